This is an optimization exercise on Yosys and OpenROAD, whose aim is small area, not a production implementation. Only simulation tests tie the RTL to the original design; equivalence was not proved. Order is by start time. A run may have started before the one above it ended, and the first run may already hold edits. Not every run is shown, and edits may drop behaviour that the tests do not exercise.

**flow/run.sh**
```bash
#!/bin/bash
# synth_recipe.tcl (not shown) runs the flow's synth.tcl, then flattens the netlist and writes it again
# the make line also repeats each setting of config.mk as NAME=value (left out here)
make -C /OpenROAD-flow-scripts/flow DESIGN_CONFIG=/design/flow/config.mk WORK_HOME=/design/flow/orfs CLKGATE_MAP_FILE= SYNTH_SCRIPT=/design/flow/synth_recipe.tcl finish
```
**flow/config.mk**
```make
export PLATFORM = sky130hd
export DESIGN_NAME = sort16_top
export DESIGN_NICKNAME = sort16_top
export VERILOG_FILES = /design/flow/design.v
export SDC_FILE = /design/flow/constraint.sdc
export NUM_CORES = 4
export LEC_CHECK = 0
export ABC_AREA = 1
export CAP_MARGIN = 20
export CORE_MARGIN = 2
export CORE_UTILIZATION = 50
export PLACE_DENSITY = 0.65
export SLEW_MARGIN = 20
```
**flow/constraint.sdc**
```tcl
create_clock -name core_clock -period 7.0 [get_ports {clk}]
set_input_delay 1.4000 -clock core_clock [delete_from_list [all_inputs] [get_ports {clk}]]
set_output_delay 1.4000 -clock core_clock [all_outputs]
set_load 0.01 [all_outputs]
```
**flow/design.v**
```verilog
module sort16_top (
    input  logic         clk,
    input  logic         rst_n,
    input  logic         in_valid,
    input  logic [255:0] in_data,    
    output logic         out_valid,
    output logic [255:0] out_data    
);
    logic [1:0] valid;
    always_ff @(posedge clk) begin
        if (!rst_n) valid <= '0;
        else valid <= {valid[0:0], in_valid};
    end
    assign out_valid = valid[1];
    logic [15:0] v0_0, v0_1, v0_2, v0_3, v0_4, v0_5, v0_6, v0_7, v0_8, v0_9, v0_10, v0_11, v0_12, v0_13, v0_14, v0_15;
    assign v0_0 = in_data[15:0];
    assign v0_1 = in_data[31:16];
    assign v0_2 = in_data[47:32];
    assign v0_3 = in_data[63:48];
    assign v0_4 = in_data[79:64];
    assign v0_5 = in_data[95:80];
    assign v0_6 = in_data[111:96];
    assign v0_7 = in_data[127:112];
    assign v0_8 = in_data[143:128];
    assign v0_9 = in_data[159:144];
    assign v0_10 = in_data[175:160];
    assign v0_11 = in_data[191:176];
    assign v0_12 = in_data[207:192];
    assign v0_13 = in_data[223:208];
    assign v0_14 = in_data[239:224];
    assign v0_15 = in_data[255:240];
    logic s1_0_13;
    gt16 u_s1_0_13 (.a(v0_0), .b(v0_13), .gt(s1_0_13));
    logic s1_1_12;
    gt16 u_s1_1_12 (.a(v0_1), .b(v0_12), .gt(s1_1_12));
    logic s1_2_15;
    gt16 u_s1_2_15 (.a(v0_2), .b(v0_15), .gt(s1_2_15));
    logic s1_3_14;
    gt16 u_s1_3_14 (.a(v0_3), .b(v0_14), .gt(s1_3_14));
    logic s1_4_8;
    gt16 u_s1_4_8 (.a(v0_4), .b(v0_8), .gt(s1_4_8));
    logic s1_5_6;
    gt16 u_s1_5_6 (.a(v0_5), .b(v0_6), .gt(s1_5_6));
    logic s1_7_11;
    gt16 u_s1_7_11 (.a(v0_7), .b(v0_11), .gt(s1_7_11));
    logic s1_9_10;
    gt16 u_s1_9_10 (.a(v0_9), .b(v0_10), .gt(s1_9_10));
    logic [15:0] v1_0, v1_13;
    assign v1_0 = s1_0_13 ? v0_13 : v0_0;
    assign v1_13 = s1_0_13 ? v0_0 : v0_13;
    logic [15:0] v1_1, v1_12;
    assign v1_1 = s1_1_12 ? v0_12 : v0_1;
    assign v1_12 = s1_1_12 ? v0_1 : v0_12;
    logic [15:0] v1_2, v1_15;
    assign v1_2 = s1_2_15 ? v0_15 : v0_2;
    assign v1_15 = s1_2_15 ? v0_2 : v0_15;
    logic [15:0] v1_3, v1_14;
    assign v1_3 = s1_3_14 ? v0_14 : v0_3;
    assign v1_14 = s1_3_14 ? v0_3 : v0_14;
    logic [15:0] v1_4, v1_8;
    assign v1_4 = s1_4_8 ? v0_8 : v0_4;
    assign v1_8 = s1_4_8 ? v0_4 : v0_8;
    logic [15:0] v1_5, v1_6;
    assign v1_5 = s1_5_6 ? v0_6 : v0_5;
    assign v1_6 = s1_5_6 ? v0_5 : v0_6;
    logic [15:0] v1_7, v1_11;
    assign v1_7 = s1_7_11 ? v0_11 : v0_7;
    assign v1_11 = s1_7_11 ? v0_7 : v0_11;
    logic [15:0] v1_9, v1_10;
    assign v1_9 = s1_9_10 ? v0_10 : v0_9;
    assign v1_10 = s1_9_10 ? v0_9 : v0_10;
    logic s2_0_5;
    gt16 u_s2_0_5 (.a(v1_0), .b(v1_5), .gt(s2_0_5));
    logic s2_1_7;
    gt16 u_s2_1_7 (.a(v1_1), .b(v1_7), .gt(s2_1_7));
    logic s2_2_9;
    gt16 u_s2_2_9 (.a(v1_2), .b(v1_9), .gt(s2_2_9));
    logic s2_3_4;
    gt16 u_s2_3_4 (.a(v1_3), .b(v1_4), .gt(s2_3_4));
    logic s2_6_13;
    gt16 u_s2_6_13 (.a(v1_6), .b(v1_13), .gt(s2_6_13));
    logic s2_8_14;
    gt16 u_s2_8_14 (.a(v1_8), .b(v1_14), .gt(s2_8_14));
    logic s2_10_15;
    gt16 u_s2_10_15 (.a(v1_10), .b(v1_15), .gt(s2_10_15));
    logic s2_11_12;
    gt16 u_s2_11_12 (.a(v1_11), .b(v1_12), .gt(s2_11_12));
    logic [15:0] v2_0, v2_5;
    assign v2_0 = s2_0_5 ? v1_5 : v1_0;
    assign v2_5 = s2_0_5 ? v1_0 : v1_5;
    logic [15:0] v2_1, v2_7;
    assign v2_1 = s2_1_7 ? v1_7 : v1_1;
    assign v2_7 = s2_1_7 ? v1_1 : v1_7;
    logic [15:0] v2_2, v2_9;
    assign v2_2 = s2_2_9 ? v1_9 : v1_2;
    assign v2_9 = s2_2_9 ? v1_2 : v1_9;
    logic [15:0] v2_3, v2_4;
    assign v2_3 = s2_3_4 ? v1_4 : v1_3;
    assign v2_4 = s2_3_4 ? v1_3 : v1_4;
    logic [15:0] v2_6, v2_13;
    assign v2_6 = s2_6_13 ? v1_13 : v1_6;
    assign v2_13 = s2_6_13 ? v1_6 : v1_13;
    logic [15:0] v2_8, v2_14;
    assign v2_8 = s2_8_14 ? v1_14 : v1_8;
    assign v2_14 = s2_8_14 ? v1_8 : v1_14;
    logic [15:0] v2_10, v2_15;
    assign v2_10 = s2_10_15 ? v1_15 : v1_10;
    assign v2_15 = s2_10_15 ? v1_10 : v1_15;
    logic [15:0] v2_11, v2_12;
    assign v2_11 = s2_11_12 ? v1_12 : v1_11;
    assign v2_12 = s2_11_12 ? v1_11 : v1_12;
    logic s3_0_1;
    gt16 u_s3_0_1 (.a(v2_0), .b(v2_1), .gt(s3_0_1));
    logic s3_2_3;
    gt16 u_s3_2_3 (.a(v2_2), .b(v2_3), .gt(s3_2_3));
    logic s3_4_5;
    gt16 u_s3_4_5 (.a(v2_4), .b(v2_5), .gt(s3_4_5));
    logic s3_6_8;
    gt16 u_s3_6_8 (.a(v2_6), .b(v2_8), .gt(s3_6_8));
    logic s3_7_9;
    gt16 u_s3_7_9 (.a(v2_7), .b(v2_9), .gt(s3_7_9));
    logic s3_10_11;
    gt16 u_s3_10_11 (.a(v2_10), .b(v2_11), .gt(s3_10_11));
    logic s3_12_13;
    gt16 u_s3_12_13 (.a(v2_12), .b(v2_13), .gt(s3_12_13));
    logic s3_14_15;
    gt16 u_s3_14_15 (.a(v2_14), .b(v2_15), .gt(s3_14_15));
    logic [15:0] v3_0, v3_1;
    assign v3_0 = s3_0_1 ? v2_1 : v2_0;
    assign v3_1 = s3_0_1 ? v2_0 : v2_1;
    logic [15:0] v3_2, v3_3;
    assign v3_2 = s3_2_3 ? v2_3 : v2_2;
    assign v3_3 = s3_2_3 ? v2_2 : v2_3;
    logic [15:0] v3_4, v3_5;
    assign v3_4 = s3_4_5 ? v2_5 : v2_4;
    assign v3_5 = s3_4_5 ? v2_4 : v2_5;
    logic [15:0] v3_6, v3_8;
    assign v3_6 = s3_6_8 ? v2_8 : v2_6;
    assign v3_8 = s3_6_8 ? v2_6 : v2_8;
    logic [15:0] v3_7, v3_9;
    assign v3_7 = s3_7_9 ? v2_9 : v2_7;
    assign v3_9 = s3_7_9 ? v2_7 : v2_9;
    logic [15:0] v3_10, v3_11;
    assign v3_10 = s3_10_11 ? v2_11 : v2_10;
    assign v3_11 = s3_10_11 ? v2_10 : v2_11;
    logic [15:0] v3_12, v3_13;
    assign v3_12 = s3_12_13 ? v2_13 : v2_12;
    assign v3_13 = s3_12_13 ? v2_12 : v2_13;
    logic [15:0] v3_14, v3_15;
    assign v3_14 = s3_14_15 ? v2_15 : v2_14;
    assign v3_15 = s3_14_15 ? v2_14 : v2_15;
    logic [15:0] r1_v3_0;
    always_ff @(posedge clk) r1_v3_0 <= v3_0;
    logic [15:0] r1_v3_1;
    always_ff @(posedge clk) r1_v3_1 <= v3_1;
    logic [15:0] r1_v3_2;
    always_ff @(posedge clk) r1_v3_2 <= v3_2;
    logic [15:0] r1_v3_3;
    always_ff @(posedge clk) r1_v3_3 <= v3_3;
    logic [15:0] r1_v3_4;
    always_ff @(posedge clk) r1_v3_4 <= v3_4;
    logic [15:0] r1_v3_5;
    always_ff @(posedge clk) r1_v3_5 <= v3_5;
    logic [15:0] r1_v3_6;
    always_ff @(posedge clk) r1_v3_6 <= v3_6;
    logic [15:0] r1_v3_7;
    always_ff @(posedge clk) r1_v3_7 <= v3_7;
    logic [15:0] r1_v3_8;
    always_ff @(posedge clk) r1_v3_8 <= v3_8;
    logic [15:0] r1_v3_9;
    always_ff @(posedge clk) r1_v3_9 <= v3_9;
    logic [15:0] r1_v3_10;
    always_ff @(posedge clk) r1_v3_10 <= v3_10;
    logic [15:0] r1_v3_11;
    always_ff @(posedge clk) r1_v3_11 <= v3_11;
    logic [15:0] r1_v3_12;
    always_ff @(posedge clk) r1_v3_12 <= v3_12;
    logic [15:0] r1_v3_13;
    always_ff @(posedge clk) r1_v3_13 <= v3_13;
    logic [15:0] r1_v3_14;
    always_ff @(posedge clk) r1_v3_14 <= v3_14;
    logic [15:0] r1_v3_15;
    always_ff @(posedge clk) r1_v3_15 <= v3_15;
    logic s4_0_2;
    gt16 u_s4_0_2 (.a(r1_v3_0), .b(r1_v3_2), .gt(s4_0_2));
    logic s4_1_3;
    gt16 u_s4_1_3 (.a(r1_v3_1), .b(r1_v3_3), .gt(s4_1_3));
    logic s4_4_10;
    gt16 u_s4_4_10 (.a(r1_v3_4), .b(r1_v3_10), .gt(s4_4_10));
    logic s4_5_11;
    gt16 u_s4_5_11 (.a(r1_v3_5), .b(r1_v3_11), .gt(s4_5_11));
    logic s4_6_7;
    gt16 u_s4_6_7 (.a(r1_v3_6), .b(r1_v3_7), .gt(s4_6_7));
    logic s4_8_9;
    gt16 u_s4_8_9 (.a(r1_v3_8), .b(r1_v3_9), .gt(s4_8_9));
    logic s4_12_14;
    gt16 u_s4_12_14 (.a(r1_v3_12), .b(r1_v3_14), .gt(s4_12_14));
    logic s4_13_15;
    gt16 u_s4_13_15 (.a(r1_v3_13), .b(r1_v3_15), .gt(s4_13_15));
    logic [15:0] v4_0, v4_2;
    assign v4_0 = s4_0_2 ? r1_v3_2 : r1_v3_0;
    assign v4_2 = s4_0_2 ? r1_v3_0 : r1_v3_2;
    logic [15:0] v4_1, v4_3;
    assign v4_1 = s4_1_3 ? r1_v3_3 : r1_v3_1;
    assign v4_3 = s4_1_3 ? r1_v3_1 : r1_v3_3;
    logic [15:0] v4_4, v4_10;
    assign v4_4 = s4_4_10 ? r1_v3_10 : r1_v3_4;
    assign v4_10 = s4_4_10 ? r1_v3_4 : r1_v3_10;
    logic [15:0] v4_5, v4_11;
    assign v4_5 = s4_5_11 ? r1_v3_11 : r1_v3_5;
    assign v4_11 = s4_5_11 ? r1_v3_5 : r1_v3_11;
    logic [15:0] v4_6, v4_7;
    assign v4_6 = s4_6_7 ? r1_v3_7 : r1_v3_6;
    assign v4_7 = s4_6_7 ? r1_v3_6 : r1_v3_7;
    logic [15:0] v4_8, v4_9;
    assign v4_8 = s4_8_9 ? r1_v3_9 : r1_v3_8;
    assign v4_9 = s4_8_9 ? r1_v3_8 : r1_v3_9;
    logic [15:0] v4_12, v4_14;
    assign v4_12 = s4_12_14 ? r1_v3_14 : r1_v3_12;
    assign v4_14 = s4_12_14 ? r1_v3_12 : r1_v3_14;
    logic [15:0] v4_13, v4_15;
    assign v4_13 = s4_13_15 ? r1_v3_15 : r1_v3_13;
    assign v4_15 = s4_13_15 ? r1_v3_13 : r1_v3_15;
    logic s5_1_2;
    gt16 u_s5_1_2 (.a(v4_1), .b(v4_2), .gt(s5_1_2));
    logic s5_3_12;
    gt16 u_s5_3_12 (.a(v4_3), .b(v4_12), .gt(s5_3_12));
    logic s5_4_6;
    gt16 u_s5_4_6 (.a(v4_4), .b(v4_6), .gt(s5_4_6));
    logic s5_5_7;
    gt16 u_s5_5_7 (.a(v4_5), .b(v4_7), .gt(s5_5_7));
    logic s5_8_10;
    gt16 u_s5_8_10 (.a(v4_8), .b(v4_10), .gt(s5_8_10));
    logic s5_9_11;
    gt16 u_s5_9_11 (.a(v4_9), .b(v4_11), .gt(s5_9_11));
    logic s5_13_14;
    gt16 u_s5_13_14 (.a(v4_13), .b(v4_14), .gt(s5_13_14));
    logic [15:0] v5_1, v5_2;
    assign v5_1 = s5_1_2 ? v4_2 : v4_1;
    assign v5_2 = s5_1_2 ? v4_1 : v4_2;
    logic [15:0] v5_3, v5_12;
    assign v5_3 = s5_3_12 ? v4_12 : v4_3;
    assign v5_12 = s5_3_12 ? v4_3 : v4_12;
    logic [15:0] v5_4, v5_6;
    assign v5_4 = s5_4_6 ? v4_6 : v4_4;
    assign v5_6 = s5_4_6 ? v4_4 : v4_6;
    logic [15:0] v5_5, v5_7;
    assign v5_5 = s5_5_7 ? v4_7 : v4_5;
    assign v5_7 = s5_5_7 ? v4_5 : v4_7;
    logic [15:0] v5_8, v5_10;
    assign v5_8 = s5_8_10 ? v4_10 : v4_8;
    assign v5_10 = s5_8_10 ? v4_8 : v4_10;
    logic [15:0] v5_9, v5_11;
    assign v5_9 = s5_9_11 ? v4_11 : v4_9;
    assign v5_11 = s5_9_11 ? v4_9 : v4_11;
    logic [15:0] v5_13, v5_14;
    assign v5_13 = s5_13_14 ? v4_14 : v4_13;
    assign v5_14 = s5_13_14 ? v4_13 : v4_14;
    logic s6_1_4;
    gt16 u_s6_1_4 (.a(v5_1), .b(v5_4), .gt(s6_1_4));
    logic s6_2_6;
    gt16 u_s6_2_6 (.a(v5_2), .b(v5_6), .gt(s6_2_6));
    logic s6_5_8;
    gt16 u_s6_5_8 (.a(v5_5), .b(v5_8), .gt(s6_5_8));
    logic s6_7_10;
    gt16 u_s6_7_10 (.a(v5_7), .b(v5_10), .gt(s6_7_10));
    logic s6_9_13;
    gt16 u_s6_9_13 (.a(v5_9), .b(v5_13), .gt(s6_9_13));
    logic s6_11_14;
    gt16 u_s6_11_14 (.a(v5_11), .b(v5_14), .gt(s6_11_14));
    logic [15:0] v6_1, v6_4;
    assign v6_1 = s6_1_4 ? v5_4 : v5_1;
    assign v6_4 = s6_1_4 ? v5_1 : v5_4;
    logic [15:0] v6_2, v6_6;
    assign v6_2 = s6_2_6 ? v5_6 : v5_2;
    assign v6_6 = s6_2_6 ? v5_2 : v5_6;
    logic [15:0] v6_5, v6_8;
    assign v6_5 = s6_5_8 ? v5_8 : v5_5;
    assign v6_8 = s6_5_8 ? v5_5 : v5_8;
    logic [15:0] v6_7, v6_10;
    assign v6_7 = s6_7_10 ? v5_10 : v5_7;
    assign v6_10 = s6_7_10 ? v5_7 : v5_10;
    logic [15:0] v6_9, v6_13;
    assign v6_9 = s6_9_13 ? v5_13 : v5_9;
    assign v6_13 = s6_9_13 ? v5_9 : v5_13;
    logic [15:0] v6_11, v6_14;
    assign v6_11 = s6_11_14 ? v5_14 : v5_11;
    assign v6_14 = s6_11_14 ? v5_11 : v5_14;
    logic s7_2_4;
    gt16 u_s7_2_4 (.a(v6_2), .b(v6_4), .gt(s7_2_4));
    logic s7_3_6;
    gt16 u_s7_3_6 (.a(v5_3), .b(v6_6), .gt(s7_3_6));
    logic s7_9_12;
    gt16 u_s7_9_12 (.a(v6_9), .b(v5_12), .gt(s7_9_12));
    logic s7_11_13;
    gt16 u_s7_11_13 (.a(v6_11), .b(v6_13), .gt(s7_11_13));
    logic [15:0] v7_2, v7_4;
    assign v7_2 = s7_2_4 ? v6_4 : v6_2;
    assign v7_4 = s7_2_4 ? v6_2 : v6_4;
    logic [15:0] v7_3, v7_6;
    assign v7_3 = s7_3_6 ? v6_6 : v5_3;
    assign v7_6 = s7_3_6 ? v5_3 : v6_6;
    logic [15:0] v7_9, v7_12;
    assign v7_9 = s7_9_12 ? v5_12 : v6_9;
    assign v7_12 = s7_9_12 ? v6_9 : v5_12;
    logic [15:0] v7_11, v7_13;
    assign v7_11 = s7_11_13 ? v6_13 : v6_11;
    assign v7_13 = s7_11_13 ? v6_11 : v6_13;
    logic [15:0] r2_v4_0;
    always_ff @(posedge clk) r2_v4_0 <= v4_0;
    logic [15:0] r2_v6_1;
    always_ff @(posedge clk) r2_v6_1 <= v6_1;
    logic [15:0] r2_v7_2;
    always_ff @(posedge clk) r2_v7_2 <= v7_2;
    logic [15:0] r2_v7_3;
    always_ff @(posedge clk) r2_v7_3 <= v7_3;
    logic [15:0] r2_v7_4;
    always_ff @(posedge clk) r2_v7_4 <= v7_4;
    logic [15:0] r2_v6_5;
    always_ff @(posedge clk) r2_v6_5 <= v6_5;
    logic [15:0] r2_v7_6;
    always_ff @(posedge clk) r2_v7_6 <= v7_6;
    logic [15:0] r2_v6_7;
    always_ff @(posedge clk) r2_v6_7 <= v6_7;
    logic [15:0] r2_v6_8;
    always_ff @(posedge clk) r2_v6_8 <= v6_8;
    logic [15:0] r2_v7_9;
    always_ff @(posedge clk) r2_v7_9 <= v7_9;
    logic [15:0] r2_v6_10;
    always_ff @(posedge clk) r2_v6_10 <= v6_10;
    logic [15:0] r2_v7_11;
    always_ff @(posedge clk) r2_v7_11 <= v7_11;
    logic [15:0] r2_v7_12;
    always_ff @(posedge clk) r2_v7_12 <= v7_12;
    logic [15:0] r2_v7_13;
    always_ff @(posedge clk) r2_v7_13 <= v7_13;
    logic [15:0] r2_v6_14;
    always_ff @(posedge clk) r2_v6_14 <= v6_14;
    logic [15:0] r2_v4_15;
    always_ff @(posedge clk) r2_v4_15 <= v4_15;
    logic s8_3_5;
    gt16 u_s8_3_5 (.a(r2_v7_3), .b(r2_v6_5), .gt(s8_3_5));
    logic s8_6_8;
    gt16 u_s8_6_8 (.a(r2_v7_6), .b(r2_v6_8), .gt(s8_6_8));
    logic s8_7_9;
    gt16 u_s8_7_9 (.a(r2_v6_7), .b(r2_v7_9), .gt(s8_7_9));
    logic s8_10_12;
    gt16 u_s8_10_12 (.a(r2_v6_10), .b(r2_v7_12), .gt(s8_10_12));
    logic [15:0] v8_3, v8_5;
    assign v8_3 = s8_3_5 ? r2_v6_5 : r2_v7_3;
    assign v8_5 = s8_3_5 ? r2_v7_3 : r2_v6_5;
    logic [15:0] v8_6, v8_8;
    assign v8_6 = s8_6_8 ? r2_v6_8 : r2_v7_6;
    assign v8_8 = s8_6_8 ? r2_v7_6 : r2_v6_8;
    logic [15:0] v8_7, v8_9;
    assign v8_7 = s8_7_9 ? r2_v7_9 : r2_v6_7;
    assign v8_9 = s8_7_9 ? r2_v6_7 : r2_v7_9;
    logic [15:0] v8_10, v8_12;
    assign v8_10 = s8_10_12 ? r2_v7_12 : r2_v6_10;
    assign v8_12 = s8_10_12 ? r2_v6_10 : r2_v7_12;
    logic s9_3_4;
    gt16 u_s9_3_4 (.a(v8_3), .b(r2_v7_4), .gt(s9_3_4));
    logic s9_5_6;
    gt16 u_s9_5_6 (.a(v8_5), .b(v8_6), .gt(s9_5_6));
    logic s9_7_8;
    gt16 u_s9_7_8 (.a(v8_7), .b(v8_8), .gt(s9_7_8));
    logic s9_9_10;
    gt16 u_s9_9_10 (.a(v8_9), .b(v8_10), .gt(s9_9_10));
    logic s9_11_12;
    gt16 u_s9_11_12 (.a(r2_v7_11), .b(v8_12), .gt(s9_11_12));
    logic [15:0] v9_3, v9_4;
    assign v9_3 = s9_3_4 ? r2_v7_4 : v8_3;
    assign v9_4 = s9_3_4 ? v8_3 : r2_v7_4;
    logic [15:0] v9_5, v9_6;
    assign v9_5 = s9_5_6 ? v8_6 : v8_5;
    assign v9_6 = s9_5_6 ? v8_5 : v8_6;
    logic [15:0] v9_7, v9_8;
    assign v9_7 = s9_7_8 ? v8_8 : v8_7;
    assign v9_8 = s9_7_8 ? v8_7 : v8_8;
    logic [15:0] v9_9, v9_10;
    assign v9_9 = s9_9_10 ? v8_10 : v8_9;
    assign v9_10 = s9_9_10 ? v8_9 : v8_10;
    logic [15:0] v9_11, v9_12;
    assign v9_11 = s9_11_12 ? v8_12 : r2_v7_11;
    assign v9_12 = s9_11_12 ? r2_v7_11 : v8_12;
    logic s10_6_7;
    gt16 u_s10_6_7 (.a(v9_6), .b(v9_7), .gt(s10_6_7));
    logic s10_8_9;
    gt16 u_s10_8_9 (.a(v9_8), .b(v9_9), .gt(s10_8_9));
    logic [15:0] v10_6, v10_7;
    assign v10_6 = s10_6_7 ? v9_7 : v9_6;
    assign v10_7 = s10_6_7 ? v9_6 : v9_7;
    logic [15:0] v10_8, v10_9;
    assign v10_8 = s10_8_9 ? v9_9 : v9_8;
    assign v10_9 = s10_8_9 ? v9_8 : v9_9;
    assign out_data = {r2_v4_15, r2_v6_14, r2_v7_13, v9_12, v9_11, v9_10, v10_9, v10_8, v10_7, v10_6, v9_5, v9_4, v9_3, r2_v7_2, r2_v6_1, r2_v4_0};
endmodule
module gt16 (
    input  logic [15:0] a,
    input  logic [15:0] b,
    output logic        gt
);
    logic [16:0] c;
    assign c[0] = 1'b0;
    for (genvar i = 0; i < 16; i++) begin : g_bit
        assign c[i+1] = (a[i] & ~b[i]) | ((a[i] | ~b[i]) & c[i]);
    end
    assign gt = c[16];
endmodule
```
==> summary.txt, run 1 <==
* Synth area leaders: nand2_1, dfxtp_1, inv_1
* Fmax at 123 MHz
* Synthesized area at between 0.04 and 0.05 sq mm
* Hold Violations, Final at 0
* Clock Skews at roughly 16 ps
* CTS Buf Count at 53
* Ys flop type: dfxtp_1
* Most used cell, CP: nand2_1
* Syn_nets at between 9k and 10k
* Fin worst setup slack at -1130 ps
* R2R Path End: r2_v6_10[3]
* Row count at roughly 120
* Clock Latency Late Sink at 640 ps
* Inst Count DP at about 13k
* Worst Hold Path EP: valid[1]
* Yosys synthesis warning count at 1
* Hold_buf cts at 0
* Register-to-Register Setup Slack at -110 ps
* H-tree depth at 2
* GRT Util Overall at 40.8%
* Synth cell count leaders: nand2_1, inv_1, o21ai_0, nand3_1, dfxtp_1
* Hold depth at 2
* Total grt overflow at 0
* Count leader, synth: nand2_1
* Number of DRC markers in iteration 0 at 7730
* Syn avg cell area at between 5 and 6 sq um
* Post-Syn Instances at 9553
* Vias per std cell at approximately 5.4
* Seq. cell area at between 0.01 and 0.015 sq mm
* Buffers added on ports at ~500
* # IOs at between 500 and 600
* DRC at 0
* Hold_ws at between 400 and 500 ps
* Critical path fanouts, max at 9
* Worst EP arrival at ~6700 ps
* First-pass GRT wire length at roughly 330000 microns
* Chip height at approximately 320 microns
* Crit Path Category: register to output port
* Critical Path Source Type: register
* Nets at around 12k
* Max Slew Vio Count at 0
* Clock net sink count at between 500 and 600
* Initial core utilization at 50.4%
* Root Buffer: clkbuf_16
* Largest net degree at the start of global routing at 58
* Tcrit/Tclk final at 116%
* CP required at between 5000 and 6000 ps
* Crit. End Element: output port
* Unrepaired setup endpoints after global routing: yes
* Synth top area share at approximately 29%
* Synth Register Bits at just over 500
* Final worst path period need at between 8000 and 9000 ps
* Die Width at 319 microns
* Slowest stage cell, crit path: o21ai_0
* Die area at approximately 0.10 sq mm
* Slew of the pin with the lowest slew margin at between 1000 and 1500 ps
* DR pass1 iterations at 8
* Status: complete, but fails checks
* Area growth from synthesis to layout at 47.4%
* Hold WC Path Type: register to register
* Detail Placement HPWL at between 150000 and 200000 microns
* Slew HR at a little under 9%
* ANT nets after route at 0
* Layout check faults: negative setup slack
* Layout cells sized above 1 at a little under a quarter
* Max Root-Sink Buffers at 3
* Hold path start: valid[0]
* Core Area at approximately 0.098 sq mm
* Wire per inst at 17.8 microns
* Placed instance area at between 0.06 and 0.07 sq mm
* Max incr delay on CP at 460 ps
* Multi-input gate area at 0.0321 sq mm
* Post-route design area at 0.0730 sq mm
* Max Cap Viol at 0
* Non-filler cells in the finished layout at between 10k and 15k
* Post-synth ARST share at 0%
* Number of global-route vias before repair at about 59k
* Yosys cell types at 44
* Seq/Total Area, Yosys at between 20% and 30%
* Worst r2r src: r1_v3_10[1]
* R2r worst-path depth at 62
* Wirelength, routed at approximately 230000 microns
* Total number of vias at approximately 70k
* Post-synth top area cell: nand2_1
* RD Place Congestion at approximately 1.1
* TritonCTS clock tree: yes
* Post-place setup slack at -1400 ps
* Setup violators final at 364
* Post-synth EDFFs at 0
* Fillers at between 8k and 9k
* Initial antenna violation count at 4
* Clock Pin Slew Worst Setup and Hold Paths at about 70 ps
cell families (layout without fill, tap and decap cells):
logic type	Yosys count	count (layout)	synth area share (%)
and+or+nand+nor	4754	4770	38.5
buffers and inverters	2386	4370	19.3
AOI/OAI and AO/OA	1891	1891	21.2
DFF	514	514	20.8
adders and majority gates	8	8	0.162
other	0	2	0
metal layers:
metal / global-route usage, % / wire [microns] / share of wire [%]
met5: 0 / 13 / 0.0057
met4: 27.9 / 19700 / 8.6
met3: 5.28 / 20100 / 8.8
met2: 67.6 / 102000 / 45
met1: 49.1 / 86600 / 38
metrics by stage:
stage,setup TNS [ps],util (%)
final,-157820,74.2
after CTS,-231550,70.0
after global routing,-492250,74.2
after floorplan,0,-
after global placement,-341760,67.6
after detailed placement,-378070,67.6
cell usage in the layout, fill, tap and decap left out, drive strengths merged, types with 7 or more instances in the layout:
master / Yosys / layout
nor2: 92 / 92
a21oi: 46 / 46
clkinv: 5 / 13
clkdlybuf4s50: 0 / 371
dlygate4sd2: 0 / 7
o211ai: 21 / 21
o21a: 19 / 19
clkdlybuf4s15: 0 / 8
dfxtp: 514 / 514
a22o: 14 / 14
a22oi: 8 / 8
buf: 227 / 1837
o221ai: 72 / 72
bufinv: 0 / 7
maj3: 8 / 8
clkbuf: 169 / 112
o22ai: 347 / 347
or2: 47 / 47
nand2: 3834 / 3850
inv: 1985 / 1990
dlymetal6s2s: 0 / 21
o21ai: 1344 / 1344
nand3: 773 / 773
layout make-up:
class | count | area share [%]
multi-input cells | 6669 | 43.9
repair buffers | 2284 | 26.9
flip-flops and latches | 514 | 14.2
inverters | 1990 | 10.2
well taps | 1287 | 2.21
clock buffers | 73 | 2.09
clock inverters | 23 | 0.472
diodes | 2 | 0.00686
what timing repair did:
action	CTS	global route
buffers inserted	26	124
hold endpoints to repair	0	0
pin swaps	32	154
resized for setup	482	965
cloned	10	45
endpoints found under the setup margin	505	570
worst max-delay path by stage:
stage	startpoint	endpoint	cells past startpoint
after global routing	r2_v6_7[1]	out_data[105]	62
after detailed placement	in_data[17]	r1_v3_13[6]	64
after floorplan	r2_v6_5[2]	out_data[57]	37
after CTS	r2_v7_6[1]	out_data[104]	70
after global placement	in_data[17]	r1_v3_12[14]	64
final	r2_v7_6[1]	out_data[97]	61
worst max-delay path: cells and delay by family (launching register included):
kind                   cells  cell delay (ps)
AOI/OAI and AO/OA         20             2550
and+or+nand+nor           30             1920
buffers and inverters     11             1290
DFF                        1              340
Power of run 1 is not shown: default switching activity piles up to over one toggle a cycle in this logic, so the estimate is an artifact.
==> run 2, diff against run 1 <==
==> flow/design.v (replaced) <==
module sort16_top (
    input  logic         clk,
    input  logic         rst_n,
    input  logic         in_valid,
    input  logic [255:0] in_data,    
    output logic         out_valid,
    output logic [255:0] out_data    
);
    logic [2:0] valid;
    always_ff @(posedge clk) begin
        if (!rst_n) valid <= '0;
        else valid <= {valid[1:0], in_valid};
    end
    assign out_valid = valid[2];
    logic [15:0] v0_0, v0_1, v0_2, v0_3, v0_4, v0_5, v0_6, v0_7, v0_8, v0_9, v0_10, v0_11, v0_12, v0_13, v0_14, v0_15;
    assign v0_0 = in_data[15:0];
    assign v0_1 = in_data[31:16];
    assign v0_2 = in_data[47:32];
    assign v0_3 = in_data[63:48];
    assign v0_4 = in_data[79:64];
    assign v0_5 = in_data[95:80];
    assign v0_6 = in_data[111:96];
    assign v0_7 = in_data[127:112];
    assign v0_8 = in_data[143:128];
    assign v0_9 = in_data[159:144];
    assign v0_10 = in_data[175:160];
    assign v0_11 = in_data[191:176];
    assign v0_12 = in_data[207:192];
    assign v0_13 = in_data[223:208];
    assign v0_14 = in_data[239:224];
    assign v0_15 = in_data[255:240];
    logic g1_0_13;
    assign g1_0_13 = v0_0 > v0_13;
    logic g1_1_12;
    assign g1_1_12 = v0_1 > v0_12;
    logic g1_2_15;
    assign g1_2_15 = v0_2 > v0_15;
    logic g1_3_14;
    assign g1_3_14 = v0_3 > v0_14;
    logic g1_4_8;
    assign g1_4_8 = v0_4 > v0_8;
    logic g1_5_6;
    assign g1_5_6 = v0_5 > v0_6;
    logic g1_7_11;
    assign g1_7_11 = v0_7 > v0_11;
    logic g1_9_10;
    assign g1_9_10 = v0_9 > v0_10;
    logic s1_0_13;
    logic [15:0] v1_0, v1_13;
    assign s1_0_13 = g1_0_13;
    assign v1_0 = s1_0_13 ? v0_13 : v0_0;
    assign v1_13 = s1_0_13 ? v0_0 : v0_13;
    logic s1_1_12;
    logic [15:0] v1_1, v1_12;
    assign s1_1_12 = g1_1_12;
    assign v1_1 = s1_1_12 ? v0_12 : v0_1;
    assign v1_12 = s1_1_12 ? v0_1 : v0_12;
    logic s1_2_15;
    logic [15:0] v1_2, v1_15;
    assign s1_2_15 = g1_2_15;
    assign v1_2 = s1_2_15 ? v0_15 : v0_2;
    assign v1_15 = s1_2_15 ? v0_2 : v0_15;
    logic s1_3_14;
    logic [15:0] v1_3, v1_14;
    assign s1_3_14 = g1_3_14;
    assign v1_3 = s1_3_14 ? v0_14 : v0_3;
    assign v1_14 = s1_3_14 ? v0_3 : v0_14;
    logic s1_4_8;
    logic [15:0] v1_4, v1_8;
    assign s1_4_8 = g1_4_8;
    assign v1_4 = s1_4_8 ? v0_8 : v0_4;
    assign v1_8 = s1_4_8 ? v0_4 : v0_8;
    logic s1_5_6;
    logic [15:0] v1_5, v1_6;
    assign s1_5_6 = g1_5_6;
    assign v1_5 = s1_5_6 ? v0_6 : v0_5;
    assign v1_6 = s1_5_6 ? v0_5 : v0_6;
    logic s1_7_11;
    logic [15:0] v1_7, v1_11;
    assign s1_7_11 = g1_7_11;
    assign v1_7 = s1_7_11 ? v0_11 : v0_7;
    assign v1_11 = s1_7_11 ? v0_7 : v0_11;
    logic s1_9_10;
    logic [15:0] v1_9, v1_10;
    assign s1_9_10 = g1_9_10;
    assign v1_9 = s1_9_10 ? v0_10 : v0_9;
    assign v1_10 = s1_9_10 ? v0_9 : v0_10;
    logic g2_0_5;
    assign g2_0_5 = v1_5 > v1_0;
    logic g2_1_7;
    assign g2_1_7 = v1_7 > v1_1;
    logic g2_2_9;
    assign g2_2_9 = v1_9 > v1_2;
    logic g2_3_4;
    assign g2_3_4 = v1_4 > v1_3;
    logic g2_6_13;
    assign g2_6_13 = v1_13 > v1_6;
    logic g2_8_14;
    assign g2_8_14 = v1_14 > v1_8;
    logic g2_10_15;
    assign g2_10_15 = v1_15 > v1_10;
    logic g2_11_12;
    assign g2_11_12 = v1_12 > v1_11;
    logic s2_0_5;
    logic [15:0] v2_0, v2_5;
    assign s2_0_5 = !g2_0_5;
    assign v2_0 = s2_0_5 ? v1_5 : v1_0;
    assign v2_5 = s2_0_5 ? v1_0 : v1_5;
    logic s2_1_7;
    logic [15:0] v2_1, v2_7;
    assign s2_1_7 = !g2_1_7;
    assign v2_1 = s2_1_7 ? v1_7 : v1_1;
    assign v2_7 = s2_1_7 ? v1_1 : v1_7;
    logic s2_2_9;
    logic [15:0] v2_2, v2_9;
    assign s2_2_9 = !g2_2_9;
    assign v2_2 = s2_2_9 ? v1_9 : v1_2;
    assign v2_9 = s2_2_9 ? v1_2 : v1_9;
    logic s2_3_4;
    logic [15:0] v2_3, v2_4;
    assign s2_3_4 = !g2_3_4;
    assign v2_3 = s2_3_4 ? v1_4 : v1_3;
    assign v2_4 = s2_3_4 ? v1_3 : v1_4;
    logic s2_6_13;
    logic [15:0] v2_6, v2_13;
    assign s2_6_13 = !g2_6_13;
    assign v2_6 = s2_6_13 ? v1_13 : v1_6;
    assign v2_13 = s2_6_13 ? v1_6 : v1_13;
    logic s2_8_14;
    logic [15:0] v2_8, v2_14;
    assign s2_8_14 = !g2_8_14;
    assign v2_8 = s2_8_14 ? v1_14 : v1_8;
    assign v2_14 = s2_8_14 ? v1_8 : v1_14;
    logic s2_10_15;
    logic [15:0] v2_10, v2_15;
    assign s2_10_15 = !g2_10_15;
    assign v2_10 = s2_10_15 ? v1_15 : v1_10;
    assign v2_15 = s2_10_15 ? v1_10 : v1_15;
    logic s2_11_12;
    logic [15:0] v2_11, v2_12;
    assign s2_11_12 = !g2_11_12;
    assign v2_11 = s2_11_12 ? v1_12 : v1_11;
    assign v2_12 = s2_11_12 ? v1_11 : v1_12;
    logic g3_0_1;
    assign g3_0_1 = v2_0 > v2_1;
    logic g3_2_3;
    assign g3_2_3 = v2_2 > v2_3;
    logic g3_4_5;
    assign g3_4_5 = v2_4 > v2_5;
    logic g3_6_8;
    assign g3_6_8 = v2_6 > v2_8;
    logic g3_7_9;
    assign g3_7_9 = v2_7 > v2_9;
    logic g3_10_11;
    assign g3_10_11 = v2_10 > v2_11;
    logic g3_12_13;
    assign g3_12_13 = v2_12 > v2_13;
    logic g3_14_15;
    assign g3_14_15 = v2_14 > v2_15;
    logic [15:0] r1_v2_0, q1_0;
    always_ff @(posedge clk) r1_v2_0 <= v2_0;
    assign q1_0 = r1_v2_0;
    logic [15:0] r1_v2_1, q1_1;
    always_ff @(posedge clk) r1_v2_1 <= v2_1;
    assign q1_1 = r1_v2_1;
    logic [15:0] r1_v2_2, q1_2;
    always_ff @(posedge clk) r1_v2_2 <= v2_2;
    assign q1_2 = r1_v2_2;
    logic [15:0] r1_v2_3, q1_3;
    always_ff @(posedge clk) r1_v2_3 <= v2_3;
    assign q1_3 = r1_v2_3;
    logic [15:0] r1_v2_4, q1_4;
    always_ff @(posedge clk) r1_v2_4 <= v2_4;
    assign q1_4 = r1_v2_4;
    logic [15:0] r1_v2_5, q1_5;
    always_ff @(posedge clk) r1_v2_5 <= v2_5;
    assign q1_5 = r1_v2_5;
    logic [15:0] r1_v2_6, q1_6;
    always_ff @(posedge clk) r1_v2_6 <= v2_6;
    assign q1_6 = r1_v2_6;
    logic [15:0] r1_v2_7, q1_7;
    always_ff @(posedge clk) r1_v2_7 <= v2_7;
    assign q1_7 = r1_v2_7;
    logic [15:0] r1_v2_8, q1_8;
    always_ff @(posedge clk) r1_v2_8 <= v2_8;
    assign q1_8 = r1_v2_8;
    logic [15:0] r1_v2_9, q1_9;
    always_ff @(posedge clk) r1_v2_9 <= v2_9;
    assign q1_9 = r1_v2_9;
    logic [15:0] r1_v2_10, q1_10;
    always_ff @(posedge clk) r1_v2_10 <= v2_10;
    assign q1_10 = r1_v2_10;
    logic [15:0] r1_v2_11, q1_11;
    always_ff @(posedge clk) r1_v2_11 <= v2_11;
    assign q1_11 = r1_v2_11;
    logic [15:0] r1_v2_12, q1_12;
    always_ff @(posedge clk) r1_v2_12 <= v2_12;
    assign q1_12 = r1_v2_12;
    logic [15:0] r1_v2_13, q1_13;
    always_ff @(posedge clk) r1_v2_13 <= v2_13;
    assign q1_13 = r1_v2_13;
    logic [15:0] r1_v2_14, q1_14;
    always_ff @(posedge clk) r1_v2_14 <= v2_14;
    assign q1_14 = r1_v2_14;
    logic [15:0] r1_v2_15, q1_15;
    always_ff @(posedge clk) r1_v2_15 <= v2_15;
    assign q1_15 = r1_v2_15;
    logic r1_g3_0_1;
    always_ff @(posedge clk) r1_g3_0_1 <= g3_0_1;
    logic r1_g3_2_3;
    always_ff @(posedge clk) r1_g3_2_3 <= g3_2_3;
    logic r1_g3_4_5;
    always_ff @(posedge clk) r1_g3_4_5 <= g3_4_5;
    logic r1_g3_6_8;
    always_ff @(posedge clk) r1_g3_6_8 <= g3_6_8;
    logic r1_g3_7_9;
    always_ff @(posedge clk) r1_g3_7_9 <= g3_7_9;
    logic r1_g3_10_11;
    always_ff @(posedge clk) r1_g3_10_11 <= g3_10_11;
    logic r1_g3_12_13;
    always_ff @(posedge clk) r1_g3_12_13 <= g3_12_13;
    logic r1_g3_14_15;
    always_ff @(posedge clk) r1_g3_14_15 <= g3_14_15;
    logic s3_0_1;
    logic [15:0] v3_0, v3_1;
    assign s3_0_1 = r1_g3_0_1;
    assign v3_0 = s3_0_1 ? q1_1 : q1_0;
    assign v3_1 = s3_0_1 ? q1_0 : q1_1;
    logic s3_2_3;
    logic [15:0] v3_2, v3_3;
    assign s3_2_3 = r1_g3_2_3;
    assign v3_2 = s3_2_3 ? q1_3 : q1_2;
    assign v3_3 = s3_2_3 ? q1_2 : q1_3;
    logic s3_4_5;
    logic [15:0] v3_4, v3_5;
    assign s3_4_5 = r1_g3_4_5;
    assign v3_4 = s3_4_5 ? q1_5 : q1_4;
    assign v3_5 = s3_4_5 ? q1_4 : q1_5;
    logic s3_6_8;
    logic [15:0] v3_6, v3_8;
    assign s3_6_8 = r1_g3_6_8;
    assign v3_6 = s3_6_8 ? q1_8 : q1_6;
    assign v3_8 = s3_6_8 ? q1_6 : q1_8;
    logic s3_7_9;
    logic [15:0] v3_7, v3_9;
    assign s3_7_9 = r1_g3_7_9;
    assign v3_7 = s3_7_9 ? q1_9 : q1_7;
    assign v3_9 = s3_7_9 ? q1_7 : q1_9;
    logic s3_10_11;
    logic [15:0] v3_10, v3_11;
    assign s3_10_11 = r1_g3_10_11;
    assign v3_10 = s3_10_11 ? q1_11 : q1_10;
    assign v3_11 = s3_10_11 ? q1_10 : q1_11;
    logic s3_12_13;
    logic [15:0] v3_12, v3_13;
    assign s3_12_13 = r1_g3_12_13;
    assign v3_12 = s3_12_13 ? q1_13 : q1_12;
    assign v3_13 = s3_12_13 ? q1_12 : q1_13;
    logic s3_14_15;
    logic [15:0] v3_14, v3_15;
    assign s3_14_15 = r1_g3_14_15;
    assign v3_14 = s3_14_15 ? q1_15 : q1_14;
    assign v3_15 = s3_14_15 ? q1_14 : q1_15;
    logic g4_0_2;
    assign g4_0_2 = v3_2 > v3_0;
    logic g4_1_3;
    assign g4_1_3 = v3_3 > v3_1;
    logic g4_4_10;
    assign g4_4_10 = v3_10 > v3_4;
    logic g4_5_11;
    assign g4_5_11 = v3_11 > v3_5;
    logic g4_6_7;
    assign g4_6_7 = v3_7 > v3_6;
    logic g4_8_9;
    assign g4_8_9 = v3_9 > v3_8;
    logic g4_12_14;
    assign g4_12_14 = v3_14 > v3_12;
    logic g4_13_15;
    assign g4_13_15 = v3_15 > v3_13;
    logic s4_0_2;
    logic [15:0] v4_0, v4_2;
    assign s4_0_2 = !g4_0_2;
    assign v4_0 = s4_0_2 ? v3_2 : v3_0;
    assign v4_2 = s4_0_2 ? v3_0 : v3_2;
    logic s4_1_3;
    logic [15:0] v4_1, v4_3;
    assign s4_1_3 = !g4_1_3;
    assign v4_1 = s4_1_3 ? v3_3 : v3_1;
    assign v4_3 = s4_1_3 ? v3_1 : v3_3;
    logic s4_4_10;
    logic [15:0] v4_4, v4_10;
    assign s4_4_10 = !g4_4_10;
    assign v4_4 = s4_4_10 ? v3_10 : v3_4;
    assign v4_10 = s4_4_10 ? v3_4 : v3_10;
    logic s4_5_11;
    logic [15:0] v4_5, v4_11;
    assign s4_5_11 = !g4_5_11;
    assign v4_5 = s4_5_11 ? v3_11 : v3_5;
    assign v4_11 = s4_5_11 ? v3_5 : v3_11;
    logic s4_6_7;
    logic [15:0] v4_6, v4_7;
    assign s4_6_7 = !g4_6_7;
    assign v4_6 = s4_6_7 ? v3_7 : v3_6;
    assign v4_7 = s4_6_7 ? v3_6 : v3_7;
    logic s4_8_9;
    logic [15:0] v4_8, v4_9;
    assign s4_8_9 = !g4_8_9;
    assign v4_8 = s4_8_9 ? v3_9 : v3_8;
    assign v4_9 = s4_8_9 ? v3_8 : v3_9;
    logic s4_12_14;
    logic [15:0] v4_12, v4_14;
    assign s4_12_14 = !g4_12_14;
    assign v4_12 = s4_12_14 ? v3_14 : v3_12;
    assign v4_14 = s4_12_14 ? v3_12 : v3_14;
    logic s4_13_15;
    logic [15:0] v4_13, v4_15;
    assign s4_13_15 = !g4_13_15;
    assign v4_13 = s4_13_15 ? v3_15 : v3_13;
    assign v4_15 = s4_13_15 ? v3_13 : v3_15;
    logic g5_1_2;
    assign g5_1_2 = v4_1 > v4_2;
    logic g5_3_12;
    assign g5_3_12 = v4_3 > v4_12;
    logic g5_4_6;
    assign g5_4_6 = v4_4 > v4_6;
    logic g5_5_7;
    assign g5_5_7 = v4_5 > v4_7;
    logic g5_8_10;
    assign g5_8_10 = v4_8 > v4_10;
    logic g5_9_11;
    assign g5_9_11 = v4_9 > v4_11;
    logic g5_13_14;
    assign g5_13_14 = v4_13 > v4_14;
    logic s5_1_2;
    logic [15:0] v5_1, v5_2;
    assign s5_1_2 = g5_1_2;
    assign v5_1 = s5_1_2 ? v4_2 : v4_1;
    assign v5_2 = s5_1_2 ? v4_1 : v4_2;
    logic s5_3_12;
    logic [15:0] v5_3, v5_12;
    assign s5_3_12 = g5_3_12;
    assign v5_3 = s5_3_12 ? v4_12 : v4_3;
    assign v5_12 = s5_3_12 ? v4_3 : v4_12;
    logic s5_4_6;
    logic [15:0] v5_4, v5_6;
    assign s5_4_6 = g5_4_6;
    assign v5_4 = s5_4_6 ? v4_6 : v4_4;
    assign v5_6 = s5_4_6 ? v4_4 : v4_6;
    logic s5_5_7;
    logic [15:0] v5_5, v5_7;
    assign s5_5_7 = g5_5_7;
    assign v5_5 = s5_5_7 ? v4_7 : v4_5;
    assign v5_7 = s5_5_7 ? v4_5 : v4_7;
    logic s5_8_10;
    logic [15:0] v5_8, v5_10;
    assign s5_8_10 = g5_8_10;
    assign v5_8 = s5_8_10 ? v4_10 : v4_8;
    assign v5_10 = s5_8_10 ? v4_8 : v4_10;
    logic s5_9_11;
    logic [15:0] v5_9, v5_11;
    assign s5_9_11 = g5_9_11;
    assign v5_9 = s5_9_11 ? v4_11 : v4_9;
    assign v5_11 = s5_9_11 ? v4_9 : v4_11;
    logic s5_13_14;
    logic [15:0] v5_13, v5_14;
    assign s5_13_14 = g5_13_14;
    assign v5_13 = s5_13_14 ? v4_14 : v4_13;
    assign v5_14 = s5_13_14 ? v4_13 : v4_14;
    logic g6_1_4;
    assign g6_1_4 = v5_4 > v5_1;
    logic g6_2_6;
    assign g6_2_6 = v5_6 > v5_2;
    logic g6_5_8;
    assign g6_5_8 = v5_8 > v5_5;
    logic g6_7_10;
    assign g6_7_10 = v5_10 > v5_7;
    logic g6_9_13;
    assign g6_9_13 = v5_13 > v5_9;
    logic g6_11_14;
    assign g6_11_14 = v5_14 > v5_11;
    logic [15:0] r2_v4_0, q2_0;
    always_ff @(posedge clk) r2_v4_0 <= v4_0;
    assign q2_0 = r2_v4_0;
    logic [15:0] r2_v5_1, q2_1;
    always_ff @(posedge clk) r2_v5_1 <= ~v5_1;
    assign q2_1 = ~r2_v5_1;
    logic [15:0] r2_v5_2, q2_2;
    always_ff @(posedge clk) r2_v5_2 <= ~v5_2;
    assign q2_2 = ~r2_v5_2;
    logic [15:0] r2_v5_3, q2_3;
    always_ff @(posedge clk) r2_v5_3 <= ~v5_3;
    assign q2_3 = ~r2_v5_3;
    logic [15:0] r2_v5_4, q2_4;
    always_ff @(posedge clk) r2_v5_4 <= ~v5_4;
    assign q2_4 = ~r2_v5_4;
    logic [15:0] r2_v5_5, q2_5;
    always_ff @(posedge clk) r2_v5_5 <= ~v5_5;
    assign q2_5 = ~r2_v5_5;
    logic [15:0] r2_v5_6, q2_6;
    always_ff @(posedge clk) r2_v5_6 <= ~v5_6;
    assign q2_6 = ~r2_v5_6;
    logic [15:0] r2_v5_7, q2_7;
    always_ff @(posedge clk) r2_v5_7 <= ~v5_7;
    assign q2_7 = ~r2_v5_7;
    logic [15:0] r2_v5_8, q2_8;
    always_ff @(posedge clk) r2_v5_8 <= ~v5_8;
    assign q2_8 = ~r2_v5_8;
    logic [15:0] r2_v5_9, q2_9;
    always_ff @(posedge clk) r2_v5_9 <= ~v5_9;
    assign q2_9 = ~r2_v5_9;
    logic [15:0] r2_v5_10, q2_10;
    always_ff @(posedge clk) r2_v5_10 <= ~v5_10;
    assign q2_10 = ~r2_v5_10;
    logic [15:0] r2_v5_11, q2_11;
    always_ff @(posedge clk) r2_v5_11 <= ~v5_11;
    assign q2_11 = ~r2_v5_11;
    logic [15:0] r2_v5_12, q2_12;
    always_ff @(posedge clk) r2_v5_12 <= ~v5_12;
    assign q2_12 = ~r2_v5_12;
    logic [15:0] r2_v5_13, q2_13;
    always_ff @(posedge clk) r2_v5_13 <= ~v5_13;
    assign q2_13 = ~r2_v5_13;
    logic [15:0] r2_v5_14, q2_14;
    always_ff @(posedge clk) r2_v5_14 <= ~v5_14;
    assign q2_14 = ~r2_v5_14;
    logic [15:0] r2_v4_15, q2_15;
    always_ff @(posedge clk) r2_v4_15 <= v4_15;
    assign q2_15 = r2_v4_15;
    logic r2_g6_1_4;
    always_ff @(posedge clk) r2_g6_1_4 <= g6_1_4;
    logic r2_g6_2_6;
    always_ff @(posedge clk) r2_g6_2_6 <= g6_2_6;
    logic r2_g6_5_8;
    always_ff @(posedge clk) r2_g6_5_8 <= g6_5_8;
    logic r2_g6_7_10;
    always_ff @(posedge clk) r2_g6_7_10 <= g6_7_10;
    logic r2_g6_9_13;
    always_ff @(posedge clk) r2_g6_9_13 <= g6_9_13;
    logic r2_g6_11_14;
    always_ff @(posedge clk) r2_g6_11_14 <= g6_11_14;
    logic s6_1_4;
    logic [15:0] v6_1, v6_4;
    assign s6_1_4 = !r2_g6_1_4;
    assign v6_1 = s6_1_4 ? q2_4 : q2_1;
    assign v6_4 = s6_1_4 ? q2_1 : q2_4;
    logic s6_2_6;
    logic [15:0] v6_2, v6_6;
    assign s6_2_6 = !r2_g6_2_6;
    assign v6_2 = s6_2_6 ? q2_6 : q2_2;
    assign v6_6 = s6_2_6 ? q2_2 : q2_6;
    logic s6_5_8;
    logic [15:0] v6_5, v6_8;
    assign s6_5_8 = !r2_g6_5_8;
    assign v6_5 = s6_5_8 ? q2_8 : q2_5;
    assign v6_8 = s6_5_8 ? q2_5 : q2_8;
    logic s6_7_10;
    logic [15:0] v6_7, v6_10;
    assign s6_7_10 = !r2_g6_7_10;
    assign v6_7 = s6_7_10 ? q2_10 : q2_7;
    assign v6_10 = s6_7_10 ? q2_7 : q2_10;
    logic s6_9_13;
    logic [15:0] v6_9, v6_13;
    assign s6_9_13 = !r2_g6_9_13;
    assign v6_9 = s6_9_13 ? q2_13 : q2_9;
    assign v6_13 = s6_9_13 ? q2_9 : q2_13;
    logic s6_11_14;
    logic [15:0] v6_11, v6_14;
    assign s6_11_14 = !r2_g6_11_14;
    assign v6_11 = s6_11_14 ? q2_14 : q2_11;
    assign v6_14 = s6_11_14 ? q2_11 : q2_14;
    logic g7_2_4;
    assign g7_2_4 = v6_2 > v6_4;
    logic g7_3_6;
    assign g7_3_6 = v6_6 > q2_3;
    logic g7_9_12;
    assign g7_9_12 = v6_9 > q2_12;
    logic g7_11_13;
    assign g7_11_13 = v6_11 > v6_13;
    logic s7_2_4;
    logic [15:0] v7_2, v7_4;
    assign s7_2_4 = g7_2_4;
    assign v7_2 = s7_2_4 ? v6_4 : v6_2;
    assign v7_4 = s7_2_4 ? v6_2 : v6_4;
    logic s7_3_6;
    logic [15:0] v7_3, v7_6;
    assign s7_3_6 = !g7_3_6;
    assign v7_3 = s7_3_6 ? v6_6 : q2_3;
    assign v7_6 = s7_3_6 ? q2_3 : v6_6;
    logic s7_9_12;
    logic [15:0] v7_9, v7_12;
    assign s7_9_12 = g7_9_12;
    assign v7_9 = s7_9_12 ? q2_12 : v6_9;
    assign v7_12 = s7_9_12 ? v6_9 : q2_12;
    logic s7_11_13;
    logic [15:0] v7_11, v7_13;
    assign s7_11_13 = g7_11_13;
    assign v7_11 = s7_11_13 ? v6_13 : v6_11;
    assign v7_13 = s7_11_13 ? v6_11 : v6_13;
    logic g8_3_5;
    assign g8_3_5 = v7_3 > v6_5;
    logic g8_6_8;
    assign g8_6_8 = v7_6 > v6_8;
    logic g8_7_9;
    assign g8_7_9 = v6_7 > v7_9;
    logic g8_10_12;
    assign g8_10_12 = v6_10 > v7_12;
    logic s8_3_5;
    logic [15:0] v8_3, v8_5;
    assign s8_3_5 = g8_3_5;
    assign v8_3 = s8_3_5 ? v6_5 : v7_3;
    assign v8_5 = s8_3_5 ? v7_3 : v6_5;
    logic s8_6_8;
    logic [15:0] v8_6, v8_8;
    assign s8_6_8 = g8_6_8;
    assign v8_6 = s8_6_8 ? v6_8 : v7_6;
    assign v8_8 = s8_6_8 ? v7_6 : v6_8;
    logic s8_7_9;
    logic [15:0] v8_7, v8_9;
    assign s8_7_9 = g8_7_9;
    assign v8_7 = s8_7_9 ? v7_9 : v6_7;
    assign v8_9 = s8_7_9 ? v6_7 : v7_9;
    logic s8_10_12;
    logic [15:0] v8_10, v8_12;
    assign s8_10_12 = g8_10_12;
    assign v8_10 = s8_10_12 ? v7_12 : v6_10;
    assign v8_12 = s8_10_12 ? v6_10 : v7_12;
    logic [15:0] r3_q2_0, q3_0;
    always_ff @(posedge clk) r3_q2_0 <= q2_0;
    assign q3_0 = r3_q2_0;
    logic [15:0] r3_v6_1, q3_1;
    always_ff @(posedge clk) r3_v6_1 <= v6_1;
    assign q3_1 = r3_v6_1;
    logic [15:0] r3_v7_2, q3_2;
    always_ff @(posedge clk) r3_v7_2 <= v7_2;
    assign q3_2 = r3_v7_2;
    logic [15:0] r3_v8_3, q3_3;
    always_ff @(posedge clk) r3_v8_3 <= ~v8_3;
    assign q3_3 = ~r3_v8_3;
    logic [15:0] r3_v7_4, q3_4;
    always_ff @(posedge clk) r3_v7_4 <= ~v7_4;
    assign q3_4 = ~r3_v7_4;
    logic [15:0] r3_v8_5, q3_5;
    always_ff @(posedge clk) r3_v8_5 <= ~v8_5;
    assign q3_5 = ~r3_v8_5;
    logic [15:0] r3_v8_6, q3_6;
    always_ff @(posedge clk) r3_v8_6 <= ~v8_6;
    assign q3_6 = ~r3_v8_6;
    logic [15:0] r3_v8_7, q3_7;
    always_ff @(posedge clk) r3_v8_7 <= ~v8_7;
    assign q3_7 = ~r3_v8_7;
    logic [15:0] r3_v8_8, q3_8;
    always_ff @(posedge clk) r3_v8_8 <= ~v8_8;
    assign q3_8 = ~r3_v8_8;
    logic [15:0] r3_v8_9, q3_9;
    always_ff @(posedge clk) r3_v8_9 <= ~v8_9;
    assign q3_9 = ~r3_v8_9;
    logic [15:0] r3_v8_10, q3_10;
    always_ff @(posedge clk) r3_v8_10 <= ~v8_10;
    assign q3_10 = ~r3_v8_10;
    logic [15:0] r3_v7_11, q3_11;
    always_ff @(posedge clk) r3_v7_11 <= ~v7_11;
    assign q3_11 = ~r3_v7_11;
    logic [15:0] r3_v8_12, q3_12;
    always_ff @(posedge clk) r3_v8_12 <= ~v8_12;
    assign q3_12 = ~r3_v8_12;
    logic [15:0] r3_v7_13, q3_13;
    always_ff @(posedge clk) r3_v7_13 <= v7_13;
    assign q3_13 = r3_v7_13;
    logic [15:0] r3_v6_14, q3_14;
    always_ff @(posedge clk) r3_v6_14 <= v6_14;
    assign q3_14 = r3_v6_14;
    logic [15:0] r3_q2_15, q3_15;
    always_ff @(posedge clk) r3_q2_15 <= q2_15;
    assign q3_15 = r3_q2_15;
    logic g9_3_4;
    assign g9_3_4 = q3_4 > q3_3;
    logic g9_5_6;
    assign g9_5_6 = q3_6 > q3_5;
    logic g9_7_8;
    assign g9_7_8 = q3_8 > q3_7;
    logic g9_9_10;
    assign g9_9_10 = q3_10 > q3_9;
    logic g9_11_12;
    assign g9_11_12 = q3_12 > q3_11;
    logic s9_3_4;
    logic [15:0] v9_3, v9_4;
    assign s9_3_4 = !g9_3_4;
    assign v9_3 = s9_3_4 ? q3_4 : q3_3;
    assign v9_4 = s9_3_4 ? q3_3 : q3_4;
    logic s9_5_6;
    logic [15:0] v9_5, v9_6;
    assign s9_5_6 = !g9_5_6;
    assign v9_5 = s9_5_6 ? q3_6 : q3_5;
    assign v9_6 = s9_5_6 ? q3_5 : q3_6;
    logic s9_7_8;
    logic [15:0] v9_7, v9_8;
    assign s9_7_8 = !g9_7_8;
    assign v9_7 = s9_7_8 ? q3_8 : q3_7;
    assign v9_8 = s9_7_8 ? q3_7 : q3_8;
    logic s9_9_10;
    logic [15:0] v9_9, v9_10;
    assign s9_9_10 = !g9_9_10;
    assign v9_9 = s9_9_10 ? q3_10 : q3_9;
    assign v9_10 = s9_9_10 ? q3_9 : q3_10;
    logic s9_11_12;
    logic [15:0] v9_11, v9_12;
    assign s9_11_12 = !g9_11_12;
    assign v9_11 = s9_11_12 ? q3_12 : q3_11;
    assign v9_12 = s9_11_12 ? q3_11 : q3_12;
    logic g10_6_7;
    assign g10_6_7 = v9_6 > v9_7;
    logic g10_8_9;
    assign g10_8_9 = v9_8 > v9_9;
    logic s10_6_7;
    logic [15:0] v10_6, v10_7;
    assign s10_6_7 = g10_6_7;
    assign v10_6 = s10_6_7 ? v9_7 : v9_6;
    assign v10_7 = s10_6_7 ? v9_6 : v9_7;
    logic s10_8_9;
    logic [15:0] v10_8, v10_9;
    assign s10_8_9 = g10_8_9;
    assign v10_8 = s10_8_9 ? v9_9 : v9_8;
    assign v10_9 = s10_8_9 ? v9_8 : v9_9;
    assign out_data = {q3_15, q3_14, q3_13, v9_12, v9_11, v9_10, v10_9, v10_8, v10_7, v10_6, v9_5, v9_4, v9_3, q3_2, q3_1, q3_0};
endmodule
==> flow/flow/run.sh (new file) <==
#!/bin/bash
set -euo pipefail
cd "$(dirname "$0")/.."
R=orfs/results/sky130hd/sort16_top/base
bash standard.sh synth > std_synth.log 2>&1
python3 flow/sortnet.py net hand_netlist.v > sortnet.log 2>&1
python3 flow/sortnet.py check $R/1_2_yosys.v hand_netlist.v > regcheck.log 2>&1
cp $R/1_2_yosys.v std_synth_netlist.v
cp hand_netlist.v $R/1_2_yosys.v
rm -f $R/1_synth.odb $R/1_synth.sdc
touch $R/1_2_yosys.v
export BUFFER_PORTS_ARGS="-buffer_cell sky130_fd_sc_hd__buf_1"
bash standard.sh finish > layout.log 2>&1
==> flow/flow/sortnet.py (new file) <==
#!/usr/bin/env python3
"""Green's 60-comparator, 10-level sorting network for 16 unsigned 16-bit values, with register
stages at CUTS: a cut k puts a register stage after level k; a cut k.5 puts it inside level
k+1, after its comparators (its comparison results and input values are registered, its
swaps come after the register).

  python3 sortnet.py rtl OUTDIR   writes OUTDIR/rtl/sort16_top.sv (and the two unused files)
  python3 sortnet.py net FILE     writes the same design as a sky130hd gate-level netlist

Both come from the same plan, so they agree register by register: the netlist builds every
compare-and-swap from inverting muxes (mux2i), so a value's wires may carry it inverted; a
register then holds the inverted value, and the RTL says so (r <= ~v). The netlist's registers
have the names and cell type Yosys gives the RTL's registers.
"""
import sys, os

L = [[(0,13),(1,12),(2,15),(3,14),(4,8),(5,6),(7,11),(9,10)],
     [(0,5),(1,7),(2,9),(3,4),(6,13),(8,14),(10,15),(11,12)],
     [(0,1),(2,3),(4,5),(6,8),(7,9),(10,11),(12,13),(14,15)],
     [(0,2),(1,3),(4,10),(5,11),(6,7),(8,9),(12,14),(13,15)],
     [(1,2),(3,12),(4,6),(5,7),(8,10),(9,11),(13,14)],
     [(1,4),(2,6),(5,8),(7,10),(9,13),(11,14)],
     [(2,4),(3,6),(9,12),(11,13)],
     [(3,5),(6,8),(7,9),(10,12)],
     [(3,4),(5,6),(7,8),(9,10),(11,12)],
     [(6,7),(8,9)]]
CUTS = [2.5, 5.5, 8]
N, W = 16, 16

# x > y from x and ny = ~y (16 bits each), mapped by ABC (&nf) from a two-group prefix form.
GT_CELLS = """\
nand2_1 A=nb5 B=a5 Y=t0
o211ai_1 A1=nb1 A2=a1 B1=nb0 C1=a0 Y=t1
a22oi_1 A1=nb2 A2=a2 B1=nb1 B2=a1 Y=t2
o22ai_1 A1=nb3 A2=a3 B1=nb2 B2=a2 Y=t3
a21oi_1 A1=t1 A2=t2 B1=t3 Y=t4
a22o_1 A1=nb4 A2=a4 B1=nb3 B2=a3 X=t5
o22ai_1 A1=nb4 A2=a4 B1=t4 B2=t5 Y=t6
o22ai_1 A1=nb6 A2=a6 B1=nb5 B2=a5 Y=t7
a21oi_1 A1=t0 A2=t6 B1=t7 Y=t8
a221oi_1 A1=nb7 A2=a7 B1=nb6 B2=a6 C1=t8 Y=t9
nor2_1 A=nb15 B=a15 Y=t10
nor2_1 A=nb8 B=a8 Y=t11
nor2_1 A=t10 B=t11 Y=t12
o22ai_1 A1=nb12 A2=a12 B1=nb11 B2=a11 Y=t13
o22ai_1 A1=nb10 A2=a10 B1=nb9 B2=a9 Y=t14
o22ai_1 A1=nb14 A2=a14 B1=nb13 B2=a13 Y=t15
nor3_1 A=t13 B=t14 C=t15 Y=t16
o211ai_1 A1=nb7 A2=a7 B1=t12 C1=t16 Y=t17
a22oi_1 A1=nb9 A2=a9 B1=nb8 B2=a8 Y=t18
a22oi_1 A1=nb11 A2=a11 B1=nb10 B2=a10 Y=t19
o21ai_0 A1=t14 A2=t18 B1=t19 Y=t20
nand2b_1 A_N=t13 B=t20 Y=t21
a22oi_1 A1=nb13 A2=a13 B1=nb12 B2=a12 Y=t22
a21oi_1 A1=t21 A2=t22 B1=t15 Y=t23
a221oi_1 A1=nb15 A2=a15 B1=nb14 B2=a14 C1=t23 Y=t24
o22ai_1 A1=t9 A2=t17 B1=t24 B2=t10 Y=gt
"""
SEL_BUF = "buf_4"


def plan():
    """The steps the two writers follow. Every mux inverts, except the last mux of a position
    that would otherwise reach its output inverted (that one is a plain mux2)."""
    steps = plan1(set())
    last = {}
    for st in steps:
        if st[0] == "mux":
            for c in st[2]:
                last[c[0]] = last[c[1]] = st[1]
    fix = {(last[i], i) for i, q in enumerate(steps[-1][1]) if q}
    steps = plan1(fix)
    assert not any(steps[-1][1])
    return steps


def plan1(noninv):
    """Walk the network, tracking each position's wire polarity (1: inverted); the outputs
    (level, position) in noninv come from non-inverting muxes. A compare-and-swap is
    (a, b, pa, pb, p, ta, tb, gab): positions a < b (min to a), their wire polarities, the
    polarity p of its mux data, whether each output mux is non-inverting, and whether its
    comparison result means A > B (else B > A)."""
    pol = [0] * N
    steps = []
    cuts = sorted(CUTS)
    ci = 0
    for lv in range(len(L) + 1):
        if ci < len(cuts) and cuts[ci] == lv:
            steps.append(("cut", ci + 1, list(pol), []))
            ci += 1
        if lv == len(L):
            break
        cas = []
        for a, b in L[lv]:
            pa, pb = pol[a], pol[b]
            if pa == pb:
                p = pa
                gab = (p == 0)       # comparator sees A^p, ~B^p
            else:
                p = 1                # the true input gets an inverted copy for the muxes
                gab = (pa == 0)      # comparator sees the true one and the inverted one
            ta, tb = (lv + 1, a) in noninv, (lv + 1, b) in noninv
            cas.append((a, b, pa, pb, p, ta, tb, gab))
            pol[a] = p if ta else 1 - p
            pol[b] = p if tb else 1 - p
        steps.append(("cmp", lv + 1, cas))
        if ci < len(cuts) and cuts[ci] == lv + 0.5:
            prev = [x[2] if x[0] == a else x[3] for a in range(N) for x in cas if a in x[:2]]
            inpol = list(pol)
            for x in cas:
                inpol[x[0]], inpol[x[1]] = x[2], x[3]
            steps.append(("cut", ci + 1, inpol, [(lv + 1, x[0], x[1]) for x in cas]))
            ci += 1
        steps.append(("mux", lv + 1, cas))
    steps.append(("out", list(pol)))
    return steps


def cut_text():
    return ", ".join("%g" % c for c in CUTS)


def write_rtl(outdir):
    steps = plan()
    o = []
    w = o.append
    w("// Streaming sorter: one vector of 16 unsigned 16-bit values may enter per")
    w("// cycle; each comes out sorted in ascending order (element 0 smallest),")
    w("// with out_valid marking the cycle, in the order the vectors entered.")
    w("// Generated by sortnet.py: Green's 60-comparator, 10-level sorting network with")
    w("// register stages at levels %s (k.5: after the comparisons of level k+1), latency %d." % (
        cut_text(), len(CUTS)))
    w("// Some registers hold their value inverted (r <= ~v), as the gate-level layout keeps it.")
    w("module sort16_top (")
    w("    input  logic         clk,")
    w("    input  logic         rst_n,")
    w("    input  logic         in_valid,")
    w("    input  logic [255:0] in_data,   // element i in bits [16*i+15:16*i]")
    w("    output logic         out_valid,")
    w("    output logic [255:0] out_data   // element i in bits [16*i+15:16*i]")
    w(");")
    n = len(CUTS)
    w("    // valid flag travelling alongside the data")
    w("    logic [%d:0] valid;" % (n - 1))
    w("    always_ff @(posedge clk) begin")
    w("        if (!rst_n) valid <= '0;")
    w("        else valid <= {valid[%d:0], in_valid};" % (n - 2) if n > 1 else "        else valid <= in_valid;")
    w("    end")
    w("    assign out_valid = valid[%d];" % (n - 1))
    w("")
    cur = ["v0_%d" % i for i in range(N)]
    w("    logic [15:0] %s;" % ", ".join(cur))
    for i in range(N):
        w("    assign v0_%d = in_data[%d:%d];" % (i, W * i + W - 1, W * i))
    sel = {}
    for st in steps:
        if st[0] == "cut":
            _, s, pol, sels = st
            w("    // register stage %d" % s)
            new = []
            for i in range(N):
                r = "r%d_%s" % (s, cur[i])
                t = "q%d_%d" % (s, i)
                w("    logic [15:0] %s, %s;" % (r, t))
                if pol[i]:
                    w("    always_ff @(posedge clk) %s <= ~%s;" % (r, cur[i]))
                    w("    assign %s = ~%s;" % (t, r))
                else:
                    w("    always_ff @(posedge clk) %s <= %s;" % (r, cur[i]))
                    w("    assign %s = %s;" % (t, r))
                new.append(t)
            cur = new
            for key in sels:
                r = "r%d_%s" % (s, sel[key])
                w("    logic %s;" % r)
                w("    always_ff @(posedge clk) %s <= %s;" % (r, sel[key]))
                sel[key] = r
        elif st[0] == "cmp":
            _, lv, cas = st
            for a, b, pa, pb, p, ta, tb, gab in cas:
                g = "g%d_%d_%d" % (lv, a, b)
                w("    logic %s;" % g)
                if gab:
                    w("    assign %s = %s > %s;" % (g, cur[a], cur[b]))
                else:
                    w("    assign %s = %s > %s;" % (g, cur[b], cur[a]))
                sel[(lv, a, b)] = g
        elif st[0] == "mux":
            _, lv, cas = st
            new = list(cur)
            for a, b, pa, pb, p, ta, tb, gab in cas:
                g = sel[(lv, a, b)]
                s = "s%d_%d_%d" % (lv, a, b)
                na, nb = "v%d_%d" % (lv, a), "v%d_%d" % (lv, b)
                w("    logic %s;" % s)
                w("    logic [15:0] %s, %s;" % (na, nb))
                # swap when A > B (equal values may go either way)
                w("    assign %s = %s%s;" % (s, "" if gab else "!", g))
                w("    assign %s = %s ? %s : %s;" % (na, s, cur[b], cur[a]))
                w("    assign %s = %s ? %s : %s;" % (nb, s, cur[a], cur[b]))
                new[a], new[b] = na, nb
            cur = new
    w("    assign out_data = {%s};" % ", ".join(reversed(cur)))
    w("endmodule")
    os.makedirs(os.path.join(outdir, "rtl"), exist_ok=True)
    with open(os.path.join(outdir, "rtl", "sort16_top.sv"), "w") as f:
        f.write("\n".join(o) + "\n")
    for m in ("sorter_base1.sv", "merger_base1.sv"):
        with open(os.path.join(outdir, "rtl", m), "w") as f:
            f.write("// Not used: sort16_top.sv holds the whole sorting network.\n")


def write_net(path):
    steps = plan()
    gt = [ln.split() for ln in GT_CELLS.strip().splitlines()]
    cells = []
    wires = []
    cnt = [0]

    def cell(t, name=None, **pins):
        if name is None:
            cnt[0] += 1
            name = "g%d" % cnt[0]
        cells.append((t, name, pins))

    def wire(nm):
        wires.append(nm)
        return nm

    def invs(src, tag):
        out = [wire("%s%d" % (tag, k)) for k in range(W)]
        for k in range(W):
            cell("inv_1", A=src[k], Y=out[k])
        return out

    # wires of the 16 positions, cur[i][bit], and their names in the RTL
    cur = [["in_data[%d]" % (W * i + k) for k in range(W)] for i in range(N)]
    names = ["v0_%d" % i for i in range(N)]
    sel = {}    # (level, a, b) -> [comparison result wire, its name in the RTL]
    for st in steps:
        if st[0] == "cut":
            _, s, pol, sels = st
            # register names follow the RTL's: r<stage>_<name of the value>
            for i in range(N):
                rn = "r%d_%s" % (s, names[i])
                q = []
                for k in range(W):
                    qn = wire("%s_q%d" % (rn, k))
                    cell("dfxtp_1", "\\%s[%d]$_DFF_P_ " % (rn, k), CLK="clk", D=cur[i][k], Q=qn)
                    q.append(qn)
                cur[i] = q
                names[i] = "q%d_%d" % (s, i)
            for key in sels:
                g, gn = sel[key]
                rn = "r%d_%s" % (s, gn)
                qn = wire("%s_q" % rn)
                cell("dfxtp_1", "\\%s$_DFF_P_ " % rn, CLK="clk", D=g, Q=qn)
                sel[key] = [qn, rn]
        elif st[0] == "cmp":
            _, lv, cas = st
            for a, b, pa, pb, p, ta, tb, gab in cas:
                tag = "l%d_%d_%d" % (lv, a, b)
                A, B = cur[a], cur[b]
                # comparator inputs: x and ny = ~y; result x > y
                if pa == pb:
                    x, ny = A, invs(B, tag + "_nb")
                elif pa == 0:
                    x, ny = A, B
                else:
                    x, ny = B, A
                g = wire("%s_gt" % tag)
                loc = {}
                for ln in gt:
                    t, ps = ln[0], dict(kv.split("=") for kv in ln[1:])
                    pins = {}
                    for pn, v in ps.items():
                        if v.startswith("nb"):
                            pins[pn] = ny[int(v[2:])]
                        elif v.startswith("a"):
                            pins[pn] = x[int(v[1:])]
                        elif v == "gt":
                            pins[pn] = g
                        else:
                            if v not in loc:
                                loc[v] = wire("%s_%s" % (tag, v))
                            pins[pn] = loc[v]
                    cell(t, **pins)
                sel[(lv, a, b)] = [g, "g%d_%d_%d" % (lv, a, b)]
        elif st[0] == "mux":
            _, lv, cas = st
            for a, b, pa, pb, p, ta, tb, gab in cas:
                tag = "l%d_%d_%d" % (lv, a, b)
                A, B = cur[a], cur[b]
                MA, MB = A, B
                if pa != pb:
                    # mux data at polarity 1: invert the true input
                    if pa == 0:
                        MA = invs(A, tag + "_ia")
                    else:
                        MB = invs(B, tag + "_ib")
                sb = wire("%s_sel" % tag)
                cell(SEL_BUF, A=sel[(lv, a, b)][0], X=sb)
                # mux2i: Y = ~(S ? A1 : A0); mux2: X = S ? A1 : A0. min goes to a, max to b;
                # swap (min = B) when S = 1 if the result means A > B, else when S = 0.
                oa = [wire("%s_oa%d" % (tag, k)) for k in range(W)]
                ob = [wire("%s_ob%d" % (tag, k)) for k in range(W)]
                ca, pa_ = ("mux2_1", "X") if ta else ("mux2i_1", "Y")
                cb, pb_ = ("mux2_1", "X") if tb else ("mux2i_1", "Y")
                for k in range(W):
                    if gab:
                        cell(ca, A0=MA[k], A1=MB[k], S=sb, **{pa_: oa[k]})
                        cell(cb, A0=MB[k], A1=MA[k], S=sb, **{pb_: ob[k]})
                    else:
                        cell(ca, A0=MB[k], A1=MA[k], S=sb, **{pa_: oa[k]})
                        cell(cb, A0=MA[k], A1=MB[k], S=sb, **{pb_: ob[k]})
                cur[a], cur[b] = oa, ob
                names[a], names[b] = "v%d_%d" % (lv, a), "v%d_%d" % (lv, b)
        elif st[0] == "out":
            ren = {}
            for i in range(N):
                for k in range(W):
                    # the final wire has no other load: it becomes the port
                    ren[cur[i][k]] = "out_data[%d]" % (W * i + k)
            for t, nm, pins in cells:
                for pn in pins:
                    if pins[pn] in ren:
                        assert pn in ("Y", "X", "Q"), (nm, pn)
                        pins[pn] = ren[pins[pn]]
            wires[:] = [x for x in wires if x not in ren]
    # valid flag: valid[s] <= rst_n & valid[s-1]
    n = len(CUTS)
    prev = "in_valid"
    for s in range(n):
        d = wire("valid_d%d" % s)
        q = "out_valid" if s == n - 1 else wire("valid_q%d" % s)
        cell("and2_1", A="rst_n", B=prev, X=d)
        cell("dfxtp_1", "\\valid[%d]$_SDFF_PN0_ " % s, CLK="clk", D=d, Q=q)
        prev = q
    o = []
    w = o.append
    w("module sort16_top(clk, rst_n, in_valid, in_data, out_valid, out_data);")
    w("  input clk;\n  input rst_n;\n  input in_valid;\n  input [255:0] in_data;")
    w("  output out_valid;\n  output [255:0] out_data;")
    for nm in wires:
        w("  wire %s;" % nm)
    for t, nm, pins in cells:
        w("  sky130_fd_sc_hd__%s %s (%s);" % (t, nm, ", ".join(".%s(%s)" % kv for kv in pins.items())))
    w("endmodule")
    with open(path, "w") as f:
        f.write("\n".join(o) + "\n")


def check_regs(std, net):
    """The registers of net must be those of std (the standard synthesis): same names, same
    cell type."""
    import re
    pat = re.compile(r"sky130_fd_sc_hd__(df\w+)\s+(\\\S+|\w+)\s*\(")
    a = {m.group(2): m.group(1) for m in pat.finditer(open(std).read())}
    b = {m.group(2): m.group(1) for m in pat.finditer(open(net).read())}
    print("standard synthesis: %d registers, netlist: %d registers" % (len(a), len(b)))
    if a != b:
        for k in sorted(set(a) | set(b)):
            if a.get(k) != b.get(k):
                print("differs:", k, a.get(k), b.get(k))
        sys.exit(1)
    print("registers match")


if __name__ == "__main__":
    if sys.argv[1] == "rtl":
        write_rtl(sys.argv[2])
    elif sys.argv[1] == "net":
        write_net(sys.argv[2])
    else:
        check_regs(sys.argv[2], sys.argv[3])
==> flow/standard.sh (new file) <==
#!/bin/bash
# synth_recipe.tcl (not shown) runs the flow's synth.tcl, then flattens the netlist and writes it again
# the make line also repeats each setting of config.mk as NAME=value (left out here)
make -C /OpenROAD-flow-scripts/flow DESIGN_CONFIG=/design/flow/config.mk WORK_HOME=/design/flow/orfs CLKGATE_MAP_FILE= SYNTH_SCRIPT=/design/flow/synth_recipe.tcl "${@:-finish}"
==> flow/config.mk (replaced) <==
export PLATFORM = sky130hd
export DESIGN_NAME = sort16_top
export DESIGN_NICKNAME = sort16_top
export VERILOG_FILES = /design/flow/design.v
export SDC_FILE = /design/flow/constraint.sdc
export NUM_CORES = 4
export LEC_CHECK = 0
export CAP_MARGIN = 20
export CORE_MARGIN = 2
export CORE_UTILIZATION = 60
export GPL_TIMING_DRIVEN = 0
export PLACE_DENSITY = 0.7
export SLEW_MARGIN = 20
removed: flow/run.sh
==> summary.txt, run 2 <==
* ANT nets after route at 0 (unchanged)
* R2r worst-path depth at 25 (was 62)
* Number of DRC markers in iteration 0 at 4698 (was 7730)
* CP required at 7480 ps (was 5600 ps)
* Initial antenna violation count at 6 (was 4)
* Fmax at 151 MHz (was 123 MHz)
* Commonest non-fill, non-tap cells in the layout: mux2i_1, inv_1, dfxtp_1 (was nand2_1, inv_1, buf_4)
* Worst EP arrival at 7120 ps (was 6730 ps)
* H-tree depth at 3 (was 2)
* Crit Path Category: register to register (was register to output port)
* Critical Path Source Type: register (unchanged)
* Hold Violations, Final at 0 (unchanged)
* Wire per inst at 24.9 microns (was 17.8 microns)
* Row count at 104 (was 115)
* Initial core utilization at 60.6% (was 50.4%)
* Critical path fanouts, max at 32 (was 9)
* Post-CTS sizing at 0 (was 482)
* Setup Fix Bufs, Post-CTS at 0 (was 26)
* Hold WC Path Type: register to register (unchanged)
* Clock Pin Slew Worst Setup and Hold Paths at 60 ps (was 70 ps)
* GRT Util Overall at 39.7% (was 40.8%)
* Tcrit/Tclk final at 94.9% (was 116%)
* Detail Placement HPWL at 145000 microns (was 183000 microns)
* RD Place Congestion at 1.07 (was 1.14)
* Max Slew Vio Count at 0 (unchanged)
* CTS Buf Count at 80 (was 53)
* Total number of vias at 44.5k (was 68.8k)
* DRC at 0 (unchanged)
* Post-Syn Instances at 5288 (was 9553)
* Final worst path period need at 6640 ps (was 8130 ps)
* Clock Latency Late Sink at 650 ps (was 640 ps)
* Syn avg cell area at 9.23 sq um (was 5.18 sq um)
* Wirelength, routed at 175000 microns (was 228000 microns)
* Clock net sink count at 785 (was 514)
* Register-to-Register Setup Slack at 360 ps (was -110 ps)
* Hold depth at 0 (was 2)
* Core Area at 0.0805 sq mm (was 0.0983 sq mm)
* DR pass1 iterations at 7 (was 8)
* Die Width at 289 microns (was 319 microns)
* Layout cells sized above 1 at 3.20% (was 22.9%)
* # IOs at 516 (unchanged)
* Chip height at 289 microns (was 319 microns)
* Slew HR at 22.9% (was 8.86%)
* Hold_ws at 325 ps (was 428 ps)
* Hold_buf cts at 0 (unchanged)
* Root Buffer: clkbuf_16 (unchanged)
* First-pass GRT wire length at 248000 microns (was 326000 microns)
* Number of global-route vias before repair at 39.9k (was 59.1k)
* Synthesized area at 0.0488 sq mm (was 0.0495 sq mm)
* Area growth from synthesis to layout at 12.1% (was 47.4%)
* Yosys synthesis warning count at 1 (unchanged)
* Max Cap Viol at 0 (unchanged)
* Largest net degree at the start of global routing at 33 (was 58)
* Clock Skews at 44.9 ps (was 15.9 ps)
* Syn_nets at 5547 (was 9812)
* Vias per std cell at 6.34 (was 5.36)
* Setup violators final at 0 (was 364)
* TritonCTS clock tree: yes (unchanged)
* Max Root-Sink Buffers at 3 (unchanged)
* Final Util at 68.0% (was 74.2%)
* Buffers added on ports at 515 (unchanged)
* Unrepaired setup endpoints after global routing: no (was yes)
* Status: finished clean (was complete, but fails checks)
* Nets at 6144 (was 11.8k)
* Slew of the pin with the lowest slew margin at 1120 ps (was 1350 ps)
* Total grt overflow at 0 (unchanged)
* Commonest non-fill, non-tap cell in the layout: mux2i_1 (was nand2_1)
* Die area at 0.0836 sq mm (was 0.102 sq mm)
* Crit. End Element: register (was output port)
* Setup TNS at 0 ps (was -157820 ps)
## run 2: area by class of cell
cell class              instances  area (sq um)
diodes                          3          7.51
clock inverters                39           459
plain buffers                  60           450
repair buffers                515          1930
well taps                    1060          1330
fillers                      6665         25800
multi-input cells            3483         29000
flip-flops and latches        785         15700
clock buffers                 101          2200
inverters                     960          3600
## run 2: worst max-delay path: stages, from the launching register on
cell and delay, ps:
dfxtp_1 310, buf_4 430, mux2i_1 640, a22oi_1 180, a21oi_1 190, o22ai_1 110, a21oi_1 210, a221oi_1 80
o22ai_1 210, buf_4 490, mux2i_1 770, o22ai_1 190, o21ai_0 200, nand2b_1 70, a21oi_1 140, a221oi_1 60
o22ai_1 150, buf_4 460, mux2i_1 470, inv_1 110, o22ai_1 260, o21ai_0 140, nand2b_1 90, a21oi_1 60
a221oi_1 250, o22ai_1 140
## run 2: path summary, 6_finish.rpt
kind,start,end
worst max-delay path,r1_g3_12_13,r2_g6_9_13
worst min-delay path,r2_v4_15[2],r3_q2_15[2]
worst max register to register,r1_g3_12_13,r2_g6_9_13
worst min register to register,r2_v4_15[2],r3_q2_15[2]
## run 2: metrics by stage
stage	cells	instance area [sq um]	setup slack (ps)
after CTS	7003	54700	689
after floorplan	5288	48800	1890
after detailed placement	6863	52100	378
after global routing	7005	54700	88.6
final	7006	54700	360
after global placement	6863	52100	453
## run 2: per-layer routing
| layer | wire [microns] | up-vias | track usage [%] | share of wire (%) |
|---|---|---|---|---|
| met1 | 69700 | 21046 | 49.3 | 40 |
| met4 | 12800 | 6 | 25.4 | 7.3 |
| met2 | 78600 | 2316 | 64.6 | 45 |
| met3 | 13600 | 471 | 5.65 | 7.8 |
| met5 | 39 | - | 0 | 0.022 |
| li1 | - | 20611 | - | - |
Power of run 2 is left out for the same reason.
==> run 3, diff against run 2 <==
--- a/flow/flow/sortnet.py
+++ b/flow/flow/sortnet.py
@@ -8,7 +8,7 @@
   python3 sortnet.py net FILE     writes the same design as a sky130hd gate-level netlist
 
 Both come from the same plan, so they agree register by register: the netlist builds every
-compare-and-swap from inverting muxes (mux2i), so a value's wires may carry it inverted; a
+compare-and-swap from inverting muxes (o22ai), so a value's wires may carry it inverted; a
 register then holds the inverted value, and the RTL says so (r <= ~v). The netlist's registers
 have the names and cell type Yosys gives the RTL's registers.
 """
@@ -56,12 +56,16 @@
 a221oi_1 A1=nb15 A2=a15 B1=nb14 B2=a14 C1=t23 Y=t24
 o22ai_1 A1=t9 A2=t17 B1=t24 B2=t10 Y=gt
 """
+# The comparison result drives the 32 swap cells of a compare-and-swap as S (through buf_4)
+# and as ~S (through inv_4). Each swap cell is an o22ai: ~((S | x0) & (~S | x1)) = ~(S ? x1 : x0),
+# an inverting 2:1 mux; o22a is the non-inverting one.
 SEL_BUF = "buf_4"
+SEL_INV = "inv_4"
 
 
 def plan():
     """The steps the two writers follow. Every mux inverts, except the last mux of a position
-    that would otherwise reach its output inverted (that one is a plain mux2)."""
+    that would otherwise reach its output inverted (that one is a non-inverting o22a)."""
     steps = plan1(set())
     last = {}
     for st in steps:
@@ -298,21 +302,28 @@
                         MA = invs(A, tag + "_ia")
                     else:
                         MB = invs(B, tag + "_ib")
+                g = sel[(lv, a, b)][0]
                 sb = wire("%s_sel" % tag)
-                cell(SEL_BUF, A=sel[(lv, a, b)][0], X=sb)
-                # mux2i: Y = ~(S ? A1 : A0); mux2: X = S ? A1 : A0. min goes to a, max to b;
-                # swap (min = B) when S = 1 if the result means A > B, else when S = 0.
+                sn = wire("%s_seln" % tag)
+                cell(SEL_BUF, A=g, X=sb)
+                cell(SEL_INV, A=g, Y=sn)
+                # min goes to a, max to b; swap (min = B) when the select is 1 if the result
+                # means A > B, else when it is 0.
                 oa = [wire("%s_oa%d" % (tag, k)) for k in range(W)]
                 ob = [wire("%s_ob%d" % (tag, k)) for k in range(W)]
-                ca, pa_ = ("mux2_1", "X") if ta else ("mux2i_1", "Y")
-                cb, pb_ = ("mux2_1", "X") if tb else ("mux2i_1", "Y")
+
+                def mux(noninv, x0, x1, y):
+                    if noninv:
+                        cell("o22a_1", A1=sb, A2=x0, B1=sn, B2=x1, X=y)
+                    else:
+                        cell("o22ai_1", A1=sb, A2=x0, B1=sn, B2=x1, Y=y)
                 for k in range(W):
                     if gab:
-                        cell(ca, A0=MA[k], A1=MB[k], S=sb, **{pa_: oa[k]})
-                        cell(cb, A0=MB[k], A1=MA[k], S=sb, **{pb_: ob[k]})
+                        mux(ta, MA[k], MB[k], oa[k])
+                        mux(tb, MB[k], MA[k], ob[k])
                     else:
-                        cell(ca, A0=MB[k], A1=MA[k], S=sb, **{pa_: oa[k]})
-                        cell(cb, A0=MA[k], A1=MB[k], S=sb, **{pb_: ob[k]})
+                        mux(ta, MB[k], MA[k], oa[k])
+                        mux(tb, MA[k], MB[k], ob[k])
                 cur[a], cur[b] = oa, ob
                 names[a], names[b] = "v%d_%d" % (lv, a), "v%d_%d" % (lv, b)
         elif st[0] == "out":
==> summary.txt, run 3 <==
* H-tree depth at 3 (unchanged)
* Chip height at 269 microns (was 289 microns)
* Total grt overflow at 0 (unchanged)
* Hold Violations, Final at 0 (unchanged)
* Yosys synthesis warning count at 1 (unchanged)
* Hold WC Path Type: register to register (unchanged)
* Die Width at 269 microns (was 289 microns)
* Setup TNS at 0 ps (unchanged)
* Synthesized area at 0.0421 sq mm (was 0.0488 sq mm)
* Final worst path period need at 6240 ps (was 6640 ps)
* Syn avg cell area at 7.87 sq um (was 9.23 sq um)
* Root Buffer: clkbuf_16 (unchanged)
* Initial antenna violation count at 10 (was 6)
* Unrepaired setup endpoints after global routing: no (unchanged)
* Core Area at 0.0698 sq mm (was 0.0805 sq mm)
* Wire per inst at 26.1 microns (was 24.9 microns)
* Die area at 0.0723 sq mm (was 0.0836 sq mm)
* Largest net degree at the start of global routing at 33 (unchanged)
* Slew HR at 28.5% (was 22.9%)
* Crit. End Element: register (unchanged)
* Number of global-route vias before repair at 42.6k (was 39.9k)
* Syn_nets at 5607 (was 5547)
* R2R Path End: r2_g6_5_8 (was r2_g6_9_13)
* DR pass1 iterations at 8 (was 7)
* Layout cells sized above 1 at 4.36% (was 3.20%)
* Total number of vias at 50.9k (was 44.5k)
* Detail Placement HPWL at 142000 microns (was 145000 microns)
* Clock Latency Late Sink at 670 ps (was 650 ps)
* Register-to-Register Setup Slack at 1120 ps (was 360 ps)
* Clock Skews at 58.7 ps (was 44.9 ps)
* Worst r2r src: r1_g3_6_8 (was r1_g3_12_13)
* # IOs at 516 (unchanged)
* ANT nets after route at 0 (unchanged)
* Setup Fix Bufs, Post-CTS at 0 (unchanged)
* Hold_buf cts at 0 (unchanged)
* Row count at 97 (was 104)
* Clock Pin Slew Worst Setup and Hold Paths at 70 ps (was 60 ps)
* CP required at 7530 ps (was 7480 ps)
* Critical Path Source Type: primary input (was register)
* Fmax at 160 MHz (was 151 MHz)
* DRC at 0 (unchanged)
* Worst Setup EP: r1_g3_0_1 (was r2_g6_9_13)
* Max Cap Viol at 0 (unchanged)
* CTS Buf Count at 78 (was 80)
* R2r worst-path depth at 25 (unchanged)
* Commonest non-fill, non-tap cell in the layout: o22ai_1 (was mux2i_1)
* Tcrit/Tclk final at 89.1% (was 94.9%)
* Max Slew Vio Count at 0 (unchanged)
* Slew of the pin with the lowest slew margin at 1070 ps (was 1120 ps)
* Vias per std cell at 7.32 (was 6.34)
* First-pass GRT wire length at 258000 microns (was 248000 microns)
* Critical Path Source: in_data[178] (was r1_g3_12_13)
* Crit Path Category: primary input to register (was register to register)
* Commonest non-fill, non-tap cells in the layout: o22ai_1, inv_1, dfxtp_1 (was mux2i_1, inv_1, dfxtp_1)
* Max Root-Sink Buffers at 3 (unchanged)
* RD Place Congestion at 1.09 (was 1.07)
* Nets at 6202 (was 6144)
* Initial core utilization at 60.3% (was 60.6%)
* Clock net sink count at 785 (unchanged)
* Post-CTS sizing at 0 (unchanged)
* Number of DRC markers in iteration 0 at 8976 (was 4698)
* Buffers added on ports at 515 (unchanged)
* Critical path fanouts, max at 32 (unchanged)
* Fillers at 5777 (was 6665)
* Setup violators final at 0 (unchanged)
* Wirelength, routed at 182000 microns (was 175000 microns)
* TritonCTS clock tree: yes (unchanged)
* Worst EP arrival at 6770 ps (was 7120 ps)
* GRT Util Overall at 47.0% (was 39.7%)
* Post-Syn Instances at 5348 (was 5288)
* Area growth from synthesis to layout at 14.2% (was 12.1%)
* Status: finished clean (unchanged)
run 3: critical path: stages:
cell and delay, ps:
buf_1 160, inv_1 80, a22oi_1 160, a21oi_1 100
o22ai_1 170, a21oi_1 90, a221oi_1 440, o22ai_1 240
buf_4 290, o22ai_1 340, inv_1 120, a22oi_1 190
a21oi_1 90, o22ai_1 210, a21oi_1 110, a221oi_1 240
o22ai_1 190, buf_4 270, o22ai_1 820, inv_1 170
a22o_1 260, o22ai_1 130, a21oi_1 110, a221oi_1 250
o22ai_1 130
run 3: through the flow:
| stage | std cells | utilization (%) | hold slack [ps] | setup WS, ps | instance area, sq um |
|---|---|---|---|---|---|
| after detailed placement | 6803 | 64.8 | 314 | 441 | 45200 |
| after global placement | 6803 | 64.8 | 310 | 494 | 45200 |
| final | 6955 | 68.9 | 328 | 763 | 48100 |
| after CTS | 6949 | 68.9 | 330 | 1060 | 48100 |
| after global routing | 6954 | 68.9 | 332 | 476 | 48100 |
| after floorplan | 5348 | - | 310 | 2060 | 42100 |
run 3: area by class of cell:
type | count | area (sq um) | area share [%]
Buffer | 60 | 450 | 0.937
Inverter | 1020 | 3980 | 8.27
Clock buffer | 95 | 2150 | 4.46
Timing Repair Buffer | 515 | 1930 | 4.02
Antenna cell | 6 | 15.0 | 0.0312
Multi-Input combinational cell | 3483 | 22000 | 45.7
Tap cell | 940 | 1180 | 2.45
Sequential cell | 785 | 15700 | 32.7
Clock inverter | 51 | 723 | 1.50
run 3: worst min path at each step:
stage,startpoint,endpoint,slack [ps],depth (start not counted)
detailed placement,r2_v4_0[10],r3_q2_0[10],310,0
global route,r2_v4_15[11],r3_q2_15[11],330,0
finish,r2_v4_15[10],r3_q2_15[10],330,0
floorplan,r2_v4_0[0],r3_q2_0[0],310,0
global placement,r2_v4_15[0],r3_q2_15[0],310,0
CTS,r2_v4_15[3],r3_q2_15[3],330,0
run 3: metal layers:
layer	wire length [microns]	up-vias	GRT usage, %
met1	65900	23231	58.7
li1	-	22708	-
met2	76700	4196	71.6
met3	22300	785	9.11
met5	51	-	0
met4	16600	6	36.3
Power of run 3 is left out for the same reason.
==> run 4, diff against run 3 <==
--- a/flow/config.mk
+++ b/flow/config.mk
@@ -8,6 +8,8 @@
 export CAP_MARGIN = 20
 export CORE_MARGIN = 2
 export CORE_UTILIZATION = 60
+export CTS_BUF_LIST = sky130_fd_sc_hd__clkbuf_8
+export CTS_CLUSTER_SIZE = 20
 export GPL_TIMING_DRIVEN = 0
 export PLACE_DENSITY = 0.7
 export SLEW_MARGIN = 20
==> summary.txt, run 4 <==
* Status: finished clean (unchanged)
* Commonest non-fill, non-tap cells in the layout: o22ai_1, inv_1, dfxtp_1 (unchanged)
* Crit. End Element: register (unchanged)
* Root Buffer: clkbuf_8 (was clkbuf_16)
* Max Cap Viol at 0 (unchanged)
* Total grt overflow at 0 (unchanged)
* Wirelength, routed at 182000 microns (about the same)
* Fillers at 5858 (was 5777)
* Layout cells sized above 1 at 4.90% (was 4.36%)
* Hold Violations, Final at 0 (unchanged)
* Total number of vias at 51.1k (was 50.9k)
* Detail Placement HPWL at 142000 microns (unchanged)
* Slew of the pin with the lowest slew margin at 1150 ps (was 1070 ps)
* H-tree depth at 3 (unchanged)
* Worst EP arrival at 6880 ps (was 6770 ps)
* Initial core utilization at 60.3% (unchanged)
* Syn_nets at 5607 (unchanged)
* Critical Path Source Type: register (was primary input)
* Area growth from synthesis to layout at 13.6% (was 14.2%)
* Grt met3 use at 8.67% (was 9.11%)
* Final Util at 68.6% (was 68.9%)
* Setup violators final at 0 (unchanged)
* Fmax at 160 MHz (about the same)
* Unrepaired setup endpoints after global routing: no (unchanged)
* Clock net sink count at 785 (unchanged)
* Crit Path Category: register to register (was primary input to register)
* CP required at 7640 ps (was 7530 ps)
* Core Area at 0.0698 sq mm (unchanged)
* Setup TNS at 0 ps (unchanged)
* Post-Syn Instances at 5348 (unchanged)
* First-pass GRT wire length at 257000 microns (was 258000 microns)
* Initial antenna violation count at 9 (was 10)
* Clock Pin Slew Worst Setup and Hold Paths at 70 ps (about the same)
* DRC at 0 (unchanged)
* CTS Buf Count at 120 (was 78)
* Hold_buf cts at 0 (unchanged)
* Number of global-route vias before repair at 43.0k (was 42.6k)
* Setup Fix Bufs, Post-CTS at 0 (unchanged)
* Commonest non-fill, non-tap cell in the layout: o22ai_1 (unchanged)
* Max Slew Vio Count at 0 (unchanged)
* Tcrit/Tclk final at 89.0% (was 89.1%)
* Die Width at 269 microns (unchanged)
* Row count at 97 (unchanged)
* Synthesized area at 0.0421 sq mm (unchanged)
* Buffers added on ports at 515 (unchanged)
* Wire per inst at 25.9 microns (was 26.1 microns)
* Largest net degree at the start of global routing at 33 (unchanged)
* Die area at 0.0723 sq mm (unchanged)
* Final worst path period need at 6230 ps (was 6240 ps)
* GRT Util Overall at 46.9% (was 47.0%)
* Nets at 6244 (was 6202)
* RD Place Congestion at 1.09 (unchanged)
* TritonCTS clock tree: yes (unchanged)
* Syn avg cell area at 7.87 sq um (unchanged)
* Chip height at 269 microns (unchanged)
* Slew HR at 23.3% (was 28.5%)
* Critical path fanouts, max at 32 (unchanged)
* # IOs at 516 (unchanged)
* GR Util met1 at 58.7% (about the same)
* Clock Latency Late Sink at 780 ps (was 670 ps)
* Clock Skews at 59.0 ps (was 58.7 ps)
* Hold WC Path Type: register to register (unchanged)
* Yosys synthesis warning count at 1 (unchanged)
* Post-CTS sizing at 0 (unchanged)
* Register-to-Register Setup Slack at 770 ps (was 1120 ps)
* Max Root-Sink Buffers at 3 (unchanged)
* Vias per std cell at 7.26 (was 7.32)
* Number of DRC markers in iteration 0 at 8714 (was 8976)
* Busiest layer in global routing: met2 (unchanged)
* GR Util met2 at 71.9% (was 71.6%)
* ANT nets after route at 0 (unchanged)
* DR pass1 iterations at 12 (was 8)
-- run 4: cell count changes in the layout (fill, tap and decap cells not counted), moves of 3 or more --
cell        previous run  this run
clkinvlp_4            10         3
inv_1                960      1002
diode_2                6         9
clkbuf_8              13       141
clkinv_2              10        16
clkbuf_1               4         0
clkinv_4               6         2
inv_6                  5         1
clkbuf_16             78         0
inv_12                 0         3
-- run 4: layout make-up --
class / instances / area, sq um / share of cell area [%]
multi-input combinational: 3483 / 22000 / 45.9
sequential: 785 / 15700 / 32.8
inverter: 1020 / 3980 / 8.32
clock buffer: 141 / 1940 / 4.06
timing repair buffer: 515 / 1930 / 4.04
tap: 940 / 1180 / 2.46
clock inverter: 79 / 668 / 1.40
buffer: 60 / 450 / 0.942
antenna: 9 / 22.5 / 0.0471
-- run 4: per-stage QoR --
stage,area [sq um],worst slack (ps),std cells,hold WS [ps]
2_1_floorplan,42100,2060,5348,310
3_3_place_gp,45200,494,6803,310
3_5_place_dp,45200,441,6803,314
4_1_cts,47800,1010,7023,328
5_1_grt,47800,577,7029,333
6_report,47800,769,7032,326
-- run 4: worst paths after layout --
path               start          end  depth (start not counted)
max            r1_g3_7_9    r2_g6_2_6                         27
min          r2_v4_0[10]  r3_q2_0[10]                          0
max reg2reg    r1_g3_7_9    r2_g6_2_6                         27
min reg2reg  r2_v4_0[10]  r3_q2_0[10]                          0
-- run 4: worst max-delay path, cell delays in order (launching register included) --
cell and delay (ps):
dfxtp_1 350, buf_4 240, o22ai_1 450, inv_1 120, o22ai_1 250, o21ai_0 120
nand2b_1 100, a21oi_1 60, a221oi_1 230, o22ai_1 190, buf_4 280, o22ai_1 570
inv_1 150, a22oi_1 220, a21oi_1 90, o22ai_1 140, a21oi_1 90, a221oi_1 250
o22ai_1 200, buf_4 260, o22ai_1 490, inv_1 170, o22ai_1 300, o21ai_0 170
nand2b_1 90, a21oi_1 80, a221oi_1 320, o22ai_1 150
-- run 4: routing by layer --
layer  part of all wire (%)  wire length, microns
met3                     12                 21500
met5                  0.014                    25
met4                    8.8                 16000
met2                     42                 77200
met1                     37                 67200
Power of run 4 is left out for the same reason.
==> run 5, diff against run 4 <==
==> flow/design.v (replaced) <==
module sort16_top (
    input  logic         clk,
    input  logic         rst_n,
    input  logic         in_valid,
    input  logic [255:0] in_data,    
    output logic         out_valid,
    output logic [255:0] out_data    
);
    logic [1:0] valid;
    always_ff @(posedge clk) begin
        if (!rst_n) valid <= '0;
        else valid <= {valid[0:0], in_valid};
    end
    assign out_valid = valid[1];
    logic [15:0] v0_0, v0_1, v0_2, v0_3, v0_4, v0_5, v0_6, v0_7, v0_8, v0_9, v0_10, v0_11, v0_12, v0_13, v0_14, v0_15;
    assign v0_0 = in_data[15:0];
    assign v0_1 = in_data[31:16];
    assign v0_2 = in_data[47:32];
    assign v0_3 = in_data[63:48];
    assign v0_4 = in_data[79:64];
    assign v0_5 = in_data[95:80];
    assign v0_6 = in_data[111:96];
    assign v0_7 = in_data[127:112];
    assign v0_8 = in_data[143:128];
    assign v0_9 = in_data[159:144];
    assign v0_10 = in_data[175:160];
    assign v0_11 = in_data[191:176];
    assign v0_12 = in_data[207:192];
    assign v0_13 = in_data[223:208];
    assign v0_14 = in_data[239:224];
    assign v0_15 = in_data[255:240];
    logic g1_0_13;
    assign g1_0_13 = v0_0 > v0_13;
    logic g1_1_12;
    assign g1_1_12 = v0_1 > v0_12;
    logic g1_2_15;
    assign g1_2_15 = v0_2 > v0_15;
    logic g1_3_14;
    assign g1_3_14 = v0_3 > v0_14;
    logic g1_4_8;
    assign g1_4_8 = v0_4 > v0_8;
    logic g1_5_6;
    assign g1_5_6 = v0_5 > v0_6;
    logic g1_7_11;
    assign g1_7_11 = v0_7 > v0_11;
    logic g1_9_10;
    assign g1_9_10 = v0_9 > v0_10;
    logic s1_0_13;
    logic [15:0] v1_0, v1_13;
    assign s1_0_13 = g1_0_13;
    assign v1_0 = s1_0_13 ? v0_13 : v0_0;
    assign v1_13 = s1_0_13 ? v0_0 : v0_13;
    logic s1_1_12;
    logic [15:0] v1_1, v1_12;
    assign s1_1_12 = g1_1_12;
    assign v1_1 = s1_1_12 ? v0_12 : v0_1;
    assign v1_12 = s1_1_12 ? v0_1 : v0_12;
    logic s1_2_15;
    logic [15:0] v1_2, v1_15;
    assign s1_2_15 = g1_2_15;
    assign v1_2 = s1_2_15 ? v0_15 : v0_2;
    assign v1_15 = s1_2_15 ? v0_2 : v0_15;
    logic s1_3_14;
    logic [15:0] v1_3, v1_14;
    assign s1_3_14 = g1_3_14;
    assign v1_3 = s1_3_14 ? v0_14 : v0_3;
    assign v1_14 = s1_3_14 ? v0_3 : v0_14;
    logic s1_4_8;
    logic [15:0] v1_4, v1_8;
    assign s1_4_8 = g1_4_8;
    assign v1_4 = s1_4_8 ? v0_8 : v0_4;
    assign v1_8 = s1_4_8 ? v0_4 : v0_8;
    logic s1_5_6;
    logic [15:0] v1_5, v1_6;
    assign s1_5_6 = g1_5_6;
    assign v1_5 = s1_5_6 ? v0_6 : v0_5;
    assign v1_6 = s1_5_6 ? v0_5 : v0_6;
    logic s1_7_11;
    logic [15:0] v1_7, v1_11;
    assign s1_7_11 = g1_7_11;
    assign v1_7 = s1_7_11 ? v0_11 : v0_7;
    assign v1_11 = s1_7_11 ? v0_7 : v0_11;
    logic s1_9_10;
    logic [15:0] v1_9, v1_10;
    assign s1_9_10 = g1_9_10;
    assign v1_9 = s1_9_10 ? v0_10 : v0_9;
    assign v1_10 = s1_9_10 ? v0_9 : v0_10;
    logic g2_0_5;
    assign g2_0_5 = v1_5 > v1_0;
    logic g2_1_7;
    assign g2_1_7 = v1_7 > v1_1;
    logic g2_2_9;
    assign g2_2_9 = v1_9 > v1_2;
    logic g2_3_4;
    assign g2_3_4 = v1_4 > v1_3;
    logic g2_6_13;
    assign g2_6_13 = v1_13 > v1_6;
    logic g2_8_14;
    assign g2_8_14 = v1_14 > v1_8;
    logic g2_10_15;
    assign g2_10_15 = v1_15 > v1_10;
    logic g2_11_12;
    assign g2_11_12 = v1_12 > v1_11;
    logic s2_0_5;
    logic [15:0] v2_0, v2_5;
    assign s2_0_5 = !g2_0_5;
    assign v2_0 = s2_0_5 ? v1_5 : v1_0;
    assign v2_5 = s2_0_5 ? v1_0 : v1_5;
    logic s2_1_7;
    logic [15:0] v2_1, v2_7;
    assign s2_1_7 = !g2_1_7;
    assign v2_1 = s2_1_7 ? v1_7 : v1_1;
    assign v2_7 = s2_1_7 ? v1_1 : v1_7;
    logic s2_2_9;
    logic [15:0] v2_2, v2_9;
    assign s2_2_9 = !g2_2_9;
    assign v2_2 = s2_2_9 ? v1_9 : v1_2;
    assign v2_9 = s2_2_9 ? v1_2 : v1_9;
    logic s2_3_4;
    logic [15:0] v2_3, v2_4;
    assign s2_3_4 = !g2_3_4;
    assign v2_3 = s2_3_4 ? v1_4 : v1_3;
    assign v2_4 = s2_3_4 ? v1_3 : v1_4;
    logic s2_6_13;
    logic [15:0] v2_6, v2_13;
    assign s2_6_13 = !g2_6_13;
    assign v2_6 = s2_6_13 ? v1_13 : v1_6;
    assign v2_13 = s2_6_13 ? v1_6 : v1_13;
    logic s2_8_14;
    logic [15:0] v2_8, v2_14;
    assign s2_8_14 = !g2_8_14;
    assign v2_8 = s2_8_14 ? v1_14 : v1_8;
    assign v2_14 = s2_8_14 ? v1_8 : v1_14;
    logic s2_10_15;
    logic [15:0] v2_10, v2_15;
    assign s2_10_15 = !g2_10_15;
    assign v2_10 = s2_10_15 ? v1_15 : v1_10;
    assign v2_15 = s2_10_15 ? v1_10 : v1_15;
    logic s2_11_12;
    logic [15:0] v2_11, v2_12;
    assign s2_11_12 = !g2_11_12;
    assign v2_11 = s2_11_12 ? v1_12 : v1_11;
    assign v2_12 = s2_11_12 ? v1_11 : v1_12;
    logic g3_0_1;
    assign g3_0_1 = v2_0 > v2_1;
    logic g3_2_3;
    assign g3_2_3 = v2_2 > v2_3;
    logic g3_4_5;
    assign g3_4_5 = v2_4 > v2_5;
    logic g3_6_8;
    assign g3_6_8 = v2_6 > v2_8;
    logic g3_7_9;
    assign g3_7_9 = v2_7 > v2_9;
    logic g3_10_11;
    assign g3_10_11 = v2_10 > v2_11;
    logic g3_12_13;
    assign g3_12_13 = v2_12 > v2_13;
    logic g3_14_15;
    assign g3_14_15 = v2_14 > v2_15;
    logic s3_0_1;
    logic [15:0] v3_0, v3_1;
    assign s3_0_1 = g3_0_1;
    assign v3_0 = s3_0_1 ? v2_1 : v2_0;
    assign v3_1 = s3_0_1 ? v2_0 : v2_1;
    logic s3_2_3;
    logic [15:0] v3_2, v3_3;
    assign s3_2_3 = g3_2_3;
    assign v3_2 = s3_2_3 ? v2_3 : v2_2;
    assign v3_3 = s3_2_3 ? v2_2 : v2_3;
    logic s3_4_5;
    logic [15:0] v3_4, v3_5;
    assign s3_4_5 = g3_4_5;
    assign v3_4 = s3_4_5 ? v2_5 : v2_4;
    assign v3_5 = s3_4_5 ? v2_4 : v2_5;
    logic s3_6_8;
    logic [15:0] v3_6, v3_8;
    assign s3_6_8 = g3_6_8;
    assign v3_6 = s3_6_8 ? v2_8 : v2_6;
    assign v3_8 = s3_6_8 ? v2_6 : v2_8;
    logic s3_7_9;
    logic [15:0] v3_7, v3_9;
    assign s3_7_9 = g3_7_9;
    assign v3_7 = s3_7_9 ? v2_9 : v2_7;
    assign v3_9 = s3_7_9 ? v2_7 : v2_9;
    logic s3_10_11;
    logic [15:0] v3_10, v3_11;
    assign s3_10_11 = g3_10_11;
    assign v3_10 = s3_10_11 ? v2_11 : v2_10;
    assign v3_11 = s3_10_11 ? v2_10 : v2_11;
    logic s3_12_13;
    logic [15:0] v3_12, v3_13;
    assign s3_12_13 = g3_12_13;
    assign v3_12 = s3_12_13 ? v2_13 : v2_12;
    assign v3_13 = s3_12_13 ? v2_12 : v2_13;
    logic s3_14_15;
    logic [15:0] v3_14, v3_15;
    assign s3_14_15 = g3_14_15;
    assign v3_14 = s3_14_15 ? v2_15 : v2_14;
    assign v3_15 = s3_14_15 ? v2_14 : v2_15;
    logic g4_0_2;
    assign g4_0_2 = v3_2 > v3_0;
    logic g4_1_3;
    assign g4_1_3 = v3_3 > v3_1;
    logic g4_4_10;
    assign g4_4_10 = v3_10 > v3_4;
    logic g4_5_11;
    assign g4_5_11 = v3_11 > v3_5;
    logic g4_6_7;
    assign g4_6_7 = v3_7 > v3_6;
    logic g4_8_9;
    assign g4_8_9 = v3_9 > v3_8;
    logic g4_12_14;
    assign g4_12_14 = v3_14 > v3_12;
    logic g4_13_15;
    assign g4_13_15 = v3_15 > v3_13;
    logic [15:0] r1_v3_0, q1_0;
    always_ff @(posedge clk) r1_v3_0 <= ~v3_0;
    assign q1_0 = ~r1_v3_0;
    logic [15:0] r1_v3_1, q1_1;
    always_ff @(posedge clk) r1_v3_1 <= ~v3_1;
    assign q1_1 = ~r1_v3_1;
    logic [15:0] r1_v3_2, q1_2;
    always_ff @(posedge clk) r1_v3_2 <= ~v3_2;
    assign q1_2 = ~r1_v3_2;
    logic [15:0] r1_v3_3, q1_3;
    always_ff @(posedge clk) r1_v3_3 <= ~v3_3;
    assign q1_3 = ~r1_v3_3;
    logic [15:0] r1_v3_4, q1_4;
    always_ff @(posedge clk) r1_v3_4 <= ~v3_4;
    assign q1_4 = ~r1_v3_4;
    logic [15:0] r1_v3_5, q1_5;
    always_ff @(posedge clk) r1_v3_5 <= ~v3_5;
    assign q1_5 = ~r1_v3_5;
    logic [15:0] r1_v3_6, q1_6;
    always_ff @(posedge clk) r1_v3_6 <= ~v3_6;
    assign q1_6 = ~r1_v3_6;
    logic [15:0] r1_v3_7, q1_7;
    always_ff @(posedge clk) r1_v3_7 <= ~v3_7;
    assign q1_7 = ~r1_v3_7;
    logic [15:0] r1_v3_8, q1_8;
    always_ff @(posedge clk) r1_v3_8 <= ~v3_8;
    assign q1_8 = ~r1_v3_8;
    logic [15:0] r1_v3_9, q1_9;
    always_ff @(posedge clk) r1_v3_9 <= ~v3_9;
    assign q1_9 = ~r1_v3_9;
    logic [15:0] r1_v3_10, q1_10;
    always_ff @(posedge clk) r1_v3_10 <= ~v3_10;
    assign q1_10 = ~r1_v3_10;
    logic [15:0] r1_v3_11, q1_11;
    always_ff @(posedge clk) r1_v3_11 <= ~v3_11;
    assign q1_11 = ~r1_v3_11;
    logic [15:0] r1_v3_12, q1_12;
    always_ff @(posedge clk) r1_v3_12 <= ~v3_12;
    assign q1_12 = ~r1_v3_12;
    logic [15:0] r1_v3_13, q1_13;
    always_ff @(posedge clk) r1_v3_13 <= ~v3_13;
    assign q1_13 = ~r1_v3_13;
    logic [15:0] r1_v3_14, q1_14;
    always_ff @(posedge clk) r1_v3_14 <= ~v3_14;
    assign q1_14 = ~r1_v3_14;
    logic [15:0] r1_v3_15, q1_15;
    always_ff @(posedge clk) r1_v3_15 <= ~v3_15;
    assign q1_15 = ~r1_v3_15;
    logic r1_g4_0_2;
    always_ff @(posedge clk) r1_g4_0_2 <= g4_0_2;
    logic r1_g4_1_3;
    always_ff @(posedge clk) r1_g4_1_3 <= g4_1_3;
    logic r1_g4_4_10;
    always_ff @(posedge clk) r1_g4_4_10 <= g4_4_10;
    logic r1_g4_5_11;
    always_ff @(posedge clk) r1_g4_5_11 <= g4_5_11;
    logic r1_g4_6_7;
    always_ff @(posedge clk) r1_g4_6_7 <= g4_6_7;
    logic r1_g4_8_9;
    always_ff @(posedge clk) r1_g4_8_9 <= g4_8_9;
    logic r1_g4_12_14;
    always_ff @(posedge clk) r1_g4_12_14 <= g4_12_14;
    logic r1_g4_13_15;
    always_ff @(posedge clk) r1_g4_13_15 <= g4_13_15;
    logic s4_0_2;
    logic [15:0] v4_0, v4_2;
    assign s4_0_2 = !r1_g4_0_2;
    assign v4_0 = s4_0_2 ? q1_2 : q1_0;
    assign v4_2 = s4_0_2 ? q1_0 : q1_2;
    logic s4_1_3;
    logic [15:0] v4_1, v4_3;
    assign s4_1_3 = !r1_g4_1_3;
    assign v4_1 = s4_1_3 ? q1_3 : q1_1;
    assign v4_3 = s4_1_3 ? q1_1 : q1_3;
    logic s4_4_10;
    logic [15:0] v4_4, v4_10;
    assign s4_4_10 = !r1_g4_4_10;
    assign v4_4 = s4_4_10 ? q1_10 : q1_4;
    assign v4_10 = s4_4_10 ? q1_4 : q1_10;
    logic s4_5_11;
    logic [15:0] v4_5, v4_11;
    assign s4_5_11 = !r1_g4_5_11;
    assign v4_5 = s4_5_11 ? q1_11 : q1_5;
    assign v4_11 = s4_5_11 ? q1_5 : q1_11;
    logic s4_6_7;
    logic [15:0] v4_6, v4_7;
    assign s4_6_7 = !r1_g4_6_7;
    assign v4_6 = s4_6_7 ? q1_7 : q1_6;
    assign v4_7 = s4_6_7 ? q1_6 : q1_7;
    logic s4_8_9;
    logic [15:0] v4_8, v4_9;
    assign s4_8_9 = !r1_g4_8_9;
    assign v4_8 = s4_8_9 ? q1_9 : q1_8;
    assign v4_9 = s4_8_9 ? q1_8 : q1_9;
    logic s4_12_14;
    logic [15:0] v4_12, v4_14;
    assign s4_12_14 = !r1_g4_12_14;
    assign v4_12 = s4_12_14 ? q1_14 : q1_12;
    assign v4_14 = s4_12_14 ? q1_12 : q1_14;
    logic s4_13_15;
    logic [15:0] v4_13, v4_15;
    assign s4_13_15 = !r1_g4_13_15;
    assign v4_13 = s4_13_15 ? q1_15 : q1_13;
    assign v4_15 = s4_13_15 ? q1_13 : q1_15;
    logic g5_1_2;
    assign g5_1_2 = v4_1 > v4_2;
    logic g5_3_12;
    assign g5_3_12 = v4_3 > v4_12;
    logic g5_4_6;
    assign g5_4_6 = v4_4 > v4_6;
    logic g5_5_7;
    assign g5_5_7 = v4_5 > v4_7;
    logic g5_8_10;
    assign g5_8_10 = v4_8 > v4_10;
    logic g5_9_11;
    assign g5_9_11 = v4_9 > v4_11;
    logic g5_13_14;
    assign g5_13_14 = v4_13 > v4_14;
    logic s5_1_2;
    logic [15:0] v5_1, v5_2;
    assign s5_1_2 = g5_1_2;
    assign v5_1 = s5_1_2 ? v4_2 : v4_1;
    assign v5_2 = s5_1_2 ? v4_1 : v4_2;
    logic s5_3_12;
    logic [15:0] v5_3, v5_12;
    assign s5_3_12 = g5_3_12;
    assign v5_3 = s5_3_12 ? v4_12 : v4_3;
    assign v5_12 = s5_3_12 ? v4_3 : v4_12;
    logic s5_4_6;
    logic [15:0] v5_4, v5_6;
    assign s5_4_6 = g5_4_6;
    assign v5_4 = s5_4_6 ? v4_6 : v4_4;
    assign v5_6 = s5_4_6 ? v4_4 : v4_6;
    logic s5_5_7;
    logic [15:0] v5_5, v5_7;
    assign s5_5_7 = g5_5_7;
    assign v5_5 = s5_5_7 ? v4_7 : v4_5;
    assign v5_7 = s5_5_7 ? v4_5 : v4_7;
    logic s5_8_10;
    logic [15:0] v5_8, v5_10;
    assign s5_8_10 = g5_8_10;
    assign v5_8 = s5_8_10 ? v4_10 : v4_8;
    assign v5_10 = s5_8_10 ? v4_8 : v4_10;
    logic s5_9_11;
    logic [15:0] v5_9, v5_11;
    assign s5_9_11 = g5_9_11;
    assign v5_9 = s5_9_11 ? v4_11 : v4_9;
    assign v5_11 = s5_9_11 ? v4_9 : v4_11;
    logic s5_13_14;
    logic [15:0] v5_13, v5_14;
    assign s5_13_14 = g5_13_14;
    assign v5_13 = s5_13_14 ? v4_14 : v4_13;
    assign v5_14 = s5_13_14 ? v4_13 : v4_14;
    logic g6_1_4;
    assign g6_1_4 = v5_4 > v5_1;
    logic g6_2_6;
    assign g6_2_6 = v5_6 > v5_2;
    logic g6_5_8;
    assign g6_5_8 = v5_8 > v5_5;
    logic g6_7_10;
    assign g6_7_10 = v5_10 > v5_7;
    logic g6_9_13;
    assign g6_9_13 = v5_13 > v5_9;
    logic g6_11_14;
    assign g6_11_14 = v5_14 > v5_11;
    logic s6_1_4;
    logic [15:0] v6_1, v6_4;
    assign s6_1_4 = !g6_1_4;
    assign v6_1 = s6_1_4 ? v5_4 : v5_1;
    assign v6_4 = s6_1_4 ? v5_1 : v5_4;
    logic s6_2_6;
    logic [15:0] v6_2, v6_6;
    assign s6_2_6 = !g6_2_6;
    assign v6_2 = s6_2_6 ? v5_6 : v5_2;
    assign v6_6 = s6_2_6 ? v5_2 : v5_6;
    logic s6_5_8;
    logic [15:0] v6_5, v6_8;
    assign s6_5_8 = !g6_5_8;
    assign v6_5 = s6_5_8 ? v5_8 : v5_5;
    assign v6_8 = s6_5_8 ? v5_5 : v5_8;
    logic s6_7_10;
    logic [15:0] v6_7, v6_10;
    assign s6_7_10 = !g6_7_10;
    assign v6_7 = s6_7_10 ? v5_10 : v5_7;
    assign v6_10 = s6_7_10 ? v5_7 : v5_10;
    logic s6_9_13;
    logic [15:0] v6_9, v6_13;
    assign s6_9_13 = !g6_9_13;
    assign v6_9 = s6_9_13 ? v5_13 : v5_9;
    assign v6_13 = s6_9_13 ? v5_9 : v5_13;
    logic s6_11_14;
    logic [15:0] v6_11, v6_14;
    assign s6_11_14 = !g6_11_14;
    assign v6_11 = s6_11_14 ? v5_14 : v5_11;
    assign v6_14 = s6_11_14 ? v5_11 : v5_14;
    logic g7_2_4;
    assign g7_2_4 = v6_2 > v6_4;
    logic g7_3_6;
    assign g7_3_6 = v6_6 > v5_3;
    logic g7_9_12;
    assign g7_9_12 = v6_9 > v5_12;
    logic g7_11_13;
    assign g7_11_13 = v6_11 > v6_13;
    logic s7_2_4;
    logic [15:0] v7_2, v7_4;
    assign s7_2_4 = g7_2_4;
    assign v7_2 = s7_2_4 ? v6_4 : v6_2;
    assign v7_4 = s7_2_4 ? v6_2 : v6_4;
    logic s7_3_6;
    logic [15:0] v7_3, v7_6;
    assign s7_3_6 = !g7_3_6;
    assign v7_3 = s7_3_6 ? v6_6 : v5_3;
    assign v7_6 = s7_3_6 ? v5_3 : v6_6;
    logic s7_9_12;
    logic [15:0] v7_9, v7_12;
    assign s7_9_12 = g7_9_12;
    assign v7_9 = s7_9_12 ? v5_12 : v6_9;
    assign v7_12 = s7_9_12 ? v6_9 : v5_12;
    logic s7_11_13;
    logic [15:0] v7_11, v7_13;
    assign s7_11_13 = g7_11_13;
    assign v7_11 = s7_11_13 ? v6_13 : v6_11;
    assign v7_13 = s7_11_13 ? v6_11 : v6_13;
    logic g8_3_5;
    assign g8_3_5 = v7_3 > v6_5;
    logic g8_6_8;
    assign g8_6_8 = v7_6 > v6_8;
    logic g8_7_9;
    assign g8_7_9 = v6_7 > v7_9;
    logic g8_10_12;
    assign g8_10_12 = v6_10 > v7_12;
    logic [15:0] r2_v4_0, q2_0;
    always_ff @(posedge clk) r2_v4_0 <= v4_0;
    assign q2_0 = r2_v4_0;
    logic [15:0] r2_v6_1, q2_1;
    always_ff @(posedge clk) r2_v6_1 <= v6_1;
    assign q2_1 = r2_v6_1;
    logic [15:0] r2_v7_2, q2_2;
    always_ff @(posedge clk) r2_v7_2 <= v7_2;
    assign q2_2 = r2_v7_2;
    logic [15:0] r2_v7_3, q2_3;
    always_ff @(posedge clk) r2_v7_3 <= v7_3;
    assign q2_3 = r2_v7_3;
    logic [15:0] r2_v7_4, q2_4;
    always_ff @(posedge clk) r2_v7_4 <= ~v7_4;
    assign q2_4 = ~r2_v7_4;
    logic [15:0] r2_v6_5, q2_5;
    always_ff @(posedge clk) r2_v6_5 <= v6_5;
    assign q2_5 = r2_v6_5;
    logic [15:0] r2_v7_6, q2_6;
    always_ff @(posedge clk) r2_v7_6 <= v7_6;
    assign q2_6 = r2_v7_6;
    logic [15:0] r2_v6_7, q2_7;
    always_ff @(posedge clk) r2_v6_7 <= v6_7;
    assign q2_7 = r2_v6_7;
    logic [15:0] r2_v6_8, q2_8;
    always_ff @(posedge clk) r2_v6_8 <= v6_8;
    assign q2_8 = r2_v6_8;
    logic [15:0] r2_v7_9, q2_9;
    always_ff @(posedge clk) r2_v7_9 <= v7_9;
    assign q2_9 = r2_v7_9;
    logic [15:0] r2_v6_10, q2_10;
    always_ff @(posedge clk) r2_v6_10 <= v6_10;
    assign q2_10 = r2_v6_10;
    logic [15:0] r2_v7_11, q2_11;
    always_ff @(posedge clk) r2_v7_11 <= ~v7_11;
    assign q2_11 = ~r2_v7_11;
    logic [15:0] r2_v7_12, q2_12;
    always_ff @(posedge clk) r2_v7_12 <= v7_12;
    assign q2_12 = r2_v7_12;
    logic [15:0] r2_v7_13, q2_13;
    always_ff @(posedge clk) r2_v7_13 <= v7_13;
    assign q2_13 = r2_v7_13;
    logic [15:0] r2_v6_14, q2_14;
    always_ff @(posedge clk) r2_v6_14 <= v6_14;
    assign q2_14 = r2_v6_14;
    logic [15:0] r2_v4_15, q2_15;
    always_ff @(posedge clk) r2_v4_15 <= v4_15;
    assign q2_15 = r2_v4_15;
    logic r2_g8_3_5;
    always_ff @(posedge clk) r2_g8_3_5 <= g8_3_5;
    logic r2_g8_6_8;
    always_ff @(posedge clk) r2_g8_6_8 <= g8_6_8;
    logic r2_g8_7_9;
    always_ff @(posedge clk) r2_g8_7_9 <= g8_7_9;
    logic r2_g8_10_12;
    always_ff @(posedge clk) r2_g8_10_12 <= g8_10_12;
    logic s8_3_5;
    logic [15:0] v8_3, v8_5;
    assign s8_3_5 = r2_g8_3_5;
    assign v8_3 = s8_3_5 ? q2_5 : q2_3;
    assign v8_5 = s8_3_5 ? q2_3 : q2_5;
    logic s8_6_8;
    logic [15:0] v8_6, v8_8;
    assign s8_6_8 = r2_g8_6_8;
    assign v8_6 = s8_6_8 ? q2_8 : q2_6;
    assign v8_8 = s8_6_8 ? q2_6 : q2_8;
    logic s8_7_9;
    logic [15:0] v8_7, v8_9;
    assign s8_7_9 = r2_g8_7_9;
    assign v8_7 = s8_7_9 ? q2_9 : q2_7;
    assign v8_9 = s8_7_9 ? q2_7 : q2_9;
    logic s8_10_12;
    logic [15:0] v8_10, v8_12;
    assign s8_10_12 = r2_g8_10_12;
    assign v8_10 = s8_10_12 ? q2_12 : q2_10;
    assign v8_12 = s8_10_12 ? q2_10 : q2_12;
    logic g9_3_4;
    assign g9_3_4 = q2_4 > v8_3;
    logic g9_5_6;
    assign g9_5_6 = v8_6 > v8_5;
    logic g9_7_8;
    assign g9_7_8 = v8_8 > v8_7;
    logic g9_9_10;
    assign g9_9_10 = v8_10 > v8_9;
    logic g9_11_12;
    assign g9_11_12 = v8_12 > q2_11;
    logic s9_3_4;
    logic [15:0] v9_3, v9_4;
    assign s9_3_4 = !g9_3_4;
    assign v9_3 = s9_3_4 ? q2_4 : v8_3;
    assign v9_4 = s9_3_4 ? v8_3 : q2_4;
    logic s9_5_6;
    logic [15:0] v9_5, v9_6;
    assign s9_5_6 = !g9_5_6;
    assign v9_5 = s9_5_6 ? v8_6 : v8_5;
    assign v9_6 = s9_5_6 ? v8_5 : v8_6;
    logic s9_7_8;
    logic [15:0] v9_7, v9_8;
    assign s9_7_8 = !g9_7_8;
    assign v9_7 = s9_7_8 ? v8_8 : v8_7;
    assign v9_8 = s9_7_8 ? v8_7 : v8_8;
    logic s9_9_10;
    logic [15:0] v9_9, v9_10;
    assign s9_9_10 = !g9_9_10;
    assign v9_9 = s9_9_10 ? v8_10 : v8_9;
    assign v9_10 = s9_9_10 ? v8_9 : v8_10;
    logic s9_11_12;
    logic [15:0] v9_11, v9_12;
    assign s9_11_12 = !g9_11_12;
    assign v9_11 = s9_11_12 ? v8_12 : q2_11;
    assign v9_12 = s9_11_12 ? q2_11 : v8_12;
    logic g10_6_7;
    assign g10_6_7 = v9_6 > v9_7;
    logic g10_8_9;
    assign g10_8_9 = v9_8 > v9_9;
    logic s10_6_7;
    logic [15:0] v10_6, v10_7;
    assign s10_6_7 = g10_6_7;
    assign v10_6 = s10_6_7 ? v9_7 : v9_6;
    assign v10_7 = s10_6_7 ? v9_6 : v9_7;
    logic s10_8_9;
    logic [15:0] v10_8, v10_9;
    assign s10_8_9 = g10_8_9;
    assign v10_8 = s10_8_9 ? v9_9 : v9_8;
    assign v10_9 = s10_8_9 ? v9_8 : v9_9;
    assign out_data = {q2_15, q2_14, q2_13, v9_12, v9_11, v9_10, v10_9, v10_8, v10_7, v10_6, v9_5, v9_4, v9_3, q2_2, q2_1, q2_0};
endmodule
--- a/flow/flow/sortnet.py
+++ b/flow/flow/sortnet.py
@@ -24,7 +24,7 @@
      [(3,5),(6,8),(7,9),(10,12)],
      [(3,4),(5,6),(7,8),(9,10),(11,12)],
      [(6,7),(8,9)]]
-CUTS = [2.5, 5.5, 8]
+CUTS = [3.5, 7.5]
 N, W = 16, 16
 
 # x > y from x and ny = ~y (16 bits each), mapped by ABC (&nf) from a two-group prefix form.
--- a/flow/config.mk
+++ b/flow/config.mk
@@ -7,9 +7,9 @@
 export LEC_CHECK = 0
 export CAP_MARGIN = 20
 export CORE_MARGIN = 2
-export CORE_UTILIZATION = 60
+export CORE_UTILIZATION = 70
 export CTS_BUF_LIST = sky130_fd_sc_hd__clkbuf_8
 export CTS_CLUSTER_SIZE = 20
-export GPL_TIMING_DRIVEN = 0
-export PLACE_DENSITY = 0.7
+export GPL_TIMING_DRIVEN = 1
+export PLACE_DENSITY = 0.8
 export SLEW_MARGIN = 20
==> summary.txt, run 5 <==
* Status: aborted with a tool error (was finished clean)
* Stop stage: 5_1_grt
* Error: [ERROR GRT-0116] Global routing finished with congestion. Check the congestion regions in the DRC Viewer.
* First-pass GRT wire length at between 400000 and 500000 microns
* H-tree depth at 3 (unchanged)
* Max Root-Sink Buffers at 3 (unchanged)
* Row count at 84 (was 97)
* Buffers added on ports at 515 (unchanged)
* RD Place Congestion at 1.31 (was 1.09)
* # IOs at 516 (unchanged)
* Placed instance area at 0.0476 sq mm (was 0.0452 sq mm)
* Root Buffer: clkbuf_8 (unchanged)
* Syn_nets at 5347 (was 5607)
* Die Width at 234 microns (was 269 microns)
* Syn avg cell area at 7.25 sq um (was 7.87 sq um)
* CTS Buf Count at 81 (was 120)
* Detail Placement HPWL at 152000 microns (was 142000 microns)
* Post-Syn Instances at 5088 (was 5348)
* Inst Count DP at 7279 (was 6803)
* Post-place setup slack at -652 ps (was 441 ps)
* Largest net degree at the start of global routing at 34
* Number of global-route vias before repair at approximately 70k
* Yosys synthesis warning count at 1 (unchanged)
* Chip height at 234 microns (was 269 microns)
* GRT Util Overall at 102%
* Total grt overflow at 3608
* Synthesized area at 0.0369 sq mm (was 0.0421 sq mm)
* Initial core utilization at 70.5% (was 60.3%)
run 5: stage by stage:
stage | setup TNS (ps) | hold slack [ps]
CTS | -4.54 | 438
detailed placement | -5650 | 429
global placement | -1640 | 416
floorplan | 0 | 412
run 5: metal layers:
| layer | global-route usage, % | overflow |
|---|---|---|
| met3 | 86.6 | 130 |
| met5 | 72.1 | 21 |
| met1 | 92.6 | 118 |
| met2 | 121 | 2380 |
| met4 | 114 | 959 |
run 5: timing repair:
item | in CTS
hold buffers | 0
pin swaps | 5
gates cloned | 5
resized for setup | 100
buffers inserted | 8
hold endpoints to repair | 0
setup endpoints to repair | 46
run 5: worst min path at each step:
stage	from	endpoint	slack, ps	depth (start not counted)
2_1_floorplan	r1_v3_0[0]	r2_v4_0[0]	410	1
3_3_place_gp	valid[0]	valid[1]	420	1
3_5_place_dp	r1_v3_0[4]	r2_v4_0[4]	430	1
4_1_cts	r1_v3_15[4]	r2_v4_15[4]	440	1
==> run 6, diff against run 5 <==
==> flow/design.v: back to that of run 2 <==
--- a/flow/flow/run.sh
+++ b/flow/flow/run.sh
@@ -10,4 +10,6 @@
 rm -f $R/1_synth.odb $R/1_synth.sdc
 touch $R/1_2_yosys.v
 export BUFFER_PORTS_ARGS="-buffer_cell sky130_fd_sc_hd__buf_1"
+# clock tree: small clock buffers, no dummy loads
+export CTS_ARGS="-sink_clustering_enable -repair_clock_nets -dont_use_dummy_load -sink_clustering_size 16 -sink_clustering_max_diameter 60 -root_buf sky130_fd_sc_hd__clkbuf_16 -buf_list {sky130_fd_sc_hd__clkbuf_4 sky130_fd_sc_hd__clkbuf_8}"
 bash standard.sh finish > layout.log 2>&1
--- a/flow/flow/sortnet.py
+++ b/flow/flow/sortnet.py
@@ -24,7 +24,7 @@
      [(3,5),(6,8),(7,9),(10,12)],
      [(3,4),(5,6),(7,8),(9,10),(11,12)],
      [(6,7),(8,9)]]
-CUTS = [3.5, 7.5]
+CUTS = [2.5, 5.5, 8]
 N, W = 16, 16
 
 # x > y from x and ny = ~y (16 bits each), mapped by ABC (&nf) from a two-group prefix form.
@@ -56,11 +56,11 @@
 a221oi_1 A1=nb15 A2=a15 B1=nb14 B2=a14 C1=t23 Y=t24
 o22ai_1 A1=t9 A2=t17 B1=t24 B2=t10 Y=gt
 """
-# The comparison result drives the 32 swap cells of a compare-and-swap as S (through buf_4)
-# and as ~S (through inv_4). Each swap cell is an o22ai: ~((S | x0) & (~S | x1)) = ~(S ? x1 : x0),
+# The comparison result drives the 32 swap cells of a compare-and-swap as S (through buf_2)
+# and as ~S (through inv_2). Each swap cell is an o22ai: ~((S | x0) & (~S | x1)) = ~(S ? x1 : x0),
 # an inverting 2:1 mux; o22a is the non-inverting one.
-SEL_BUF = "buf_4"
-SEL_INV = "inv_4"
+SEL_BUF = "buf_2"
+SEL_INV = "inv_2"
 
 
 def plan():
==> flow/config.mk (replaced) <==
export PLATFORM = sky130hd
export DESIGN_NAME = sort16_top
export DESIGN_NICKNAME = sort16_top
export VERILOG_FILES = /design/flow/design.v
export SDC_FILE = /design/flow/constraint.sdc
export NUM_CORES = 4
export LEC_CHECK = 0
export CAP_MARGIN = 20
export CORE_MARGIN = 2
export CORE_UTILIZATION = 60
export GPL_TIMING_DRIVEN = 0
export PLACE_DENSITY = 0.7
export SLEW_MARGIN = 20
==> summary.txt, run 6 <==
* Row count at 96 (was 84)
* First-pass GRT wire length at about 250000 microns
* Setup violators final at 0
* Unrepaired setup endpoints after global routing: no
* Post-CTS sizing at 0 (was 100)
* Critical Path Source Type: primary input
* DRC at 0
* Hold Violations, Final at 0
* H-tree depth at 3 (unchanged)
* Total grt overflow at 0
* Clock Latency Late Sink at 630 ps
* Yosys synthesis warning count at 1 (unchanged)
* CP required at ~7500 ps
* Buffers added on ports at 515 (unchanged)
* Die Width at 268 microns (was 234 microns)
* Setup Fix Bufs, Post-CTS at 0 (was 8)
* Total number of vias at between 50k and 60k
* Area growth from synthesis to layout at 9.91%
* DR pass1 iterations at 14
* Number of DRC markers in iteration 0 at 8810
* Commonest non-fill, non-tap cells in the layout: o22ai_1, inv_1, dfxtp_1
* GRT Util Overall at about 46%
* TritonCTS clock tree: yes
* Tcrit/Tclk final at 92.1%
* Detail Placement HPWL at 142000 microns (was 152000 microns)
* Clock Pin Slew Worst Setup and Hold Paths at approximately 100 ps
* Initial antenna violation count at 8
* Max Root-Sink Buffers at 3 (unchanged)
* Layout cells sized above 1 at approximately 3.2%
* Crit. End Element: register
* ANT nets after route at 0
* Root Buffer: clkbuf_16 (was clkbuf_8)
* Syn avg cell area at 7.82 sq um (was 7.25 sq um)
* Die area at 0.0718 sq mm
* Chip height at 268 microns (was 234 microns)
* Commonest non-fill, non-tap cell in the layout: o22ai_1
* RD Place Congestion at 1.15 (was 1.31)
* Core Area at just under 0.07 sq mm
* Wire per inst at approximately 26 microns
* Max Slew Vio Count at 0
* Final worst path period need at between 6000 and 7000 ps
* Clock net sink count at between 700 and 800
* Synthesized area at 0.0418 sq mm (was 0.0369 sq mm)
* Critical path fanouts, max at 32
* Setup TNS at 0 ps
* Slew HR at around a quarter
* CTS Buf Count at 66 (was 81)
* Syn_nets at 5607 (was 5347)
* Crit Path Category: primary input to register
* Fmax at 155 MHz
* # IOs at 516 (unchanged)
* Hold_buf cts at 0 (unchanged)
* Wirelength, routed at 178000 microns
* Slew of the pin with the lowest slew margin at about 1100 ps
* Post-Syn Instances at 5348 (was 5088)
* Vias per std cell at 7.33
* Status: finished clean (was aborted with a tool error)
* Clock Skews at roughly 100 ps
* Max Cap Viol at 0
* Hold WC Path Type: register to register
* Initial core utilization at 60.7% (was 70.5%)
* Largest net degree at the start of global routing at 33
* Worst EP arrival at slightly below 7000 ps
* Number of global-route vias before repair at approximately 42k
* Nets at roughly 6.2k
-- run 6: cell type report --
| cell class | instances | area, sq um |
|---|---|---|
| fill | 6043 | 22900 |
| multi-input combinational | 3483 | 22000 |
| sequential | 785 | 15700 |
| inverter | 1020 | 3830 |
| timing repair buffer | 516 | 1940 |
| tap | 931 | 1160 |
| clock buffer | 66 | 1010 |
| buffer | 60 | 300 |
| antenna | 8 | 20.0 |
-- run 6: final timing paths --
| kind | cells past startpoint | from | to | slack, ps |
|---|---|---|---|---|
| min | 0 | r2_v4_15[5] | r3_q2_15[5] | 320 |
| min reg2reg | 0 | r2_v4_15[5] | r3_q2_15[5] | 320 |
| max reg2reg | 25 | r1_g3_6_8 | r2_g6_7_10 | 570 |
| max | 26 | in_data[178] | r1_g3_0_1 | 550 |
-- run 6: per-stage QoR --
| step | utilization (%) | area [sq um] | worst slack, ps | hold WS [ps] | cells |
|---|---|---|---|---|---|
| 3_3_place_gp | 65.2 | 44900 | 473 | 310 | 6794 |
| 6_report | 66.7 | 45900 | 554 | 324 | 6869 |
| 3_5_place_dp | 65.2 | 44900 | 342 | 312 | 6794 |
| 2_1_floorplan | - | 41800 | 2020 | 310 | 5348 |
| 5_1_grt | 66.7 | 45900 | 354 | 320 | 6868 |
| 4_1_cts | 66.7 | 45900 | 972 | 326 | 6860 |
-- run 6: routing by layer --
layer | GRT usage [%] | vias up | wire [microns]
met5 | 0 | - | 0
met4 | 34.9 | 0 | 15600
met3 | 8.78 | 708 | 22000
met2 | 70.5 | 3997 | 74900
met1 | 58.9 | 23009 | 65600
li1 | - | 22627 | -
-- run 6: worst max-delay path: stages --
cell and delay [ps]:
buf_1 150, inv_1 80, a22oi_1 170, a21oi_1 90, o22ai_1 210, a21oi_1 120, a221oi_1 470, o22ai_1 210
buf_2 340, o22ai_1 470, inv_1 110, o22ai_1 230, o21ai_0 130, nand2b_1 90, a21oi_1 70, a221oi_1 260
o22ai_1 170, buf_2 310, o22ai_1 810, inv_1 200, o22ai_1 240, o21ai_0 130, nand2b_1 80, a21oi_1 50
a221oi_1 220, o22ai_1 120
Power of run 6 is left out for the same reason.
==> run 7, diff against run 6 <==
==> flow/design.v (replaced) <==
module sort16_top (
    input  logic         clk,
    input  logic         rst_n,
    input  logic         in_valid,
    input  logic [255:0] in_data,    
    output logic         out_valid,
    output logic [255:0] out_data    
);
    logic [1:0] valid;
    always_ff @(posedge clk) begin
        if (!rst_n) valid <= '0;
        else valid <= {valid[0:0], in_valid};
    end
    assign out_valid = valid[1];
    logic [15:0] v0_0, v0_1, v0_2, v0_3, v0_4, v0_5, v0_6, v0_7, v0_8, v0_9, v0_10, v0_11, v0_12, v0_13, v0_14, v0_15;
    assign v0_0 = in_data[15:0];
    assign v0_1 = in_data[31:16];
    assign v0_2 = in_data[47:32];
    assign v0_3 = in_data[63:48];
    assign v0_4 = in_data[79:64];
    assign v0_5 = in_data[95:80];
    assign v0_6 = in_data[111:96];
    assign v0_7 = in_data[127:112];
    assign v0_8 = in_data[143:128];
    assign v0_9 = in_data[159:144];
    assign v0_10 = in_data[175:160];
    assign v0_11 = in_data[191:176];
    assign v0_12 = in_data[207:192];
    assign v0_13 = in_data[223:208];
    assign v0_14 = in_data[239:224];
    assign v0_15 = in_data[255:240];
    logic g1_0_13;
    assign g1_0_13 = v0_0 > v0_13;
    logic g1_1_12;
    assign g1_1_12 = v0_1 > v0_12;
    logic g1_2_15;
    assign g1_2_15 = v0_2 > v0_15;
    logic g1_3_14;
    assign g1_3_14 = v0_3 > v0_14;
    logic g1_4_8;
    assign g1_4_8 = v0_4 > v0_8;
    logic g1_5_6;
    assign g1_5_6 = v0_5 > v0_6;
    logic g1_7_11;
    assign g1_7_11 = v0_7 > v0_11;
    logic g1_9_10;
    assign g1_9_10 = v0_9 > v0_10;
    logic s1_0_13;
    logic [15:0] v1_0, v1_13;
    assign s1_0_13 = g1_0_13;
    assign v1_0 = s1_0_13 ? v0_13 : v0_0;
    assign v1_13 = s1_0_13 ? v0_0 : v0_13;
    logic s1_1_12;
    logic [15:0] v1_1, v1_12;
    assign s1_1_12 = g1_1_12;
    assign v1_1 = s1_1_12 ? v0_12 : v0_1;
    assign v1_12 = s1_1_12 ? v0_1 : v0_12;
    logic s1_2_15;
    logic [15:0] v1_2, v1_15;
    assign s1_2_15 = g1_2_15;
    assign v1_2 = s1_2_15 ? v0_15 : v0_2;
    assign v1_15 = s1_2_15 ? v0_2 : v0_15;
    logic s1_3_14;
    logic [15:0] v1_3, v1_14;
    assign s1_3_14 = g1_3_14;
    assign v1_3 = s1_3_14 ? v0_14 : v0_3;
    assign v1_14 = s1_3_14 ? v0_3 : v0_14;
    logic s1_4_8;
    logic [15:0] v1_4, v1_8;
    assign s1_4_8 = g1_4_8;
    assign v1_4 = s1_4_8 ? v0_8 : v0_4;
    assign v1_8 = s1_4_8 ? v0_4 : v0_8;
    logic s1_5_6;
    logic [15:0] v1_5, v1_6;
    assign s1_5_6 = g1_5_6;
    assign v1_5 = s1_5_6 ? v0_6 : v0_5;
    assign v1_6 = s1_5_6 ? v0_5 : v0_6;
    logic s1_7_11;
    logic [15:0] v1_7, v1_11;
    assign s1_7_11 = g1_7_11;
    assign v1_7 = s1_7_11 ? v0_11 : v0_7;
    assign v1_11 = s1_7_11 ? v0_7 : v0_11;
    logic s1_9_10;
    logic [15:0] v1_9, v1_10;
    assign s1_9_10 = g1_9_10;
    assign v1_9 = s1_9_10 ? v0_10 : v0_9;
    assign v1_10 = s1_9_10 ? v0_9 : v0_10;
    logic g2_0_5;
    assign g2_0_5 = v1_5 > v1_0;
    logic g2_1_7;
    assign g2_1_7 = v1_7 > v1_1;
    logic g2_2_9;
    assign g2_2_9 = v1_9 > v1_2;
    logic g2_3_4;
    assign g2_3_4 = v1_4 > v1_3;
    logic g2_6_13;
    assign g2_6_13 = v1_13 > v1_6;
    logic g2_8_14;
    assign g2_8_14 = v1_14 > v1_8;
    logic g2_10_15;
    assign g2_10_15 = v1_15 > v1_10;
    logic g2_11_12;
    assign g2_11_12 = v1_12 > v1_11;
    logic s2_0_5;
    logic [15:0] v2_0, v2_5;
    assign s2_0_5 = !g2_0_5;
    assign v2_0 = s2_0_5 ? v1_5 : v1_0;
    assign v2_5 = s2_0_5 ? v1_0 : v1_5;
    logic s2_1_7;
    logic [15:0] v2_1, v2_7;
    assign s2_1_7 = !g2_1_7;
    assign v2_1 = s2_1_7 ? v1_7 : v1_1;
    assign v2_7 = s2_1_7 ? v1_1 : v1_7;
    logic s2_2_9;
    logic [15:0] v2_2, v2_9;
    assign s2_2_9 = !g2_2_9;
    assign v2_2 = s2_2_9 ? v1_9 : v1_2;
    assign v2_9 = s2_2_9 ? v1_2 : v1_9;
    logic s2_3_4;
    logic [15:0] v2_3, v2_4;
    assign s2_3_4 = !g2_3_4;
    assign v2_3 = s2_3_4 ? v1_4 : v1_3;
    assign v2_4 = s2_3_4 ? v1_3 : v1_4;
    logic s2_6_13;
    logic [15:0] v2_6, v2_13;
    assign s2_6_13 = !g2_6_13;
    assign v2_6 = s2_6_13 ? v1_13 : v1_6;
    assign v2_13 = s2_6_13 ? v1_6 : v1_13;
    logic s2_8_14;
    logic [15:0] v2_8, v2_14;
    assign s2_8_14 = !g2_8_14;
    assign v2_8 = s2_8_14 ? v1_14 : v1_8;
    assign v2_14 = s2_8_14 ? v1_8 : v1_14;
    logic s2_10_15;
    logic [15:0] v2_10, v2_15;
    assign s2_10_15 = !g2_10_15;
    assign v2_10 = s2_10_15 ? v1_15 : v1_10;
    assign v2_15 = s2_10_15 ? v1_10 : v1_15;
    logic s2_11_12;
    logic [15:0] v2_11, v2_12;
    assign s2_11_12 = !g2_11_12;
    assign v2_11 = s2_11_12 ? v1_12 : v1_11;
    assign v2_12 = s2_11_12 ? v1_11 : v1_12;
    logic g3_0_1;
    assign g3_0_1 = v2_0 > v2_1;
    logic g3_2_3;
    assign g3_2_3 = v2_2 > v2_3;
    logic g3_4_5;
    assign g3_4_5 = v2_4 > v2_5;
    logic g3_6_8;
    assign g3_6_8 = v2_6 > v2_8;
    logic g3_7_9;
    assign g3_7_9 = v2_7 > v2_9;
    logic g3_10_11;
    assign g3_10_11 = v2_10 > v2_11;
    logic g3_12_13;
    assign g3_12_13 = v2_12 > v2_13;
    logic g3_14_15;
    assign g3_14_15 = v2_14 > v2_15;
    logic s3_0_1;
    logic [15:0] v3_0, v3_1;
    assign s3_0_1 = g3_0_1;
    assign v3_0 = s3_0_1 ? v2_1 : v2_0;
    assign v3_1 = s3_0_1 ? v2_0 : v2_1;
    logic s3_2_3;
    logic [15:0] v3_2, v3_3;
    assign s3_2_3 = g3_2_3;
    assign v3_2 = s3_2_3 ? v2_3 : v2_2;
    assign v3_3 = s3_2_3 ? v2_2 : v2_3;
    logic s3_4_5;
    logic [15:0] v3_4, v3_5;
    assign s3_4_5 = g3_4_5;
    assign v3_4 = s3_4_5 ? v2_5 : v2_4;
    assign v3_5 = s3_4_5 ? v2_4 : v2_5;
    logic s3_6_8;
    logic [15:0] v3_6, v3_8;
    assign s3_6_8 = g3_6_8;
    assign v3_6 = s3_6_8 ? v2_8 : v2_6;
    assign v3_8 = s3_6_8 ? v2_6 : v2_8;
    logic s3_7_9;
    logic [15:0] v3_7, v3_9;
    assign s3_7_9 = g3_7_9;
    assign v3_7 = s3_7_9 ? v2_9 : v2_7;
    assign v3_9 = s3_7_9 ? v2_7 : v2_9;
    logic s3_10_11;
    logic [15:0] v3_10, v3_11;
    assign s3_10_11 = g3_10_11;
    assign v3_10 = s3_10_11 ? v2_11 : v2_10;
    assign v3_11 = s3_10_11 ? v2_10 : v2_11;
    logic s3_12_13;
    logic [15:0] v3_12, v3_13;
    assign s3_12_13 = g3_12_13;
    assign v3_12 = s3_12_13 ? v2_13 : v2_12;
    assign v3_13 = s3_12_13 ? v2_12 : v2_13;
    logic s3_14_15;
    logic [15:0] v3_14, v3_15;
    assign s3_14_15 = g3_14_15;
    assign v3_14 = s3_14_15 ? v2_15 : v2_14;
    assign v3_15 = s3_14_15 ? v2_14 : v2_15;
    logic [15:0] r1_v3_0, q1_0;
    always_ff @(posedge clk) r1_v3_0 <= ~v3_0;
    assign q1_0 = ~r1_v3_0;
    logic [15:0] r1_v3_1, q1_1;
    always_ff @(posedge clk) r1_v3_1 <= ~v3_1;
    assign q1_1 = ~r1_v3_1;
    logic [15:0] r1_v3_2, q1_2;
    always_ff @(posedge clk) r1_v3_2 <= ~v3_2;
    assign q1_2 = ~r1_v3_2;
    logic [15:0] r1_v3_3, q1_3;
    always_ff @(posedge clk) r1_v3_3 <= ~v3_3;
    assign q1_3 = ~r1_v3_3;
    logic [15:0] r1_v3_4, q1_4;
    always_ff @(posedge clk) r1_v3_4 <= ~v3_4;
    assign q1_4 = ~r1_v3_4;
    logic [15:0] r1_v3_5, q1_5;
    always_ff @(posedge clk) r1_v3_5 <= ~v3_5;
    assign q1_5 = ~r1_v3_5;
    logic [15:0] r1_v3_6, q1_6;
    always_ff @(posedge clk) r1_v3_6 <= ~v3_6;
    assign q1_6 = ~r1_v3_6;
    logic [15:0] r1_v3_7, q1_7;
    always_ff @(posedge clk) r1_v3_7 <= ~v3_7;
    assign q1_7 = ~r1_v3_7;
    logic [15:0] r1_v3_8, q1_8;
    always_ff @(posedge clk) r1_v3_8 <= ~v3_8;
    assign q1_8 = ~r1_v3_8;
    logic [15:0] r1_v3_9, q1_9;
    always_ff @(posedge clk) r1_v3_9 <= ~v3_9;
    assign q1_9 = ~r1_v3_9;
    logic [15:0] r1_v3_10, q1_10;
    always_ff @(posedge clk) r1_v3_10 <= ~v3_10;
    assign q1_10 = ~r1_v3_10;
    logic [15:0] r1_v3_11, q1_11;
    always_ff @(posedge clk) r1_v3_11 <= ~v3_11;
    assign q1_11 = ~r1_v3_11;
    logic [15:0] r1_v3_12, q1_12;
    always_ff @(posedge clk) r1_v3_12 <= ~v3_12;
    assign q1_12 = ~r1_v3_12;
    logic [15:0] r1_v3_13, q1_13;
    always_ff @(posedge clk) r1_v3_13 <= ~v3_13;
    assign q1_13 = ~r1_v3_13;
    logic [15:0] r1_v3_14, q1_14;
    always_ff @(posedge clk) r1_v3_14 <= ~v3_14;
    assign q1_14 = ~r1_v3_14;
    logic [15:0] r1_v3_15, q1_15;
    always_ff @(posedge clk) r1_v3_15 <= ~v3_15;
    assign q1_15 = ~r1_v3_15;
    logic g4_0_2;
    assign g4_0_2 = q1_2 > q1_0;
    logic g4_1_3;
    assign g4_1_3 = q1_3 > q1_1;
    logic g4_4_10;
    assign g4_4_10 = q1_10 > q1_4;
    logic g4_5_11;
    assign g4_5_11 = q1_11 > q1_5;
    logic g4_6_7;
    assign g4_6_7 = q1_7 > q1_6;
    logic g4_8_9;
    assign g4_8_9 = q1_9 > q1_8;
    logic g4_12_14;
    assign g4_12_14 = q1_14 > q1_12;
    logic g4_13_15;
    assign g4_13_15 = q1_15 > q1_13;
    logic s4_0_2;
    logic [15:0] v4_0, v4_2;
    assign s4_0_2 = !g4_0_2;
    assign v4_0 = s4_0_2 ? q1_2 : q1_0;
    assign v4_2 = s4_0_2 ? q1_0 : q1_2;
    logic s4_1_3;
    logic [15:0] v4_1, v4_3;
    assign s4_1_3 = !g4_1_3;
    assign v4_1 = s4_1_3 ? q1_3 : q1_1;
    assign v4_3 = s4_1_3 ? q1_1 : q1_3;
    logic s4_4_10;
    logic [15:0] v4_4, v4_10;
    assign s4_4_10 = !g4_4_10;
    assign v4_4 = s4_4_10 ? q1_10 : q1_4;
    assign v4_10 = s4_4_10 ? q1_4 : q1_10;
    logic s4_5_11;
    logic [15:0] v4_5, v4_11;
    assign s4_5_11 = !g4_5_11;
    assign v4_5 = s4_5_11 ? q1_11 : q1_5;
    assign v4_11 = s4_5_11 ? q1_5 : q1_11;
    logic s4_6_7;
    logic [15:0] v4_6, v4_7;
    assign s4_6_7 = !g4_6_7;
    assign v4_6 = s4_6_7 ? q1_7 : q1_6;
    assign v4_7 = s4_6_7 ? q1_6 : q1_7;
    logic s4_8_9;
    logic [15:0] v4_8, v4_9;
    assign s4_8_9 = !g4_8_9;
    assign v4_8 = s4_8_9 ? q1_9 : q1_8;
    assign v4_9 = s4_8_9 ? q1_8 : q1_9;
    logic s4_12_14;
    logic [15:0] v4_12, v4_14;
    assign s4_12_14 = !g4_12_14;
    assign v4_12 = s4_12_14 ? q1_14 : q1_12;
    assign v4_14 = s4_12_14 ? q1_12 : q1_14;
    logic s4_13_15;
    logic [15:0] v4_13, v4_15;
    assign s4_13_15 = !g4_13_15;
    assign v4_13 = s4_13_15 ? q1_15 : q1_13;
    assign v4_15 = s4_13_15 ? q1_13 : q1_15;
    logic g5_1_2;
    assign g5_1_2 = v4_1 > v4_2;
    logic g5_13_14;
    assign g5_13_14 = v4_13 > v4_14;
    logic g5_3_12;
    assign g5_3_12 = v4_3 > v4_12;
    logic g5_4_6;
    assign g5_4_6 = v4_4 > v4_6;
    logic g5_9_11;
    assign g5_9_11 = v4_9 > v4_11;
    logic g5_5_7;
    assign g5_5_7 = v4_5 > v4_7;
    logic g5_8_10;
    assign g5_8_10 = v4_8 > v4_10;
    logic s5_1_2;
    logic [15:0] v5_1, v5_2;
    assign s5_1_2 = g5_1_2;
    assign v5_1 = s5_1_2 ? v4_2 : v4_1;
    assign v5_2 = s5_1_2 ? v4_1 : v4_2;
    logic s5_13_14;
    logic [15:0] v5_13, v5_14;
    assign s5_13_14 = g5_13_14;
    assign v5_13 = s5_13_14 ? v4_14 : v4_13;
    assign v5_14 = s5_13_14 ? v4_13 : v4_14;
    logic s5_3_12;
    logic [15:0] v5_3, v5_12;
    assign s5_3_12 = g5_3_12;
    assign v5_3 = s5_3_12 ? v4_12 : v4_3;
    assign v5_12 = s5_3_12 ? v4_3 : v4_12;
    logic s5_4_6;
    logic [15:0] v5_4, v5_6;
    assign s5_4_6 = g5_4_6;
    assign v5_4 = s5_4_6 ? v4_6 : v4_4;
    assign v5_6 = s5_4_6 ? v4_4 : v4_6;
    logic s5_9_11;
    logic [15:0] v5_9, v5_11;
    assign s5_9_11 = g5_9_11;
    assign v5_9 = s5_9_11 ? v4_11 : v4_9;
    assign v5_11 = s5_9_11 ? v4_9 : v4_11;
    logic s5_5_7;
    logic [15:0] v5_5, v5_7;
    assign s5_5_7 = g5_5_7;
    assign v5_5 = s5_5_7 ? v4_7 : v4_5;
    assign v5_7 = s5_5_7 ? v4_5 : v4_7;
    logic s5_8_10;
    logic [15:0] v5_8, v5_10;
    assign s5_8_10 = g5_8_10;
    assign v5_8 = s5_8_10 ? v4_10 : v4_8;
    assign v5_10 = s5_8_10 ? v4_8 : v4_10;
    logic g6_1_4;
    assign g6_1_4 = v5_4 > v5_1;
    logic g6_11_14;
    assign g6_11_14 = v5_14 > v5_11;
    logic g6_2_6;
    assign g6_2_6 = v5_6 > v5_2;
    logic g6_9_13;
    assign g6_9_13 = v5_13 > v5_9;
    logic g6_3_10;
    assign g6_3_10 = v5_10 > v5_3;
    logic g6_5_12;
    assign g6_5_12 = v5_12 > v5_5;
    logic g6_7_8;
    assign g6_7_8 = v5_8 > v5_7;
    logic s6_1_4;
    logic [15:0] v6_1, v6_4;
    assign s6_1_4 = !g6_1_4;
    assign v6_1 = s6_1_4 ? v5_4 : v5_1;
    assign v6_4 = s6_1_4 ? v5_1 : v5_4;
    logic s6_11_14;
    logic [15:0] v6_11, v6_14;
    assign s6_11_14 = !g6_11_14;
    assign v6_11 = s6_11_14 ? v5_14 : v5_11;
    assign v6_14 = s6_11_14 ? v5_11 : v5_14;
    logic s6_2_6;
    logic [15:0] v6_2, v6_6;
    assign s6_2_6 = !g6_2_6;
    assign v6_2 = s6_2_6 ? v5_6 : v5_2;
    assign v6_6 = s6_2_6 ? v5_2 : v5_6;
    logic s6_9_13;
    logic [15:0] v6_9, v6_13;
    assign s6_9_13 = !g6_9_13;
    assign v6_9 = s6_9_13 ? v5_13 : v5_9;
    assign v6_13 = s6_9_13 ? v5_9 : v5_13;
    logic s6_3_10;
    logic [15:0] v6_3, v6_10;
    assign s6_3_10 = !g6_3_10;
    assign v6_3 = s6_3_10 ? v5_10 : v5_3;
    assign v6_10 = s6_3_10 ? v5_3 : v5_10;
    logic s6_5_12;
    logic [15:0] v6_5, v6_12;
    assign s6_5_12 = !g6_5_12;
    assign v6_5 = s6_5_12 ? v5_12 : v5_5;
    assign v6_12 = s6_5_12 ? v5_5 : v5_12;
    logic s6_7_8;
    logic [15:0] v6_7, v6_8;
    assign s6_7_8 = !g6_7_8;
    assign v6_7 = s6_7_8 ? v5_8 : v5_7;
    assign v6_8 = s6_7_8 ? v5_7 : v5_8;
    logic g7_2_4;
    assign g7_2_4 = v6_2 > v6_4;
    logic g7_11_13;
    assign g7_11_13 = v6_11 > v6_13;
    logic g7_3_7;
    assign g7_3_7 = v6_3 > v6_7;
    logic g7_8_12;
    assign g7_8_12 = v6_8 > v6_12;
    logic g7_5_6;
    assign g7_5_6 = v6_5 > v6_6;
    logic g7_9_10;
    assign g7_9_10 = v6_9 > v6_10;
    logic [15:0] r2_v4_0, q2_0;
    always_ff @(posedge clk) r2_v4_0 <= v4_0;
    assign q2_0 = r2_v4_0;
    logic [15:0] r2_v6_1, q2_1;
    always_ff @(posedge clk) r2_v6_1 <= v6_1;
    assign q2_1 = r2_v6_1;
    logic [15:0] r2_v6_2, q2_2;
    always_ff @(posedge clk) r2_v6_2 <= v6_2;
    assign q2_2 = r2_v6_2;
    logic [15:0] r2_v6_3, q2_3;
    always_ff @(posedge clk) r2_v6_3 <= v6_3;
    assign q2_3 = r2_v6_3;
    logic [15:0] r2_v6_4, q2_4;
    always_ff @(posedge clk) r2_v6_4 <= v6_4;
    assign q2_4 = r2_v6_4;
    logic [15:0] r2_v6_5, q2_5;
    always_ff @(posedge clk) r2_v6_5 <= v6_5;
    assign q2_5 = r2_v6_5;
    logic [15:0] r2_v6_6, q2_6;
    always_ff @(posedge clk) r2_v6_6 <= v6_6;
    assign q2_6 = r2_v6_6;
    logic [15:0] r2_v6_7, q2_7;
    always_ff @(posedge clk) r2_v6_7 <= v6_7;
    assign q2_7 = r2_v6_7;
    logic [15:0] r2_v6_8, q2_8;
    always_ff @(posedge clk) r2_v6_8 <= v6_8;
    assign q2_8 = r2_v6_8;
    logic [15:0] r2_v6_9, q2_9;
    always_ff @(posedge clk) r2_v6_9 <= v6_9;
    assign q2_9 = r2_v6_9;
    logic [15:0] r2_v6_10, q2_10;
    always_ff @(posedge clk) r2_v6_10 <= v6_10;
    assign q2_10 = r2_v6_10;
    logic [15:0] r2_v6_11, q2_11;
    always_ff @(posedge clk) r2_v6_11 <= v6_11;
    assign q2_11 = r2_v6_11;
    logic [15:0] r2_v6_12, q2_12;
    always_ff @(posedge clk) r2_v6_12 <= v6_12;
    assign q2_12 = r2_v6_12;
    logic [15:0] r2_v6_13, q2_13;
    always_ff @(posedge clk) r2_v6_13 <= v6_13;
    assign q2_13 = r2_v6_13;
    logic [15:0] r2_v6_14, q2_14;
    always_ff @(posedge clk) r2_v6_14 <= v6_14;
    assign q2_14 = r2_v6_14;
    logic [15:0] r2_v4_15, q2_15;
    always_ff @(posedge clk) r2_v4_15 <= v4_15;
    assign q2_15 = r2_v4_15;
    logic r2_g7_2_4;
    always_ff @(posedge clk) r2_g7_2_4 <= g7_2_4;
    logic r2_g7_11_13;
    always_ff @(posedge clk) r2_g7_11_13 <= g7_11_13;
    logic r2_g7_3_7;
    always_ff @(posedge clk) r2_g7_3_7 <= g7_3_7;
    logic r2_g7_8_12;
    always_ff @(posedge clk) r2_g7_8_12 <= g7_8_12;
    logic r2_g7_5_6;
    always_ff @(posedge clk) r2_g7_5_6 <= g7_5_6;
    logic r2_g7_9_10;
    always_ff @(posedge clk) r2_g7_9_10 <= g7_9_10;
    logic s7_2_4;
    logic [15:0] v7_2, v7_4;
    assign s7_2_4 = r2_g7_2_4;
    assign v7_2 = s7_2_4 ? q2_4 : q2_2;
    assign v7_4 = s7_2_4 ? q2_2 : q2_4;
    logic s7_11_13;
    logic [15:0] v7_11, v7_13;
    assign s7_11_13 = r2_g7_11_13;
    assign v7_11 = s7_11_13 ? q2_13 : q2_11;
    assign v7_13 = s7_11_13 ? q2_11 : q2_13;
    logic s7_3_7;
    logic [15:0] v7_3, v7_7;
    assign s7_3_7 = r2_g7_3_7;
    assign v7_3 = s7_3_7 ? q2_7 : q2_3;
    assign v7_7 = s7_3_7 ? q2_3 : q2_7;
    logic s7_8_12;
    logic [15:0] v7_8, v7_12;
    assign s7_8_12 = r2_g7_8_12;
    assign v7_8 = s7_8_12 ? q2_12 : q2_8;
    assign v7_12 = s7_8_12 ? q2_8 : q2_12;
    logic s7_5_6;
    logic [15:0] v7_5, v7_6;
    assign s7_5_6 = r2_g7_5_6;
    assign v7_5 = s7_5_6 ? q2_6 : q2_5;
    assign v7_6 = s7_5_6 ? q2_5 : q2_6;
    logic s7_9_10;
    logic [15:0] v7_9, v7_10;
    assign s7_9_10 = r2_g7_9_10;
    assign v7_9 = s7_9_10 ? q2_10 : q2_9;
    assign v7_10 = s7_9_10 ? q2_9 : q2_10;
    logic g8_3_5;
    assign g8_3_5 = v7_5 > v7_3;
    logic g8_10_12;
    assign g8_10_12 = v7_12 > v7_10;
    logic g8_6_7;
    assign g8_6_7 = v7_7 > v7_6;
    logic g8_8_9;
    assign g8_8_9 = v7_9 > v7_8;
    logic s8_3_5;
    logic [15:0] v8_3, v8_5;
    assign s8_3_5 = !g8_3_5;
    assign v8_3 = s8_3_5 ? v7_5 : v7_3;
    assign v8_5 = s8_3_5 ? v7_3 : v7_5;
    logic s8_10_12;
    logic [15:0] v8_10, v8_12;
    assign s8_10_12 = !g8_10_12;
    assign v8_10 = s8_10_12 ? v7_12 : v7_10;
    assign v8_12 = s8_10_12 ? v7_10 : v7_12;
    logic s8_6_7;
    logic [15:0] v8_6, v8_7;
    assign s8_6_7 = !g8_6_7;
    assign v8_6 = s8_6_7 ? v7_7 : v7_6;
    assign v8_7 = s8_6_7 ? v7_6 : v7_7;
    logic s8_8_9;
    logic [15:0] v8_8, v8_9;
    assign s8_8_9 = !g8_8_9;
    assign v8_8 = s8_8_9 ? v7_9 : v7_8;
    assign v8_9 = s8_8_9 ? v7_8 : v7_9;
    logic g9_3_4;
    assign g9_3_4 = v8_3 > v7_4;
    logic g9_5_6;
    assign g9_5_6 = v8_5 > v8_6;
    logic g9_7_8;
    assign g9_7_8 = v8_7 > v8_8;
    logic g9_9_10;
    assign g9_9_10 = v8_9 > v8_10;
    logic g9_11_12;
    assign g9_11_12 = v8_12 > v7_11;
    logic s9_3_4;
    logic [15:0] v9_3, v9_4;
    assign s9_3_4 = g9_3_4;
    assign v9_3 = s9_3_4 ? v7_4 : v8_3;
    assign v9_4 = s9_3_4 ? v8_3 : v7_4;
    logic s9_5_6;
    logic [15:0] v9_5, v9_6;
    assign s9_5_6 = g9_5_6;
    assign v9_5 = s9_5_6 ? v8_6 : v8_5;
    assign v9_6 = s9_5_6 ? v8_5 : v8_6;
    logic s9_7_8;
    logic [15:0] v9_7, v9_8;
    assign s9_7_8 = g9_7_8;
    assign v9_7 = s9_7_8 ? v8_8 : v8_7;
    assign v9_8 = s9_7_8 ? v8_7 : v8_8;
    logic s9_9_10;
    logic [15:0] v9_9, v9_10;
    assign s9_9_10 = g9_9_10;
    assign v9_9 = s9_9_10 ? v8_10 : v8_9;
    assign v9_10 = s9_9_10 ? v8_9 : v8_10;
    logic s9_11_12;
    logic [15:0] v9_11, v9_12;
    assign s9_11_12 = !g9_11_12;
    assign v9_11 = s9_11_12 ? v8_12 : v7_11;
    assign v9_12 = s9_11_12 ? v7_11 : v8_12;
    assign out_data = {q2_15, q2_14, v7_13, v9_12, v9_11, v9_10, v9_9, v9_8, v9_7, v9_6, v9_5, v9_4, v9_3, v7_2, q2_1, q2_0};
endmodule
--- a/flow/flow/run.sh
+++ b/flow/flow/run.sh
@@ -12,4 +12,5 @@
 export BUFFER_PORTS_ARGS="-buffer_cell sky130_fd_sc_hd__buf_1"
 # clock tree: small clock buffers, no dummy loads
 export CTS_ARGS="-sink_clustering_enable -repair_clock_nets -dont_use_dummy_load -sink_clustering_size 16 -sink_clustering_max_diameter 60 -root_buf sky130_fd_sc_hd__clkbuf_16 -buf_list {sky130_fd_sc_hd__clkbuf_4 sky130_fd_sc_hd__clkbuf_8}"
-bash standard.sh finish > layout.log 2>&1
+# sizing may change a cell's footprint (the platform default limits repair to same-size swaps)
+bash standard.sh finish MATCH_CELL_FOOTPRINT=0 > layout.log 2>&1
--- a/flow/flow/sortnet.py
+++ b/flow/flow/sortnet.py
@@ -1,5 +1,6 @@
 #!/usr/bin/env python3
-"""Green's 60-comparator, 10-level sorting network for 16 unsigned 16-bit values, with register
+"""a 61-comparator, 9-level sorting network (the 4-level hypercube start of Green's network,
+then 5 levels found by a search, checked on all 2^16 0-1 inputs) for 16 unsigned 16-bit values, with register
 stages at CUTS: a cut k puts a register stage after level k; a cut k.5 puts it inside level
 k+1, after its comparators (its comparison results and input values are registered, its
 swaps come after the register).
@@ -18,13 +19,12 @@
      [(0,5),(1,7),(2,9),(3,4),(6,13),(8,14),(10,15),(11,12)],
      [(0,1),(2,3),(4,5),(6,8),(7,9),(10,11),(12,13),(14,15)],
      [(0,2),(1,3),(4,10),(5,11),(6,7),(8,9),(12,14),(13,15)],
-     [(1,2),(3,12),(4,6),(5,7),(8,10),(9,11),(13,14)],
-     [(1,4),(2,6),(5,8),(7,10),(9,13),(11,14)],
-     [(2,4),(3,6),(9,12),(11,13)],
-     [(3,5),(6,8),(7,9),(10,12)],
-     [(3,4),(5,6),(7,8),(9,10),(11,12)],
-     [(6,7),(8,9)]]
-CUTS = [2.5, 5.5, 8]
+     [(1,2),(13,14),(3,12),(4,6),(9,11),(5,7),(8,10)],
+     [(1,4),(11,14),(2,6),(9,13),(3,10),(5,12),(7,8)],
+     [(2,4),(11,13),(3,7),(8,12),(5,6),(9,10)],
+     [(3,5),(10,12),(6,7),(8,9)],
+     [(3,4),(5,6),(7,8),(9,10),(11,12)]]
+CUTS = [3, 6.5]
 N, W = 16, 16
 
 # x > y from x and ny = ~y (16 bits each), mapped by ABC (&nf) from a two-group prefix form.
@@ -56,11 +56,11 @@
 a221oi_1 A1=nb15 A2=a15 B1=nb14 B2=a14 C1=t23 Y=t24
 o22ai_1 A1=t9 A2=t17 B1=t24 B2=t10 Y=gt
 """
-# The comparison result drives the 32 swap cells of a compare-and-swap as S (through buf_2)
-# and as ~S (through inv_2). Each swap cell is an o22ai: ~((S | x0) & (~S | x1)) = ~(S ? x1 : x0),
+# The comparison result drives the 32 swap cells of a compare-and-swap as S (through buf_4)
+# and as ~S (through inv_4). Each swap cell is an o22ai: ~((S | x0) & (~S | x1)) = ~(S ? x1 : x0),
 # an inverting 2:1 mux; o22a is the non-inverting one.
-SEL_BUF = "buf_2"
-SEL_INV = "inv_2"
+SEL_BUF = "buf_4"
+SEL_INV = "inv_4"
 
 
 def plan():
@@ -131,7 +131,7 @@
     w("// Streaming sorter: one vector of 16 unsigned 16-bit values may enter per")
     w("// cycle; each comes out sorted in ascending order (element 0 smallest),")
     w("// with out_valid marking the cycle, in the order the vectors entered.")
-    w("// Generated by sortnet.py: Green's 60-comparator, 10-level sorting network with")
+    w("// Generated by sortnet.py: a 61-comparator, 9-level sorting network with")
     w("// register stages at levels %s (k.5: after the comparisons of level k+1), latency %d." % (
         cut_text(), len(CUTS)))
     w("// Some registers hold their value inverted (r <= ~v), as the gate-level layout keeps it.")
--- a/flow/config.mk
+++ b/flow/config.mk
@@ -10,4 +10,5 @@
 export CORE_UTILIZATION = 60
 export GPL_TIMING_DRIVEN = 0
 export PLACE_DENSITY = 0.7
+export SETUP_SLACK_MARGIN = 0.35
 export SLEW_MARGIN = 20
==> summary.txt, run 7 <==
* Status: finished clean (unchanged)
* First-pass GRT wire length at 240000 microns (was 253000 microns)
* Worst EP arrival at 7030 ps (was 6950 ps)
* CP required at 7430 ps (was 7500 ps)
* Hold Violations, Final at 0 (unchanged)
* Slew of the pin with the lowest slew margin at 963 ps (was 1100 ps)
* Number of DRC markers in iteration 0 at 10.0k (was 8810)
* Layout cells sized above 1 at 11.0% (was 3.17%)
* Die Width at 253 microns (was 268 microns)
* Final worst path period need at 6610 ps (was 6450 ps)
* Hold WC Path Type: register to register (unchanged)
* Row count at 91 (was 96)
* DRC at 0 (unchanged)
* Total number of vias at 50.2k (was 50.3k)
* Number of global-route vias before repair at 40.7k (was 41.8k)
* Initial antenna violation count at 9 (was 8)
* Chip height at 253 microns (was 268 microns)
* Wirelength, routed at 174000 microns (was 178000 microns)
* Vias per std cell at 7.63 (was 7.33)
* Syn avg cell area at 7.23 sq um (was 7.82 sq um)
* Root Buffer: clkbuf_16 (unchanged)
* CTS Buf Count at 46 (was 66)
* Crit Path Category: register to register (was primary input to register)
* Largest net degree at the start of global routing at 33 (unchanged)
* TritonCTS clock tree: yes (unchanged)
* Setup TNS at 0 ps (unchanged)
* Detail Placement HPWL at 135000 microns (was 142000 microns)
* Nets at 5987 (was 6191)
* Crit. End Element: register (unchanged)
* Setup violators final at 0 (unchanged)
* Clock Pin Slew Worst Setup and Hold Paths at 90 ps (was 100 ps)
* Area growth from synthesis to layout at 19.8% (was 9.91%)
* Initial core utilization at 60.6% (was 60.7%)
* Critical path fanouts, max at 32 (unchanged)
* Tcrit/Tclk final at 94.4% (was 92.1%)
* Commonest non-fill, non-tap cells in the layout: o22ai_1, inv_1, buf_1 (was o22ai_1, inv_1, dfxtp_1)
* Clock Latency Late Sink at 590 ps (was 630 ps)
* Hold_buf cts at 0 (unchanged)
* Clock Skews at 70.7 ps (was 99.8 ps)
* Max incr delay on CP at 530 ps (was 810 ps)
* Yosys synthesis warning count at 1 (unchanged)
* Wire per inst at 26.5 microns (was 25.9 microns)
* Fmax at 151 MHz (was 155 MHz)
* Max Slew Vio Count at 0 (unchanged)
* Syn_nets at 5417 (was 5607)
* GRT Util Overall at 48.9% (was 46.5%)
* Hold depth at 1 (was 0)
* Most used cell, CP: o22ai_1 (unchanged)
* ANT nets after route at 0 (unchanged)
* DR pass1 iterations at 15 (was 14)
* Post-Syn Instances at 5158 (was 5348)
* Slew HR at 35.8% (was 26.5%)
* Slowest stage cell, crit path: dfxtp_1 (was o22ai_1)
* Max Cap Viol at 0 (unchanged)
* Total grt overflow at 0 (unchanged)
* Max Root-Sink Buffers at 3 (unchanged)
* Clock net sink count at 520 (was 785)
* R2r worst-path depth at 31 (was 25)
* # IOs at 516 (unchanged)
* H-tree depth at 2 (was 3)
* Core Area at 0.0616 sq mm (was 0.0688 sq mm)
* Unrepaired setup endpoints after global routing: yes (was no)
* Die area at 0.0642 sq mm (was 0.0718 sq mm)
* RD Place Congestion at 1.15 (about the same)
* Synthesized area at 0.0373 sq mm (was 0.0418 sq mm)
* Buffers added on ports at 515 (unchanged)
* Commonest non-fill, non-tap cell in the layout: o22ai_1 (unchanged)
* Critical Path Source Type: register (was primary input)
run 7: layout make-up:
class / instances / area [sq um]
clock buffer: 46 / 689
antenna: 9 / 22.5
fill: 5054 / 16900
timing repair inverter: 5 / 38.8
inverter: 1037 / 4270
buffer: 61 / 616
multi-input combinational: 3540 / 25600
tap: 837 / 1050
timing repair buffer: 517 / 1950
sequential: 520 / 10400
run 7: worst max-delay path: cells and delay by family (launching register included):
family                 cells  cell delay, ps
buffers and inverters      6            1050
flip-flops                 1             530
AO/OA/AOI/OAI             23            4490
AND/OR/NAND/NOR            2             400
run 7: what timing repair did:
| item | CTS | global route |
|---|---|---|
| endpoints found under the hold margin | 0 | 0 |
| endpoints found under the setup margin | 3 | 358 |
| gates resized for setup | 24 | 586 |
| setup buffers | 0 | 2 |
| pin swaps | 0 | 5 |
| gates cloned | 0 | 5 |
run 7: path summary, 6_finish.rpt:
| check | startpoint | end | slack (ps) |
|---|---|---|---|
| setup / recovery | r1_v3_12[9] | r2_g7_8_12 | 390 |
| hold / removal | valid[0] | valid[1] | 440 |
| hold reg to reg | valid[0] | valid[1] | 440 |
| setup reg to reg | r1_v3_12[9] | r2_g7_8_12 | 390 |
run 7: stage by stage:
| stage | util, % | hold WS (ps) | instances | area (sq um) | setup WS, ps |
|---|---|---|---|---|---|
| 4_1_cts | 66.8 | 453 | 6556 | 41100 | 321 |
| 3_3_place_gp | 65.4 | 426 | 6510 | 40300 | -60.0 |
| 2_1_floorplan | - | 412 | 5158 | 37300 | 1520 |
| 3_5_place_dp | 65.4 | 437 | 6510 | 40300 | -94.3 |
| 5_1_grt | 72.6 | 480 | 6568 | 44700 | 132 |
| 6_report | 72.6 | 445 | 6572 | 44700 | 393 |
run 7: layer usage:
layer | GRT usage (%) | share of wire [%]
met5 | 0 | 0
met4 | 36.7 | 9.9
met3 | 11.9 | 14
met2 | 74.3 | 41
met1 | 59.8 | 35
Power of run 7 is left out for the same reason.
==> run 8, diff against run 7 <==
--- a/flow/flow/sortnet.py
+++ b/flow/flow/sortnet.py
@@ -56,11 +56,11 @@
 a221oi_1 A1=nb15 A2=a15 B1=nb14 B2=a14 C1=t23 Y=t24
 o22ai_1 A1=t9 A2=t17 B1=t24 B2=t10 Y=gt
 """
-# The comparison result drives the 32 swap cells of a compare-and-swap as S (through buf_4)
-# and as ~S (through inv_4). Each swap cell is an o22ai: ~((S | x0) & (~S | x1)) = ~(S ? x1 : x0),
+# The comparison result drives the 32 swap cells of a compare-and-swap as S (through buf_6)
+# and as ~S (through inv_6). Each swap cell is an o22ai: ~((S | x0) & (~S | x1)) = ~(S ? x1 : x0),
 # an inverting 2:1 mux; o22a is the non-inverting one.
-SEL_BUF = "buf_4"
-SEL_INV = "inv_4"
+SEL_BUF = "buf_6"
+SEL_INV = "inv_6"
 
 
 def plan():
@@ -234,7 +234,7 @@
     def invs(src, tag):
         out = [wire("%s%d" % (tag, k)) for k in range(W)]
         for k in range(W):
-            cell("inv_1", A=src[k], Y=out[k])
+            cell("inv_2", A=src[k], Y=out[k])
         return out
 
     # wires of the 16 positions, cur[i][bit], and their names in the RTL
==> summary.txt, run 8 <==
* Status: finished clean (unchanged)
* Crit Path Category: primary input to register (was register to register)
* Clock Skews at 72.4 ps (was 70.7 ps)
* Clock Latency Late Sink at 590 ps (about the same)
* Area growth from synthesis to layout at 17.2% (was 19.8%)
* Hold WC Path Type: register to register (unchanged)
* Non-filler cells in the finished layout at 6570 (was 6572)
* H-tree depth at 2 (unchanged)
* Worst Hold Path EP: valid[1] (unchanged)
* Critical Path Source: in_data[130] (was r1_v3_12[9])
* Fillers at 5124 (was 5054)
* Initial core utilization at 60.8% (was 60.6%)
* First-pass GRT wire length at 240000 microns (about the same)
* Commonest non-fill, non-tap cell in the layout: o22ai_1 (unchanged)
* Largest net degree at the start of global routing at 33 (unchanged)
* Clock net sink count at 520 (unchanged)
* Post-Syn Instances at 5158 (unchanged)
* Tcrit/Tclk final at 95.0% (was 94.4%)
* GRT Util Overall at 48.5% (was 48.9%)
* Core Area at 0.0619 sq mm (was 0.0616 sq mm)
* Detail Placement HPWL at 135000 microns (about the same)
* Layout cells sized above 1 at 26.5% (was 11.0%)
* Syn avg cell area at 7.31 sq um (was 7.23 sq um)
* Max Slew Vio Count at 0 (unchanged)
* Worst r2r src: r1_v3_14[4] (was r1_v3_12[9])
* Die Width at 255 microns (was 253 microns)
* Inst Count DP at 6510 (unchanged)
* Root Buffer: clkbuf_16 (unchanged)
* Buffers added on ports at 515 (unchanged)
* Slew of the pin with the lowest slew margin at 977 ps (was 963 ps)
* Clock Pin Slew Worst Setup and Hold Paths at 100 ps (was 90 ps)
* Hold path start: valid[0] (unchanged)
* Initial antenna violation count at 5 (was 9)
* Hold depth at 1 (unchanged)
* DR pass1 iterations at 10 (was 15)
* Commonest non-fill, non-tap cells in the layout: o22ai_1, inv_2, buf_1 (was o22ai_1, inv_1, buf_1)
* R2R Path End: r2_g7_5_6 (was r2_g7_8_12)
* Vias per std cell at 7.64 (was 7.63)
* R2r worst-path depth at 30 (was 31)
* Hold Violations, Final at 0 (unchanged)
* Yosys synthesis warning count at 1 (unchanged)
* Max Root-Sink Buffers at 3 (unchanged)
* Max Cap Viol at 0 (unchanged)
* Syn_nets at 5417 (unchanged)
* Nets at 5990 (was 5987)
* Final worst path period need at 6650 ps (was 6610 ps)
* Worst EP arrival at 7080 ps (was 7030 ps)
* TritonCTS clock tree: yes (unchanged)
* # IOs at 516 (unchanged)
* Critical Path Source Type: primary input (was register)
* Wirelength, routed at 173000 microns (was 174000 microns)
* Total number of vias at 50.2k (about the same)
* Wire per inst at 26.3 microns (was 26.5 microns)
* Final Util at 71.3% (was 72.6%)
* Slew HR at 34.9% (was 35.8%)
* Number of global-route vias before repair at 40.8k (was 40.7k)
* Chip height at 255 microns (was 253 microns)
* Unrepaired setup endpoints after global routing: yes (unchanged)
* Row count at 91 (unchanged)
* Die area at 0.0648 sq mm (was 0.0642 sq mm)
* Synthesized area at 0.0377 sq mm (was 0.0373 sq mm)
* Total grt overflow at 0 (unchanged)
* CP required at 7430 ps (about the same)
* CTS Buf Count at 44 (was 46)
* Register-to-Register Setup Slack at 440 ps (was 390 ps)
* Number of DRC markers in iteration 0 at 9713 (was 10.0k)
* Crit. End Element: register (unchanged)
* Setup violators final at 0 (unchanged)
* RD Place Congestion at 1.13 (was 1.15)
* ANT nets after route at 0 (unchanged)
* DRC at 0 (unchanged)
* Fmax at 150 MHz (was 151 MHz)
* Critical path fanouts, max at 32 (unchanged)
run 8: how the worst max path moves through the flow:
stage | end | depth (start not counted)
detailed placement | r1_v3_3[14] | 28
finish | r1_v3_3[14] | 26
global placement | r1_v3_3[11] | 28
global route | r2_g7_8_12 | 34
floorplan | r1_v3_11[4] | 26
CTS | r2_g7_3_7 | 31
run 8: per-stage QoR:
| stage | hold WS, ps | area [sq um] | setup WS (ps) | TNS [ps] |
|---|---|---|---|---|
| 5_1_grt | 476 | 44100 | 91.6 | 0 |
| 3_5_place_dp | 431 | 40700 | -55.7 | -527 |
| 3_3_place_gp | 425 | 40700 | 10.4 | 0 |
| 4_1_cts | 458 | 41400 | 345 | 0 |
| 2_1_floorplan | 412 | 37700 | 1490 | 0 |
| 6_report | 453 | 44200 | 348 | 0 |
run 8: what timing repair did:
| action | 4_1_cts | 5_1_grt |
|---|---|---|
| pin swaps | 0 | 14 |
| hold buffers | 0 | 0 |
| gates cloned | 0 | 1 |
| buffers inserted | 0 | 11 |
| gates resized for setup | 19 | 425 |
| setup endpoints to repair | 5 | 249 |
run 8: layer usage:
metal | global-route usage [%] | wire, microns
met5 | 0 | 30
met4 | 36.5 | 16400
met2 | 74.2 | 72200
met3 | 10.7 | 22900
met1 | 59.7 | 61400
run 8: critical path, cell delays in order:
cell      delay, ps
buf_1           180
inv_2            60
a22oi_1         180
a21oi_1          90
o22ai_1         140
a21oi_1          90
a221oi_1        320
o22ai_1         260
buf_6           240
o22ai_1         440
inv_2            70
o22ai_1         230
o21ai_0         130
nand2b_1         80
a21oi_1          60
a221oi_1        250
o22ai_2         190
buf_6           230
o22ai_1         710
inv_2            70
o22ai_1         230
a21oi_1          70
a221oi_1        370
o22ai_1         280
buf_6           260
o22ai_1         440
run 8: area by class of cell:
class | count | area [sq um] | share of cell area (%)
inverter | 1037 | 4250 | 9.62
sequential | 520 | 10400 | 23.6
multi-input combinational | 3540 | 25000 | 56.5
timing repair buffer | 526 | 2020 | 4.57
antenna | 4 | 10.0 | 0.0227
buffer | 61 | 764 | 1.73
tap | 837 | 1050 | 2.37
timing repair inverter | 1 | 5.00 | 0.0113
clock buffer | 44 | 662 | 1.50
Power of run 8 is left out for the same reason.
==> run 9, diff against run 8 <==
--- a/flow/config.mk
+++ b/flow/config.mk
@@ -10,5 +10,5 @@
 export CORE_UTILIZATION = 60
 export GPL_TIMING_DRIVEN = 0
 export PLACE_DENSITY = 0.7
-export SETUP_SLACK_MARGIN = 0.35
+export SETUP_SLACK_MARGIN = 0.28
 export SLEW_MARGIN = 20
==> summary.txt, run 9 <==
* H-tree depth at 2 (unchanged)
* Area growth from synthesis to layout at 15.9% (was 17.2%)
* Root Buffer: clkbuf_16 (unchanged)
* Status: finished clean (unchanged)
* Total number of vias at 49.9k (was 50.2k)
* Commonest non-fill, non-tap cells in the layout: o22ai_1, inv_2, buf_1 (unchanged)
* Wire per inst at 26.3 microns (about the same)
* Buffers added on ports at 515 (unchanged)
* Critical Path Source: in_data[130] (unchanged)
* Hold WC Path Type: register to register (unchanged)
* Slew HR at 38.1% (was 34.9%)
* Post-place setup slack at -55.7 ps (unchanged)
* DR pass1 iterations at 10 (unchanged)
* Die area at 0.0648 sq mm (unchanged)
* Final worst path period need at 6640 ps (was 6650 ps)
* Synthesized area at 0.0377 sq mm (unchanged)
* CP required at 7410 ps (was 7430 ps)
* Max Cap Viol at 0 (unchanged)
* RD Place Congestion at 1.13 (unchanged)
* Wirelength, routed at 173000 microns (about the same)
* Clock net sink count at 520 (unchanged)
* CTS Buf Count at 44 (unchanged)
* Number of DRC markers in iteration 0 at 9547 (was 9713)
* Vias per std cell at 7.59 (was 7.64)
* Worst EP arrival at 7050 ps (was 7080 ps)
* Worst Setup EP: r1_v3_6[4] (was r1_v3_3[14])
* R2r worst-path depth at 32 (was 30)
* ANT nets after route at 0 (unchanged)
* Die Width at 255 microns (unchanged)
* Clock Skews at 67.0 ps (was 72.4 ps)
* Fillers at 5212 (was 5124)
* DRC at 0 (unchanged)
* Nets at 5983 (was 5990)
* Layout cells sized above 1 at 25.6% (was 26.5%)
* Initial antenna violation count at 5 (unchanged)
* Critical Path Source Type: primary input (unchanged)
* Crit. End Element: register (unchanged)
* Yosys synthesis warning count at 1 (unchanged)
* Setup violators final at 0 (unchanged)
* Clock Pin Slew Worst Setup and Hold Paths at 100 ps (about the same)
* First-pass GRT wire length at 240000 microns (about the same)
* Fin worst setup slack at 363 ps (was 348 ps)
* Max Root-Sink Buffers at 3 (unchanged)
* Initial core utilization at 60.8% (unchanged)
* Chip height at 255 microns (unchanged)
* Register-to-Register Setup Slack at 460 ps (was 440 ps)
* Clock Latency Late Sink at 590 ps (about the same)
* Number of global-route vias before repair at 40.8k (about the same)
* Post-Syn Instances at 5158 (unchanged)
* Core Area at 0.0619 sq mm (unchanged)
* GRT Util Overall at 48.5% (about the same)
* Hold_buf cts at 0 (unchanged)
* Slew of the pin with the lowest slew margin at 929 ps (was 977 ps)
* Largest net degree at the start of global routing at 33 (unchanged)
* Hold_ws at 453 ps (about the same)
* Max Slew Vio Count at 0 (unchanged)
* TritonCTS clock tree: yes (unchanged)
* # IOs at 516 (unchanged)
* Total grt overflow at 0 (unchanged)
* Commonest non-fill, non-tap cell in the layout: o22ai_1 (unchanged)
* Crit Path Category: primary input to register (unchanged)
* Unrepaired setup endpoints after global routing: yes (unchanged)
* Worst r2r src: r1_v3_4[2] (was r1_v3_14[4])
* Detail Placement HPWL at 135000 microns (unchanged)
* Row count at 91 (unchanged)
* Hold Violations, Final at 0 (unchanged)
* R2R Path End: r2_g7_5_6 (unchanged)
* Syn_nets at 5417 (unchanged)
* Fmax at 151 MHz (was 150 MHz)
* Syn avg cell area at 7.31 sq um (unchanged)
* Critical path fanouts, max at 32 (unchanged)
* Tcrit/Tclk final at 94.8% (was 95.0%)
## run 9: cell type report
cell class	instances	area [sq um]	share of cell area, %
timing repair buffer	520	1970	4.51
tap	837	1050	2.40
buffer	61	707	1.62
clock buffer	44	662	1.51
multi-input combinational	3540	24600	56.4
inverter	1037	4220	9.66
antenna	5	12.5	0.0286
sequential	520	10400	23.9
## run 9: worst min path at each step
stage | start | to | slack (ps) | cells past startpoint
after floorplan | valid[0] | valid[1] | 410 | 1
after global placement | valid[0] | valid[1] | 420 | 1
after detailed placement | valid[0] | valid[1] | 430 | 1
after CTS | valid[0] | valid[1] | 460 | 1
after global routing | valid[0] | valid[1] | 480 | 1
final | valid[0] | valid[1] | 450 | 1
## run 9: through the flow
step | area [sq um] | utilization [%] | cells | TNS, ps
after global routing | 43700 | 70.5 | 6561 | 0
after detailed placement | 40700 | 65.7 | 6510 | -527
final | 43700 | 70.5 | 6564 | 0
after global placement | 40700 | 65.7 | 6510 | 0
after floorplan | 37700 | - | 5158 | 0
after CTS | 41400 | 66.9 | 6554 | 0
## run 9: metal layers
| layer | GRT usage [%] | part of all wire, % | vias up |
|---|---|---|---|
| met5 | 0 | 0.017 | - |
| met4 | 36.8 | 9.6 | 4 |
| met3 | 10.9 | 14 | 954 |
| met2 | 74.0 | 42 | 4230 |
| met1 | 59.5 | 35 | 22438 |
| li1 | - | - | 22225 |
## run 9: critical path: stages
cell,delay [ps]
buf_1,180
inv_2,60
a22oi_1,180
a21oi_1,90
o22ai_1,140
a21oi_1,90
a221oi_1,310
o22ai_1,250
buf_6,240
o22ai_1,480
o22ai_1,150
a21oi_1,170
o22ai_1,110
a21oi_1,170
a221oi_1,70
o22ai_1,430
inv_6,190
o22ai_1,650
inv_2,70
a22oi_1,190
a21oi_1,120
a221oi_1,280
o22ai_1,240
buf_6,240
o22ai_1,520
## run 9: repair_timing
| item | 4_1_cts | 5_1_grt |
|---|---|---|
| buffers inserted | 0 | 5 |
| gates resized for setup | 13 | 368 |
| pin swaps | 0 | 13 |
| setup endpoints to repair | 5 | 220 |
Power of run 9 is left out for the same reason.
==> run 10, diff against run 9 <==
--- a/flow/config.mk
+++ b/flow/config.mk
@@ -10,5 +10,5 @@
 export CORE_UTILIZATION = 60
 export GPL_TIMING_DRIVEN = 0
 export PLACE_DENSITY = 0.7
-export SETUP_SLACK_MARGIN = 0.28
+export SETUP_SLACK_MARGIN = 0.2
 export SLEW_MARGIN = 20
==> summary.txt, run 10 <==
* Unrepaired setup endpoints after global routing: yes (unchanged)
* Commonest non-fill, non-tap cell in the layout: o22ai_1 (unchanged)
* RD Place Congestion at 1.13 (unchanged)
* Number of DRC markers in iteration 0 at 9515 (was 9547)
* Buffers added on ports at 515 (unchanged)
* Synthesized area at 0.0377 sq mm (unchanged)
* Status: finished clean (unchanged)
* Crit Path Category: primary input to register (unchanged)
* Yosys synthesis warning count at 1 (unchanged)
* Setup TNS at 0 ps (unchanged)
* Worst EP arrival at 7150 ps (was 7050 ps)
* Hold WC Path Type: register to register (unchanged)
* Detail Placement HPWL at 135000 microns (unchanged)
* Post-Syn Instances at 5158 (unchanged)
* Die area at 0.0648 sq mm (unchanged)
* Commonest non-fill, non-tap cells in the layout: o22ai_1, inv_2, buf_1 (unchanged)
* Slew HR at 30.2% (was 38.1%)
* Clock net sink count at 520 (unchanged)
* ANT nets after route at 0 (unchanged)
* H-tree depth at 2 (unchanged)
* Nets at 5988 (was 5983)
* Die Width at 255 microns (unchanged)
* Max Slew Vio Count at 0 (unchanged)
* Final worst path period need at 6720 ps (was 6640 ps)
* # IOs at 516 (unchanged)
* Wire per inst at 26.2 microns (was 26.3 microns)
* Max incr delay on CP at 560 ps (was 650 ps)
* First-pass GRT wire length at 241000 microns (was 240000 microns)
* Core Area at 0.0619 sq mm (unchanged)
* Total grt overflow at 0 (unchanged)
* TritonCTS clock tree: yes (unchanged)
* Inst Count DP at 6510 (unchanged)
* DR pass1 iterations at 10 (unchanged)
* DRC at 0 (unchanged)
* Slowest stage cell, crit path: o22ai_1 (unchanged)
* CP required at 7430 ps (was 7410 ps)
* Max Root-Sink Buffers at 3 (unchanged)
* Most used cell, CP: o22ai_1 (unchanged)
* Syn avg cell area at 7.31 sq um (unchanged)
* Non-filler cells in the finished layout at 6568 (was 6564)
* Chip height at 255 microns (unchanged)
* Max Cap Viol at 0 (unchanged)
* CTS Buf Count at 44 (unchanged)
* GRT Util Overall at 48.6% (was 48.5%)
* Clock Pin Slew Worst Setup and Hold Paths at 100 ps (about the same)
* Layout cells sized above 1 at 23.9% (was 25.6%)
* R2r worst-path depth at 34 (was 32)
* Crit. End Element: register (unchanged)
* Hold_ws at 453 ps (about the same)
* Area growth from synthesis to layout at 13.9% (was 15.9%)
* Initial antenna violation count at 5 (unchanged)
* Hold path start: valid[0] (unchanged)
* Number of global-route vias before repair at 40.8k (about the same)
* Row count at 91 (unchanged)
* Wirelength, routed at 172000 microns (was 173000 microns)
* Hold depth at 1 (unchanged)
* Largest net degree at the start of global routing at 33 (unchanged)
* Vias per std cell at 7.59 (about the same)
* R2R Path End: r2_g7_11_13 (was r2_g7_5_6)
* Syn_nets at 5417 (unchanged)
* Setup violators final at 0 (unchanged)
* Critical Path Source Type: primary input (unchanged)
* Critical path fanouts, max at 32 (unchanged)
* Hold Violations, Final at 0 (unchanged)
* Worst Hold Path EP: valid[1] (unchanged)
* Slew of the pin with the lowest slew margin at 1050 ps (was 929 ps)
* Fmax at 149 MHz (was 151 MHz)
* Final Util at 69.3% (was 70.5%)
* Initial core utilization at 60.8% (unchanged)
* Clock Skews at 68.3 ps (was 67.0 ps)
* Worst r2r src: r1_v3_14[2] (was r1_v3_4[2])
* Tcrit/Tclk final at 96.0% (was 94.8%)
* Clock Latency Late Sink at 580 ps (was 590 ps)
* Total number of vias at 49.9k (about the same)
* Fillers at 5347 (was 5212)
* Register-to-Register Setup Slack at 370 ps (was 460 ps)
* Root Buffer: clkbuf_16 (unchanged)
[run 10: metal layers]
layer | track usage (%) | vias up | part of all wire, %
met2 | 74.3 | 4158 | 42
li1 | - | 22195 | -
met3 | 11.2 | 967 | 13
met4 | 36.2 | 4 | 9.2
met5 | 0 | - | 0.016
met1 | 59.8 | 22530 | 35
[run 10: worst max-delay path: cells and delay by family]
family | cells | cell delay (ps)
compound gates | 20 | 4530
buf+inv | 7 | 1120
simple gates | 1 | 80
[run 10: metrics by stage]
stage / area (sq um) / setup WS (ps)
after global placement: 40700 / 10.4
after CTS: 41400 / 205
after floorplan: 37700 / 1490
after global routing: 42900 / 50.7
final: 42900 / 279
after detailed placement: 40700 / -55.7
[run 10: timing repair]
| action | 4_1_cts | 5_1_grt |
|---|---|---|
| hold buffers | 0 | 0 |
| gates cloned | 0 | 3 |
| endpoints found under the setup margin | 3 | 120 |
| pin swaps | 0 | 9 |
| gates resized for setup | 8 | 236 |
| buffers inserted | 0 | 7 |
[run 10: layout make-up]
| class | count | area (sq um) | area share, % |
|---|---|---|---|
| antenna | 4 | 10.0 | 0.0233 |
| tap | 837 | 1050 | 2.44 |
| sequential | 520 | 10400 | 24.3 |
| buffer | 61 | 698 | 1.63 |
| clock buffer | 44 | 662 | 1.54 |
| timing repair inverter | 2 | 10.0 | 0.0233 |
| timing repair buffer | 523 | 1990 | 4.64 |
| multi-input combinational | 3540 | 23900 | 55.6 |
| inverter | 1037 | 4210 | 9.80 |
[run 10: worst max path at each step]
stage	startpoint	depth (start not counted)	slack [ps]	end
finish	in_data[130]	28	280	r1_v3_3[11]
global route	r1_v3_14[2]	33	50	r2_g7_9_10
CTS	r1_v3_3[1]	33	200	r2_g7_8_12
detailed placement	in_data[130]	28	-60	r1_v3_3[14]
global placement	in_data[138]	28	10	r1_v3_3[11]
floorplan	in_data[241]	26	1490	r1_v3_11[4]
Power of run 10 is left out for the same reason.

-- port drivers added, routing unchanged --
The flow's constraints put no driver on any port. The routed layouts listed below were extracted and timed again, unchanged, in two steps. Step 1: set_driving_cell puts a clkbuf_16 on clk and a buf_2 on each other input, an assumption about the parent block. Step 2 also shifts input and output timing later by t, the mid clock arrival at the registers, as if the neighbouring blocks saw the same clock. a / b / c = no drivers / after step 1 / after step 2; a / b = the first two.
run | shift t [ns] | slack for setup (ns) | hold WS [ns]
run 1 | 0.704 | -1.131 / -1.204 / -1.134 | 0.428 / 0.428 / 0.428
run 2 | 0.699 | 0.360 / 0.360 / 0.032 | 0.325 / 0.325 / 0.325
run 3 | 0.712 | 0.763 / 0.813 / 0.101 | 0.328 / 0.328 / 0.328
run 4 | 0.815 | 0.769 / 0.769 / 0.146 | 0.326 / 0.326 / 0.326
run 6 | 0.651 | 0.554 / 0.574 / -0.053 | 0.324 / 0.324 / 0.324
run 7 | 0.627 | 0.393 / 0.393 / -0.093 | 0.445 / 0.445 / 0.445
run 8 | 0.630 | 0.348 / 0.384 / -0.229 | 0.453 / 0.453 / 0.453
run 9 | 0.627 | 0.363 / 0.335 / -0.214 | 0.453 / 0.453 / 0.453
run 10 | 0.624 | 0.279 / 0.287 / -0.295 | 0.453 / 0.453 / 0.453
Met with ideal ports but missed after step 2: setup timing in 5 of these runs. The setup slack of run 3, which loses most, moves by +0.050 ns with the drivers and by -0.662 ns with both steps.
